Context: an optimization exercise on an open-source flow, tuned for small area. The choices shown serve that exercise and are no tape-out recipe. At most, simulation tests tie the RTL to the original design; equivalence was not proved. Order is by start time. A run may have started before the one above it ended, and the first run may already hold edits. Not every run is shown, and edits may drop behaviour that the tests do not exercise. No functional check of the RTL was part of runs 19 and 20.

==> design/flow/design.v <==
`timescale 1ns / 1ps
module clockrecovery (input  clk,
		      input  reset,
		      input  tos_in,
		      output tos_ce,
		      output tos_data);
   parameter CLK_FREQUENCY = 100000000;
   parameter SAMPLE_RATE = 48000;
   parameter BIT_RATE = SAMPLE_RATE * 32 * 2 * 2;
   parameter CLOCKS_PER_PERIOD = CLK_FREQUENCY / BIT_RATE;
   parameter SAMPLE_AT = CLOCKS_PER_PERIOD / 2;
   reg [5:0] 	     ctr;
   wire 	     ctr_reset;
   always @(posedge clk)
     begin
	if (ctr_reset)
	  ctr <= 0;
	else begin
	   if (ctr == CLOCKS_PER_PERIOD - 1)
	     ctr <= 0;
	   else
	     ctr <= ctr + 1'b1;
	end
     end;
   reg [2:0] shift_reg;
   reg [1:0] clean_reg;
   always @(posedge clk or posedge reset)
     begin
	if (reset)
	  begin
	     shift_reg <= 3'b000;
	     clean_reg <= 2'b00;
	  end
	else
	  begin
	     shift_reg <= { tos_in, shift_reg[2:1] };
	     casez (shift_reg)
	       3'b010:  clean_reg <= 2'b00;
	       3'b101:  clean_reg <= 2'b11;
	       default: clean_reg <= shift_reg[1:0];
	     endcase  
	  end;  
     end;
   wire at_edge = (~clean_reg[0] & clean_reg[1]);
   assign ctr_reset = reset | at_edge;
   reg data;
   reg dce;
   always @(posedge clk or posedge reset)
     begin
	if (reset)
	  begin
	     data <= 1'b0;
	     dce <= 1'b0;
	  end
	else
	  begin
	     dce <= 1'b0;
	     if (ctr == SAMPLE_AT) begin
		data <= clean_reg[0];
		dce <= 1'b1;
	     end
	  end;  
     end;
   assign tos_ce = dce;
   assign tos_data = data;
endmodule
`timescale 1ns / 1ps
module capture(input 		 clock,
	       input 		 reset,
	       input 		 tos_in,
	       input [31:0] 	 frames,
	       input 		 start,
	       output reg [31:0] frames_remaining,
	       output 		 done,
	       output reg 	 sync,
	       input [2:0] 	 cs_word_sel,
	       output reg [31:0] cs_word,
	       output 		 cmd_clk,
	       output reg 	 cmd_en,
	       output reg [2:0]  cmd_instr,
	       output reg [5:0]  cmd_bl,
	       output reg [29:0] cmd_byte_addr,
	       input 		 cmd_empty,
	       input 		 cmd_full,
	       output 		 wr_clk,
	       output reg 	 wr_en,
	       output [3:0] 	 wr_mask,
	       output reg [31:0] wr_data,
	       input 		 wr_full,
	       input 		 wr_empty,
	       input [6:0] 	 wr_count,
	       input 		 wr_underrun,
	       input 		 wr_error,
	       output 		 rd_clk,
	       output 		 rd_en,
	       input [31:0] 	 rd_data,
	       input 		 rd_full,
	       input 		 rd_empty,
	       input [6:0] 	 rd_count,
	       input 		 rd_overflow,
	       input 		 rd_error,
	       output [15:0] 	 debug);
   assign cmd_clk = clock;
   assign wr_clk = clock;
   assign rd_clk = clock;
   assign wr_mask = 0;
   assign rd_en = 0;
   localparam MEM_WRITE    = 3'b000;
   localparam MEM_READ     = 3'b001;
   localparam MEM_WRITE_AP = 3'b010;
   localparam MEM_READ_AP  = 3'b011;
   localparam MEM_REFRESH  = 3'b100;
   reg [29:0] 	  address;
   assign done = frames_remaining == 0;
   wire       tos_ce;
   wire       tos_data;
   clockrecovery cdr(clock, reset, tos_in, tos_ce, tos_data);
   reg [7:0] 	syncword;
   wire 	tos_bsync;
   wire 	tos_msync;
   wire 	tos_wsync;
   always @(posedge clock or posedge reset) begin
      if (reset)
	syncword <= 0;
      else if (tos_ce)
	syncword <= { syncword[6:0], tos_data };
   end;
   assign tos_bsync = (syncword == 8'b11101000
		       || syncword == 8'b00010111);
   assign tos_msync = (syncword == 8'b11100010
		       || syncword == 8'b00011101);
   assign tos_wsync = (syncword == 8'b11100100
		       || syncword == 8'b00011011);
   reg [31:0] word;
   reg        word_complete;
   wire       tos_sync = tos_bsync || tos_msync || tos_wsync;
   reg 	      prev_bm;  
   reg 	      bm_bit;   
   reg [4:0]  bits;     
   reg        parity;   
   wire        decoded_bit = prev_bm ^ tos_data;
   wire        next_parity = parity ^ decoded_bit;
   wire [31:0] next_word = { next_parity, word[29:0], decoded_bit };
   localparam STATE_IDLE          = 3'b000;
   localparam STATE_BEGIN_CAPTURE = 3'b001;
   localparam STATE_WAIT_WORD     = 3'b010;
   localparam STATE_WRITE_WORD    = 3'b011;
   reg [2:0]  state;
   reg [2:0]  next_state;
   always @(posedge clock or posedge reset) begin
      if (reset)
	state <= STATE_IDLE;
      else
	state <= next_state;
   end
   always @(*) begin
      next_state = state;
      case (state)
	STATE_IDLE:
	  if (start)
	    next_state = STATE_BEGIN_CAPTURE;
	STATE_BEGIN_CAPTURE:
	  next_state = STATE_WAIT_WORD;
	STATE_WAIT_WORD:
	  if (frames_remaining == 0)
	    next_state = STATE_IDLE;
	  else if (word_complete)
	    next_state = STATE_WRITE_WORD;
	STATE_WRITE_WORD:
	  next_state = STATE_WAIT_WORD;
      endcase
   end
   integer n;
   always @(posedge clock or posedge reset) begin
      if (reset) begin
	 wr_en <= 1'b0;
	 cmd_en <= 1'b0;
	 frames_remaining <= 0;
      end else begin
	 wr_en <= 1'b0;
	 cmd_en <= 1'b0;
	 case (next_state)
	   STATE_IDLE:
	     ;
	   STATE_BEGIN_CAPTURE:
	     begin
		frames_remaining <= frames;
		address <= 0;
	     end
	   STATE_WAIT_WORD:
	     ;
	   STATE_WRITE_WORD:
	     begin
		for (n = 0; n < 32; n = n + 1) begin
		   wr_data[n] <= word[31 - n];
		end
		wr_en <= 1'b1;
		frames_remaining <= frames_remaining - 1;
		cmd_instr <= MEM_WRITE;
		cmd_byte_addr <= address;
		cmd_bl <= 0;
		cmd_en <= 1'b1;
		address <= address + 29'h4;
	     end
	 endcase  
      end  
   end  
   reg [191:0] channel_status;
   reg [191:0] next_channel_status;
   assign debug[0] = word_complete;
   assign debug[1] = word[1];
   assign debug[2] = tos_bsync;
   assign debug[5:3] = cs_word_sel;
   assign debug[15:6] = 0;
   always @(posedge clock) begin
      if (word_complete)
	 next_channel_status <= { next_channel_status[190:0], word[1] };
      if (tos_bsync)
	channel_status <= next_channel_status;
   end  
   always @(*) begin
      case (cs_word_sel)
	3'd0:
	  cs_word = channel_status[191:160];
	3'd1:
	  cs_word = channel_status[159:128];
	3'd2:
	  cs_word = channel_status[127:96];
	3'd3:
	  cs_word = channel_status[95:64];
	3'd4:
	  cs_word = channel_status[63:32];
	3'd5:
	  cs_word = channel_status[31:0];
	default:
	  cs_word = 0;
      endcase
   end
   always @(posedge clock or posedge reset) begin
      if (reset) begin
	 sync <= 1'b0;
	 word_complete <= 1'b0;
      end else begin
	 word_complete <= 1'b0;
	 if (tos_ce) begin
	    if (tos_sync) begin
	       bm_bit <= 1'b1;
	       if (tos_bsync)
		 word <= 4'b0000;
	       else if (tos_msync)
		 word <= 4'b0010;
	       else if (tos_wsync)
		 word <= 4'b0001;
	       bits <= 4;
	       parity <= 1'b0;
	       sync <= 1'b1;
	    end else if (sync) begin
	       bm_bit <= ~bm_bit;
	       if (bm_bit) begin
		  parity <= next_parity;
		  word <= next_word;
		  bits <= bits + 1'b1;
		  if (bits == 5'b11111) begin
		     word_complete <= 1'b1;
		     sync <= 1'b0;
		  end
	       end
	    end  
	    prev_bm <= tos_data;
	 end  
      end  
   end  
endmodule  
`timescale 1ns / 1ps
module command(input             clock,
	       input 		 reset,
	       output reg [31:0] capture_frames,
	       output reg 	 capture_start,
	       input [31:0] 	 capture_frames_remaining,
	       input 		 capture_done,
	       input 		 capture_sync,
	       output reg [2:0]  cs_word_sel,
	       input [31:0] 	 cs_word,
	       output reg [31:0] tx,
	       output reg 	 tx_en,
	       input 		 tx_ce,
	       input [31:0] 	 rx,
	       output reg 	 rx_en,
	       input 		 rx_ce,
               output 		 cmd_clk,
               output reg 	 cmd_en,
               output reg [2:0]  cmd_instr,
               output reg [5:0]  cmd_bl,
               output reg [29:0] cmd_byte_addr,
               input 		 cmd_empty,
               input 		 cmd_full,
               output 		 wr_clk,
               output reg 	 wr_en,
               output [3:0] 	 wr_mask,
               output reg [31:0] wr_data,
               input 		 wr_full,
               input 		 wr_empty,
               input [6:0] 	 wr_count,
               input 		 wr_underrun,
               input 		 wr_error,
               output 		 rd_clk,
               output reg 	 rd_en,
               input [31:0] 	 rd_data,
               input 		 rd_full,
               input 		 rd_empty,
               input [6:0] 	 rd_count,
               input 		 rd_overflow,
               input 		 rd_error);
   assign cmd_clk = clock;
   assign wr_clk = clock;
   assign rd_clk = clock;
   assign wr_mask = 0;
   localparam CMD_NOP      = 31'd0;
   localparam CMD_READ     = 31'd1;
   localparam CMD_WRITE    = 31'd2;
   localparam CMD_CAPTURE  = 31'd3;
   localparam CMD_STATUS   = 31'd4;
   localparam CMD_CHSTATUS = 31'd5;
   localparam STATE_IDLE             = 4'b0000;
   localparam STATE_CMD              = 4'b0001;
   localparam STATE_ARGS             = 4'b0010;
   localparam STATE_READ             = 4'b0011;
   localparam STATE_READ_BURST       = 4'b0100;
   localparam STATE_READ_BURST_WAIT  = 4'b0101;
   localparam STATE_WRITE            = 4'b0110;
   localparam STATE_WRITE_BURST      = 4'b0111;
   localparam STATE_CAPTURE          = 4'b1000;
   localparam STATE_STATUS           = 4'b1001;
   localparam STATE_STATUS_2         = 4'b1010;
   localparam STATE_STATUS_3         = 4'b1011;
   localparam STATE_CHSTATUS         = 4'b1100;
   localparam STATE_CHSTATUS_2       = 4'b1101;
   localparam STATE_CHSTATUS_3       = 4'b1110;
   localparam MEM_WRITE    = 3'b000;
   localparam MEM_READ     = 3'b001;
   localparam MEM_WRITE_AP = 3'b010;
   localparam MEM_READ_AP  = 3'b011;
   localparam MEM_REFRESH  = 3'b100;
   reg [31:0] command;
   reg [31:0] args[0:7];
   reg [2:0]  nargs;
   reg [2:0]  argndx;
   reg [3:0]  state;
   reg [3:0]  next_state;
   always @(posedge clock or posedge reset) begin
      if (reset)
	state <= STATE_IDLE;
      else
	state <= next_state;
   end
   always @(*) begin
      next_state = state;
      case (state)
	STATE_IDLE:
	  if (rx_ce)
	    next_state = STATE_CMD;
	STATE_CMD:
	  case (command)
	    CMD_NOP:
	      next_state = STATE_IDLE;
	    CMD_STATUS:
	      next_state = STATE_STATUS;
	    CMD_CHSTATUS:
	      next_state = STATE_CHSTATUS;
	    CMD_READ, CMD_WRITE, CMD_CAPTURE:
	      next_state = STATE_ARGS;
	    default:
	      next_state = STATE_IDLE;
	  endcase
	STATE_ARGS:
	  if (nargs == argndx) begin
	     case (command)
	       CMD_READ:
		 next_state = STATE_READ;
	       CMD_WRITE:
		 next_state = STATE_WRITE;
	       CMD_CAPTURE:
		 next_state = STATE_CAPTURE;
	     endcase  
	  end  
	STATE_READ:
	  next_state = STATE_READ_BURST;
	STATE_READ_BURST:
	  if (tx_en)
	    next_state = STATE_READ_BURST_WAIT;
	STATE_READ_BURST_WAIT:
	  if (burst_len == 0) begin
	     if (args[1] == 0)
	       next_state = STATE_IDLE;
	     else
	       next_state = STATE_READ;
	  end else begin
	     next_state = STATE_READ_BURST;
	  end
	STATE_WRITE:
	  next_state = STATE_WRITE_BURST;
	STATE_WRITE_BURST:
	  if (burst_len == 0) begin
	     if (args[1] == 0)
	       next_state = STATE_IDLE;
	     else
	       next_state = STATE_WRITE;
	  end
	STATE_STATUS:
	  if (tx_en)
	    next_state = STATE_STATUS_2;
	STATE_STATUS_2:
	  next_state = STATE_STATUS_3;
	STATE_STATUS_3:
	  if (tx_en)
	    next_state = STATE_IDLE;
	STATE_CHSTATUS:
	  next_state = STATE_CHSTATUS_2;
	STATE_CHSTATUS_2:
	  if (tx_en)
	    next_state = STATE_CHSTATUS_3;
	STATE_CHSTATUS_3:
	  if (cs_word_sel == 3'd6)
	    next_state = STATE_IDLE;
	  else
	    next_state = STATE_CHSTATUS_2;
	default:
	  next_state = STATE_IDLE;
      endcase  
   end
   wire [2:0] next_argndx = argndx + 1'b1;
   wire [5:0] to_do = args[1] > 32 ? 32 : args[1];
   reg [5:0]  burst_len;
   always @(posedge clock or posedge reset) begin
      if (reset) begin
	 capture_start <= 1'b0;
	 tx_en <= 1'b0;
	 rx_en <= 1'b0;
	 rd_en <= 1'b0;
	 wr_en <= 1'b0;
	 cmd_en <= 1'b0;
	 capture_start <= 1'b0;
	 cs_word_sel <= 3'd0;
      end else begin
	 tx_en <= 1'b0;
	 rx_en <= 1'b0;
	 rd_en <= 1'b0;
	 wr_en <= 1'b0;
	 cmd_en <= 1'b0;
	 capture_start <= 1'b0;
	 case (next_state)
	   STATE_IDLE:
	     rx_en <= 1'b1;
	   STATE_CMD:
	     begin
		command <= rx;
		argndx <= 0;
		case (rx)
		  CMD_NOP:
		    nargs <= 0;
		  CMD_READ:
		    begin
		       nargs <= 2;
		       rx_en <= 1'b1;
		    end
		  CMD_WRITE:
		    begin
		       nargs <= 2;
		       rx_en <= 1'b1;
		    end
		  CMD_CAPTURE:
		    begin
		       nargs <= 1;
		       rx_en <= 1'b1;
		    end
		  default:
		    nargs <= 0;
		endcase  
	     end  
	   STATE_ARGS:
	     begin
		if (!rx_ce)
		  rx_en <= 1'b1;
		else begin
		   args[argndx] <= rx;
		   argndx <= next_argndx;
		   rx_en <= next_argndx != nargs;
		end
	     end  
	   STATE_READ:
	     begin
		args[0] <= args[0] + { to_do, 2'b00 };
		args[1] <= args[1] - to_do;
		cmd_instr <= MEM_READ;
		cmd_byte_addr <= { args[0][29:2], 2'b00 };
		cmd_bl <= to_do - 1'b1;
		cmd_en <= 1'b1;
		burst_len <= to_do;
	     end
	   STATE_READ_BURST:
	     begin
		if (!rd_empty && tx_ce) begin
		   tx <= rd_data;
		   tx_en <= 1'b1;
		   rd_en <= 1'b1;
		   burst_len <= burst_len - 1'b1;
		end
	     end
	   STATE_READ_BURST_WAIT:
	     ;
	   STATE_WRITE:
	     begin
		args[0] <= args[0] + { to_do, 2'b00 };
		args[1] <= args[1] - to_do;
		cmd_instr <= MEM_WRITE;
		cmd_byte_addr <= { args[0][29:2], 2'b00 };
		cmd_bl <= to_do - 1'b1;
		burst_len <= to_do;
		rx_en <= !wr_full;
	     end
	   STATE_WRITE_BURST:
	     begin
		if (!wr_full && rx_ce) begin
		   wr_data <= rx;
		   wr_en <= 1'b1;
		   burst_len <= burst_len - 1'b1;
		   if (burst_len == 1)
		     cmd_en <= 1'b1;
		end
		rx_en <= !wr_full;
	     end  
	   STATE_CAPTURE:
	     begin
		if (capture_done) begin
		   capture_frames <= args[0];
		   capture_start <= 1'b1;
		end
	     end
	   STATE_STATUS:
	     begin
		if (tx_ce) begin
		   tx <= { 30'b0, capture_done, capture_sync };
		   tx_en <= 1'b1;
		end
	     end
	   STATE_STATUS_2:
	     ;
	   STATE_STATUS_3:
	     begin
		if (tx_ce) begin
		   tx <= capture_frames_remaining;
		   tx_en <= 1'b1;
		end
	     end
	   STATE_CHSTATUS:
	     cs_word_sel <= 0;
	   STATE_CHSTATUS_2:
	     begin
		if (tx_ce) begin
		   tx <= cs_word;
		   tx_en <= 1'b1;
		   cs_word_sel <= cs_word_sel + 1'b1;
		end
	     end
	   STATE_CHSTATUS_3:
	     ;
	 endcase  
      end
   end
endmodule  
`timescale 1ns / 1ps
module ftdififo(input             clock,
		input 		  reset,
		input [7:0] 	  usb_data_in,
		output [7:0] 	  usb_data_out,
		output 		  usb_data_oe,
		input 		  usb_rxf,
		input 		  usb_txe,
		output reg 	  usb_rd,
		output reg 	  usb_wr,
		output 		  usb_siwua,
		input [31:0] 	  tx,
		input 		  tx_en,
		output reg 	  tx_ce,
		output reg [31:0] rx,
		input 		  rx_en,
		output reg 	  rx_ce);
   assign usb_siwua = 0;
   reg [31:0] 		      tx_data;
   reg [1:0] 		      tx_bytes;
   reg [1:0] 		      rx_bytes;
   localparam STATE_IDLE    = 4'b0000;
   localparam STATE_READ    = 4'b0001;  
   localparam STATE_READ_1  = 4'b0010;  
   localparam STATE_READ_2  = 4'b0011;  
   localparam STATE_READ_3  = 4'b0100;  
   localparam STATE_READ_4  = 4'b0101;  
   localparam STATE_WRITE   = 4'b1000;  
   localparam STATE_WRITE_1 = 4'b1001;  
   localparam STATE_WRITE_2 = 4'b1010;  
   localparam STATE_WRITE_3 = 4'b1011;  
   reg [4:0] 		      state;
   reg [4:0] 		      next_state;
   reg [7:0] 		      usb_out;
   reg 			      usb_oe;
   assign usb_data_out = usb_out;
   assign usb_data_oe = usb_oe;
   reg [1:0] 		      txebuf;
   reg [1:0] 		      rxfbuf;
   always @(posedge clock or posedge reset) begin
      if (reset) begin
	 txebuf <= 2'b11;
	 rxfbuf <= 2'b11;
      end else begin
	 txebuf <= { txebuf[0] | usb_txe, usb_txe };
	 rxfbuf <= { rxfbuf[0] | usb_rxf, usb_rxf };
      end
   end
   wire txe = txebuf[1];
   wire rxf = rxfbuf[1];
   always @(posedge clock or posedge reset) begin
      if (reset)
	state <= STATE_IDLE;
      else
	state <= next_state;
   end
   always @(*) begin
      next_state = state;
      case (state)
	STATE_IDLE:
	  if (rx_en && !rxf)
	    next_state = STATE_READ;
	  else if (!tx_ce && !txe)
	    next_state = STATE_WRITE;
	STATE_READ:
	  next_state = STATE_READ_1;
	STATE_READ_1:
	  next_state = STATE_READ_2;
	STATE_READ_2:
	  next_state = STATE_READ_3;
	STATE_READ_3:
	  next_state = STATE_READ_4;
	STATE_READ_4:
	  next_state = STATE_IDLE;
	STATE_WRITE:
	  next_state = STATE_WRITE_1;
	STATE_WRITE_1:
	  next_state = STATE_WRITE_2;
	STATE_WRITE_2:
	  next_state = STATE_WRITE_3;
	STATE_WRITE_3:
	  next_state = STATE_IDLE;
      endcase  
   end
   always @(posedge clock or posedge reset) begin
      if (reset) begin
	 usb_oe <= 1'b0;
	 usb_rd <= 1'b1;
	 usb_wr <= 1'b1;
	 tx_ce <= 1'b1;
	 rx_ce <= 1'b0;
	 rx_bytes <= 2'b0;
	 tx_bytes <= 2'b0;
      end else begin
	 usb_oe <= 1'b0;
	 usb_rd <= 1'b1;
	 usb_wr <= 1'b1;
	 rx_ce <= 1'b0;
	 case (next_state)
	   STATE_IDLE:
	     if (tx_ce && tx_en) begin
		tx_data <= tx;
		tx_ce <= 1'b0;
	     end
	   STATE_READ:
	     usb_rd <= 1'b0;
	   STATE_READ_1:
	     usb_rd <= 1'b0;
	   STATE_READ_2:
	     begin
		usb_rd <= 1'b0;
		rx <= { rx[23:0], usb_data_in };
	     end
	   STATE_READ_3:
	     begin
		if (rx_bytes == 3)
		  rx_ce <= 1'b1;
		rx_bytes <= rx_bytes + 1'b1;
	     end
	   STATE_READ_4:
	     ;
	   STATE_WRITE:
	     begin
		usb_oe <= 1'b1;
		usb_out <= tx_data[31:24];
	     end
	   STATE_WRITE_1:
	     begin
		usb_oe <= 1'b1;
		usb_wr <= 1'b0;
		tx_data <= { tx_data[23:0], 8'b0 };
	     end
	   STATE_WRITE_2:
	     usb_wr <= 1'b0;
	   STATE_WRITE_3:
	     begin
		usb_wr <= 1'b0;
		if (tx_bytes == 3)
		  tx_ce <= 1'b1;
		tx_bytes <= tx_bytes + 1'b1;
	     end
	 endcase
      end
   end
endmodule  
`timescale 1ns / 1ps
module toslink_core(
    input 	  clock,
    input 	  reset,
    input 	  tos_in,
    input [7:0]   usb_data_in,
    output [7:0]  usb_data_out,
    output 	  usb_data_oe,
    input 	  usb_rxf,
    input 	  usb_txe,
    output 	  usb_rd,
    output 	  usb_wr,
    output 	  usb_siwua,
    output 	  port0_cmd_en,
    output [2:0]  port0_cmd_instr,
    output [5:0]  port0_cmd_bl,
    output [29:0] port0_cmd_byte_addr,
    output 	  port0_wr_en,
    output [31:0] port0_wr_data,
    input 	  port0_wr_full,
    output 	  port0_rd_en,
    input [31:0]  port0_rd_data,
    input 	  port0_rd_empty,
    output 	  port1_cmd_en,
    output [2:0]  port1_cmd_instr,
    output [5:0]  port1_cmd_bl,
    output [29:0] port1_cmd_byte_addr,
    output 	  port1_wr_en,
    output [31:0] port1_wr_data,
    output 	  done_led,
    output 	  sync_led,
    output [15:0] debug);
   wire [31:0] fifo_tx;
   wire        fifo_tx_en;
   wire        fifo_tx_ce;
   wire [31:0] fifo_rx;
   wire        fifo_rx_en;
   wire        fifo_rx_ce;
   wire [31:0] capture_frames;
   wire [31:0] capture_frames_remaining;
   wire        capture_start;
   wire        capture_done;
   wire        capture_sync;
   wire [2:0]  cs_word_sel;
   wire [31:0] cs_word;
   wire        port0_cmd_clk, port0_wr_clk, port0_rd_clk;
   wire [3:0]  port0_wr_mask;
   wire        port1_cmd_clk, port1_wr_clk, port1_rd_clk;
   wire [3:0]  port1_wr_mask;
   wire        port1_rd_en;
   assign done_led = capture_done;
   assign sync_led = capture_sync;
   command command(.clock(clock),
                   .reset(reset),
		   .capture_frames(capture_frames),
		   .capture_start(capture_start),
		   .capture_done(capture_done),
		   .capture_frames_remaining(capture_frames_remaining),
		   .capture_sync(capture_sync),
		   .cs_word_sel(cs_word_sel),
		   .cs_word(cs_word),
                   .rx(fifo_rx),
                   .rx_en(fifo_rx_en),
                   .rx_ce(fifo_rx_ce),
                   .tx(fifo_tx),
                   .tx_en(fifo_tx_en),
                   .tx_ce(fifo_tx_ce),
                   .cmd_clk(port0_cmd_clk),
                   .cmd_en(port0_cmd_en),
                   .cmd_instr(port0_cmd_instr),
                   .cmd_bl(port0_cmd_bl),
                   .cmd_byte_addr(port0_cmd_byte_addr),
                   .cmd_empty(1'b1),
                   .cmd_full(1'b0),
                   .wr_clk(port0_wr_clk),
                   .wr_en(port0_wr_en),
                   .wr_mask(port0_wr_mask),
                   .wr_data(port0_wr_data),
                   .wr_full(port0_wr_full),
                   .wr_empty(1'b1),
                   .wr_count(7'd0),
                   .wr_underrun(1'b0),
                   .wr_error(1'b0),
                   .rd_clk(port0_rd_clk),
                   .rd_en(port0_rd_en),
                   .rd_data(port0_rd_data),
                   .rd_full(1'b0),
                   .rd_empty(port0_rd_empty),
                   .rd_count(7'd0),
                   .rd_overflow(1'b0),
                   .rd_error(1'b0));
   ftdififo fifo(.clock(clock),
                 .reset(reset),
                 .usb_data_in(usb_data_in),
                 .usb_data_out(usb_data_out),
                 .usb_data_oe(usb_data_oe),
                 .usb_rxf(usb_rxf),
                 .usb_txe(usb_txe),
                 .usb_rd(usb_rd),
                 .usb_wr(usb_wr),
                 .usb_siwua(usb_siwua),
                 .tx(fifo_tx),
                 .tx_en(fifo_tx_en),
                 .tx_ce(fifo_tx_ce),
                 .rx(fifo_rx),
                 .rx_en(fifo_rx_en),
                 .rx_ce(fifo_rx_ce));
   capture capture(.clock(clock),
		   .reset(reset),
		   .tos_in(tos_in),
		   .frames(capture_frames),
		   .start(capture_start),
		   .frames_remaining(capture_frames_remaining),
		   .done(capture_done),
		   .sync(capture_sync),
		   .cs_word_sel(cs_word_sel),
		   .cs_word(cs_word),
                   .cmd_clk(port1_cmd_clk),
                   .cmd_en(port1_cmd_en),
                   .cmd_instr(port1_cmd_instr),
                   .cmd_bl(port1_cmd_bl),
                   .cmd_byte_addr(port1_cmd_byte_addr),
                   .cmd_empty(1'b1),
                   .cmd_full(1'b0),
                   .wr_clk(port1_wr_clk),
                   .wr_en(port1_wr_en),
                   .wr_mask(port1_wr_mask),
                   .wr_data(port1_wr_data),
                   .wr_full(1'b0),
                   .wr_empty(1'b1),
                   .wr_count(7'd0),
                   .wr_underrun(1'b0),
                   .wr_error(1'b0),
                   .rd_clk(port1_rd_clk),
                   .rd_en(port1_rd_en),
                   .rd_data(32'd0),
                   .rd_full(1'b0),
                   .rd_empty(1'b1),
                   .rd_count(7'd0),
                   .rd_overflow(1'b0),
                   .rd_error(1'b0),
		   .debug(debug));
endmodule
==> design/flow/run.sh <==
#!/bin/bash
# synth_recipe.tcl (not shown) runs the flow's synth.tcl, then flattens the netlist and writes it again
# the make line also repeats each setting of config.mk as NAME=value (left out here)
make -C /OpenROAD-flow-scripts/flow DESIGN_CONFIG=/design/flow/config.mk WORK_HOME=/design/flow/orfs CLKGATE_MAP_FILE= SYNTH_SCRIPT=/design/flow/synth_recipe.tcl finish
==> design/flow/config.mk <==
export PLATFORM = sky130hd
export DESIGN_NAME = toslink_core
export DESIGN_NICKNAME = toslink_core
export VERILOG_FILES = /design/flow/design.v
export SDC_FILE = /design/flow/constraint.sdc
export NUM_CORES = 4
export LEC_CHECK = 0
export CAP_MARGIN = 20
export CORE_MARGIN = 2
export CORE_UTILIZATION = 40
export SLEW_MARGIN = 20
==> design/flow/constraint.sdc <==
create_clock -name core_clock -period 10.0 [get_ports {clock}]
set_input_delay 2.0000 -clock core_clock [delete_from_list [all_inputs] [get_ports {clock}]]
set_output_delay 2.0000 -clock core_clock [all_outputs]
set_load 0.01 [all_outputs]
==> results.yml, run 1 <==
finish:
  syn_to_final_growth_pct: 18.3
  antennaDiodeCount: 0
  largest_registers: "capture.channel_status x192, capture.next_channel_status x192, command.args x64"
  stdcell_count: 3654
  drive_above_1_share: 0.140
  multi_input_area_sq_um: 7950
  area.sequential_sq_um: 26900
  n_fill_cell: 7514
  nets: 2488
  design_area_sq_um: 41900
cts:
  worstSkewPairLatency_ns: 0.66
  hold_buffers: 0
  ctsLongestPathBuffers: 3
  clkTransAtPathRegs_ns: 0.06
  clock-sinks: 912
  cts_tree: "done"
  post-cts-setup-buffer-count: 0
  cts_inserted_buffers: 94
  htree_levels: 3
  clock-root-buffer: "clkbuf_16"
  cts_resized: 0
synthesis:
  postSynthAreaPerCell_sq_um: 16.2
  synthArstFlopShare: 0.0921
  syn_inst: 2183
  synth_area_leader_cell: "edfxtp_1"
  seq_area_frac_synth: 0.759
  synth_seq_cells: 912
  synthTopCellsByCount: "edfxtp_1 (822), mux2_2 (129), nor2_1 (119), nand2_1 (114)"
  ys_warn_count: 5
  synth_area_leaders: "edfxtp_1 (70%), dfrtp_1 (5.4%), mux2_2 (4.1%), xor2_1 (1.3%), nor2_1 (1.3%)"
  yosysUniqueCellTypes: 80
  synth-edff-count: 822
  synth.top_cell.area_share: 0.696
  yosysMostFrequentCell: "edfxtp_1"
  syn_area_sq_um: 35400
  synth_flop_cell: "edfxtp_1"
sta:
  rsz0062_at_grt: "no"
  period_needed_ns: 5.47
  tns_ns: 0
  setup_viol: 0
  tightest_slew_ns: 1.15
  fmax_ghz: 0.183
  slew_violations: 0
  maxSlewHeadroom: 0.231
  period_share: 0.547
  worst_slack_ns: 4.53
  skew_ns: 0.0376
  hold_viol_final: 0
worst_setup_path:
  critPathMaxStageDelay_ns: 0.66
  crit_type: "reg2out"
  r2r_end: "command.args[0][24]$_DFFE_PP_"
  path_max_fanout: 10
  slowest_stage: "or4_1"
  path_cells: "or4_1 -> or2_2 -> or4_1 -> inv_1 -> clkdlybuf4s50_1"
  cp.arrival_ns: 3.47
  regToRegStartpoint: "command.args[1][8]$_DFFE_PP_"
  crit_path_end_kind: "output port"
  path_delay_family: "simple AND/OR/NAND/NOR gates"
  cp_data_required_time_ns: 8.00
  r2r_cells: 16
  crit_buf_inv: 2
  critPathMostFrequentCell: "or4_1"
  reg2reg_slack_ns: 4.74
  cp-start-kind: "register"
placed_design:
  hpwl_um: 51500
  portBuffers: 197
  place_congestion: 0.850
  placed_cell_area_sq_um: 38800
  place_ws_ns: 4.79
  dp.cells: 3480
routing:
  drt_iter0_markers: 2163
  drt-vias-per-instance: 5.37
  drc: 0
  vias: 19600
  postRouteAntennaNets: 0
  dr.pass1.iters: 7
  wl_um: 79100
  wl_per_cell_um: 21.7
floorplan:
  fp.dieW_um: 302
  rows: 109
  initial_core_util: 0.402
  io_pins: 224
  fp.coreArea_sq_um: 88100
  fp.dieH_um: 302
  fp.dieArea_sq_um: 91000
global_routing:
  gr-usage-met2: 0.255
  gr-usage-all-layers: 0.172
  grt_pass1_vias: 19300
  grt_util_met1: 0.255
  grt_use_met3: 0.0370
  grt_max_degree: 188
  grt_pass1_wl_um: 119000
  antenna_found_initial: 3
  grt.busiest_layer: "met1"
  overflow: 0
job:
  maxCapViolCount: 0
run_status:
  status: "timing/DRC/antenna clean"
worst_hold_path:
  hold_class: "reg2reg"
  hold_path_depth: 0
  worstHoldEndpoint: "capture.cdr.clean_reg[0]$_DFF_PP0_"
  hp-start: "capture.cdr.shift_reg[0]$_DFF_PP0_"
per-stage QoR:
stage / utilization / hold slack [ns]
2_1_floorplan: - / 0.357
3_3_place_gp: 0.440 / 0.363
3_5_place_dp: 0.440 / 0.373
4_1_cts: 0.475 / 0.388
5_1_grt: 0.476 / 0.404
6_report: 0.476 / 0.380
cell usage in the layout, fill, tap and decap left out, types with 10 or more instances in the layout:
cell	instances
a211oi_1	22
clkbuf_16	94
clkbuf_1	24
a21oi_1	49
dfrtp_1	75
clkdlybuf4s50_1	197
xor2_1	52
nand2_1	114
nand3_1	44
clkinv_2	17
nor4_1	31
a21o_1	10
inv_1	55
nand4_1	18
mux2_2	129
xnor2_1	50
bufinv_16	11
o22ai_1	11
edfxtp_1	822
or2_2	11
nor2b_1	15
buf_4	29
a222oi_1	28
nand2b_1	14
nor2_1	112
o21ai_0	37
clkinv_1	12
mux2i_1	17
and3_1	17
a221oi_1	17
and2_1	40
ha_1	26
a221o_1	33
nor3_1	48
a22o_1	10
or4_1	12
conb_1	27
or3_1	15
logic make-up after synthesis:
group / synth area share
DFF: 0.759
and+or+nand+nor: 0.0746
AOI/OAI and AO/OA: 0.0622
buffers and inverters: 0.0222
muxes: 0.0458
xor gates and xnor gates: 0.0252
adders and majority gates: 0.0104
other: 0.000212
metal layers:
layer	part of all wire	wire length, um
met2	0.44	35100
met1	0.45	35600
met5	0.00016	13
met3	0.081	6390
met4	0.026	2070
worst max path at each step:
stage	depth (start not counted)	start	slack [ns]	endpoint
3_3_place_gp	6	reset	4.80	command.args[0][11]$_DFFE_PP_
3_5_place_dp	16	command.args[1][16]$_DFFE_PP_	4.79	command.args[0][24]$_DFFE_PP_
2_1_floorplan	4	capture.word_complete$_DFF_PP0_	1.08	capture.cmd_byte_addr[10]$_DFFE_PP_
4_1_cts	5	capture.frames_remaining[22]$_DFFE_PP0N_	4.48	done_led
6_report	5	capture.frames_remaining[22]$_DFFE_PP0N_	4.53	done_led
5_1_grt	16	command.args[1][16]$_DFFE_PP_	4.19	command.args[0][24]$_DFFE_PP_
area by class of cell:
cell class	instances	area share
Sequential cell	912	0.642
Timing Repair Buffer	229	0.0540
Tap cell	1165	0.0348
Clock buffer	122	0.0596
Multi-Input combinational cell	1119	0.190
Inverter	57	0.00516
Clock inverter	50	0.0144
Power of run 1 is not shown: the default activity estimate is doubtful for this run.
==> run 2: changes to the inputs <==
==> design/flow/design.v (replaced) <==
`timescale 1ns / 1ps
module clockrecovery (input  clk,
		      input  reset,
		      input  tos_in,
		      output tos_ce,
		      output tos_data);
   reg [3:0] ctr;
   wire      ctr_reset;
   always @(posedge clk)
     if (ctr_reset)
       ctr <= 4'd0;
     else
       ctr <= ctr + 1'b1;
   reg [2:0] shift_reg;
   reg [1:0] clean_reg;
   always @(posedge clk or posedge reset)
     if (reset) begin
	shift_reg <= 3'b000;
	clean_reg <= 2'b00;
     end else begin
	shift_reg <= { tos_in, shift_reg[2:1] };
	clean_reg <= { (shift_reg[2] & shift_reg[1]) | (shift_reg[2] & shift_reg[0]) |
		       (shift_reg[1] & shift_reg[0]), shift_reg[0] };
     end
   wire at_edge = ~clean_reg[0] & clean_reg[1];
   assign ctr_reset = reset | at_edge;
   reg data;
   reg dce;
   always @(posedge clk or posedge reset)
     if (reset) begin
	data <= 1'b0;
	dce <= 1'b0;
     end else begin
	dce <= ctr == 4'd8;
	if (ctr == 4'd8)
	  data <= clean_reg[0];
     end
   assign tos_ce = dce;
   assign tos_data = data;
endmodule
`timescale 1ns / 1ps
module capture(input 		 clock,
	       input 		 reset,
	       input 		 tos_in,
	       input [31:0] 	 frames,
	       input 		 start,
	       output reg [31:0] frames_remaining,
	       output 		 done,
	       output reg 	 sync,
	       input [2:0] 	 cs_word_sel,
	       output [31:0] 	 cs_word,
	       output 		 cmd_en,
	       output [2:0] 	 cmd_instr,
	       output [5:0] 	 cmd_bl,
	       output [29:0] 	 cmd_byte_addr,
	       output 		 wr_en,
	       output [31:0] 	 wr_data,
	       output [15:0] 	 debug);
   assign done = frames_remaining == 0;
   wire       tos_ce;
   wire       tos_data;
   clockrecovery cdr(clock, reset, tos_in, tos_ce, tos_data);
   reg [7:0] 	syncword;
   always @(posedge clock or posedge reset) begin
      if (reset)
	syncword <= 0;
      else if (tos_ce)
	syncword <= { syncword[6:0], tos_data };
   end
   wire [7:0] sw = syncword[0] ? ~syncword : syncword;
   wire       sw_head = sw[7:4] == 4'b1110;
   wire       tos_bsync = sw_head && sw[3:1] == 3'b100;
   wire       tos_msync = sw_head && sw[3:1] == 3'b001;
   wire       tos_wsync = sw_head && sw[3:1] == 3'b010;
   wire       tos_sync = tos_bsync || tos_msync || tos_wsync;
   reg [31:0] word;
   reg        word_complete;
   reg 	      prev_bm;  
   reg 	      bm_bit;   
   reg [4:0]  bits;     
   wire        decoded_bit = prev_bm ^ tos_data;
   localparam STATE_IDLE          = 2'b00;
   localparam STATE_BEGIN_CAPTURE = 2'b01;
   localparam STATE_WAIT_WORD     = 2'b10;
   localparam STATE_WRITE_WORD    = 2'b11;
   reg [1:0]  state;
   reg [1:0]  next_state;
   always @(posedge clock or posedge reset) begin
      if (reset)
	state <= STATE_IDLE;
      else
	state <= next_state;
   end
   always @(*) begin
      next_state = state;
      case (state)
	STATE_IDLE:
	  if (start)
	    next_state = STATE_BEGIN_CAPTURE;
	STATE_BEGIN_CAPTURE:
	  next_state = STATE_WAIT_WORD;
	STATE_WAIT_WORD:
	  if (done)
	    next_state = STATE_IDLE;
	  else if (word_complete)
	    next_state = STATE_WRITE_WORD;
	STATE_WRITE_WORD:
	  next_state = STATE_WAIT_WORD;
      endcase
   end
   reg [29:2] address;
   always @(posedge clock or posedge reset) begin
      if (reset)
	frames_remaining <= 0;
      else if (next_state == STATE_BEGIN_CAPTURE)
	frames_remaining <= frames;
      else if (next_state == STATE_WRITE_WORD)
	frames_remaining <= frames_remaining - 1;
   end
   always @(posedge clock)
     if (next_state == STATE_BEGIN_CAPTURE)
       address <= 28'hfffffff;
     else if (next_state == STATE_WRITE_WORD)
       address <= address + 1'b1;
   genvar n;
   generate
      for (n = 0; n < 32; n = n + 1) begin : rev
	 assign wr_data[n] = word[31 - n];
      end
   endgenerate
   assign wr_en = state == STATE_WRITE_WORD;
   assign cmd_en = state == STATE_WRITE_WORD;
   assign cmd_instr = 3'b000;
   assign cmd_bl = 6'd0;
   assign cmd_byte_addr = { address, 2'b00 };
   reg [191:0] channel_status;
   reg [191:0] next_channel_status;
   assign debug[0] = word_complete;
   assign debug[1] = word[1];
   assign debug[2] = tos_bsync;
   assign debug[5:3] = cs_word_sel;
   assign debug[15:6] = 0;
   always @(posedge clock) begin
      if (word_complete)
	 next_channel_status <= { next_channel_status[190:0], word[1] };
      if (tos_bsync)
	channel_status <= next_channel_status;
   end
   wire [31:0] cs_lo = cs_word_sel[1] ?
	       (cs_word_sel[0] ? channel_status[95:64] : channel_status[127:96]) :
	       (cs_word_sel[0] ? channel_status[159:128] : channel_status[191:160]);
   wire [31:0] cs_hi = cs_word_sel[0] ? channel_status[31:0] : channel_status[63:32];
   assign cs_word = cs_word_sel[2] ? cs_hi : cs_lo;
   always @(posedge clock or posedge reset) begin
      if (reset) begin
	 sync <= 1'b0;
	 word_complete <= 1'b0;
      end else begin
	 word_complete <= 1'b0;
	 if (tos_ce) begin
	    if (tos_sync)
	      sync <= 1'b1;
	    else if (sync && bm_bit && bits == 5'b11111) begin
	       word_complete <= 1'b1;
	       sync <= 1'b0;
	    end
	 end
      end
   end
   always @(posedge clock) begin
      if (tos_ce) begin
	 if (tos_sync) begin
	    bm_bit <= 1'b1;
	    word[31] <= 1'b0;
	    word[2:0] <= { 1'b0, tos_msync, tos_wsync };
	    bits <= 5'd4;
	 end else if (sync) begin
	    bm_bit <= ~bm_bit;
	    if (bm_bit) begin
	       word <= { word[31] ^ decoded_bit, word[29:0], decoded_bit };
	       bits <= bits + 1'b1;
	    end
	 end
	 prev_bm <= tos_data;
      end
   end
endmodule  
`timescale 1ns / 1ps
module command(input             clock,
	       input 		 reset,
	       output [31:0] 	 capture_frames,
	       output reg 	 capture_start,
	       input [31:0] 	 capture_frames_remaining,
	       input 		 capture_done,
	       input 		 capture_sync,
	       output reg [2:0]  cs_word_sel,
	       input [31:0] 	 cs_word,
	       output reg [31:0] tx,
	       output reg 	 tx_en,
	       input 		 tx_ce,
	       input [31:0] 	 rx,
	       output reg 	 rx_en,
	       input 		 rx_ce,
               output 		 cmd_en,
               output [2:0] 	 cmd_instr,
               output [5:0] 	 cmd_bl,
               output [29:0] 	 cmd_byte_addr,
               output reg 	 wr_en,
               output [31:0] 	 wr_data,
               input 		 wr_full,
               output 		 rd_en,
               input [31:0] 	 rd_data,
               input 		 rd_empty);
   localparam STATE_IDLE             = 4'b0000;
   localparam STATE_CMD              = 4'b0001;
   localparam STATE_ARGS             = 4'b0010;
   localparam STATE_READ             = 4'b0011;
   localparam STATE_READ_BURST       = 4'b0100;
   localparam STATE_READ_BURST_WAIT  = 4'b0101;
   localparam STATE_WRITE            = 4'b0110;
   localparam STATE_WRITE_BURST      = 4'b0111;
   localparam STATE_CAPTURE          = 4'b1000;
   localparam STATE_STATUS           = 4'b1001;
   localparam STATE_STATUS_2         = 4'b1010;
   localparam STATE_STATUS_3         = 4'b1011;
   localparam STATE_CHSTATUS         = 4'b1100;
   localparam STATE_CHSTATUS_2       = 4'b1101;
   localparam STATE_CHSTATUS_3       = 4'b1110;
   wire       rx_small = rx[31:3] == 29'd0;
   wire       is_nop      = rx_small && rx[2:0] == 3'd0;
   wire       is_read     = rx_small && rx[2:0] == 3'd1;
   wire       is_write    = rx_small && rx[2:0] == 3'd2;
   wire       is_capture  = rx_small && rx[2:0] == 3'd3;
   wire       is_status   = rx_small && rx[2:0] == 3'd4;
   wire       is_chstatus = rx_small && rx[2:0] == 3'd5;
   reg [1:0]  kind;
   reg [1:0]  argndx;
   reg [31:0] args0;   
   reg [31:0] args1;   
   reg [3:0]  state;
   reg [3:0]  next_state;
   reg [5:0]  bl;
   reg [5:0]  cnt;
   wire       burst_done = cnt == bl;
   wire       args_done = argndx[1] | (argndx[0] & kind == 2'b11);
   always @(posedge clock or posedge reset) begin
      if (reset)
	state <= STATE_IDLE;
      else
	state <= next_state;
   end
   always @(*) begin
      next_state = state;
      case (state)
	STATE_IDLE:
	  if (rx_ce)
	    next_state = STATE_CMD;
	STATE_CMD:
	  if (is_status)
	    next_state = STATE_STATUS;
	  else if (is_chstatus)
	    next_state = STATE_CHSTATUS;
	  else if (is_read || is_write || is_capture)
	    next_state = STATE_ARGS;
	  else
	    next_state = STATE_IDLE;
	STATE_ARGS:
	  if (args_done) begin
	     case (kind)
	       2'b01:
		 next_state = STATE_READ;
	       2'b10:
		 next_state = STATE_WRITE;
	       default:
		 next_state = STATE_CAPTURE;
	     endcase
	  end
	STATE_READ:
	  next_state = STATE_READ_BURST;
	STATE_READ_BURST:
	  if (tx_en)
	    next_state = STATE_READ_BURST_WAIT;
	STATE_READ_BURST_WAIT:
	  if (burst_done) begin
	     if (args1 == 0)
	       next_state = STATE_IDLE;
	     else
	       next_state = STATE_READ;
	  end else begin
	     next_state = STATE_READ_BURST;
	  end
	STATE_WRITE:
	  next_state = STATE_WRITE_BURST;
	STATE_WRITE_BURST:
	  if (burst_done) begin
	     if (args1 == 0)
	       next_state = STATE_IDLE;
	     else
	       next_state = STATE_WRITE;
	  end
	STATE_STATUS:
	  if (tx_en)
	    next_state = STATE_STATUS_2;
	STATE_STATUS_2:
	  next_state = STATE_STATUS_3;
	STATE_STATUS_3:
	  if (tx_en)
	    next_state = STATE_IDLE;
	STATE_CHSTATUS:
	  next_state = STATE_CHSTATUS_2;
	STATE_CHSTATUS_2:
	  if (tx_en)
	    next_state = STATE_CHSTATUS_3;
	STATE_CHSTATUS_3:
	  if (cs_word_sel == 3'd6)
	    next_state = STATE_IDLE;
	  else
	    next_state = STATE_CHSTATUS_2;
	default:
	  next_state = STATE_IDLE;
      endcase  
   end
   wire       gt32 = (|args1[31:6]) | (args1[5] & (|args1[4:0]));
   wire [5:0] to_do = gt32 ? 6'd32 : args1[5:0];
   wire [31:0] args1_left = gt32 ? { args1[31:5] - 1'b1, args1[4:0] } : 32'd0;
   assign cmd_en = state == STATE_READ ||
		   (state == STATE_WRITE_BURST && burst_done && bl != 6'd63);
   assign cmd_instr = { 2'b00, state == STATE_READ };
   assign cmd_bl = bl;
   assign cmd_byte_addr = { args0[29:2], 2'b00 };
   assign rd_en = state == STATE_READ_BURST && tx_en;
   assign wr_data = rx;
   assign capture_frames = args0;
   wire       advance = state == STATE_READ ||
			(state == STATE_WRITE_BURST && burst_done);
   always @(posedge clock)
     if (advance)
       args0[29:7] <= args0[29:7] + 1'b1;
     else if (next_state == STATE_ARGS && rx_ce && !argndx[0])
       args0 <= rx;
   always @(posedge clock) begin
      case (next_state)
	STATE_CMD:
	  begin
	     kind <= { is_write | is_capture, is_read | is_capture };
	     argndx <= 2'd0;
	  end
	STATE_ARGS:
	  if (rx_ce) begin
	     if (argndx[0])
	       args1 <= rx;
	     argndx <= argndx + 1'b1;
	  end
	STATE_READ, STATE_WRITE:
	  begin
	     args1 <= args1_left;
	     bl <= to_do - 1'b1;
	     cnt <= 6'd63;
	  end
	STATE_READ_BURST:
	  if (!rd_empty && tx_ce) begin
	     tx <= rd_data;
	     cnt <= cnt + 1'b1;
	  end
	STATE_WRITE_BURST:
	  if (!wr_full && rx_ce)
	    cnt <= cnt + 1'b1;
	STATE_STATUS:
	  if (tx_ce)
	    tx <= { 30'b0, capture_done, capture_sync };
	STATE_STATUS_3:
	  if (tx_ce)
	    tx <= capture_frames_remaining;
	STATE_CHSTATUS_2:
	  if (tx_ce)
	    tx <= cs_word;
      endcase
   end
   always @(posedge clock or posedge reset) begin
      if (reset) begin
	 capture_start <= 1'b0;
	 tx_en <= 1'b0;
	 rx_en <= 1'b0;
	 wr_en <= 1'b0;
	 cs_word_sel <= 3'd0;
      end else begin
	 tx_en <= 1'b0;
	 rx_en <= 1'b0;
	 wr_en <= 1'b0;
	 capture_start <= 1'b0;
	 case (next_state)
	   STATE_IDLE:
	     rx_en <= 1'b1;
	   STATE_CMD:
	     rx_en <= is_read | is_write | is_capture;
	   STATE_ARGS:
	     rx_en <= !rx_ce || !(argndx[0] || kind == 2'b11);
	   STATE_READ_BURST:
	     tx_en <= !rd_empty && tx_ce;
	   STATE_WRITE:
	     rx_en <= !wr_full;
	   STATE_WRITE_BURST:
	     begin
		wr_en <= !wr_full && rx_ce;
		rx_en <= !wr_full;
	     end
	   STATE_CAPTURE:
	     capture_start <= capture_done;
	   STATE_STATUS, STATE_STATUS_3:
	     tx_en <= tx_ce;
	   STATE_CHSTATUS:
	     cs_word_sel <= 3'd0;
	   STATE_CHSTATUS_2:
	     if (tx_ce) begin
		tx_en <= 1'b1;
		cs_word_sel <= cs_word_sel + 1'b1;
	     end
	 endcase  
      end
   end
endmodule  
`timescale 1ns / 1ps
module ftdififo(input             clock,
		input 		  reset,
		input [7:0] 	  usb_data_in,
		output [7:0] 	  usb_data_out,
		output 		  usb_data_oe,
		input 		  usb_rxf,
		input 		  usb_txe,
		output 		  usb_rd,
		output 		  usb_wr,
		output 		  usb_siwua,
		input [31:0] 	  tx,
		input 		  tx_en,
		output reg 	  tx_ce,
		output reg [31:0] rx,
		input 		  rx_en,
		output 		  rx_ce);
   assign usb_siwua = 0;
   reg [1:0] 		      tx_bytes;
   reg [1:0] 		      rx_bytes;
   localparam STATE_IDLE    = 4'b0000;
   localparam STATE_READ    = 4'b0001;  
   localparam STATE_READ_1  = 4'b0010;  
   localparam STATE_READ_2  = 4'b0011;  
   localparam STATE_READ_3  = 4'b0100;  
   localparam STATE_READ_4  = 4'b0101;  
   localparam STATE_WRITE   = 4'b1000;  
   localparam STATE_WRITE_1 = 4'b1001;  
   localparam STATE_WRITE_2 = 4'b1010;  
   localparam STATE_WRITE_3 = 4'b1011;  
   reg [3:0] 		      state;
   reg [3:0] 		      next_state;
   reg [1:0] 		      txebuf;
   reg [1:0] 		      rxfbuf;
   always @(posedge clock or posedge reset) begin
      if (reset) begin
	 txebuf <= 2'b11;
	 rxfbuf <= 2'b11;
      end else begin
	 txebuf <= { txebuf[0] | usb_txe, usb_txe };
	 rxfbuf <= { rxfbuf[0] | usb_rxf, usb_rxf };
      end
   end
   wire txe = txebuf[1];
   wire rxf = rxfbuf[1];
   always @(posedge clock or posedge reset) begin
      if (reset)
	state <= STATE_IDLE;
      else
	state <= next_state;
   end
   always @(*) begin
      next_state = state;
      case (state)
	STATE_IDLE:
	  if (rx_en && !rxf)
	    next_state = STATE_READ;
	  else if (!tx_ce && !txe)
	    next_state = STATE_WRITE;
	STATE_READ:
	  next_state = STATE_READ_1;
	STATE_READ_1:
	  next_state = STATE_READ_2;
	STATE_READ_2:
	  next_state = STATE_READ_3;
	STATE_READ_3:
	  next_state = STATE_READ_4;
	STATE_READ_4:
	  next_state = STATE_IDLE;
	STATE_WRITE:
	  next_state = STATE_WRITE_1;
	STATE_WRITE_1:
	  next_state = STATE_WRITE_2;
	STATE_WRITE_2:
	  next_state = STATE_WRITE_3;
	STATE_WRITE_3:
	  next_state = STATE_IDLE;
      endcase  
   end
   assign usb_rd = !(state == STATE_READ || state == STATE_READ_1 ||
		     state == STATE_READ_2);
   assign usb_wr = !(state == STATE_WRITE_1 || state == STATE_WRITE_2 ||
		     state == STATE_WRITE_3);
   assign usb_data_oe = state == STATE_WRITE || state == STATE_WRITE_1;
   assign rx_ce = state == STATE_READ_3 && rx_bytes == 2'd0;
   assign usb_data_out = tx_bytes[1] ? (tx_bytes[0] ? tx[7:0] : tx[15:8])
                                     : (tx_bytes[0] ? tx[23:16] : tx[31:24]);
   always @(posedge clock)
     if (state == STATE_READ_1)
       rx <= { rx[23:0], usb_data_in };
   always @(posedge clock or posedge reset) begin
      if (reset) begin
	 tx_ce <= 1'b1;
	 rx_bytes <= 2'b0;
	 tx_bytes <= 2'b0;
      end else begin
	 if (next_state == STATE_IDLE && tx_ce && tx_en)
	   tx_ce <= 1'b0;
	 if (state == STATE_READ_2)
	   rx_bytes <= rx_bytes + 1'b1;
	 if (state == STATE_WRITE_2) begin
	    if (tx_bytes == 3)
	      tx_ce <= 1'b1;
	    tx_bytes <= tx_bytes + 1'b1;
	 end
      end
   end
endmodule  
`timescale 1ns / 1ps
module toslink_core(
    input 	  clock,
    input 	  reset,
    input 	  tos_in,
    input [7:0]   usb_data_in,
    output [7:0]  usb_data_out,
    output 	  usb_data_oe,
    input 	  usb_rxf,
    input 	  usb_txe,
    output 	  usb_rd,
    output 	  usb_wr,
    output 	  usb_siwua,
    output 	  port0_cmd_en,
    output [2:0]  port0_cmd_instr,
    output [5:0]  port0_cmd_bl,
    output [29:0] port0_cmd_byte_addr,
    output 	  port0_wr_en,
    output [31:0] port0_wr_data,
    input 	  port0_wr_full,
    output 	  port0_rd_en,
    input [31:0]  port0_rd_data,
    input 	  port0_rd_empty,
    output 	  port1_cmd_en,
    output [2:0]  port1_cmd_instr,
    output [5:0]  port1_cmd_bl,
    output [29:0] port1_cmd_byte_addr,
    output 	  port1_wr_en,
    output [31:0] port1_wr_data,
    output 	  done_led,
    output 	  sync_led,
    output [15:0] debug);
   wire [31:0] fifo_tx;
   wire        fifo_tx_en;
   wire        fifo_tx_ce;
   wire [31:0] fifo_rx;
   wire        fifo_rx_en;
   wire        fifo_rx_ce;
   wire [31:0] capture_frames;
   wire [31:0] capture_frames_remaining;
   wire        capture_start;
   wire        capture_done;
   wire        capture_sync;
   wire [2:0]  cs_word_sel;
   wire [31:0] cs_word;
   assign done_led = capture_done;
   assign sync_led = capture_sync;
   command command(.clock(clock),
                   .reset(reset),
		   .capture_frames(capture_frames),
		   .capture_start(capture_start),
		   .capture_done(capture_done),
		   .capture_frames_remaining(capture_frames_remaining),
		   .capture_sync(capture_sync),
		   .cs_word_sel(cs_word_sel),
		   .cs_word(cs_word),
                   .rx(fifo_rx),
                   .rx_en(fifo_rx_en),
                   .rx_ce(fifo_rx_ce),
                   .tx(fifo_tx),
                   .tx_en(fifo_tx_en),
                   .tx_ce(fifo_tx_ce),
                   .cmd_en(port0_cmd_en),
                   .cmd_instr(port0_cmd_instr),
                   .cmd_bl(port0_cmd_bl),
                   .cmd_byte_addr(port0_cmd_byte_addr),
                   .wr_en(port0_wr_en),
                   .wr_data(port0_wr_data),
                   .wr_full(port0_wr_full),
                   .rd_en(port0_rd_en),
                   .rd_data(port0_rd_data),
                   .rd_empty(port0_rd_empty));
   ftdififo fifo(.clock(clock),
                 .reset(reset),
                 .usb_data_in(usb_data_in),
                 .usb_data_out(usb_data_out),
                 .usb_data_oe(usb_data_oe),
                 .usb_rxf(usb_rxf),
                 .usb_txe(usb_txe),
                 .usb_rd(usb_rd),
                 .usb_wr(usb_wr),
                 .usb_siwua(usb_siwua),
                 .tx(fifo_tx),
                 .tx_en(fifo_tx_en),
                 .tx_ce(fifo_tx_ce),
                 .rx(fifo_rx),
                 .rx_en(fifo_rx_en),
                 .rx_ce(fifo_rx_ce));
   capture capture(.clock(clock),
		   .reset(reset),
		   .tos_in(tos_in),
		   .frames(capture_frames),
		   .start(capture_start),
		   .frames_remaining(capture_frames_remaining),
		   .done(capture_done),
		   .sync(capture_sync),
		   .cs_word_sel(cs_word_sel),
		   .cs_word(cs_word),
                   .cmd_en(port1_cmd_en),
                   .cmd_instr(port1_cmd_instr),
                   .cmd_bl(port1_cmd_bl),
                   .cmd_byte_addr(port1_cmd_byte_addr),
                   .wr_en(port1_wr_en),
                   .wr_data(port1_wr_data),
		   .debug(debug));
endmodule
==> run 2 against run 1 <==
Against the previous run:
- maximum frequency decreased by 2.5%
- critical endpoint unchanged
- die area decreased by 22%
- clock-buffer cell count decreased by 37
- synthesized area decreased by 22%
- worst hold slack got worse by 0.0022 ns
- largest cell class unchanged
- sequential share of layout area decreased by 4.3 points
- highest routed layer is now met4
- critical path depth unchanged
- first-iteration DRC count decreased by 32%
- clock skew increased by 0.0046 ns
- global-route usage increased by 0.53 points
- via count decreased by 19%
- sequential cell count decreased by 238
==> results.yml, run 2 <==
run_status:
  status: "timing/DRC/antenna clean"
sta:
  hold_viol_final: 0
  slew_violations: 0
  period_needed_ns: 5.61
  rsz0062_at_grt: "no"
  period_share: 0.561
  tightest_slew_ns: 1.10
  maxSlewHeadroom: 0.266
  skew_ns: 0.0422
  tns_ns: 0
  setup_viol: 0
  fmax_ghz: 0.178
floorplan:
  fp.dieH_um: 266
  fp.dieArea_sq_um: 70800
  initial_core_util: 0.402
  fp.dieW_um: 266
  io_pins: 224
  fp.coreArea_sq_um: 68300
  rows: 96
synthesis:
  postSynthAreaPerCell_sq_um: 14.8
  yosysUniqueCellTypes: 87
  synth_xor_area_frac: 0.0309
  yosysMostFrequentCell: "edfxtp_1"
  synth_seq_cells: 674
  ys_warn_count: 4
  synth_area_leaders: "edfxtp_1 (62%), dfrtp_1 (6.4%), mux4_2 (3.3%), dfxtp_1 (2.3%), nand2_1 (2.3%)"
  seq_area_frac_synth: 0.712
  syn_inst: 1852
  synth_compound_area_frac: 0.0696
  synthArstFlopShare: 0.111
  synthAdderAreaFrac: 0.00856
  syn_area_sq_um: 27500
  synth_mux_area_frac: 0.0523
  synth-edff-count: 567
  synth_top_family_by_area: "simple AND/OR/NAND/NOR gates"
  synth.top_cell.area_share: 0.620
  synthSimpleGateAreaFrac: 0.0913
  synth_area_leader_cell: "edfxtp_1"
  synthTopCellsByCount: "edfxtp_1 (567), nand2_1 (169), o21ai_0 (100), nor2_1 (90), dfrtp_1 (70)"
  synth_flop_cell: "edfxtp_1"
finish:
  layout_common_cells: "edfxtp_1 (567), clkdlybuf4s50_1 (197), nand2_1 (169), o21ai_0 (98), nor2_1 (89)"
  largest_registers: "capture.channel_status x192, capture.next_channel_status x192"
  nets: 2098
  syn_to_final_growth_pct: 18.7
  drive_above_1_share: 0.115
  final_common_cell: "edfxtp_1"
cts:
  cts_inserted_buffers: 71
  htree_levels: 3
  ctsLongestPathBuffers: 3
  cts_tree: "done"
  clkTransAtPathRegs_ns: 0.06
  clock-root-buffer: "clkbuf_16"
  post-cts-setup-buffer-count: 0
  clock-sinks: 674
  worstSkewPairLatency_ns: 0.64
  cts_resized: 0
  hold_buffers: 0
worst_hold_path:
  hold_class: "reg2reg"
global_routing:
  grt_pass1_wl_um: 96400
  grt_max_degree: 95
  gr-usage-all-layers: 0.178
  overflow: 0
  antenna_found_initial: 2
  grt_pass1_vias: 15700
worst_setup_path:
  critPathMostFrequentCell: "or4_4"
  slowest_stage: "clkdlybuf4s50_1"
  path_delay_family: "simple AND/OR/NAND/NOR gates"
  crit_type: "reg2out"
  path_max_fanout: 6
  crit_buf_inv: 1
  crit_path_end_kind: "output port"
  critPathMaxStageDelay_ns: 0.69
  cp.arrival_ns: 3.61
  cp_data_required_time_ns: 8.00
  path_cells: "or4_4 -> or4_4 -> or3b_4 -> nor3_2 -> clkdlybuf4s50_1"
  cp-start-kind: "register"
placed_design:
  hpwl_um: 42900
  portBuffers: 197
  place_congestion: 0.875
routing:
  vias: 15800
  dr.pass1.iters: 5
  drc: 0
  drt_iter0_markers: 1477
  drt-vias-per-instance: 5.33
  wl_per_cell_um: 21.2
  postRouteAntennaNets: 0
  wl_um: 63000
job:
  maxCapViolCount: 0
[run 2: cell types whose count changed after synthesis, moves of 28 or more]
| cell | change |
|---|---|
| a221o_1 | -30 |
| a222oi_1 | -28 |
| buf_4 | +31 |
| edfxtp_1 | -255 |
| mux2_2 | -116 |
| mux4_2 | +40 |
| nand2_1 | +55 |
| nor2_1 | -29 |
| o211ai_1 | +29 |
| o21ai_0 | +63 |
[run 2: layer usage]
layer  wire length (um)  part of all wire  track usage
met2              30800              0.49        0.293
met4               1330             0.021       0.0524
met5                  0                 0            0
met1              27700              0.44        0.244
met3               3150             0.050       0.0287
[run 2: area by class of cell]
type                            count  area, sq um
Antenna cell                        3         7.51
Clock buffer                       85         1870
Clock inverter                     41          637
Fill cell                        5791        35700
Inverter                           40          156
Multi-Input combinational cell   1022         7100
Sequential cell                   674        19600
Tap cell                          882         1100
Timing Repair Buffer              224         2180
[run 2: cell families after synthesis]
| logic type | count (synthesis) |
|---|---|
| buffers and inverters | 181 |
| DFF | 674 |
| and+or+nand+nor | 498 |
| muxes | 92 |
| adders and majority gates | 19 |
| other | 1 |
| xor gates and xnor gates | 96 |
| AOI/OAI and AO/OA | 291 |
[run 2: metrics by stage]
stage / setup slack [ns] / util / hold WS, ns / cell area [sq um] / std cells
after floorplan: 0.983 / - / 0.356 / 27600 / 1877
after global placement: 5.06 / 0.440 / 0.360 / 30100 / 2842
after detailed placement: 5.03 / 0.440 / 0.371 / 30100 / 2842
after CTS: 4.35 / 0.477 / 0.385 / 32600 / 2968
after global routing: 4.28 / 0.477 / 0.393 / 32600 / 2968
final: 4.39 / 0.477 / 0.378 / 32600 / 2971
[run 2: worst paths after layout]
check / start / to / slack, ns / depth (start not counted)
worst min register to register: capture.cdr.shift_reg[0]$_DFF_PP0_ / capture.cdr.clean_reg[0]$_DFF_PP0_ / 0.38 / 0
max in group asynchronous: reset / capture.word_complete$_DFF_PP0_ / 7.18 / 3
worst max-delay path: capture.frames_remaining[19]$_DFFE_PP0P_ / done_led / 4.39 / 5
min in group asynchronous: reset / capture.sync$_DFFE_PP0P_ / 1.68 / 2
worst min-delay path: capture.cdr.shift_reg[0]$_DFF_PP0_ / capture.cdr.clean_reg[0]$_DFF_PP0_ / 0.38 / 0
worst max register to register: fifo.rx[15]$_DFFE_PP_ / command.args1[4]$_DFFE_PP_ / 5.37 / 9
[run 2: worst reg2reg max path: cells and delay by family (launching register included)]
family                 cells  cell delay, ns
XOR/XNOR                   1            0.88
AO/OA/AOI/OAI              1            0.28
flip-flops                 1            0.48
AND/OR/NAND/NOR            6            2.50
buffers and inverters      1            0.20
Power of run 2 is not shown: the default activity estimate is doubtful for this run.
==> run 3: changes to the inputs <==
--- a/design/flow/config.mk
+++ b/design/flow/config.mk
@@ -8,4 +8,6 @@
 export CAP_MARGIN = 20
 export CORE_MARGIN = 2
 export CORE_UTILIZATION = 40
+export CTS_BUF_LIST = sky130_fd_sc_hd__clkbuf_8 sky130_fd_sc_hd__clkbuf_16
+export CTS_CLUSTER_SIZE = 16
 export SLEW_MARGIN = 20
==> run 3 against run 2 <==
Against the previous run:
- still clean
- final area about the same
- cell count about the same
- synthesized area unchanged
- utilization about the same
- sequential cell count unchanged
- register-to-register slack better by 0.02 ns
- synthesized cell count unchanged
- maximum frequency about the same
- largest cell class unchanged
==> results.yml, run 3 <==
worst_setup_path:
  path_cells: "or4_4 -> or4_4 -> or3b_4 -> nor3_2 -> clkdlybuf4s50_1"
  r2r_end: "command.args1[4]$_DFFE_PP_"
  cp_data_required_time_ns: 8.00
  r2r_cells: 9
  path_delay_family: "simple AND/OR/NAND/NOR gates"
  cp-start-kind: "register"
  crit_type: "reg2out"
  critPathMostFrequentCell: "or4_4"
  crit_buf_inv: 1
  cp.arrival_ns: 3.60
  reg2reg_slack_ns: 5.39
  path_max_fanout: 6
  critPathMaxStageDelay_ns: 0.69
  regToRegStartpoint: "fifo.rx[15]$_DFFE_PP_"
  slowest_stage: "clkdlybuf4s50_1"
  crit_path_end_kind: "output port"
synthesis:
  synth.top_cell.area_share: 0.620
  synth_flop_cell: "edfxtp_1"
  yosysMostFrequentCell: "edfxtp_1"
  synth-edff-count: 567
  synth_area_leader_cell: "edfxtp_1"
  seq_area_frac_synth: 0.712
  synth_seq_cells: 674
  synthTopCellsByCount: "edfxtp_1 (567), nand2_1 (169), o21ai_0 (100), nor2_1 (90), dfrtp_1 (70)"
  postSynthAreaPerCell_sq_um: 14.8
  yosysUniqueCellTypes: 87
  ys_warn_count: 4
  syn_inst: 1852
  synth_area_leaders: "edfxtp_1 (62%), dfrtp_1 (6.4%), mux4_2 (3.3%), dfxtp_1 (2.3%), nand2_1 (2.3%)"
  synthArstFlopShare: 0.111
  syn_area_sq_um: 27500
sta:
  worst_slack_ns: 4.40
  skew_ns: 0.0427
  tightest_slew_ns: 1.08
  rsz0062_at_grt: "no"
  maxSlewHeadroom: 0.275
  tns_ns: 0
  period_needed_ns: 5.60
  setup_viol: 0
  fmax_ghz: 0.178
  slew_violations: 0
  period_share: 0.560
  hold_viol_final: 0
finish:
  layout_common_cells: "edfxtp_1 (567), clkdlybuf4s50_1 (197), nand2_1 (169), o21ai_0 (98), nor2_1 (89)"
  nets: 2098
  area.sequential_sq_um: 19600
  stdcell_count: 2970
  n_fill_cell: 5792
  drive_above_1_share: 0.115
  final_common_cell: "edfxtp_1"
  syn_to_final_growth_pct: 18.7
  multi_input_area_sq_um: 7100
  largest_registers: "capture.channel_status x192, capture.next_channel_status x192"
worst_hold_path:
  hold_class: "reg2reg"
  hp-start: "capture.cdr.shift_reg[1]$_DFF_PP0_"
  hold_path_depth: 0
  worstHoldEndpoint: "capture.cdr.shift_reg[0]$_DFF_PP0_"
placed_design:
  place_ws_ns: 5.03
  dp.cells: 2842
  portBuffers: 197
  place_congestion: 0.875
  hpwl_um: 42900
global_routing:
  gr-usage-all-layers: 0.178
  antenna_found_initial: 2
  grt_max_degree: 95
  grt_pass1_wl_um: 96400
  grt_pass1_vias: 15700
  overflow: 0
cts:
  clock-sinks: 674
  cts_resized: 0
  cts_inserted_buffers: 71
  post-cts-setup-buffer-count: 0
  ctsLongestPathBuffers: 3
  worstSkewPairLatency_ns: 0.64
  htree_levels: 3
  clkTransAtPathRegs_ns: 0.06
  clock-root-buffer: "clkbuf_16"
  cts_tree: "done"
  hold_buffers: 0
routing:
  topRoutingLayerUsed: "met4"
  wl_per_cell_um: 21.2
  wl_um: 63100
  wl_met3_um: 3250
  dr.pass1.iters: 5
  drt_iter0_markers: 1654
  drt-vias-per-instance: 5.35
  postRouteAntennaNets: 0
  drc: 0
  route.met2.wl_um: 30800
  vias: 15900
  met1Wirelength_um: 27700
floorplan:
  rows: 96
  fp.dieH_um: 266
  fp.dieArea_sq_um: 70800
  initial_core_util: 0.402
  fp.dieW_um: 266
  io_pins: 224
  fp.coreArea_sq_um: 68300
job:
  maxCapViolCount: 0
run_status:
  status: "timing/DRC/antenna clean"
## run 3: layout make-up
cell class,instances,share of cell area
Sequential cell,674,0.600
Antenna cell,2,0.000153
Timing Repair Buffer,224,0.0668
Tap cell,882,0.0338
Clock buffer,75,0.0562
Inverter,40,0.00480
Multi-Input combinational cell,1022,0.218
Clock inverter,51,0.0207
## run 3: routing by layer
metal  vias up  track usage
li1       7286            -
met1      8031        0.244
met2       468        0.293
met3        95       0.0287
met4         0       0.0524
met5         -            0
## run 3: how the worst max path moves through the flow
stage | startpoint | to | slack (ns) | depth (start not counted)
after floorplan | capture.syncword[3]$_DFFE_PP0P_ | debug[2] | 0.98 | 4
after global placement | capture.frames_remaining[19]$_DFFE_PP0P_ | done_led | 5.06 | 5
after detailed placement | capture.frames_remaining[19]$_DFFE_PP0P_ | done_led | 5.03 | 5
after CTS | capture.frames_remaining[19]$_DFFE_PP0P_ | done_led | 4.35 | 5
after global routing | capture.frames_remaining[19]$_DFFE_PP0P_ | done_led | 4.28 | 5
final | capture.frames_remaining[19]$_DFFE_PP0P_ | done_led | 4.40 | 5
## run 3: kinds of logic (layout without fill, tap and decap cells)
family / Yosys count / after routing / share of synthesized area
buffers and inverters: 181 / 390 / 0.0357
adder cells (fa/ha/maj): 19 / 19 / 0.00856
AND/OR/NAND/NOR: 498 / 498 / 0.0913
AO/OA/AOI/OAI: 291 / 291 / 0.0696
other: 1 / 28 / 0.000136
XOR/XNOR: 96 / 96 / 0.0309
flip-flops: 674 / 674 / 0.712
multiplexers: 92 / 92 / 0.0523
## run 3: metrics by stage
step | area [sq um] | utilization | hold WS [ns]
floorplan | 27600 | - | 0.356
global placement | 30100 | 0.440 | 0.360
detailed placement | 30100 | 0.440 | 0.371
CTS | 32600 | 0.477 | 0.385
global route | 32600 | 0.477 | 0.393
finish | 32600 | 0.477 | 0.380
Power of run 3 is not shown: the default activity estimate is doubtful for this run.
==> run 4: changes to the inputs <==
==> design/flow/flow/run.sh (new file) <==
#!/bin/bash
# The standard layout, with buf_1 port buffers and a clock tree without
# dummy loads.  Each tool's output goes to the ORFS logs; make's to standard.log.
set -e
cat >> config.mk <<'EOC'
export BUFFER_PORTS_ARGS = -buffer_cell sky130_fd_sc_hd__buf_1
export CTS_ARGS = -sink_clustering_enable -repair_clock_nets -dont_use_dummy_load -buf_list sky130_fd_sc_hd__clkbuf_8 -sink_clustering_size 20
EOC
bash standard.sh > standard.log 2>&1
==> design/flow/standard.sh (new file) <==
#!/bin/bash
# synth_recipe.tcl (not shown) runs the flow's synth.tcl, then flattens the netlist and writes it again
# the make line also repeats each setting of config.mk as NAME=value (left out here)
make -C /OpenROAD-flow-scripts/flow DESIGN_CONFIG=/design/flow/config.mk WORK_HOME=/design/flow/orfs CLKGATE_MAP_FILE= SYNTH_SCRIPT=/design/flow/synth_recipe.tcl "${@:-finish}"
--- a/design/flow/config.mk
+++ b/design/flow/config.mk
@@ -8,6 +8,6 @@
 export CAP_MARGIN = 20
 export CORE_MARGIN = 2
 export CORE_UTILIZATION = 40
-export CTS_BUF_LIST = sky130_fd_sc_hd__clkbuf_8 sky130_fd_sc_hd__clkbuf_16
-export CTS_CLUSTER_SIZE = 16
 export SLEW_MARGIN = 20
+export BUFFER_PORTS_ARGS = -buffer_cell sky130_fd_sc_hd__buf_1
+export CTS_ARGS = -sink_clustering_enable -repair_clock_nets -dont_use_dummy_load -buf_list sky130_fd_sc_hd__clkbuf_8 -sink_clustering_size 20
removed: design/flow/run.sh
==> run 4 against run 3 <==
Against the previous run:
- still clean on timing, DRC and antenna
- cell count decreased by 0.84%
- sequential share of layout area increased by 4.6 points
- synthesized cell count unchanged
- register-to-register slack got worse by 0.16 ns
- sequential cell count unchanged
- non-clock buffer count decreased by 4
- critical path type unchanged
- critical endpoint unchanged
- largest cell class unchanged
==> results.yml, run 4 <==
placed_design:
  placed_cell_area_sq_um: 28900
  hpwl_um: 43900
  portBuffers: 197
  place_congestion: 0.886
worst_setup_path:
  crit_type: "reg2out"
  crit_start: "capture.frames_remaining[19]$_DFFE_PP0P_"
  path_max_fanout: 6
  crit_end: "done_led"
  cp_data_required_time_ns: 8.00
  reg2reg_slack_ns: 5.23
  regToRegStartpoint: "command.bl[5]$_DFFE_PN_"
  r2r_cells: 9
  crit_path_end_kind: "output port"
  cp-start-kind: "register"
  cp.arrival_ns: 3.34
  r2r_end: "command.args1[0]$_DFFE_PP_"
synthesis:
  synthArstFlopShare: 0.111
  yosysMostFrequentCell: "edfxtp_1"
  synth_seq_cells: 674
  ys_warn_count: 4
  synthSimpleGateAreaFrac: 0.0913
  synth_top_family_by_area: "simple AND/OR/NAND/NOR gates"
  synth_compound_area_frac: 0.0696
  synthAdderAreaFrac: 0.00856
  synth_mux_area_frac: 0.0523
  postSynthAreaPerCell_sq_um: 14.8
  synth-edff-count: 567
  syn_inst: 1852
  seq_area_frac_synth: 0.712
  synth_area_leaders: "edfxtp_1 (62%), dfrtp_1 (6.4%), mux4_2 (3.3%), dfxtp_1 (2.3%), nand2_1 (2.3%)"
  synth.top_cell.area_share: 0.620
  syn_area_sq_um: 27500
  synthTopCellsByCount: "edfxtp_1 (567), nand2_1 (169), o21ai_0 (100), nor2_1 (90), dfrtp_1 (70)"
  synth_area_leader_cell: "edfxtp_1"
  synth_xor_area_frac: 0.0309
  yosysUniqueCellTypes: 87
  synth_flop_cell: "edfxtp_1"
sta:
  fmax_ghz: 0.187
  hold_viol_final: 0
  period_needed_ns: 5.34
  tns_ns: 0
  slew_violations: 0
  setup_viol: 0
  skew_ns: 0.0835
  maxSlewHeadroom: 0.305
  rsz0062_at_grt: "no"
  tightest_slew_ns: 1.04
  period_share: 0.534
cts:
  clock-sinks: 674
  clkTransAtPathRegs_ns: 0.06
  htree_levels: 3
  ctsLongestPathBuffers: 3
  worstSkewPairLatency_ns: 0.71
  cts_tree: "done"
  hold_buffers: 0
  cts_resized: 0
  clock-root-buffer: "clkbuf_8"
  cts_inserted_buffers: 105
  post-cts-setup-buffer-count: 0
finish:
  layout_common_cells: "edfxtp_1 (567), buf_1 (197), nand2_1 (169), clkbuf_8 (105), o21ai_0 (98)"
  drive_above_1_share: 0.113
  syn_to_final_growth_pct: 10.3
  area.sequential_sq_um: 19600
  n_fill_cell: 6047
  design_area_sq_um: 30300
  multi_input_area_sq_um: 7110
  nets: 2128
  final_common_cell: "edfxtp_1"
  largest_registers: "capture.channel_status x192, capture.next_channel_status x192"
floorplan:
  fp.dieW_um: 266
  fp.dieArea_sq_um: 70800
  initial_core_util: 0.402
  io_pins: 224
  rows: 96
  fp.coreArea_sq_um: 68300
  fp.dieH_um: 266
global_routing:
  grt_pass1_vias: 15700
  gr-usage-all-layers: 0.179
  overflow: 0
  antenna_found_initial: 4
  grt_pass1_wl_um: 96400
  grt_max_degree: 152
routing:
  drc: 0
  drt-vias-per-instance: 5.39
  vias: 15900
  drt_iter0_markers: 1559
  dr.pass1.iters: 5
  wl_um: 63700
  wl_per_cell_um: 21.6
  postRouteAntennaNets: 0
job:
  maxCapViolCount: 0
worst_hold_path:
  hold_class: "reg2reg"
run_status:
  status: "timing/DRC/antenna clean"
-- run 4: cell counts after synthesis --
No cell type changed its count.
-- run 4: layout make-up --
| type | count | share of cell area |
|---|---|---|
| sequential | 674 | 0.645 |
| multi-input combinational | 1022 | 0.235 |
| clock buffer | 105 | 0.0477 |
| tap | 882 | 0.0364 |
| timing repair buffer | 220 | 0.0306 |
| inverter | 40 | 0.00516 |
| antenna | 2 | 0.000165 |
-- run 4: worst min path at each step --
stage,startpoint,to,slack [ns],cells past startpoint
after global routing,capture.cdr.shift_reg[1]$_DFF_PP0_,capture.cdr.shift_reg[0]$_DFF_PP0_,0.38,0
after detailed placement,capture.cdr.shift_reg[1]$_DFF_PP0_,capture.cdr.shift_reg[0]$_DFF_PP0_,0.37,0
after CTS,capture.cdr.shift_reg[0]$_DFF_PP0_,capture.cdr.clean_reg[0]$_DFF_PP0_,0.38,0
after global placement,capture.cdr.shift_reg[1]$_DFF_PP0_,capture.cdr.shift_reg[0]$_DFF_PP0_,0.36,0
final,capture.cdr.shift_reg[0]$_DFF_PP0_,capture.cdr.clean_reg[0]$_DFF_PP0_,0.37,0
after floorplan,capture.cdr.shift_reg[2]$_DFF_PP0_,capture.cdr.shift_reg[1]$_DFF_PP0_,0.36,0
-- run 4: kinds of logic (layout without fill, tap and decap cells) --
| logic type | Yosys count | count (layout) |
|---|---|---|
| buf+inv | 181 | 365 |
| mux | 92 | 92 |
| simple gates | 498 | 498 |
| xor+xnor | 96 | 96 |
| other cells | 1 | 28 |
| compound gates | 291 | 291 |
| fa+ha+maj | 19 | 19 |
| flops | 674 | 674 |
-- run 4: layer usage --
metal	routed length, um	part of all wire	up-vias	track usage
met5	23	0.00036	-	0
met1	27000	0.42	8024	0.237
met4	1420	0.022	4	0.0585
met2	31500	0.49	492	0.296
met3	3670	0.058	98	0.0355
li1	-	-	7270	-
-- run 4: metrics by stage --
step                      setup WS (ns)  cells   util  hold WS [ns]
after global routing               4.55   2943  0.443         0.384
after floorplan                   0.983   1877      -         0.356
final                              4.66   2945  0.443         0.374
after global placement             5.39   2838  0.422         0.362
after detailed placement           5.27   2838  0.422         0.368
after CTS                          4.59   2943  0.443         0.378
-- run 4: worst max-delay path, stage by stage (launching register included) --
cell	delay, ns
dfrtp_1	0.44
or4_4	0.58
or4_4	0.43
or3b_4	0.44
nor3_2	0.45
buf_1	0.29
Power of run 4 is not shown: the default activity estimate is doubtful for this run.
==> run 5: changes to the inputs <==
==> design/flow/flow/run.sh (replaced) <==
#!/bin/bash
# The standard layout, with buf_1 port buffers and a clock tree without
# dummy loads.  Each tool's output goes to the ORFS logs; make's to standard.log.
set -e
cat >> config.mk <<'EOC'
export BUFFER_PORTS_ARGS = -buffer_cell sky130_fd_sc_hd__buf_1
export CTS_ARGS = -sink_clustering_enable -repair_clock_nets -dont_use_dummy_load -buf_list sky130_fd_sc_hd__clkbuf_4 -sink_clustering_size 12
EOC
bash standard.sh > standard.log 2>&1
--- a/design/flow/config.mk
+++ b/design/flow/config.mk
@@ -10,4 +10,4 @@
 export CORE_UTILIZATION = 40
 export SLEW_MARGIN = 20
 export BUFFER_PORTS_ARGS = -buffer_cell sky130_fd_sc_hd__buf_1
-export CTS_ARGS = -sink_clustering_enable -repair_clock_nets -dont_use_dummy_load -buf_list sky130_fd_sc_hd__clkbuf_8 -sink_clustering_size 20
+export CTS_ARGS = -sink_clustering_enable -repair_clock_nets -dont_use_dummy_load -buf_list sky130_fd_sc_hd__clkbuf_4 -sink_clustering_size 12
==> run 5 against run 4 <==
Against the previous run:
- synthesized cell count is the same
- register-to-register slack barely moved
- utilization is 0.25 points lower
- via count grew 2.7%
- first-iteration DRC count fell by 13%
- clock-buffer cell count increased by 65
- routed wire length increased by 0.82%
- critical path depth is the same
- synthesized area stayed put
- critical path type unchanged
==> results.yml, run 5 <==
synthesis:
  syn_area_sq_um: 27500
  ys_warn_count: 4
  yosysMostFrequentCell: "edfxtp_1"
  syn_inst: 1852
  yosysUniqueCellTypes: 87
  synth_seq_cells: 674
  synthArstFlopShare: 0.111
  seq_area_frac_synth: 0.712
  synth_area_leader_cell: "edfxtp_1"
  synth-edff-count: 567
  synth.top_cell.area_share: 0.620
  synth_flop_cell: "edfxtp_1"
  postSynthAreaPerCell_sq_um: 14.8
  synthTopCellsByCount: "edfxtp_1 (567), nand2_1 (169), o21ai_0 (100), nor2_1 (90), dfrtp_1 (70)"
  synth_area_leaders: "edfxtp_1 (62%), dfrtp_1 (6.4%), mux4_2 (3.3%), dfxtp_1 (2.3%), nand2_1 (2.3%)"
routing:
  vias: 16300
  drt_iter0_markers: 1361
  wl_per_cell_um: 21.3
  dr.pass1.iters: 5
  drt-vias-per-instance: 5.42
  wl_um: 64200
  drc: 0
  postRouteAntennaNets: 0
worst_setup_path:
  crit_type: "reg2out"
  reg2reg_slack_ns: 5.23
  r2r_end: "command.args1[0]$_DFFE_PP_"
  crit_path_end_kind: "output port"
  crit_start: "capture.frames_remaining[19]$_DFFE_PP0P_"
  path_max_fanout: 6
  r2r_cells: 9
  regToRegStartpoint: "fifo.rx[13]$_DFFE_PP_"
  cp_data_required_time_ns: 8.00
  cp-start-kind: "register"
  cp.arrival_ns: 3.60
  crit_end: "done_led"
floorplan:
  fp.dieW_um: 266
  fp.dieH_um: 266
  fp.coreArea_sq_um: 68300
  initial_core_util: 0.402
  rows: 96
  fp.dieArea_sq_um: 70800
  io_pins: 224
global_routing:
  overflow: 0
  grt_pass1_vias: 16200
  antenna_found_initial: 5
  grt_max_degree: 152
  gr-usage-all-layers: 0.181
  grt_pass1_wl_um: 97200
placed_design:
  place_ws_ns: 5.27
  place_congestion: 0.886
  portBuffers: 197
  hpwl_um: 43900
  placed_cell_area_sq_um: 28900
sta:
  worst_slack_ns: 4.40
  period_share: 0.560
  slew_violations: 0
  fmax_ghz: 0.178
  tightest_slew_ns: 1.02
  skew_ns: 0.102
  maxSlewHeadroom: 0.316
  setup_viol: 0
  period_needed_ns: 5.60
  hold_viol_final: 0
  tns_ns: 0
  rsz0062_at_grt: "no"
finish:
  drive_above_1_share: 0.140
  design_area_sq_um: 30100
  syn_to_final_growth_pct: 9.70
  layout_common_cells: "edfxtp_1 (567), buf_1 (197), clkbuf_4 (170), nand2_1 (169), o21ai_0 (98)"
  nets: 2193
  largest_registers: "capture.channel_status x192, capture.next_channel_status x192"
  final_common_cell: "edfxtp_1"
cts:
  post-cts-setup-buffer-count: 0
  htree_levels: 4
  ctsLongestPathBuffers: 3
  clkTransAtPathRegs_ns: 0.05
  cts_tree: "done"
  clock-root-buffer: "clkbuf_4"
  cts_inserted_buffers: 170
  clock-sinks: 674
  worstSkewPairLatency_ns: 0.98
  cts_resized: 0
  hold_buffers: 0
worst_hold_path:
  hold_class: "reg2reg"
  hp-start: "capture.cdr.shift_reg[1]$_DFF_PP0_"
run_status:
  status: "timing/DRC/antenna clean"
job:
  maxCapViolCount: 0
==> run 5: changes by cell type in the layout (fill, tap and decap cells not counted), sizes merged <==
| cell | previous run | this run |
|---|---|---|
| clkbuf | 105 | 170 |
==> run 5: through the flow <==
step / instances / util / hold slack, ns
finish: 3010 / 0.441 / 0.376
global route: 3009 / 0.441 / 0.386
CTS: 3008 / 0.441 / 0.380
detailed placement: 2838 / 0.422 / 0.368
global placement: 2838 / 0.422 / 0.362
floorplan: 1877 / - / 0.356
==> run 5: kinds of logic after synthesis <==
family,synth area share
other,0.000136
adder cells (fa/ha/maj),0.00856
AO/OA/AOI/OAI,0.0696
AND/OR/NAND/NOR,0.0913
XOR/XNOR,0.0309
flip-flops,0.712
multiplexers,0.0523
buffers and inverters,0.0357
==> run 5: area by class of cell <==
class | instances | area, sq um
clock buffers | 170 | 1280
flip-flops and latches | 674 | 19600
fillers | 6105 | 38200
diodes | 2 | 5.00
multi-input cells | 1022 | 7110
inverters | 40 | 156
well taps | 882 | 1100
repair buffers | 220 | 928
==> run 5: worst min path at each step <==
stage                                               endpoint  depth (start not counted)
after global routing      capture.cdr.shift_reg[0]$_DFF_PP0_                          0
after global placement    capture.cdr.shift_reg[0]$_DFF_PP0_                          0
final                     capture.cdr.shift_reg[0]$_DFF_PP0_                          0
after CTS                 capture.cdr.shift_reg[0]$_DFF_PP0_                          0
after detailed placement  capture.cdr.shift_reg[0]$_DFF_PP0_                          0
after floorplan           capture.cdr.shift_reg[1]$_DFF_PP0_                          0
==> run 5: metal layers <==
| layer | wire [um] | up-vias | GRT usage |
|---|---|---|---|
| met5 | 37 | - | 0 |
| met4 | 1620 | 6 | 0.0670 |
| met3 | 3780 | 117 | 0.0506 |
| met2 | 31700 | 531 | 0.294 |
| met1 | 27100 | 8200 | 0.233 |
| li1 | - | 7469 | - |
==> run 5: critical path, cell delays in order (launching register included) <==
cell     delay [ns]
dfrtp_1        0.44
or4_4          0.58
or4_4          0.43
or3b_4         0.44
nor3_2         0.47
buf_1          0.29
Power of run 5 is not shown: the default activity estimate is doubtful for this run.
==> run 6: changes to the inputs <==
--- a/design/flow/design.v
+++ b/design/flow/design.v
@@ -75,7 +75,7 @@
    wire       tos_sync = tos_bsync || tos_msync || tos_wsync;
    reg [31:0] word;
    reg        word_complete;
-   reg 	      prev_bm;  
+   wire       prev_bm = syncword[0];
    reg 	      bm_bit;   
    reg [4:0]  bits;     
    wire        decoded_bit = prev_bm ^ tos_data;
@@ -181,7 +181,6 @@
 	       bits <= bits + 1'b1;
 	    end
 	 end
-	 prev_bm <= tos_data;
       end
    end
 endmodule  
==> design/flow/flow/run.sh (replaced) <==
#!/bin/bash
# The standard layout, with buf_1 port buffers and a clock tree without
# dummy loads.  Each tool's output goes to the ORFS logs; make's to standard.log.
set -e
cat >> config.mk <<'EOC'
export BUFFER_PORTS_ARGS = -buffer_cell sky130_fd_sc_hd__buf_1
export CTS_ARGS = -sink_clustering_enable -repair_clock_nets -dont_use_dummy_load -buf_list sky130_fd_sc_hd__clkbuf_4 -sink_clustering_size 10 -sink_clustering_max_diameter 40
EOC
bash standard.sh > standard.log 2>&1
--- a/design/flow/config.mk
+++ b/design/flow/config.mk
@@ -10,4 +10,4 @@
 export CORE_UTILIZATION = 40
 export SLEW_MARGIN = 20
 export BUFFER_PORTS_ARGS = -buffer_cell sky130_fd_sc_hd__buf_1
-export CTS_ARGS = -sink_clustering_enable -repair_clock_nets -dont_use_dummy_load -buf_list sky130_fd_sc_hd__clkbuf_4 -sink_clustering_size 12
+export CTS_ARGS = -sink_clustering_enable -repair_clock_nets -dont_use_dummy_load -buf_list sky130_fd_sc_hd__clkbuf_4 -sink_clustering_size 10 -sink_clustering_max_diameter 40
==> run 6 against run 5 <==
Against the previous run:
- sequential cell count shrank 1
- utilization decreased by 0.57 points
- routed wire length grew 0.33%
- setup slack improved by 0.28 ns
- register-to-register slack better by 0.09 ns
- still clean on timing, DRC and antenna
- worst hold slack worse by 0.0073 ns
- die area about the same
- via count decreased by 0.94%
- global-route usage is 0.12 points lower
- maximum frequency rose by 5.2%
- first-iteration DRC count up 33%
- critical path type unchanged
- sequential share of layout area is 0.75 points higher
==> results.yml, run 6 <==
synthesis:
  seq_area_frac_synth: 0.711
  syn_inst: 1842
  postSynthAreaPerCell_sq_um: 14.9
  synth_flop_cell: "edfxtp_1"
  yosysUniqueCellTypes: 81
  synthArstFlopShare: 0.111
  synthSimpleGateAreaFrac: 0.0888
  synth-edff-count: 566
  synthAdderAreaFrac: 0.00856
  synth_area_leader_cell: "edfxtp_1"
  yosysMostFrequentCell: "edfxtp_1"
  synth_mux_area_frac: 0.0620
  synth.top_cell.area_share: 0.619
  synthTopCellsByCount: "edfxtp_1 (566), nor2_1 (163), nand2_1 (96), a21oi_1 (70), dfrtp_1 (70)"
  syn_area_sq_um: 27500
  synth_seq_cells: 673
  synth_area_leaders: "edfxtp_1 (62%), dfrtp_1 (6.4%), mux4_2 (3.3%), dfxtp_1 (2.3%), nor2_1 (2.2%)"
  synth_xor_area_frac: 0.0287
  synth_compound_area_frac: 0.0678
  synth_top_family_by_area: "simple AND/OR/NAND/NOR gates"
  ys_warn_count: 4
global_routing:
  gr-usage-all-layers: 0.180
  grt_pass1_wl_um: 96500
  grt_pass1_vias: 15800
  antenna_found_initial: 5
  grt_max_degree: 82
  overflow: 0
routing:
  wl_met3_um: 4890
  drc: 0
  dr.pass1.iters: 5
  route.met2.wl_um: 29300
  postRouteAntennaNets: 0
  wl_per_cell_um: 21.9
  drt_iter0_markers: 1816
  topRoutingLayerUsed: "met5"
  met1Wirelength_um: 28200
  vias: 16200
  drt-vias-per-instance: 5.49
  wl_um: 64400
run_status:
  status: "timing/DRC/antenna clean"
finish:
  layout_common_cells: "edfxtp_1 (566), buf_1 (197), nor2_1 (161), clkbuf_4 (104), nand2_1 (96)"
  largest_registers: "capture.channel_status x192, capture.next_channel_status x192"
  syn_to_final_growth_pct: 8.31
  nets: 2129
  drive_above_1_share: 0.124
  final_common_cell: "edfxtp_1"
cts:
  post-cts-setup-buffer-count: 0
  htree_levels: 3
  cts_resized: 0
  ctsLongestPathBuffers: 3
  worstSkewPairLatency_ns: 0.91
  clock-root-buffer: "clkbuf_4"
  clkTransAtPathRegs_ns: 0.09
  cts_tree: "done"
  cts_inserted_buffers: 104
  hold_buffers: 0
  clock-sinks: 673
floorplan:
  initial_core_util: 0.402
  rows: 96
  io_pins: 224
  fp.dieH_um: 266
  fp.dieW_um: 266
  fp.dieArea_sq_um: 70800
  fp.coreArea_sq_um: 68300
sta:
  setup_viol: 0
  hold_viol_final: 0
  maxSlewHeadroom: 0.271
  fmax_ghz: 0.188
  period_share: 0.533
  tightest_slew_ns: 1.09
  slew_violations: 0
  skew_ns: 0.163
  period_needed_ns: 5.33
  rsz0062_at_grt: "no"
  tns_ns: 0
worst_hold_path:
  hp-start: "capture.next_channel_status[63]$_DFFE_PP_"
  hold_class: "reg2reg"
worst_setup_path:
  regToRegStartpoint: "command.args1[8]$_DFFE_PP_"
  cp.arrival_ns: 3.33
  crit_start: "command.bl[0]$_DFFE_PN_"
  cp-start-kind: "register"
  path_max_fanout: 38
  crit_path_end_kind: "output port"
  cp_data_required_time_ns: 8.00
  crit_type: "reg2out"
placed_design:
  place_congestion: 0.866
  portBuffers: 197
  hpwl_um: 44000
job:
  maxCapViolCount: 0
==> run 6: final timing paths <==
kind | to | slack [ns] | depth (start not counted)
worst max-delay path | port0_cmd_en | 4.67 | 8
worst min-delay path | capture.channel_status[63]$_DFFE_PP_ | 0.37 | 0
worst max register to register | command.args0[14]$_DFFE_PP_ | 5.32 | 8
worst min register to register | capture.channel_status[63]$_DFFE_PP_ | 0.37 | 0
max in group asynchronous | command.cs_word_sel[0]$_DFFE_PP0P_ | 7.70 | 3
min in group asynchronous | capture.syncword[0]$_DFFE_PP0P_ | 0.99 | 2
==> run 6: kinds of logic (layout without fill, tap and decap cells) <==
family | after synthesis | count (layout)
compound gates | 275 | 275
xor+xnor | 90 | 90
fa+ha+maj | 19 | 19
buf+inv | 179 | 374
other cells | 1 | 28
flops | 673 | 673
simple gates | 493 | 493
mux | 112 | 112
==> run 6: through the flow <==
step,worst slack (ns),cells,area [sq um],utilization,hold WS (ns)
4_1_cts,4.51,2943,29700,0.435,0.357
2_1_floorplan,1.01,1867,27600,-,0.356
6_report,4.67,2946,29700,0.435,0.368
3_5_place_dp,5.22,2839,28900,0.423,0.373
5_1_grt,4.39,2945,29700,0.435,0.384
3_3_place_gp,5.29,2838,28900,0.423,0.368
==> run 6: routing by layer <==
layer	up-vias	track usage
met4	2	0.0720
li1	7340	-
met3	126	0.0357
met1	8067	0.255
met2	634	0.274
met5	-	0
==> run 6: area by class of cell <==
class	instances	area, sq um
diodes	2	5.00
clock buffers	104	781
fillers	6152	38600
inverters	46	174
multi-input cells	1015	7200
flip-flops and latches	673	19500
well taps	882	1100
repair buffers	224	953
==> run 6: worst max-delay path, cell delays in order (launching register included) <==
cell and delay, ns:
edfxtp_1 0.44, xor2_1 0.18, nor4_1 0.47, and2_1 0.27, a21o_1 0.15, buf_4 0.35
inv_1 0.30, nor2_1 0.17, buf_1 0.17
Power of run 6 is not shown: the default activity estimate is doubtful for this run.
==> run 7: changes to the inputs <==
==> design/flow/flow/run.sh (replaced) <==
#!/bin/bash
# The standard layout, with buf_1 port buffers and a clock tree without
# dummy loads.  Each tool's output goes to the ORFS logs; make's to standard.log.
set -e
cat >> config.mk <<'EOC'
export BUFFER_PORTS_ARGS = -buffer_cell sky130_fd_sc_hd__buf_1
export CTS_ARGS = -sink_clustering_enable -repair_clock_nets -dont_use_dummy_load -buf_list sky130_fd_sc_hd__clkbuf_8 -sink_clustering_size 20 -sink_clustering_max_diameter 50
EOC
bash standard.sh > standard.log 2>&1
--- a/design/flow/config.mk
+++ b/design/flow/config.mk
@@ -10,4 +10,4 @@
 export CORE_UTILIZATION = 40
 export SLEW_MARGIN = 20
 export BUFFER_PORTS_ARGS = -buffer_cell sky130_fd_sc_hd__buf_1
-export CTS_ARGS = -sink_clustering_enable -repair_clock_nets -dont_use_dummy_load -buf_list sky130_fd_sc_hd__clkbuf_4 -sink_clustering_size 10 -sink_clustering_max_diameter 40
+export CTS_ARGS = -sink_clustering_enable -repair_clock_nets -dont_use_dummy_load -buf_list sky130_fd_sc_hd__clkbuf_8 -sink_clustering_size 20 -sink_clustering_max_diameter 50
==> run 7 against run 6 <==
Against the previous run:
- utilization up 0.36 points
- non-clock buffer count unchanged
- first-iteration DRC count fell by 10%
- clock skew is 0.073 ns lower
- worst hold slack better by 0.019 ns
- register-to-register slack better by 0.07 ns
- synthesized area is the same
- global-route usage is 0.12 points lower
- final area grew 0.83%
- routed wire length down 0.54%
- sequential share of layout area fell by 0.54 points
- maximum frequency is 3.2% higher
==> results.yml, run 7 <==
synthesis:
  synth_area_leaders: "edfxtp_1 (62%), dfrtp_1 (6.4%), mux4_2 (3.3%), dfxtp_1 (2.3%), nor2_1 (2.2%)"
  syn_area_sq_um: 27500
  synth_flop_cell: "edfxtp_1"
  synth_seq_cells: 673
  synthTopCellsByCount: "edfxtp_1 (566), nor2_1 (163), nand2_1 (96), a21oi_1 (70), dfrtp_1 (70)"
  yosysMostFrequentCell: "edfxtp_1"
  syn_inst: 1842
  seq_area_frac_synth: 0.711
  ys_warn_count: 4
  synth-edff-count: 566
  postSynthAreaPerCell_sq_um: 14.9
  synthArstFlopShare: 0.111
  synth_area_leader_cell: "edfxtp_1"
  yosysUniqueCellTypes: 81
  synth.top_cell.area_share: 0.619
finish:
  layout_common_cells: "edfxtp_1 (566), buf_1 (197), nor2_1 (161), nand2_1 (96), clkbuf_8 (75)"
  drive_above_1_share: 0.112
  syn_to_final_growth_pct: 9.21
  antennaDiodeCount: 0
  stdcell_count: 2915
  largest_registers: "capture.channel_status x192, capture.next_channel_status x192"
  nets: 2100
  final_common_cell: "edfxtp_1"
global_routing:
  antenna_found_initial: 2
  grt_util_met1: 0.258
  grt_use_met3: 0.0294
  grt_pass1_vias: 15500
  grt_max_degree: 82
  grt.busiest_layer: "met2"
  gr-usage-met2: 0.282
  grt_pass1_wl_um: 96000
  overflow: 0
  gr-usage-all-layers: 0.179
cts:
  clock-sinks: 673
  cts_inserted_buffers: 75
  clock-root-buffer: "clkbuf_8"
  cts_resized: 0
  cts_tree: "done"
  worstSkewPairLatency_ns: 0.71
  ctsLongestPathBuffers: 3
  htree_levels: 3
  hold_buffers: 0
  post-cts-setup-buffer-count: 0
  clkTransAtPathRegs_ns: 0.08
sta:
  maxSlewHeadroom: 0.285
  whs_ns: 0.388
  fmax_ghz: 0.194
  setup_viol: 0
  hold_viol_final: 0
  skew_ns: 0.0902
  period_share: 0.516
  period_needed_ns: 5.16
  slew_violations: 0
  tns_ns: 0
  tightest_slew_ns: 1.06
  rsz0062_at_grt: "no"
placed_design:
  portBuffers: 197
  place_congestion: 0.866
  hpwl_um: 44000
  dp.cells: 2839
worst_setup_path:
  slowest_stage: "nor4_1"
  r2r_cells: 8
  crit_path_end_kind: "output port"
  path_cells: "xor2_1 -> nor4_1 -> and2_1 -> a21o_1 -> buf_4 -> inv_1 -> nor2_1 -> buf_1"
  crit_type: "reg2out"
  cp.arrival_ns: 3.16
  reg2reg_slack_ns: 5.39
  path_max_fanout: 38
  regToRegStartpoint: "command.args1[8]$_DFFE_PP_"
  cp_data_required_time_ns: 8.00
  critPathMaxStageDelay_ns: 0.47
  path_delay_family: "simple AND/OR/NAND/NOR gates"
  crit_buf_inv: 3
  cp-start-kind: "register"
  r2r_end: "command.args0[10]$_DFFE_PP_"
floorplan:
  rows: 96
  fp.coreArea_sq_um: 68300
  fp.dieH_um: 266
  fp.dieArea_sq_um: 70800
  initial_core_util: 0.402
  fp.dieW_um: 266
  io_pins: 224
routing:
  drc: 0
  wl_per_cell_um: 22.0
  wl_um: 64100
  dr.pass1.iters: 5
  vias: 16000
  postRouteAntennaNets: 0
  drt-vias-per-instance: 5.48
  drt_iter0_markers: 1630
worst_hold_path:
  hold_path_depth: 0
  hold_class: "reg2reg"
  worstHoldEndpoint: "capture.cdr.shift_reg[0]$_DFF_PP0_"
  hp-start: "capture.cdr.shift_reg[1]$_DFF_PP0_"
job:
  maxCapViolCount: 0
run_status:
  status: "timing/DRC/antenna clean"
run 7: cell count changes in the layout (fill, tap and decap cells not counted), sizes merged:
cell    before  now
clkbuf     104   75
diode        2    0
run 7: layout make-up:
class                   count  area [sq um]
fillers                  6080         38400
flip-flops and latches    673         19500
multi-input cells        1015          7200
well taps                 882          1100
clock buffers              75          1030
repair buffers            224           953
inverters                  46           174
run 7: logic make-up after synthesis:
| logic type | count (synthesis) | synth area share |
|---|---|---|
| other | 1 | 0.000137 |
| AOI/OAI and AO/OA | 275 | 0.0678 |
| adders and majority gates | 19 | 0.00856 |
| buffers and inverters | 179 | 0.0333 |
| xor gates and xnor gates | 90 | 0.0287 |
| and+or+nand+nor | 493 | 0.0888 |
| muxes | 112 | 0.0620 |
| DFF | 673 | 0.711 |
run 7: worst max-delay path by stage:
stage / from / endpoint / slack [ns] / cells past startpoint
2_1_floorplan: capture.syncword[3]$_DFFE_PP0P_ / debug[2] / 1.01 / 4
3_3_place_gp: command.args1[8]$_DFFE_PP_ / command.args0[10]$_DFFE_PP_ / 5.29 / 7
3_5_place_dp: command.args1[8]$_DFFE_PP_ / command.args0[14]$_DFFE_PP_ / 5.22 / 7
4_1_cts: command.cnt[0]$_SDFFCE_PN1P_ / port0_cmd_en / 4.72 / 8
5_1_grt: command.cnt[0]$_SDFFCE_PN1P_ / port0_cmd_en / 4.58 / 8
6_report: command.cnt[0]$_SDFFCE_PN1P_ / port0_cmd_en / 4.84 / 8
run 7: metal layers:
| metal | vias up | share of wire |
|---|---|---|
| li1 | 7245 | - |
| met1 | 8071 | 0.45 |
| met2 | 565 | 0.47 |
| met3 | 86 | 0.066 |
| met4 | 0 | 0.018 |
| met5 | - | 0 |
run 7: per-stage QoR:
step	util	area [sq um]	setup slack (ns)
finish	0.439	30000	4.84
global placement	0.423	28900	5.29
CTS	0.439	30000	4.72
floorplan	-	27600	1.01
global route	0.439	30000	4.58
detailed placement	0.423	28900	5.22
Power of run 7 is not shown: the default activity estimate is doubtful for this run.
==> run 8: changes to the inputs <==
--- a/design/flow/config.mk
+++ b/design/flow/config.mk
@@ -7,7 +7,7 @@
 export LEC_CHECK = 0
 export CAP_MARGIN = 20
 export CORE_MARGIN = 2
-export CORE_UTILIZATION = 40
+export CORE_UTILIZATION = 65
 export SLEW_MARGIN = 20
 export BUFFER_PORTS_ARGS = -buffer_cell sky130_fd_sc_hd__buf_1
 export CTS_ARGS = -sink_clustering_enable -repair_clock_nets -dont_use_dummy_load -buf_list sky130_fd_sc_hd__clkbuf_8 -sink_clustering_size 20 -sink_clustering_max_diameter 50
==> run 8 against run 7 <==
Against the previous run:
- still clean
- clock-buffer cell count down 24
- sequential share of layout area grew 1.7 points
- critical path depth unchanged
- setup slack got worse by 0.032 ns
- die area down 38%
- cell count shrank 13%
- via count fell by 2.0%
- global-route usage grew 8.7 points
- synthesized area unchanged
- maximum frequency down 0.61%
- first-iteration DRC count rose by 0.55%
- clock skew fell by 0.021 ns
- highest routed layer unchanged
==> results.yml, run 8 <==
worst_setup_path:
  r2r_cells: 7
  cp.arrival_ns: 3.19
  crit_start: "command.bl[0]$_DFFE_PN_"
  cp-start-kind: "register"
  critPathMaxStageDelay_ns: 0.47
  crit_path_end_kind: "output port"
  regToRegStartpoint: "command.args1[8]$_DFFE_PP_"
  crit_type: "reg2out"
  cp_data_required_time_ns: 8.00
  path_cells: "xor2_1 -> nor4_1 -> and2_1 -> a21o_1 -> buf_4 -> inv_1 -> nor2_1 -> buf_1"
  slowest_stage: "nor4_1"
  path_max_fanout: 38
synthesis:
  synth-edff-count: 566
  seq_area_frac_synth: 0.711
  synth_flop_cell: "edfxtp_1"
  synth_area_leader_cell: "edfxtp_1"
  synth_seq_cells: 673
  synth.top_cell.area_share: 0.619
  ys_warn_count: 4
  syn_area_sq_um: 27500
  yosysUniqueCellTypes: 81
  synthTopCellsByCount: "edfxtp_1 (566), nor2_1 (163), nand2_1 (96), a21oi_1 (70), dfrtp_1 (70)"
  synthArstFlopShare: 0.111
  postSynthAreaPerCell_sq_um: 14.9
  synth_area_leaders: "edfxtp_1 (62%), dfrtp_1 (6.4%), mux4_2 (3.3%), dfxtp_1 (2.3%), nor2_1 (2.2%)"
  yosysMostFrequentCell: "edfxtp_1"
  syn_inst: 1842
cts:
  cts_inserted_buffers: 51
  post-cts-setup-buffer-count: 0
  clock-sinks: 673
  clkTransAtPathRegs_ns: 0.10
  worstSkewPairLatency_ns: 0.66
  cts_tree: "done"
  htree_levels: 2
  clock-root-buffer: "clkbuf_8"
  ctsLongestPathBuffers: 3
  cts_resized: 0
  hold_buffers: 0
floorplan:
  fp.dieArea_sq_um: 43900
  fp.dieW_um: 210
  io_pins: 224
  fp.coreArea_sq_um: 41900
  rows: 75
  fp.dieH_um: 210
  initial_core_util: 0.656
global_routing:
  grt_max_degree: 166
  overflow: 0
  grt_pass1_vias: 15000
  antenna_found_initial: 2
  grt_pass1_wl_um: 88200
  gr-usage-all-layers: 0.266
finish:
  design_area_sq_um: 29200
  final_common_cell: "edfxtp_1"
  drive_above_1_share: 0.0993
  layout_common_cells: "edfxtp_1 (566), buf_1 (197), nor2_1 (161), nand2_1 (96)"
  largest_registers: "capture.channel_status x192, capture.next_channel_status x192"
  nets: 2071
  n_fill_cell: 2832
  stdcell_count: 2546
  syn_to_final_growth_pct: 6.37
routing:
  drt_iter0_markers: 1639
  wl_um: 58100
  drt-vias-per-instance: 6.15
  wl_per_cell_um: 22.8
  vias: 15700
  drc: 0
  postRouteAntennaNets: 0
  dr.pass1.iters: 5
sta:
  setup_viol: 0
  maxSlewHeadroom: 0.302
  skew_ns: 0.0695
  period_share: 0.519
  tightest_slew_ns: 1.04
  hold_viol_final: 0
  period_needed_ns: 5.19
  slew_violations: 0
  whs_ns: 0.388
  fmax_ghz: 0.193
  tns_ns: 0
  rsz0062_at_grt: "no"
placed_design:
  place_congestion: 0.873
  placed_cell_area_sq_um: 28500
  portBuffers: 197
  hpwl_um: 39600
  dp.cells: 2491
worst_hold_path:
  hp-start: "capture.cdr.shift_reg[2]$_DFF_PP0_"
  hold_path_depth: 0
  hold_class: "reg2reg"
run_status:
  status: "timing/DRC/antenna clean"
job:
  maxCapViolCount: 0
run 8: cell counts after synthesis:
Identical to the previous run, type by type.
run 8: cell families after synthesis:
group / count (synthesis) / synth area share
and+or+nand+nor: 493 / 0.0888
AOI/OAI and AO/OA: 275 / 0.0678
muxes: 112 / 0.0620
xor gates and xnor gates: 90 / 0.0287
other: 1 / 0.000137
DFF: 673 / 0.711
buffers and inverters: 179 / 0.0333
adders and majority gates: 19 / 0.00856
run 8: worst max-delay path, delay by kind of cell, from the launching register on:
family / cells / cell delay, ns
simple gates: 3 / 0.95
buf+inv: 3 / 0.81
flops: 1 / 0.45
xor+xnor: 1 / 0.19
compound gates: 1 / 0.15
run 8: per-layer routing:
layer	part of all wire	track usage	routed length, um	up-vias
met5	0	0	0	-
met3	0.061	0.0325	3540	96
met2	0.48	0.431	28100	520
met1	0.42	0.384	24600	7850
li1	-	-	-	7184
met4	0.030	0.0876	1750	0
run 8: path summary, 6_finish.rpt:
path	end	slack, ns
hold / removal	capture.cdr.shift_reg[1]$_DFF_PP0_	0.39
min in group asynchronous	capture.cdr.data$_DFFE_PP0P_	1.21
max in group asynchronous	command.cs_word_sel[0]$_DFFE_PP0P_	7.51
hold reg to reg	capture.cdr.shift_reg[1]$_DFF_PP0_	0.39
setup reg to reg	command.args1[1]$_DFFE_PP_	5.57
setup / recovery	port0_cmd_en	4.81
run 8: metrics by stage:
| stage | util | worst slack (ns) |
|---|---|---|
| after detailed placement | 0.681 | 5.27 |
| after global routing | 0.698 | 4.57 |
| final | 0.698 | 4.81 |
| after CTS | 0.697 | 4.77 |
| after global placement | 0.681 | 5.36 |
| after floorplan | - | 1.01 |
run 8: layout make-up:
cell class / instances / area, sq um / area share
Inverter: 46 / 174 / 0.00595
Tap cell: 539 / 674 / 0.0231
Clock buffer: 51 / 702 / 0.0240
Multi-Input combinational cell: 1015 / 7200 / 0.246
Sequential cell: 673 / 19500 / 0.668
Timing Repair Buffer: 219 / 933 / 0.0319
Antenna cell: 3 / 7.51 / 0.000257
Power of run 8 is not shown: the default activity estimate is doubtful for this run.
==> run 9: changes to the inputs <==
--- a/design/flow/design.v
+++ b/design/flow/design.v
@@ -27,14 +27,13 @@
    reg data;
    reg dce;
    always @(posedge clk or posedge reset)
-     if (reset) begin
-	data <= 1'b0;
-	dce <= 1'b0;
-     end else begin
-	dce <= ctr == 4'd8;
-	if (ctr == 4'd8)
-	  data <= clean_reg[0];
-     end
+     if (reset)
+       dce <= 1'b0;
+     else
+       dce <= ctr == 4'd8;
+   always @(posedge clk)
+     if (ctr == 4'd8)
+       data <= clean_reg[0];
    assign tos_ce = dce;
    assign tos_data = data;
 endmodule
==> design/flow/flow/run.sh (replaced) <==
#!/bin/bash
# The standard layout, with buf_1 port buffers and a clock tree without
# dummy loads.  Each tool's output goes to the ORFS logs; make's to standard.log.
set -e
cat >> config.mk <<'EOC'
export BUFFER_PORTS_ARGS = -buffer_cell sky130_fd_sc_hd__buf_1
export CTS_ARGS = -sink_clustering_enable -repair_clock_nets -dont_use_dummy_load -buf_list sky130_fd_sc_hd__clkbuf_4 -sink_clustering_size 10 -sink_clustering_max_diameter 40
EOC
bash standard.sh > standard.log 2>&1
--- a/design/flow/config.mk
+++ b/design/flow/config.mk
@@ -10,4 +10,4 @@
 export CORE_UTILIZATION = 65
 export SLEW_MARGIN = 20
 export BUFFER_PORTS_ARGS = -buffer_cell sky130_fd_sc_hd__buf_1
-export CTS_ARGS = -sink_clustering_enable -repair_clock_nets -dont_use_dummy_load -buf_list sky130_fd_sc_hd__clkbuf_8 -sink_clustering_size 20 -sink_clustering_max_diameter 50
+export CTS_ARGS = -sink_clustering_enable -repair_clock_nets -dont_use_dummy_load -buf_list sky130_fd_sc_hd__clkbuf_4 -sink_clustering_size 10 -sink_clustering_max_diameter 40
==> run 9 against run 8 <==
Against the previous run:
- global-route usage down 0.39 points
- via count down 0.61%
- synthesized area fell by 1.1%
==> results.yml, run 9 <==
global_routing:
  grt_pass1_wl_um: 86500
  gr-usage-all-layers: 0.262
  overflow: 0
  grt_pass1_vias: 15000
  grt_max_degree: 162
  antenna_found_initial: 2
synthesis:
  synth.top_cell.area_share: 0.627
  seq_area_frac_synth: 0.719
  synth_area_leaders: "edfxtp_1 (63%), dfrtp_1 (6.4%), mux4_2 (3.3%), dfxtp_1 (2.4%), o21ai_0 (2.0%)"
  synthArstFlopShare: 0.110
  yosysMostFrequentCell: "edfxtp_1"
  postSynthAreaPerCell_sq_um: 15.0
  syn_area_sq_um: 27200
  yosysUniqueCellTypes: 77
  ys_warn_count: 4
  synth_seq_cells: 673
  synth-edff-count: 567
  synth_flop_cell: "edfxtp_1"
  synth_area_leader_cell: "edfxtp_1"
  syn_inst: 1805
  synthTopCellsByCount: "edfxtp_1 (567), nor2_1 (123), nand2_1 (117), o21ai_0 (106), dfrtp_1 (69)"
sta:
  period_share: 0.531
  hold_viol_final: 0
  period_needed_ns: 5.31
  maxSlewHeadroom: 0.229
  tns_ns: 0
  rsz0062_at_grt: "no"
  skew_ns: 0.114
  slew_violations: 0
  fmax_ghz: 0.188
  tightest_slew_ns: 1.15
  whs_ns: 0.379
  setup_viol: 0
floorplan:
  fp.dieW_um: 208
  io_pins: 224
  initial_core_util: 0.662
  fp.dieH_um: 208
  fp.coreArea_sq_um: 41000
  rows: 74
  fp.dieArea_sq_um: 43400
routing:
  postRouteAntennaNets: 0
  vias: 15600
  wl_um: 56300
  wl_per_cell_um: 22.2
  dr.pass1.iters: 7
  drc: 0
  drt_iter0_markers: 1525
  drt-vias-per-instance: 6.15
finish:
  layout_common_cells: "edfxtp_1 (567), buf_1 (197), nor2_1 (122), nand2_1 (117), o21ai_0 (106)"
  n_fill_cell: 2831
  largest_registers: "capture.channel_status x192, capture.next_channel_status x192"
  final_common_cell: "edfxtp_1"
  nets: 2063
  drive_above_1_share: 0.0977
  syn_to_final_growth_pct: 6.17
  design_area_sq_um: 28800
placed_design:
  portBuffers: 197
  hpwl_um: 38100
  place_congestion: 0.862
  placed_cell_area_sq_um: 28200
cts:
  worstSkewPairLatency_ns: 0.87
  cts_resized: 0
  clkTransAtPathRegs_ns: 0.10
  hold_buffers: 0
  cts_tree: "done"
  cts_inserted_buffers: 85
  clock-root-buffer: "clkbuf_4"
  post-cts-setup-buffer-count: 0
  htree_levels: 3
  ctsLongestPathBuffers: 3
  clock-sinks: 673
worst_setup_path:
  r2r_end: "command.tx[27]$_DFFE_PP_"
  regToRegStartpoint: "command.args1[8]$_DFFE_PP_"
  slowest_stage: "nor4_1"
  path_max_fanout: 7
  cp-start-kind: "register"
  crit_buf_inv: 1
  cp_data_required_time_ns: 8.00
  crit_type: "reg2out"
  r2r_cells: 10
  cp.arrival_ns: 3.31
  path_cells: "nor4_1 -> nand4_1 -> nor3_1 -> buf_1"
  critPathMaxStageDelay_ns: 0.87
  reg2reg_slack_ns: 5.17
  path_delay_family: "simple AND/OR/NAND/NOR gates"
  crit_path_end_kind: "output port"
worst_hold_path:
  hold_class: "reg2reg"
  hold_path_depth: 0
  worstHoldEndpoint: "capture.cdr.shift_reg[0]$_DFF_PP0_"
  hp-start: "capture.cdr.shift_reg[1]$_DFF_PP0_"
job:
  maxCapViolCount: 0
run_status:
  status: "timing/DRC/antenna clean"
==> run 9: cell count changes after synthesis, sizes merged, moves of 9 or more <==
cell   change
and3      +16
nand2     +21
o21ai     +39
o41ai     +25
xor2      +10
mux2      -23
a21oi     -19
nor3       -9
inv       -12
nor2      -39
==> run 9: per-stage QoR <==
stage	setup WS (ns)	std cells	utilization
after floorplan	0.978	1830	-
after global placement	5.31	2443	0.687
after detailed placement	5.19	2443	0.687
after CTS	4.72	2528	0.702
after global routing	4.37	2531	0.703
final	4.69	2531	0.703
==> run 9: worst max-delay path by stage <==
| stage | startpoint | end | depth (start not counted) | slack, ns |
|---|---|---|---|---|
| final | capture.frames_remaining[2]$_DFFE_PP0P_ | done_led | 4 | 4.69 |
| after global routing | capture.frames_remaining[2]$_DFFE_PP0P_ | done_led | 4 | 4.37 |
| after CTS | capture.frames_remaining[2]$_DFFE_PP0P_ | done_led | 4 | 4.72 |
| after detailed placement | command.cs_word_sel[1]$_DFFE_PP0P_ | command.args0[29]$_DFFE_PP_ | 10 | 5.19 |
| after global placement | command.cs_word_sel[1]$_DFFE_PP0P_ | command.args0[27]$_DFFE_PP_ | 10 | 5.31 |
| after floorplan | capture.syncword[0]$_DFFE_PP0P_ | debug[2] | 4 | 0.98 |
==> run 9: kinds of logic (layout without fill, tap and decap cells) <==
group,Yosys count,after routing,synth area share
flip-flops,673,673,0.719
XOR/XNOR,96,96,0.0312
buffers and inverters,171,337,0.0320
adder cells (fa/ha/maj),19,19,0.00866
other,1,29,0.000138
AND/OR/NAND/NOR,457,457,0.0835
AO/OA/AOI/OAI,301,301,0.0745
multiplexers,87,87,0.0510
==> run 9: routing by layer <==
layer / vias up / part of all wire / global-route usage / wire length [um]
met4: 0 / 0.024 / 0.0727 / 1330
li1: 7174 / - / - / -
met2: 542 / 0.48 / 0.422 / 27100
met3: 98 / 0.065 / 0.0474 / 3660
met1: 7741 / 0.43 / 0.374 / 24200
met5: - / 0 / 0 / 0
==> run 9: final cells by class <==
cell class / instances / area, sq um / area share
Sequential cell: 673 / 19500 / 0.677
Multi-Input combinational cell: 986 / 6950 / 0.241
Timing Repair Buffer: 218 / 910 / 0.0315
Tap cell: 532 / 666 / 0.0231
Clock buffer: 85 / 638 / 0.0221
Inverter: 34 / 129 / 0.00447
Antenna cell: 3 / 7.51 / 0.000260
Power of run 9 is not shown: the default activity estimate is doubtful for this run.
==> run 10: changes to the inputs <==
==> design/flow/flow/run.sh (replaced) <==
#!/bin/bash
# The standard layout, with three changes:
#  - ABC maps the combinational logic for area (amap) instead of speed; the
#    rest of the synthesis is synth_recipe.tcl's (same flip-flops and names);
#  - buf_1 port buffers;
#  - a clock tree of clkbuf_4 without dummy loads.
# make's output goes to standard.log; each tool's to the ORFS logs.
set -e
here=$PWD
cat > my_synth.tcl <<EOS
proc abc {args} {
  set i [lsearch \$args -script]
  set args [lreplace \$args \$i [expr {\$i+1}] -script $here/flow/abc_area.script]
  yosys abc {*}\$args
}
EOS
cat synth_recipe.tcl >> my_synth.tcl
cat >> config.mk <<'EOC'
export BUFFER_PORTS_ARGS = -buffer_cell sky130_fd_sc_hd__buf_1
export CTS_ARGS = -sink_clustering_enable -repair_clock_nets -dont_use_dummy_load -buf_list sky130_fd_sc_hd__clkbuf_4 -sink_clustering_size 10 -sink_clustering_max_diameter 40
EOC
bash standard.sh SYNTH_SCRIPT=$here/my_synth.tcl finish > standard.log 2>&1
==> design/flow/flow/abc_area.script (new file) <==
strash
dch
amap
topo
==> run 10 against run 9 <==
Against the previous run:
- still clean
- synthesized area down 2.1%
- first-iteration DRC count rose by 16%
- sequential cell count unchanged
- utilization hardly changed
- critical path depth grew 6
- synthesized cell count up 6.3%
==> results.yml, run 10 <==
cts:
  clock-sinks: 673
  cts_tree: "done"
  cts_inserted_buffers: 86
  post-cts-setup-buffer-count: 0
  clkTransAtPathRegs_ns: 0.09
  cts_resized: 0
  clock-root-buffer: "clkbuf_4"
  worstSkewPairLatency_ns: 0.83
  hold_buffers: 0
  ctsLongestPathBuffers: 3
  htree_levels: 3
floorplan:
  fp.dieArea_sq_um: 42600
  fp.coreArea_sq_um: 40600
  fp.dieH_um: 206
  io_pins: 224
  initial_core_util: 0.654
  fp.dieW_um: 206
  rows: 74
sta:
  fmax_ghz: 0.138
  hold_viol_final: 0
  setup_viol: 0
  tightest_slew_ns: 1.12
  slew_violations: 0
  period_share: 0.722
  tns_ns: 0
  maxSlewHeadroom: 0.253
  rsz0062_at_grt: "no"
  skew_ns: 0.0778
  period_needed_ns: 7.22
  worst_slack_ns: 2.78
finish:
  layout_common_cells: "edfxtp_1 (567), clkinv_1 (215), buf_1 (197), nor2_1 (142), nand2_1 (113)"
  design_area_sq_um: 28600
  nets: 2260
  drive_above_1_share: 0.0597
  largest_registers: "capture.channel_status x192, capture.next_channel_status x192"
  syn_to_final_growth_pct: 7.41
  final_common_cell: "edfxtp_1"
worst_setup_path:
  crit_path_end_kind: "output port"
  cp_data_required_time_ns: 8.00
  reg2reg_slack_ns: 3.41
  path_depth: 10
  path_max_fanout: 26
  path_cells: "clkinv_1 -> nor2_1 -> a211oi_1 -> o2111ai_1 -> a2111oi_0 -> clkinv_1 -> o22ai_2 -> clkinv_1 -> nor2_1 -> buf_1"
  slowest_stage: "clkinv_1"
  path_delay_family: "compound AO/OA/AOI/OAI gates"
  cp-start-kind: "register"
  critPathMostFrequentCell: "clkinv_1"
  crit_type: "reg2out"
  r2r_cells: 19
  crit_buf_inv: 4
  cp.arrival_ns: 5.22
  critPathMaxStageDelay_ns: 0.99
routing:
  postRouteAntennaNets: 0
  drt_iter0_markers: 1769
  dr.pass1.iters: 7
  wl_um: 60300
  drc: 0
  vias: 17100
  wl_per_cell_um: 22.1
  drt-vias-per-instance: 6.27
synthesis:
  synthArstFlopShare: 0.110
  synth_area_leader_cell: "edfxtp_1"
  synth_flop_cell: "edfxtp_1"
  syn_area_sq_um: 26600
  seq_area_frac_synth: 0.734
  synth-edff-count: 567
  syn_inst: 1919
  synthTopCellsByCount: "edfxtp_1 (567), clkinv_1 (218), nor2_1 (145), nand2_1 (114), o22ai_1 (102)"
  synth.top_cell.area_share: 0.640
  postSynthAreaPerCell_sq_um: 13.9
  synth_seq_cells: 673
  yosysUniqueCellTypes: 50
  yosysMostFrequentCell: "edfxtp_1"
  synth_area_leaders: "edfxtp_1 (64%), dfrtp_1 (6.5%), clkinv_1 (3.1%), o221ai_1 (2.7%), dfxtp_1 (2.4%)"
  ys_warn_count: 4
global_routing:
  antenna_found_initial: 2
  grt_max_degree: 80
  grt_pass1_wl_um: 91300
  grt_pass1_vias: 16100
  gr-usage-all-layers: 0.286
  overflow: 0
job:
  maxCapViolCount: 0
placed_design:
  portBuffers: 197
  hpwl_um: 41400
  place_congestion: 0.926
  placed_cell_area_sq_um: 27900
  place_ws_ns: 3.44
run_status:
  status: "timing/DRC/antenna clean"
worst_hold_path:
  hold_class: "reg2reg"
  hold_path_depth: 0
[run 10: cell count changes in the layout (fill, tap and decap cells not counted), moves of 41 or more]
cell,before,now
clkinv_1,0,215
o21ai_0,106,65
o221ai_1,1,83
o22ai_1,3,100
xnor2_1,50,0
xor2_1,45,0
[run 10: worst paths after layout]
kind / from / to
worst max-delay path: command.cnt[3]$_SDFFCE_PN1P_ / port0_cmd_en
min in group asynchronous: reset / capture.sync$_DFFE_PP0P_
worst min register to register: capture.cdr.shift_reg[1]$_DFF_PP0_ / capture.cdr.shift_reg[0]$_DFF_PP0_
worst max register to register: command.args1[7]$_DFFE_PP_ / command.tx[13]$_DFFE_PP_
worst min-delay path: capture.cdr.shift_reg[1]$_DFF_PP0_ / capture.cdr.shift_reg[0]$_DFF_PP0_
max in group asynchronous: reset / command.cs_word_sel[0]$_DFFE_PP0P_
[run 10: layout make-up]
class	instances	area, sq um
Fill cell	2844	12100
Tap cell	532	666
Multi-Input combinational cell	994	5970
Sequential cell	673	19500
Clock buffer	86	646
Timing Repair Buffer	222	927
Antenna cell	3	7.51
Inverter	218	820
[run 10: through the flow]
| stage | hold slack, ns | instances | util |
|---|---|---|---|
| 2_1_floorplan | 0.354 | 1944 | - |
| 3_3_place_gp | 0.361 | 2638 | 0.687 |
| 3_5_place_dp | 0.370 | 2639 | 0.687 |
| 4_1_cts | 0.391 | 2725 | 0.703 |
| 5_1_grt | 0.402 | 2728 | 0.703 |
| 6_report | 0.388 | 2728 | 0.703 |
[run 10: worst register-to-register path, stage by stage (launching register included)]
cell       delay (ns)
edfxtp_1         0.41
nor3_1           0.27
clkinv_1         0.13
nor3_1           0.26
clkinv_1         0.13
nor2_1           0.15
clkinv_1         0.10
nor2_1           0.14
clkinv_1         0.15
or3_1            0.40
nor4_1           0.64
o31ai_1          0.18
a2111oi_0        0.72
clkinv_1         0.31
nand2_1          0.22
nor2_2           0.06
buf_4            0.24
nor3_1           0.51
clkinv_1         0.88
o221ai_1         0.46
[run 10: logic make-up after synthesis]
kind of cell / share of synthesized area
other: 0.000141
and+or+nand+nor: 0.0778
adders and majority gates: 0.00847
buffers and inverters: 0.0473
DFF: 0.734
AOI/OAI and AO/OA: 0.132
[run 10: routing by layer]
layer  share of wire  wire length (um)  global-route usage
met5               0                 0                   0
met4           0.038              2300               0.118
met3           0.082              4950              0.0533
met2            0.46             27900               0.439
met1            0.42             25100               0.409
Power of run 10 is not shown: the default activity estimate is doubtful for this run.
==> run 11: changes to the inputs <==
--- a/design/flow/flow/run.sh
+++ b/design/flow/flow/run.sh
@@ -1,6 +1,6 @@
 #!/bin/bash
 # The standard layout, with three changes:
-#  - ABC maps the combinational logic for area (amap) instead of speed; the
+#  - ABC maps the combinational logic for area (dc2, dch, amap) instead of speed; the
 #    rest of the synthesis is synth_recipe.tcl's (same flip-flops and names);
 #  - buf_1 port buffers;
 #  - a clock tree of clkbuf_4 without dummy loads.
==> design/flow/flow/abc_area.script (replaced) <==
strash
ifraig
dc2
dch -f
amap
topo
==> run 11 against run 10 <==
Against the previous run:
- setup slack gained 0.68 ns
- sequential share of layout area barely moved
- first-iteration DRC count shrank 12%
- die area fell by 0.22%
- clock-buffer cell count up 4
- worst hold slack got worse by 0.0046 ns
- routed wire length rose by 1.1%
- maximum frequency up 10%
==> results.yml, run 11 <==
worst_setup_path:
  crit_path_end_kind: "register"
  cp_data_required_time_ns: 10.57
  crit_type: "reg2reg"
  path_max_fanout: 23
  cp-start-kind: "register"
  cp.arrival_ns: 7.12
cts:
  ctsLongestPathBuffers: 3
  cts_tree: "done"
  clock-sinks: 673
  cts_inserted_buffers: 90
  hold_buffers: 0
  htree_levels: 3
  clock-root-buffer: "clkbuf_4"
  clkTransAtPathRegs_ns: 0.10
  worstSkewPairLatency_ns: 0.85
  post-cts-setup-buffer-count: 0
  cts_resized: 0
sta:
  period_needed_ns: 6.55
  slew_violations: 0
  setup_viol: 0
  skew_ns: 0.0970
  tns_ns: 0
  maxSlewHeadroom: 0.249
  period_share: 0.655
  tightest_slew_ns: 1.12
  fmax_ghz: 0.153
  rsz0062_at_grt: "no"
  hold_viol_final: 0
global_routing:
  grt_max_degree: 78
  gr-usage-all-layers: 0.289
  overflow: 0
  antenna_found_initial: 2
  grt_pass1_wl_um: 91700
  grt_pass1_vias: 16200
synthesis:
  synth-edff-count: 567
  synthTopCellsByCount: "edfxtp_1 (567), nor2_1 (201), clkinv_1 (165), nand2_1 (154), o21ai_0 (125)"
  syn_inst: 1938
  synth_area_leaders: "edfxtp_1 (64%), dfrtp_1 (6.5%), nor2_1 (2.8%), dfxtp_1 (2.4%), o21ai_0 (2.4%)"
  yosysMostFrequentCell: "edfxtp_1"
  seq_area_frac_synth: 0.736
  synth_area_leader_cell: "edfxtp_1"
  synthArstFlopShare: 0.110
  synth.top_cell.area_share: 0.642
  synth_flop_cell: "edfxtp_1"
  postSynthAreaPerCell_sq_um: 13.7
  synth_seq_cells: 673
  syn_area_sq_um: 26500
  ys_warn_count: 4
  yosysUniqueCellTypes: 52
job:
  maxCapViolCount: 0
finish:
  n_fill_cell: 2829
  syn_to_final_growth_pct: 7.75
  drive_above_1_share: 0.0630
  largest_registers: "capture.channel_status x192, capture.next_channel_status x192"
  final_common_cell: "edfxtp_1"
  nets: 2288
  layout_common_cells: "edfxtp_1 (567), nor2_1 (200), buf_1 (197), clkinv_1 (163), nand2_1 (154)"
routing:
  postRouteAntennaNets: 0
  drc: 0
  vias: 17200
  drt_iter0_markers: 1555
  wl_per_cell_um: 22.1
  wl_um: 61000
  drt-vias-per-instance: 6.22
  dr.pass1.iters: 5
floorplan:
  fp.dieH_um: 206
  fp.dieArea_sq_um: 42500
  rows: 74
  fp.dieW_um: 206
  io_pins: 224
  initial_core_util: 0.654
  fp.coreArea_sq_um: 40600
placed_design:
  hpwl_um: 41300
  place_congestion: 0.894
  portBuffers: 197
worst_hold_path:
  hold_class: "reg2reg"
run_status:
  status: "timing/DRC/antenna clean"
-- run 11: cell count changes after synthesis, sizes merged, moves of 21 or more --
cell / before / now
o21ai: 66 / 125
nor2: 145 / 201
o221ai: 83 / 29
clkinv: 218 / 165
nand2: 114 / 154
o221a: 0 / 30
o22ai: 102 / 75
a221oi: 38 / 13
o22a: 37 / 13
o311a: 0 / 22
a21oi: 88 / 67
-- run 11: cells by family after synthesis --
kind of cell             Yosys count  synth area share
AO/OA/AOI/OAI                    474             0.123
XOR/XNOR                           3          0.000990
adder cells (fa/ha/maj)           18           0.00849
buffers and inverters            224            0.0399
flip-flops                       673             0.736
other                              1          0.000141
AND/OR/NAND/NOR                  545            0.0914
-- run 11: worst paths after layout --
path                                                     from                            endpoint  slack (ns)  cells after the start
setup reg to reg                  command.args1[20]$_DFFE_PP_         command.args1[31]$_DFFE_PP_        3.45                     18
max in group asynchronous                               reset  command.cs_word_sel[0]$_DFFE_PP0P_        7.79                      3
setup / recovery                  command.args1[20]$_DFFE_PP_         command.args1[31]$_DFFE_PP_        3.45                     18
hold / removal             capture.cdr.shift_reg[2]$_DFF_PP0_  capture.cdr.shift_reg[1]$_DFF_PP0_        0.38                      0
min in group asynchronous                               reset            capture.sync$_DFFE_PP0P_        0.96                      2
hold reg to reg            capture.cdr.shift_reg[2]$_DFF_PP0_  capture.cdr.shift_reg[1]$_DFF_PP0_        0.38                      0
-- run 11: layout make-up --
cell class | count | area, sq um | share of cell area
Tap cell | 532 | 666 | 0.0233
Sequential cell | 673 | 19500 | 0.683
Antenna cell | 5 | 12.5 | 0.000438
Multi-Input combinational cell | 1066 | 6120 | 0.214
Inverter | 165 | 621 | 0.0217
Timing Repair Buffer | 227 | 965 | 0.0337
Clock buffer | 90 | 676 | 0.0236
-- run 11: through the flow --
stage	util	hold WS (ns)	cell area [sq um]	setup WS (ns)	instances
final	0.705	0.384	28600	3.45	2758
after global routing	0.705	0.403	28600	2.94	2758
after CTS	0.705	0.404	28600	3.53	2753
after detailed placement	0.688	0.374	27900	3.64	2663
after global placement	0.688	0.376	27900	3.81	2663
after floorplan	-	0.348	26600	0.388	1963
-- run 11: per-layer routing --
layer  wire length [um]  GRT usage
met5                  0          0
met1              25100      0.406
met4               2040      0.115
met3               4510     0.0527
met2              29300      0.454
-- run 11: critical path, stage by stage (launching register included) --
cell and delay (ns):
edfxtp_1 0.43, or2_0 0.29, or3_1 0.40, or4_1 0.43
nor4_1 0.50, and3_1 0.30, nor3_1 0.06, nor2_1 0.10
o21ai_0 0.12, or4_1 0.42, a2111oi_1 0.31, buf_4 0.23
nand2_1 0.10, o32ai_2 0.15, buf_4 0.34, clkinv_1 0.59
nor2_1 0.51, clkinv_1 0.60, o21ai_0 0.38
Power of run 11 is not shown: the default activity estimate is doubtful for this run.
==> run 12: changes to the inputs <==
--- a/design/flow/flow/run.sh
+++ b/design/flow/flow/run.sh
@@ -1,6 +1,6 @@
 #!/bin/bash
 # The standard layout, with three changes:
-#  - ABC maps the combinational logic for area (dc2, dch, amap) instead of speed; the
+#  - ABC maps the combinational logic for area (dc2, then dch and amap five times) instead of speed; the
 #    rest of the synthesis is synth_recipe.tcl's (same flip-flops and names);
 #  - buf_1 port buffers;
 #  - a clock tree of clkbuf_4 without dummy loads.
==> design/flow/flow/abc_area.script (replaced) <==
strash
ifraig
dc2
dch -f
amap
strash
dch -f
amap
strash
dch -f
amap
strash
dch -f
amap
strash
dch -f
amap
topo
==> run 12 against run 11 <==
Against the previous run:
- clock skew decreased by 0.025 ns
- first-iteration DRC count increased by 12%
- sequential share of layout area increased by 0.91 points
- register-to-register slack improved by 0.66 ns
- synthesized cell count decreased by 3.3%
- maximum frequency decreased by 12%
- critical endpoint is now port0_cmd_en
==> results.yml, run 12 <==
worst_setup_path:
  regToRegStartpoint: "command.bl[1]$_DFFE_PN_"
  cp.arrival_ns: 5.40
  path_delay_family: "compound AO/OA/AOI/OAI gates"
  path_max_fanout: 25
  crit_buf_inv: 3
  cp_data_required_time_ns: 8.00
  reg2reg_slack_ns: 4.11
  crit_start: "command.bl[1]$_DFFE_PN_"
  slowest_stage: "clkinv_1"
  path_cells: "nor2_1 -> a21oi_1 -> a221oi_1 -> nand2_1 -> a2111oi_0 -> clkinv_1 -> o22ai_2 -> clkinv_1 -> a31oi_1 -> buf_1"
  path_depth: 10
  crit_type: "reg2out"
  r2r_end: "command.args1[6]$_DFFE_PP_"
  cp-start-kind: "register"
  critPathMostFrequentCell: "clkinv_1"
  crit_path_end_kind: "output port"
  r2r_cells: 20
  critPathMaxStageDelay_ns: 1.03
synthesis:
  synth_area_leaders: "edfxtp_1 (65%), dfrtp_1 (6.6%), o22ai_1 (4.1%), clkinv_1 (2.6%), dfxtp_1 (2.4%)"
  syn_inst: 1874
  synth_compound_area_frac: 0.126
  synth-edff-count: 567
  synth_seq_cells: 673
  ys_warn_count: 4
  synth_area_leader_cell: "edfxtp_1"
  yosysUniqueCellTypes: 45
  yosysMostFrequentCell: "edfxtp_1"
  postSynthAreaPerCell_sq_um: 14.0
  synth_top_family_by_area: "compound AO/OA/AOI/OAI gates"
  seq_area_frac_synth: 0.745
  synthTopCellsByCount: "edfxtp_1 (567), clkinv_1 (180), o22ai_1 (170), nor2_1 (137), nand2_1 (126)"
  synthSimpleGateAreaFrac: 0.0779
  synth_mux_area_frac: 0
  synth_xor_area_frac: 0
  synth.top_cell.area_share: 0.649
  syn_area_sq_um: 26200
  synthArstFlopShare: 0.110
  synthAdderAreaFrac: 0.00859
  synth_flop_cell: "edfxtp_1"
global_routing:
  grt_pass1_wl_um: 90300
  gr-usage-all-layers: 0.289
  grt_pass1_vias: 16000
  overflow: 0
  grt_max_degree: 83
  antenna_found_initial: 2
sta:
  setup_viol: 0
  maxSlewHeadroom: 0.277
  tightest_slew_ns: 1.08
  hold_viol_final: 0
  rsz0062_at_grt: "no"
  tns_ns: 0
  whs_ns: 0.307
  worst_slack_ns: 2.60
  slew_violations: 0
  skew_ns: 0.0724
  period_share: 0.740
  fmax_ghz: 0.135
  period_needed_ns: 7.40
floorplan:
  rows: 73
  io_pins: 224
  fp.dieH_um: 205
  initial_core_util: 0.659
  fp.dieW_um: 205
  fp.coreArea_sq_um: 39800
  fp.dieArea_sq_um: 42000
placed_design:
  place_ws_ns: 3.55
  place_congestion: 0.954
  portBuffers: 197
  hpwl_um: 40600
cts:
  cts_inserted_buffers: 89
  hold_buffers: 0
  htree_levels: 3
  clock-root-buffer: "clkbuf_4"
  worstSkewPairLatency_ns: 0.83
  clock-sinks: 673
  clkTransAtPathRegs_ns: 0.09
  ctsLongestPathBuffers: 3
  cts_tree: "done"
  post-cts-setup-buffer-count: 0
  cts_resized: 0
routing:
  wl_um: 59700
  vias: 16900
  postRouteAntennaNets: 0
  drt-vias-per-instance: 6.31
  dr.pass1.iters: 5
  drt_iter0_markers: 1739
  wl_per_cell_um: 22.3
  drc: 0
finish:
  layout_common_cells: "edfxtp_1 (567), buf_1 (197), clkinv_1 (178), o22ai_1 (169), nor2_1 (134)"
  nets: 2218
  fin_util: 0.708
  syn_to_final_growth_pct: 7.59
  drive_above_1_share: 0.0618
  largest_registers: "capture.channel_status x192, capture.next_channel_status x192"
  final_common_cell: "edfxtp_1"
worst_hold_path:
  worstHoldEndpoint: "capture.cdr.shift_reg[1]$_DFF_PP0_"
  hp-start: "capture.cdr.shift_reg[2]$_DFF_PP0_"
  hold_path_depth: 0
  hold_class: "reg2reg"
job:
  maxCapViolCount: 0
run_status:
  status: "timing/DRC/antenna clean"
## run 12: changes by cell type after synthesis, sizes merged, moves of 12 or more
cell	change
o21ai	-45
a22o	+27
o221ai	+15
clkinv	+15
nor2	-64
nand2	-28
nor3	-13
a22oi	+15
a31oi	-12
o221a	-30
o311a	-22
o22ai	+95
## run 12: cells by family after synthesis
| logic type | after synthesis |
|---|---|
| and+or+nand+nor | 446 |
| AOI/OAI and AO/OA | 497 |
| buffers and inverters | 239 |
| DFF | 673 |
| adders and majority gates | 18 |
| other | 1 |
## run 12: worst reg2reg max path, stage by stage, from the launching register on
cell and delay, ns:
edfxtp_1 0.45, nor2_1 0.13, a21oi_1 0.05, a221oi_1 0.23
nand2_1 0.09, a2111oi_0 0.76, clkinv_1 0.29, nor3_1 0.25
nor3_1 0.10, o21ai_0 0.08, nor4_1 0.07, o221ai_1 0.16
clkinv_1 0.32, nor2_1 0.23, clkinv_1 0.15, o32ai_2 0.23
buf_4 0.34, clkinv_1 0.52, nor2_1 0.35, clkinv_1 0.56
o21ai_0 0.37
## run 12: how the worst max path moves through the flow
stage	to
finish	port0_cmd_en
global route	port0_cmd_en
CTS	port0_cmd_en
detailed placement	port0_cmd_en
global placement	port0_cmd_en
floorplan	debug[2]
## run 12: metrics by stage
stage          cell area (sq um)  instances
5_1_grt                    28200       2677
2_1_floorplan              26300       1899
6_report                   28200       2677
3_3_place_gp               27500       2587
3_5_place_dp               27500       2587
4_1_cts                    28200       2676
## run 12: layout make-up
type                            instances  area [sq um]
Antenna cell                            1          2.50
Clock buffer                           89           668
Fill cell                            2836         11600
Inverter                              180           677
Multi-Input combinational cell        987          5750
Sequential cell                       673         19500
Tap cell                              525           657
Timing Repair Buffer                  222           927
## run 12: routing by layer
metal  global-route usage  wire length (um)  vias to the layer above
li1                     -                 -                     7735
met2                0.461             28800                      802
met1                0.399             23800                     8220
met5                    0                 0                        -
met3               0.0555              5090                      138
met4                0.113              2000                        0
Power of run 12 is not shown: the default activity estimate is doubtful for this run.
==> run 13: changes to the inputs <==
--- a/design/flow/design.v
+++ b/design/flow/design.v
@@ -145,11 +145,15 @@
       if (tos_bsync)
 	channel_status <= next_channel_status;
    end
-   wire [31:0] cs_lo = cs_word_sel[1] ?
-	       (cs_word_sel[0] ? channel_status[95:64] : channel_status[127:96]) :
-	       (cs_word_sel[0] ? channel_status[159:128] : channel_status[191:160]);
-   wire [31:0] cs_hi = cs_word_sel[0] ? channel_status[31:0] : channel_status[63:32];
-   assign cs_word = cs_word_sel[2] ? cs_hi : cs_lo;
+   genvar k;
+   generate
+      for (k = 0; k < 6; k = k + 1) begin : cs_sel
+	 wire [31:0] w = channel_status[191 - 32 * k -: 32] &
+			 {32{cs_word_sel == k}};
+      end
+   endgenerate
+   assign cs_word = cs_sel[0].w | cs_sel[1].w | cs_sel[2].w |
+		    cs_sel[3].w | cs_sel[4].w | cs_sel[5].w;
    always @(posedge clock or posedge reset) begin
       if (reset) begin
 	 sync <= 1'b0;
@@ -336,6 +340,15 @@
        args0[29:7] <= args0[29:7] + 1'b1;
      else if (next_state == STATE_ARGS && rx_ce && !argndx[0])
        args0 <= rx;
+   wire        ld_read = next_state == STATE_READ_BURST && !rd_empty;
+   wire        ld_status = next_state == STATE_STATUS;
+   wire        ld_frames = next_state == STATE_STATUS_3;
+   wire        ld_cs = next_state == STATE_CHSTATUS_2;
+   wire        tx_load = tx_ce && (ld_read || ld_status || ld_frames || ld_cs);
+   wire [31:0] tx_next = (rd_data & {32{ld_read}}) |
+			 (capture_frames_remaining & {32{ld_frames}}) |
+			 ({ 30'b0, capture_done, capture_sync } & {32{ld_status}}) |
+			 (cs_word & {32{ld_cs}});
    always @(posedge clock) begin
       case (next_state)
 	STATE_CMD:
@@ -356,23 +369,14 @@
 	     cnt <= 6'd63;
 	  end
 	STATE_READ_BURST:
-	  if (!rd_empty && tx_ce) begin
-	     tx <= rd_data;
-	     cnt <= cnt + 1'b1;
-	  end
+	  if (!rd_empty && tx_ce)
+	    cnt <= cnt + 1'b1;
 	STATE_WRITE_BURST:
 	  if (!wr_full && rx_ce)
 	    cnt <= cnt + 1'b1;
-	STATE_STATUS:
-	  if (tx_ce)
-	    tx <= { 30'b0, capture_done, capture_sync };
-	STATE_STATUS_3:
-	  if (tx_ce)
-	    tx <= capture_frames_remaining;
-	STATE_CHSTATUS_2:
-	  if (tx_ce)
-	    tx <= cs_word;
       endcase
+      if (tx_load)
+	tx <= tx_next;
    end
    always @(posedge clock or posedge reset) begin
       if (reset) begin
==> run 13 against run 12 <==
Against the previous run:
- critical path depth grew 8
- final area shrank 0.82%
- routed wire length shrank 1.4%
- die area shrank 0.86%
- cell count shrank 1.2%
- utilization shrank 0.26 points
- clock skew grew 0.034 ns
- synthesized cell count shrank 1.6%
- non-clock buffer count shrank 2
- sequential cell count is the same
- global-route usage shrank 0.30 points
- via count shrank 2.5%
==> results.yml, run 13 <==
run_status:
  status: "timing/DRC/antenna clean"
floorplan:
  rows: 73
  fp.dieH_um: 204
  initial_core_util: 0.656
  io_pins: 224
  fp.coreArea_sq_um: 39600
  fp.dieW_um: 204
  fp.dieArea_sq_um: 41600
routing:
  wl_um: 58900
  vias: 16500
  postRouteAntennaNets: 0
  wl_per_cell_um: 22.3
  drt-vias-per-instance: 6.23
  dr.pass1.iters: 7
  drc: 0
  drt_iter0_markers: 1967
cts:
  cts_resized: 0
  clkTransAtPathRegs_ns: 0.10
  cts_tree: "done"
  cts_inserted_buffers: 87
  worstSkewPairLatency_ns: 0.81
  post-cts-setup-buffer-count: 0
  hold_buffers: 0
  clock-root-buffer: "clkbuf_4"
  htree_levels: 3
  clock-sinks: 673
  ctsLongestPathBuffers: 3
finish:
  syn_to_final_growth_pct: 7.64
  layout_common_cells: "edfxtp_1 (567), buf_1 (197), clkinv_1 (185), nor2_1 (135), o21ai_0 (111)"
  largest_registers: "capture.channel_status x192, capture.next_channel_status x192"
  final_common_cell: "edfxtp_1"
  nets: 2187
  drive_above_1_share: 0.0624
synthesis:
  syn_inst: 1844
  synth_seq_cells: 673
  synth-edff-count: 567
  synth.top_cell.area_share: 0.655
  synth_flop_cell: "edfxtp_1"
  syn_area_sq_um: 26000
  synth_area_leaders: "edfxtp_1 (65%), dfrtp_1 (6.6%), clkinv_1 (2.7%), dfxtp_1 (2.5%), o21ai_0 (2.2%)"
  synthTopCellsByCount: "edfxtp_1 (567), clkinv_1 (186), nor2_1 (139), o21ai_0 (113), a21oi_1 (109)"
  yosysUniqueCellTypes: 46
  yosysMostFrequentCell: "edfxtp_1"
  synthArstFlopShare: 0.110
  synth_area_leader_cell: "edfxtp_1"
  ys_warn_count: 4
  postSynthAreaPerCell_sq_um: 14.1
  seq_area_frac_synth: 0.751
worst_setup_path:
  path_delay_family: "compound AO/OA/AOI/OAI gates"
  crit_type: "reg2reg"
  path_max_fanout: 29
  crit_path_end_kind: "register"
  path_depth: 18
  crit_buf_inv: 5
  slowest_stage: "a2111oi_0"
  cp.arrival_ns: 6.41
  critPathMaxStageDelay_ns: 0.67
  path_cells: "clkinv_1 -> o22ai_1 -> a221o_1 -> or4_1 -> a2111oi_0 -> clkinv_1 -> nor2_1 -> nor2_1 -> a211o_1 -> nor2_1 -> nand3_1 -> o21a_1 -> nor2_2 -> buf_4 -> clkinv_1 -> nor2_1 -> clkinv_1 -> o21ai_0"
  cp-start-kind: "register"
  r2r_cells: 18
  cp_data_required_time_ns: 10.60
placed_design:
  hpwl_um: 39300
  place_congestion: 0.903
  portBuffers: 197
global_routing:
  overflow: 0
  grt_max_degree: 165
  gr-usage-all-layers: 0.286
  grt_pass1_wl_um: 89700
  grt_pass1_vias: 15700
  antenna_found_initial: 4
sta:
  tns_ns: 0
  fmax_ghz: 0.172
  rsz0062_at_grt: "no"
  hold_viol_final: 0
  maxSlewHeadroom: 0.296
  skew_ns: 0.106
  period_share: 0.582
  slew_violations: 0
  tightest_slew_ns: 1.06
  setup_viol: 0
  period_needed_ns: 5.82
worst_hold_path:
  hold_class: "reg2reg"
  hold_path_depth: 0
job:
  maxCapViolCount: 0
## run 13: path summary, 6_finish.rpt
| check | start | to | slack, ns |
|---|---|---|---|
| min in group asynchronous | reset | capture.frames_remaining[14]$_DFFE_PP0P_ | 1.48 |
| setup reg to reg | command.cnt[5]$_SDFFCE_PN1P_ | command.args1[10]$_DFFE_PP_ | 4.18 |
| max in group asynchronous | reset | capture.word_complete$_DFF_PP0_ | 7.78 |
| setup / recovery | command.cnt[5]$_SDFFCE_PN1P_ | command.args1[10]$_DFFE_PP_ | 4.18 |
| hold reg to reg | capture.cdr.shift_reg[2]$_DFF_PP0_ | capture.cdr.shift_reg[1]$_DFF_PP0_ | 0.39 |
| hold / removal | capture.cdr.shift_reg[2]$_DFF_PP0_ | capture.cdr.shift_reg[1]$_DFF_PP0_ | 0.39 |
## run 13: logic make-up (layout without fill, tap and decap cells)
family          after synthesis  after routing  synth area share
simple gates                430            430            0.0767
flops                       673            673             0.751
compound gates              474            474             0.118
fa+ha+maj                    21             21            0.0101
buf+inv                     245            493            0.0438
other cells                   1             29          0.000144
## run 13: layout make-up
class | instances | area, sq um
timing repair buffer | 220 | 937
clock buffer | 87 | 653
tap | 525 | 657
antenna | 3 | 7.51
multi-input combinational | 951 | 5500
inverter | 186 | 699
sequential | 673 | 19500
fill | 2778 | 11700
## run 13: stage by stage
stage / hold slack [ns] / setup slack (ns) / utilization / std cells / instance area [sq um]
2_1_floorplan: 0.348 / 0.398 / - / 1869 / 26100
3_3_place_gp: 0.367 / 4.32 / 0.689 / 2555 / 27300
3_5_place_dp: 0.368 / 4.24 / 0.689 / 2555 / 27300
4_1_cts: 0.394 / 4.13 / 0.706 / 2642 / 28000
5_1_grt: 0.405 / 3.60 / 0.706 / 2645 / 28000
6_report: 0.389 / 4.18 / 0.706 / 2645 / 28000
## run 13: routing by layer
metal | vias to the layer above | track usage | wire length (um)
met1 | 8080 | 0.418 | 24400
met5 | - | 0 | 0
met2 | 760 | 0.446 | 28100
li1 | 7519 | - | -
met3 | 122 | 0.0525 | 4870
met4 | 0 | 0.0870 | 1540
## run 13: worst reg2reg max path, stage by stage (launching register included)
cell       delay, ns
edfxtp_1        0.41
clkinv_1        0.08
o22ai_1         0.08
a221o_1         0.26
or4_1           0.40
a2111oi_0       0.67
clkinv_1        0.20
nor2_1          0.23
nor2_1          0.06
a211o_1         0.29
nor2_1          0.34
nand3_1         0.21
o21a_1          0.20
nor2_2          0.07
buf_4           0.33
clkinv_1        0.48
nor2_1          0.30
clkinv_1        0.63
o21ai_0         0.41
Power of run 13 is not shown: the default activity estimate is doubtful for this run.
==> run 14: changes to the inputs <==
--- a/design/flow/config.mk
+++ b/design/flow/config.mk
@@ -5,9 +5,9 @@
 export SDC_FILE = /design/flow/constraint.sdc
 export NUM_CORES = 4
 export LEC_CHECK = 0
-export CAP_MARGIN = 20
+export CAP_MARGIN = 5
 export CORE_MARGIN = 2
 export CORE_UTILIZATION = 65
-export SLEW_MARGIN = 20
+export SLEW_MARGIN = 5
 export BUFFER_PORTS_ARGS = -buffer_cell sky130_fd_sc_hd__buf_1
 export CTS_ARGS = -sink_clustering_enable -repair_clock_nets -dont_use_dummy_load -buf_list sky130_fd_sc_hd__clkbuf_4 -sink_clustering_size 10 -sink_clustering_max_diameter 40
==> run 14 against run 13 <==
Against the previous run:
- still clean on timing, DRC and antenna
- via count decreased by 0.12%
- non-clock buffer count unchanged
- clock skew increased by 0.0035 ns
- synthesized cell count did not move
- register-to-register slack got worse by 0.18 ns
==> results.yml, run 14 <==
routing:
  vias: 16500
  dr.pass1.iters: 7
  drt_iter0_markers: 1963
  drt-vias-per-instance: 6.22
  drc: 0
  postRouteAntennaNets: 0
  wl_per_cell_um: 22.3
  wl_um: 58900
synthesis:
  synth_flop_cell: "edfxtp_1"
  synth.top_cell.area_share: 0.655
  synth_area_leader_cell: "edfxtp_1"
  syn_area_sq_um: 26000
  syn_inst: 1844
  synth_seq_cells: 673
  synth_area_leaders: "edfxtp_1 (65%), dfrtp_1 (6.6%), clkinv_1 (2.7%), dfxtp_1 (2.5%), o21ai_0 (2.2%)"
  yosysUniqueCellTypes: 46
  ys_warn_count: 4
  postSynthAreaPerCell_sq_um: 14.1
  seq_area_frac_synth: 0.751
  synthArstFlopShare: 0.110
  yosysMostFrequentCell: "edfxtp_1"
  synth-edff-count: 567
  synthTopCellsByCount: "edfxtp_1 (567), clkinv_1 (186), nor2_1 (139), o21ai_0 (113), a21oi_1 (109)"
sta:
  setup_viol: 0
  skew_ns: 0.109
  fmax_ghz: 0.167
  tns_ns: 0
  slew_violations: 0
  period_needed_ns: 5.99
  period_share: 0.599
  maxSlewHeadroom: 0.212
  rsz0062_at_grt: "no"
  tightest_slew_ns: 1.18
  hold_viol_final: 0
finish:
  layout_common_cells: "edfxtp_1 (567), buf_1 (197), clkinv_1 (185), nor2_1 (136), o21ai_0 (111)"
  drive_above_1_share: 0.0619
  area.sequential_sq_um: 19500
  nets: 2187
  final_common_cell: "edfxtp_1"
  largest_registers: "capture.channel_status x192, capture.next_channel_status x192"
  n_fill_cell: 2777
  multi_input_area_sq_um: 5500
  syn_to_final_growth_pct: 7.63
worst_setup_path:
  critPathMaxStageDelay_ns: 1.10
  cp_data_required_time_ns: 10.71
  path_delay_family: "simple AND/OR/NAND/NOR gates"
  regToRegStartpoint: "capture.frames_remaining[21]$_DFFE_PP0P_"
  cp.arrival_ns: 6.70
  reg2reg_slack_ns: 4.01
  critPathMostFrequentCell: "clkinv_1"
  path_depth: 13
  path_cells: "clkinv_1 -> nand3_1 -> or3_1 -> or3_1 -> nor4_1 -> clkinv_1 -> nand4_1 -> buf_4 -> clkinv_1 -> nor2_1 -> clkinv_1 -> a31oi_1 -> o32a_1"
  r2r_end: "capture.frames_remaining[29]$_DFFE_PP0P_"
  r2r_cells: 13
  crit_path_end_kind: "register"
  crit_type: "reg2reg"
  path_max_fanout: 25
  crit_buf_inv: 5
  cp-start-kind: "register"
  slowest_stage: "nor2_1"
cts:
  hold_buffers: 0
  clock-sinks: 673
  post-cts-setup-buffer-count: 0
  cts_inserted_buffers: 87
  cts_tree: "done"
  ctsLongestPathBuffers: 3
  worstSkewPairLatency_ns: 0.82
  clkTransAtPathRegs_ns: 0.09
  htree_levels: 3
  clock-root-buffer: "clkbuf_4"
  cts_resized: 0
global_routing:
  antenna_found_initial: 4
  gr-usage-all-layers: 0.286
  grt_max_degree: 165
  overflow: 0
  grt_pass1_wl_um: 89700
  grt_pass1_vias: 15700
worst_hold_path:
  hp-start: "capture.cdr.shift_reg[2]$_DFF_PP0_"
  hold_class: "reg2reg"
  worstHoldEndpoint: "capture.cdr.shift_reg[1]$_DFF_PP0_"
  hold_path_depth: 0
placed_design:
  portBuffers: 197
  hpwl_um: 39300
  place_congestion: 0.903
floorplan:
  rows: 73
  initial_core_util: 0.656
  io_pins: 224
  fp.coreArea_sq_um: 39600
  fp.dieW_um: 204
  fp.dieH_um: 204
  fp.dieArea_sq_um: 41600
run_status:
  status: "timing/DRC/antenna clean"
job:
  maxCapViolCount: 0
==> run 14: cell counts after synthesis <==
Identical to the previous run, type by type.
==> run 14: per-stage QoR <==
stage               instances  cell area (sq um)  hold slack [ns]  setup WS [ns]   util
global placement         2555              27300            0.367           4.32  0.689
CTS                      2642              28000            0.394           4.13  0.706
global route             2645              28000            0.405           3.60  0.706
floorplan                1869              26100            0.348          0.398      -
detailed placement       2555              27300            0.368           4.24  0.689
finish                   2645              28000            0.388           4.01  0.706
==> run 14: cell type report <==
| cell class | count | share of cell area |
|---|---|---|
| tap | 525 | 0.0235 |
| clock buffer | 87 | 0.0233 |
| sequential | 673 | 0.698 |
| inverter | 186 | 0.0250 |
| multi-input combinational | 951 | 0.196 |
| timing repair buffer | 220 | 0.0335 |
| antenna | 3 | 0.000268 |
==> run 14: how the worst max path moves through the flow <==
stage	from	to	slack, ns
floorplan	capture.syncword[0]$_DFFE_PP0P_	debug[2]	0.40
global placement	capture.frames_remaining[21]$_DFFE_PP0P_	capture.frames_remaining[29]$_DFFE_PP0P_	4.32
detailed placement	command.cnt[3]$_SDFFCE_PN1P_	command.args1[26]$_DFFE_PP_	4.24
CTS	command.cnt[5]$_SDFFCE_PN1P_	port0_cmd_en	4.13
global route	command.cnt[5]$_SDFFCE_PN1P_	command.args1[10]$_DFFE_PP_	3.60
finish	capture.frames_remaining[21]$_DFFE_PP0P_	capture.frames_remaining[29]$_DFFE_PP0P_	4.01
==> run 14: per-layer routing <==
metal	vias up	GRT usage	routed length (um)
li1	7523	-	-
met1	8051	0.418	24200
met2	766	0.446	28000
met3	122	0.0525	5100
met4	0	0.0870	1560
met5	-	0	0
==> run 14: cells by family (layout without fill, tap and decap cells) <==
logic type,count (synthesis),count (layout),share of synthesized area
AOI/OAI and AO/OA,474,474,0.118
other,1,29,0.000144
buffers and inverters,245,493,0.0438
adders and majority gates,21,21,0.0101
DFF,673,673,0.751
and+or+nand+nor,430,430,0.0767
==> run 14: worst reg2reg max path, cell delays in order, from the launching register on <==
cell      delay, ns
dfrtp_1        0.41
clkinv_1       0.11
nand3_1        0.10
or3_1          0.35
or3_1          0.32
nor4_1         0.73
clkinv_1       0.41
nand4_1        0.19
buf_4          0.30
clkinv_1       0.57
nor2_1         1.10
clkinv_1       0.78
a31oi_1        0.39
o32a_1         0.16
Power of run 14 is not shown: the default activity estimate is doubtful for this run.
==> run 15: changes to the inputs <==
==> design/flow/flow/run.sh (replaced) <==
#!/bin/bash
# The standard layout, with three changes:
#  - ABC maps the combinational logic for area (dc2, then dch and amap -m twelve times) instead of speed; the
#    rest of the synthesis is synth_recipe.tcl's (same flip-flops and names);
#  - buf_1 port buffers;
#  - a clock tree of clkbuf_4 without dummy loads.
# make's output goes to standard.log; each tool's to the ORFS logs.
set -e
here=$PWD
cat > my_synth.tcl <<EOS
proc abc {args} {
  set i [lsearch \$args -script]
  set args [lreplace \$args \$i [expr {\$i+1}] -script $here/flow/abc_area.script]
  yosys abc {*}\$args
}
EOS
cat synth_recipe.tcl >> my_synth.tcl
cat >> config.mk <<'EOC'
export BUFFER_PORTS_ARGS = -buffer_cell sky130_fd_sc_hd__buf_1
export CTS_ARGS = -sink_clustering_enable -repair_clock_nets -dont_use_dummy_load -buf_list {sky130_fd_sc_hd__clkbuf_2 sky130_fd_sc_hd__clkbuf_4} -sink_clustering_size 8 -sink_clustering_max_diameter 35
EOC
bash standard.sh SYNTH_SCRIPT=$here/my_synth.tcl finish > standard.log 2>&1
==> design/flow/flow/abc_area.script (replaced) <==
strash
ifraig
dc2
dch -f
amap -m
strash
dch -f
amap -m
strash
dch -f
amap -m
strash
dch -f
amap -m
strash
dch -f
amap -m
strash
dch -f
amap -m
strash
dch -f
amap -m
strash
dch -f
amap -m
strash
dch -f
amap -m
strash
dch -f
amap -m
strash
dch -f
amap -m
strash
dch -f
amap -m
topo
==> design/flow/config.mk (replaced) <==
export PLATFORM = sky130hd
export DESIGN_NAME = toslink_core
export DESIGN_NICKNAME = toslink_core
export VERILOG_FILES = /design/flow/design.v
export SDC_FILE = /design/flow/constraint.sdc
export NUM_CORES = 4
export LEC_CHECK = 0
export CAP_MARGIN = 20
export CORE_MARGIN = 2
export CORE_UTILIZATION = 65
export SLEW_MARGIN = 20
export BUFFER_PORTS_ARGS = -buffer_cell sky130_fd_sc_hd__buf_1
export CTS_ARGS = -sink_clustering_enable -repair_clock_nets -dont_use_dummy_load -buf_list {sky130_fd_sc_hd__clkbuf_2 sky130_fd_sc_hd__clkbuf_4} -sink_clustering_size 8 -sink_clustering_max_diameter 35
==> run 15 against run 14 <==
Against the previous run:
- still clean
- cell count down 0.53%
- maximum frequency down 8.7%
- synthesized cell count down 1.7%
- routed wire length down 0.25%
- clock skew down 0.015 ns
- non-clock buffer count up 2
- sequential cell count unchanged
- synthesized area down 0.44%
- setup slack worse by 0.57 ns
- via count down 1.1%
- final area about the same
- register-to-register slack worse by 0.57 ns
- largest cell class unchanged
==> results.yml, run 15 <==
finish:
  drive_above_1_share: 0.0722
  syn_to_final_growth_pct: 8.20
  final_common_cell: "edfxtp_1"
  nets: 2175
  n_fill_cell: 2772
  layout_common_cells: "edfxtp_1 (567), buf_1 (197), clkinv_1 (158), nor2_1 (133), nand2_1 (126)"
  area.sequential_sq_um: 19500
  fin_util: 0.708
  multi_input_area_sq_um: 5490
  largest_registers: "capture.channel_status x192, capture.next_channel_status x192"
routing:
  wl_um: 58700
  drt-vias-per-instance: 6.19
  postRouteAntennaNets: 0
  drt_iter0_markers: 1612
  wl_per_cell_um: 22.3
  drc: 0
  dr.pass1.iters: 7
  vias: 16300
synthesis:
  synthAdderAreaFrac: 0.0102
  seq_area_frac_synth: 0.754
  syn_area_sq_um: 25900
  synth_area_leaders: "edfxtp_1 (66%), dfrtp_1 (6.7%), dfxtp_1 (2.5%), clkinv_1 (2.3%), o21ai_0 (2.1%)"
  synth-edff-count: 567
  synth_xor_area_frac: 0
  yosysUniqueCellTypes: 50
  postSynthAreaPerCell_sq_um: 14.3
  synth_compound_area_frac: 0.119
  synth_mux_area_frac: 0
  synthSimpleGateAreaFrac: 0.0758
  synth_flop_cell: "edfxtp_1"
  synth_top_family_by_area: "compound AO/OA/AOI/OAI gates"
  synth.top_cell.area_share: 0.658
  synthTopCellsByCount: "edfxtp_1 (567), clkinv_1 (160), nor2_1 (136), nand2_1 (126), o21ai_0 (108)"
  yosysMostFrequentCell: "edfxtp_1"
  synth_seq_cells: 673
  syn_inst: 1813
  synth_area_leader_cell: "edfxtp_1"
  ys_warn_count: 4
  synthArstFlopShare: 0.110
cts:
  clkTransAtPathRegs_ns: 0.08
  clock-root-buffer: "clkbuf_4"
  hold_buffers: 0
  clock-sinks: 673
  post-cts-setup-buffer-count: 0
  cts_tree: "done"
  htree_levels: 3
  ctsLongestPathBuffers: 3
  worstSkewPairLatency_ns: 0.83
  cts_resized: 0
  cts_inserted_buffers: 104
floorplan:
  fp.dieH_um: 204
  fp.dieW_um: 204
  fp.dieArea_sq_um: 41400
  fp.coreArea_sq_um: 39500
  initial_core_util: 0.654
  io_pins: 224
  rows: 73
worst_setup_path:
  r2r_cells: 19
  r2r_end: "command.args1[6]$_DFFE_PP_"
  cp-start-kind: "register"
  path_max_fanout: 32
  regToRegStartpoint: "command.args1[20]$_DFFE_PP_"
  crit_path_end_kind: "register"
  cp.arrival_ns: 7.14
  reg2reg_slack_ns: 3.44
  crit_type: "reg2reg"
  cp_data_required_time_ns: 10.58
run_status:
  status: "timing/DRC/antenna clean"
sta:
  period_needed_ns: 6.56
  tightest_slew_ns: 1.10
  rsz0062_at_grt: "no"
  slew_violations: 0
  period_share: 0.656
  tns_ns: 0
  maxSlewHeadroom: 0.264
  setup_viol: 0
  fmax_ghz: 0.152
  skew_ns: 0.0948
  hold_viol_final: 0
placed_design:
  portBuffers: 197
  hpwl_um: 38800
  place_congestion: 0.886
worst_hold_path:
  worstHoldEndpoint: "capture.next_channel_status[169]$_DFFE_PP_"
  hp-start: "capture.next_channel_status[168]$_DFFE_PP_"
  hold_path_depth: 0
  hold_class: "reg2reg"
global_routing:
  grt_pass1_wl_um: 88600
  grt_max_degree: 80
  gr-usage-all-layers: 0.287
  grt_pass1_vias: 15600
  overflow: 0
  antenna_found_initial: 1
job:
  maxCapViolCount: 0
run 15: cell type report:
| cell class | instances | area share |
|---|---|---|
| antenna | 1 | 0.0000894 |
| clock buffer | 104 | 0.0279 |
| inverter | 160 | 0.0215 |
| multi-input combinational | 946 | 0.196 |
| sequential | 673 | 0.697 |
| tap | 525 | 0.0235 |
| timing repair buffer | 222 | 0.0338 |
run 15: cell families (layout without fill, tap and decap cells):
group / Yosys count / in the layout
adders and majority gates: 21 / 21
buffers and inverters: 219 / 486
AOI/OAI and AO/OA: 467 / 467
DFF: 673 / 673
other: 1 / 27
and+or+nand+nor: 432 / 432
run 15: worst max path at each step:
| stage | slack [ns] | to | from | cells after the start |
|---|---|---|---|---|
| after floorplan | 0.43 | debug[2] | capture.syncword[0]$_DFFE_PP0P_ | 5 |
| after global placement | 3.37 | command.args1[6]$_DFFE_PP_ | command.args1[20]$_DFFE_PP_ | 17 |
| after detailed placement | 3.60 | command.args1[6]$_DFFE_PP_ | command.args1[20]$_DFFE_PP_ | 17 |
| after CTS | 3.54 | command.args1[6]$_DFFE_PP_ | command.args1[20]$_DFFE_PP_ | 17 |
| after global routing | 2.98 | command.args1[6]$_DFFE_PP_ | command.args1[20]$_DFFE_PP_ | 19 |
| final | 3.44 | command.args1[6]$_DFFE_PP_ | command.args1[20]$_DFFE_PP_ | 19 |
run 15: per-layer routing:
layer	routed length, um	vias to the layer above	part of all wire	GRT usage
li1	-	7477	-	-
met5	0	-	0	0
met2	27800	716	0.47	0.441
met1	24600	7990	0.42	0.412
met3	5030	93	0.086	0.0658
met4	1330	0	0.023	0.0938
run 15: critical path, stage by stage, from the launching register on:
cell,delay (ns)
edfxtp_1,0.47
or4_1,0.57
or2_0,0.25
or3_1,0.37
or2_0,0.25
or3_1,0.41
nor3_1,0.48
and3_1,0.28
nor3_1,0.09
a21oi_1,0.12
o2111ai_1,0.31
clkinv_1,0.23
nand3_1,0.17
o21a_1,0.20
nor2_2,0.07
buf_4,0.34
clkinv_1,0.45
nor2_1,0.27
clkinv_1,0.61
o21ai_0,0.41
run 15: metrics by stage:
stage / area (sq um) / std cells / hold WS [ns] / setup WS [ns]
global route: 28000 / 2631 / 0.404 / 2.98
detailed placement: 27200 / 2525 / 0.377 / 3.60
CTS: 28000 / 2629 / 0.374 / 3.54
floorplan: 26000 / 1838 / 0.348 / 0.426
finish: 28000 / 2631 / 0.395 / 3.44
global placement: 27200 / 2525 / 0.359 / 3.37
Power of run 15 is not shown: the default activity estimate is doubtful for this run.
==> run 16: changes to the inputs <==
--- a/design/flow/flow/run.sh
+++ b/design/flow/flow/run.sh
@@ -17,6 +17,6 @@
 cat synth_recipe.tcl >> my_synth.tcl
 cat >> config.mk <<'EOC'
 export BUFFER_PORTS_ARGS = -buffer_cell sky130_fd_sc_hd__buf_1
-export CTS_ARGS = -sink_clustering_enable -repair_clock_nets -dont_use_dummy_load -buf_list {sky130_fd_sc_hd__clkbuf_2 sky130_fd_sc_hd__clkbuf_4} -sink_clustering_size 8 -sink_clustering_max_diameter 35
+export CTS_ARGS = -sink_clustering_enable -repair_clock_nets -dont_use_dummy_load -buf_list sky130_fd_sc_hd__clkbuf_4 -sink_clustering_size 10 -sink_clustering_max_diameter 40
 EOC
 bash standard.sh SYNTH_SCRIPT=$here/my_synth.tcl finish > standard.log 2>&1
==> design/flow/config.mk (replaced) <==
export PLATFORM = sky130hd
export DESIGN_NAME = toslink_core
export DESIGN_NICKNAME = toslink_core
export VERILOG_FILES = /design/flow/design.v
export SDC_FILE = /design/flow/constraint.sdc
export NUM_CORES = 4
export LEC_CHECK = 0
export CAP_MARGIN = 20
export CORE_MARGIN = 2
export CORE_UTILIZATION = 70
export SLEW_MARGIN = 20
export BUFFER_PORTS_ARGS = -buffer_cell sky130_fd_sc_hd__buf_1
export CTS_ARGS = -sink_clustering_enable -repair_clock_nets -dont_use_dummy_load -buf_list sky130_fd_sc_hd__clkbuf_4 -sink_clustering_size 10 -sink_clustering_max_diameter 40
==> run 16 against run 15 <==
Against the previous run:
- maximum frequency is 0.38% higher
- die area decreased by 7.0%
- worst hold slack got worse by 0.0059 ns
- global-route usage rose by 1.4 points
- final area shrank 0.82%
- synthesized area stayed put
- sequential cell count stayed put
- cell count is 3.0% lower
- critical path depth unchanged
- sequential share of layout area up 0.58 points
- non-clock buffer count fell by 1
- utilization is 5.2 points higher
- highest routed layer unchanged
==> results.yml, run 16 <==
run_status:
  status: "timing/DRC/antenna clean"
worst_hold_path:
  hold_path_depth: 0
  hold_class: "reg2reg"
worst_setup_path:
  critPathMaxStageDelay_ns: 0.65
  critPathMostFrequentCell: "clkinv_1"
  slowest_stage: "clkinv_1"
  cp_data_required_time_ns: 10.56
  crit_path_end_kind: "register"
  cp.arrival_ns: 7.09
  path_max_fanout: 32
  crit_type: "reg2reg"
  crit_buf_inv: 4
  r2r_cells: 19
  path_delay_family: "simple AND/OR/NAND/NOR gates"
  path_cells: "or4_1 -> or2_0 -> or3_1 -> or2_0 -> or3_1 -> nor3_1 -> and3_1 -> nor3_1 -> a21oi_1 -> o2111ai_1 -> clkinv_1 -> nand3_1 -> o21a_1 -> nor2_2 -> buf_4 -> clkinv_1 -> nor2_1 -> clkinv_1 -> o21ai_0"
  cp-start-kind: "register"
  path_depth: 19
cts:
  hold_buffers: 0
  clock-sinks: 673
  htree_levels: 3
  clkTransAtPathRegs_ns: 0.09
  worstSkewPairLatency_ns: 0.80
  cts_inserted_buffers: 83
  cts_resized: 0
  ctsLongestPathBuffers: 3
  post-cts-setup-buffer-count: 0
  cts_tree: "done"
  clock-root-buffer: "clkbuf_4"
floorplan:
  fp.dieW_um: 196
  fp.dieArea_sq_um: 38500
  fp.coreArea_sq_um: 36500
  io_pins: 224
  initial_core_util: 0.709
  rows: 70
  fp.dieH_um: 196
sta:
  fmax_ghz: 0.153
  maxSlewHeadroom: 0.321
  setup_viol: 0
  rsz0062_at_grt: "no"
  tightest_slew_ns: 1.01
  period_share: 0.653
  slew_violations: 0
  tns_ns: 0
  hold_viol_final: 0
  skew_ns: 0.0821
  period_needed_ns: 6.53
finish:
  nets: 2153
  area.sequential_sq_um: 19500
  final_common_cell: "edfxtp_1"
  stdcell_count: 2552
  multi_input_area_sq_um: 5490
  syn_to_final_growth_pct: 7.31
  n_fill_cell: 2255
  layout_common_cells: "edfxtp_1 (567), buf_1 (197), clkinv_1 (159), nor2_1 (133), nand2_1 (126)"
  drive_above_1_share: 0.0614
  largest_registers: "capture.channel_status x192, capture.next_channel_status x192"
synthesis:
  syn_area_sq_um: 25900
  postSynthAreaPerCell_sq_um: 14.3
  synth_area_leaders: "edfxtp_1 (66%), dfrtp_1 (6.7%), dfxtp_1 (2.5%), clkinv_1 (2.3%), o21ai_0 (2.1%)"
  synthTopCellsByCount: "edfxtp_1 (567), clkinv_1 (160), nor2_1 (136), nand2_1 (126), o21ai_0 (108)"
  yosysMostFrequentCell: "edfxtp_1"
  synth.top_cell.area_share: 0.658
  synth_flop_cell: "edfxtp_1"
  synth-edff-count: 567
  synthArstFlopShare: 0.110
  ys_warn_count: 4
  yosysUniqueCellTypes: 50
  synth_area_leader_cell: "edfxtp_1"
  synth_seq_cells: 673
  seq_area_frac_synth: 0.754
  syn_inst: 1813
global_routing:
  grt_max_degree: 88
  grt_pass1_vias: 15500
  antenna_found_initial: 1
  overflow: 0
  grt_pass1_wl_um: 87100
  gr-usage-all-layers: 0.301
job:
  maxCapViolCount: 0
placed_design:
  dp.cells: 2467
  portBuffers: 197
  hpwl_um: 38500
  place_congestion: 0.867
routing:
  wl_um: 57400
  drt-vias-per-instance: 6.38
  drc: 0
  postRouteAntennaNets: 0
  wl_per_cell_um: 22.5
  drt_iter0_markers: 1683
  vias: 16300
  dr.pass1.iters: 7
-- run 16: per-stage QoR --
| stage | worst slack (ns) | instance area (sq um) | utilization | hold WS [ns] |
|---|---|---|---|---|
| 6_report | 3.47 | 27800 | 0.760 | 0.390 |
| 5_1_grt | 3.03 | 27800 | 0.760 | 0.398 |
| 4_1_cts | 3.26 | 27700 | 0.759 | 0.392 |
| 3_5_place_dp | 3.29 | 27100 | 0.742 | 0.370 |
| 3_3_place_gp | 3.50 | 27100 | 0.742 | 0.360 |
| 2_1_floorplan | 0.426 | 26000 | - | 0.348 |
-- run 16: cells by family after synthesis --
logic type / share of synthesized area
flops: 0.754
simple gates: 0.0758
other cells: 0.000145
compound gates: 0.119
fa+ha+maj: 0.0102
buf+inv: 0.0402
-- run 16: cell type report --
| cell class | count | share of cell area |
|---|---|---|
| multi-input combinational | 946 | 0.198 |
| clock buffer | 83 | 0.0224 |
| timing repair buffer | 221 | 0.0340 |
| sequential | 673 | 0.703 |
| tap | 468 | 0.0211 |
| inverter | 160 | 0.0216 |
| antenna | 1 | 0.0000901 |
-- run 16: worst paths after layout --
| path | startpoint | to | slack (ns) |
|---|---|---|---|
| max | command.args1[20]$_DFFE_PP_ | command.args1[20]$_DFFE_PP_ | 3.47 |
| min | capture.cdr.shift_reg[2]$_DFF_PP0_ | capture.cdr.shift_reg[1]$_DFF_PP0_ | 0.39 |
| max reg2reg | command.args1[20]$_DFFE_PP_ | command.args1[20]$_DFFE_PP_ | 3.47 |
| min reg2reg | capture.cdr.shift_reg[2]$_DFF_PP0_ | capture.cdr.shift_reg[1]$_DFF_PP0_ | 0.39 |
| max in group asynchronous | reset | command.rx_en$_DFF_PP0_ | 7.81 |
| min in group asynchronous | reset | capture.cdr.shift_reg[2]$_DFF_PP0_ | 1.03 |
-- run 16: worst register-to-register path, delay by kind of cell (launching register included) --
kind,cells,cell delay (ns)
buffers and inverters,4,1.65
AOI/OAI and AO/OA,4,1.04
DFF,1,0.46
and+or+nand+nor,11,3.20
-- run 16: layer usage --
metal	track usage	part of all wire	wire length, um
met5	0	0	0
met4	0.0878	0.021	1220
met3	0.0636	0.094	5410
met2	0.471	0.47	27100
met1	0.438	0.41	23700
Power of run 16 is not shown: the default activity estimate is doubtful for this run.
==> run 17: changes to the inputs <==
--- a/design/flow/config.mk
+++ b/design/flow/config.mk
@@ -7,7 +7,7 @@
 export LEC_CHECK = 0
 export CAP_MARGIN = 20
 export CORE_MARGIN = 2
-export CORE_UTILIZATION = 70
+export CORE_UTILIZATION = 65
 export SLEW_MARGIN = 20
 export BUFFER_PORTS_ARGS = -buffer_cell sky130_fd_sc_hd__buf_1
 export CTS_ARGS = -sink_clustering_enable -repair_clock_nets -dont_use_dummy_load -buf_list sky130_fd_sc_hd__clkbuf_4 -sink_clustering_size 10 -sink_clustering_max_diameter 40
==> run 17 against run 16 <==
Against the previous run:
- still clean on timing, DRC and antenna
- clock-buffer cell count grew 3
- die area grew 7.5%
- synthesized cell count did not move
- cell count increased by 2.4%
- routed wire length is 2.1% higher
- non-clock buffer count increased by 1
- setup slack improved by 0.0019 ns
- utilization shrank 5.6 points
- critical endpoint unchanged
- highest routed layer unchanged
==> results.yml, run 17 <==
synthesis:
  seq_area_frac_synth: 0.754
  synthTopCellsByCount: "edfxtp_1 (567), clkinv_1 (160), nor2_1 (136), nand2_1 (126), o21ai_0 (108)"
  synth.top_cell.area_share: 0.658
  synth-edff-count: 567
  synth_area_leader_cell: "edfxtp_1"
  synthArstFlopShare: 0.110
  synth_flop_cell: "edfxtp_1"
  yosysUniqueCellTypes: 50
  yosysMostFrequentCell: "edfxtp_1"
  syn_inst: 1813
  postSynthAreaPerCell_sq_um: 14.3
  synth_area_leaders: "edfxtp_1 (66%), dfrtp_1 (6.7%), dfxtp_1 (2.5%), clkinv_1 (2.3%), o21ai_0 (2.1%)"
  synth_seq_cells: 673
  ys_warn_count: 4
  syn_area_sq_um: 25900
global_routing:
  gr-usage-all-layers: 0.285
  grt_max_degree: 80
  grt_use_met3: 0.0607
  grt_pass1_wl_um: 88100
  gr-usage-met2: 0.437
  antenna_found_initial: 1
  overflow: 0
  grt_pass1_vias: 15300
  grt.busiest_layer: "met2"
  grt_util_met1: 0.416
placed_design:
  portBuffers: 197
  placed_cell_area_sq_um: 27200
  hpwl_um: 38800
  place_congestion: 0.886
worst_setup_path:
  cp.arrival_ns: 7.12
  crit_type: "reg2reg"
  critPathMaxStageDelay_ns: 0.62
  path_delay_family: "simple AND/OR/NAND/NOR gates"
  cp_data_required_time_ns: 10.59
  path_max_fanout: 32
  path_cells: "or4_1 -> or2_0 -> or3_1 -> or2_0 -> or3_1 -> nor3_1 -> and3_1 -> nor3_1 -> a21oi_1 -> o2111ai_1 -> clkinv_1 -> nand3_1 -> o21a_1 -> nor2_2 -> buf_4 -> clkinv_1 -> nor2_1 -> clkinv_1 -> o21ai_0"
  slowest_stage: "clkinv_1"
  critPathMostFrequentCell: "clkinv_1"
  cp-start-kind: "register"
  crit_buf_inv: 4
  crit_path_end_kind: "register"
sta:
  maxSlewHeadroom: 0.268
  skew_ns: 0.0894
  tightest_slew_ns: 1.10
  period_needed_ns: 6.53
  slew_violations: 0
  period_share: 0.653
  hold_viol_final: 0
  rsz0062_at_grt: "no"
  fmax_ghz: 0.153
  tns_ns: 0
  setup_viol: 0
routing:
  drt-vias-per-instance: 6.18
  dr.pass1.iters: 6
  wl_um: 58600
  postRouteAntennaNets: 0
  drc: 0
  drt_iter0_markers: 1824
  wl_per_cell_um: 22.4
  vias: 16200
floorplan:
  io_pins: 224
  fp.dieH_um: 204
  fp.coreArea_sq_um: 39500
  fp.dieArea_sq_um: 41400
  fp.dieW_um: 204
  initial_core_util: 0.654
  rows: 73
worst_hold_path:
  hold_class: "reg2reg"
cts:
  ctsLongestPathBuffers: 3
  cts_resized: 0
  htree_levels: 3
  clock-sinks: 673
  cts_inserted_buffers: 86
  clock-root-buffer: "clkbuf_4"
  post-cts-setup-buffer-count: 0
  worstSkewPairLatency_ns: 0.82
  hold_buffers: 0
  clkTransAtPathRegs_ns: 0.10
  cts_tree: "done"
finish:
  n_fill_cell: 2780
  nets: 2157
  area.sequential_sq_um: 19500
  layout_common_cells: "edfxtp_1 (567), buf_1 (197), clkinv_1 (158), nor2_1 (133), nand2_1 (126)"
  multi_input_area_sq_um: 5490
  design_area_sq_um: 27900
  syn_to_final_growth_pct: 7.63
  drive_above_1_share: 0.0642
  final_common_cell: "edfxtp_1"
  largest_registers: "capture.channel_status x192, capture.next_channel_status x192"
run_status:
  status: "timing/DRC/antenna clean"
job:
  maxCapViolCount: 0
## run 17: cell families after synthesis
logic type	after synthesis	share of synthesized area
buffers and inverters	219	0.0402
adder cells (fa/ha/maj)	21	0.0102
flip-flops	673	0.754
AO/OA/AOI/OAI	467	0.119
AND/OR/NAND/NOR	432	0.0758
other	1	0.000145
## run 17: worst register-to-register path, stage by stage (launching register included)
cell and delay, ns:
edfxtp_1 0.47, or4_1 0.56, or2_0 0.25, or3_1 0.37, or2_0 0.24, or3_1 0.41
nor3_1 0.48, and3_1 0.28, nor3_1 0.09, a21oi_1 0.12, o2111ai_1 0.31, clkinv_1 0.23
nand3_1 0.17, o21a_1 0.20, nor2_2 0.07, buf_4 0.35, clkinv_1 0.47, nor2_1 0.28
clkinv_1 0.62, o21ai_0 0.40
## run 17: worst paths after layout
| path | from | to | slack, ns | depth (start not counted) |
|---|---|---|---|---|
| setup / recovery | command.args1[20]$_DFFE_PP_ | command.args1[20]$_DFFE_PP_ | 3.47 | 19 |
| hold / removal | capture.cdr.shift_reg[0]$_DFF_PP0_ | capture.cdr.clean_reg[0]$_DFF_PP0_ | 0.39 | 0 |
| setup reg to reg | command.args1[20]$_DFFE_PP_ | command.args1[20]$_DFFE_PP_ | 3.47 | 19 |
| hold reg to reg | capture.cdr.shift_reg[0]$_DFF_PP0_ | capture.cdr.clean_reg[0]$_DFF_PP0_ | 0.39 | 0 |
| max in group asynchronous | reset | command.wr_en$_DFF_PP0_ | 7.79 | 3 |
| min in group asynchronous | reset | capture.word_complete$_DFF_PP0_ | 1.02 | 2 |
## run 17: final cells by class
type / instances / area share
diodes: 1 / 0.0000898
clock buffers: 86 / 0.0232
inverters: 160 / 0.0216
multi-input cells: 946 / 0.197
flip-flops and latches: 673 / 0.701
well taps: 525 / 0.0236
repair buffers: 222 / 0.0336
## run 17: layer usage
metal	routed length, um	part of all wire
met5	0	0
met4	1580	0.027
met3	5320	0.091
met2	27300	0.47
met1	24400	0.42
## run 17: stage by stage
step,hold slack [ns],setup slack (ns),cells,utilization
after global routing,0.407,2.99,2613,0.704
after CTS,0.392,3.58,2611,0.704
after detailed placement,0.377,3.60,2525,0.688
after global placement,0.359,3.37,2525,0.687
after floorplan,0.348,0.426,1838,-
final,0.392,3.47,2613,0.704
Power of run 17 is not shown: the default activity estimate is doubtful for this run.
==> run 18: changes to the inputs <==
--- a/design/flow/design.v
+++ b/design/flow/design.v
@@ -237,7 +237,7 @@
    wire       is_chstatus = rx_small && rx[2:0] == 3'd5;
    reg [1:0]  kind;
    reg [1:0]  argndx;
-   reg [31:0] args0;   
+   reg [29:2] args0;   
    reg [31:0] args1;   
    reg [3:0]  state;
    reg [3:0]  next_state;
@@ -332,14 +332,14 @@
    assign cmd_byte_addr = { args0[29:2], 2'b00 };
    assign rd_en = state == STATE_READ_BURST && tx_en;
    assign wr_data = rx;
-   assign capture_frames = args0;
+   assign capture_frames = rx;
    wire       advance = state == STATE_READ ||
 			(state == STATE_WRITE_BURST && burst_done);
    always @(posedge clock)
      if (advance)
        args0[29:7] <= args0[29:7] + 1'b1;
      else if (next_state == STATE_ARGS && rx_ce && !argndx[0])
-       args0 <= rx;
+       args0 <= rx[29:2];
    wire        ld_read = next_state == STATE_READ_BURST && !rd_empty;
    wire        ld_status = next_state == STATE_STATUS;
    wire        ld_frames = next_state == STATE_STATUS_3;
==> run 18 against run 17 <==
Against the previous run:
- utilization grew 1.2 points
- synthesized area down 0.88%
- final area decreased by 0.16%
- highest routed layer is now met5
- routed wire length shrank 1.5%
- clock-buffer cell count stayed put
==> results.yml, run 18 <==
floorplan:
  fp.dieW_um: 203
  fp.coreArea_sq_um: 38800
  fp.dieArea_sq_um: 41100
  rows: 72
  io_pins: 224
  fp.dieH_um: 203
  initial_core_util: 0.661
global_routing:
  grt_max_degree: 186
  overflow: 0
  antenna_found_initial: 2
  grt_pass1_vias: 15400
  grt_pass1_wl_um: 87400
  gr-usage-all-layers: 0.284
synthesis:
  yosysMostFrequentCell: "edfxtp_1"
  synth_seq_cells: 669
  synthTopCellsByCount: "edfxtp_1 (563), clkinv_1 (169), nor2_1 (165), a21oi_1 (112), o21ai_0 (110)"
  synthSimpleGateAreaFrac: 0.0795
  synth_area_leader_cell: "edfxtp_1"
  synth_mux_area_frac: 0
  postSynthAreaPerCell_sq_um: 14.2
  seq_area_frac_synth: 0.756
  yosysUniqueCellTypes: 49
  synth_xor_area_frac: 0.000683
  synth-edff-count: 563
  synth.top_cell.area_share: 0.659
  synthArstFlopShare: 0.111
  synth_compound_area_frac: 0.119
  synth_flop_cell: "edfxtp_1"
  syn_inst: 1807
  synth_area_leaders: "edfxtp_1 (66%), dfrtp_1 (6.7%), dfxtp_1 (2.5%), clkinv_1 (2.5%), nor2_1 (2.4%)"
  syn_area_sq_um: 25700
  synthAdderAreaFrac: 0.0102
  synth_top_family_by_area: "compound AO/OA/AOI/OAI gates"
  ys_warn_count: 4
worst_setup_path:
  cp.arrival_ns: 7.79
  critPathMaxStageDelay_ns: 1.06
  slowest_stage: "clkinv_1"
  path_max_fanout: 33
  path_cells: "clkinv_1 -> nand2_1 -> or4_1 -> or3_1 -> or3_1 -> nand3b_1 -> nor4_1 -> and3_1 -> o21ai_0 -> a211oi_1 -> clkinv_1 -> nand2_1 -> nor2_1 -> a32oi_1 -> clkinv_1 -> o21ai_0 -> clkinv_1"
  critPathMostFrequentCell: "clkinv_1"
  crit_path_end_kind: "register"
  cp_data_required_time_ns: 10.21
  path_delay_family: "simple AND/OR/NAND/NOR gates"
  crit_buf_inv: 4
  reg2reg_slack_ns: 2.42
  crit_type: "reg2reg"
  cp-start-kind: "register"
sta:
  hold_viol_final: 0
  slew_violations: 0
  period_share: 0.758
  skew_ns: 0.0815
  period_needed_ns: 7.58
  setup_viol: 0
  tightest_slew_ns: 1.09
  maxSlewHeadroom: 0.273
  tns_ns: 0
  rsz0062_at_grt: "no"
  fmax_ghz: 0.132
  whs_ns: 0.378
finish:
  final_common_cell: "edfxtp_1"
  syn_to_final_growth_pct: 8.41
  drive_above_1_share: 0.0608
  nets: 2175
  largest_registers: "capture.channel_status x192, capture.next_channel_status x192"
  layout_common_cells: "edfxtp_1 (563), buf_1 (197), clkinv_1 (168), nor2_1 (163), a21oi_1 (112)"
placed_design:
  place_congestion: 0.918
  hpwl_um: 38600
  portBuffers: 197
routing:
  drc: 0
  vias: 16200
  drt_iter0_markers: 1510
  drt-vias-per-instance: 6.16
  wl_per_cell_um: 22.0
  dr.pass1.iters: 6
  postRouteAntennaNets: 0
  wl_um: 57700
cts:
  worstSkewPairLatency_ns: 0.81
  clock-root-buffer: "clkbuf_4"
  cts_resized: 0
  clkTransAtPathRegs_ns: 0.11
  cts_tree: "done"
  ctsLongestPathBuffers: 3
  cts_inserted_buffers: 86
  htree_levels: 3
  hold_buffers: 0
  clock-sinks: 669
  post-cts-setup-buffer-count: 0
job:
  maxCapViolCount: 0
worst_hold_path:
  hold_class: "reg2reg"
run_status:
  status: "timing/DRC/antenna clean"
==> run 18: cell count changes after synthesis, moves of 8 or more <==
cell / delta
a221oi_1: +9
o32ai_1: +9
nor2_1: +29
o221ai_1: -8
nand2_1: -26
a21oi_1: +11
clkinv_1: +9
buf_4: -28
a22o_1: +9
a222oi_1: -9
==> run 18: cell type report <==
class | instances | area (sq um)
antenna | 1 | 2.50
inverter | 169 | 636
sequential | 669 | 19400
tap | 518 | 648
clock buffer | 86 | 646
timing repair buffer | 218 | 910
fill | 2643 | 11000
multi-input combinational | 963 | 5560
==> run 18: cell families after synthesis <==
logic type	after synthesis
AND/OR/NAND/NOR	446
XOR/XNOR	2
buffers and inverters	200
other	1
AO/OA/AOI/OAI	468
flip-flops	669
adder cells (fa/ha/maj)	21
==> run 18: path summary, 6_finish.rpt <==
kind / startpoint / depth (start not counted) / endpoint
max in group asynchronous: reset / 3 / fifo.state[2]$_DFF_PP0_
max reg2reg: command.args1[11]$_DFFE_PP_ / 17 / command.args1[21]$_DFFE_PP_
min: capture.cdr.shift_reg[2]$_DFF_PP0_ / 0 / capture.cdr.shift_reg[1]$_DFF_PP0_
min reg2reg: capture.cdr.shift_reg[2]$_DFF_PP0_ / 0 / capture.cdr.shift_reg[1]$_DFF_PP0_
min in group asynchronous: reset / 3 / capture.word_complete$_DFF_PP0_
max: command.args1[11]$_DFFE_PP_ / 17 / command.args1[21]$_DFFE_PP_
==> run 18: through the flow <==
| step | worst slack (ns) | cells | util | instance area [sq um] |
|---|---|---|---|---|
| after global routing | 1.67 | 2624 | 0.716 | 27800 |
| after detailed placement | 2.61 | 2537 | 0.699 | 27200 |
| after CTS | 2.53 | 2623 | 0.716 | 27800 |
| after floorplan | 0.420 | 1832 | - | 25800 |
| after global placement | 2.93 | 2537 | 0.699 | 27200 |
| final | 2.42 | 2624 | 0.716 | 27800 |
==> run 18: per-layer routing <==
layer	track usage	vias to the layer above	share of wire	wire length, um
met3	0.0562	114	0.085	4910
met1	0.411	7861	0.42	24500
li1	-	7453	-	-
met4	0.111	2	0.031	1790
met2	0.433	744	0.46	26500
met5	0	-	0.00023	13
Power of run 18 is not shown: the default activity estimate is doubtful for this run.
==> run 19: changes to the inputs <==
--- a/design/flow/design.v
+++ b/design/flow/design.v
@@ -72,7 +72,9 @@
    wire       tos_msync = sw_head && sw[3:1] == 3'b001;
    wire       tos_wsync = sw_head && sw[3:1] == 3'b010;
    wire       tos_sync = tos_bsync || tos_msync || tos_wsync;
-   reg [31:0] word;
+   reg [29:0] word_lo;
+   reg 	      parity;
+   wire [31:0] word = { parity, 1'b0, word_lo };
    reg        word_complete;
    wire       prev_bm = syncword[0];
    reg 	      bm_bit;   
@@ -174,13 +176,14 @@
       if (tos_ce) begin
 	 if (tos_sync) begin
 	    bm_bit <= 1'b1;
-	    word[31] <= 1'b0;
-	    word[2:0] <= { 1'b0, tos_msync, tos_wsync };
+	    parity <= 1'b0;
+	    word_lo[1:0] <= { tos_msync, tos_wsync };
 	    bits <= 5'd4;
 	 end else if (sync) begin
 	    bm_bit <= ~bm_bit;
 	    if (bm_bit) begin
-	       word <= { word[31] ^ decoded_bit, word[29:0], decoded_bit };
+	       parity <= parity ^ decoded_bit;
+	       word_lo <= { word_lo[28:0], decoded_bit };
 	       bits <= bits + 1'b1;
 	    end
 	 end
==> run 19 against run 18 <==
Against the previous run:
- cell count grew 0.65%
- worst hold slack gained 0.010 ns
- setup slack gained 0.71 ns
- first-iteration DRC count shrank 3.2%
- non-clock buffer count grew 5
- synthesized area is essentially flat
- critical path type unchanged
- highest routed layer is now met4
- final area grew 0.16%
- sequential cell count shrank 1
- utilization grew 0.11 points
- clock skew grew 0.037 ns
- still clean
- critical path depth grew 3
==> results.yml, run 19 <==
global_routing:
  overflow: 0
  gr-usage-all-layers: 0.277
  grt_pass1_vias: 15600
  grt_max_degree: 80
  grt_pass1_wl_um: 86200
  antenna_found_initial: 2
cts:
  worstSkewPairLatency_ns: 0.84
  clkTransAtPathRegs_ns: 0.10
  clock-root-buffer: "clkbuf_4"
  clock-sinks: 668
  ctsLongestPathBuffers: 3
  post-cts-setup-buffer-count: 0
  hold_buffers: 0
  cts_inserted_buffers: 86
  cts_tree: "done"
  htree_levels: 3
  cts_resized: 0
finish:
  final_common_cell: "edfxtp_1"
  layout_common_cells: "edfxtp_1 (562), buf_1 (196), clkinv_1 (190), nor2_1 (153), nand2_1 (113)"
  largest_registers: "capture.channel_status x192, capture.next_channel_status x192"
  syn_to_final_growth_pct: 8.53
  nets: 2191
  drive_above_1_share: 0.0622
floorplan:
  fp.dieArea_sq_um: 41100
  initial_core_util: 0.661
  fp.dieW_um: 203
  io_pins: 224
  fp.coreArea_sq_um: 38800
  rows: 72
  fp.dieH_um: 203
worst_setup_path:
  slowest_stage: "clkinv_1"
  path_max_fanout: 27
  cp-start-kind: "register"
  cp.arrival_ns: 7.08
  cp_data_required_time_ns: 10.20
  critPathMaxStageDelay_ns: 0.81
  path_cells: "clkinv_1 -> nand3_1 -> or3_1 -> or2_0 -> nor2_1 -> clkinv_1 -> nor2_1 -> clkinv_1 -> nor2_1 -> nand2_1 -> nor2_1 -> a21oi_1 -> nor4_1 -> clkinv_1 -> nand2_1 -> nor2_1 -> o22ai_1 -> clkinv_1 -> o21ai_0 -> clkinv_1"
  critPathMostFrequentCell: "clkinv_1"
  crit_type: "reg2reg"
  crit_path_end_kind: "register"
sta:
  rsz0062_at_grt: "no"
  period_needed_ns: 6.88
  slew_violations: 0
  tightest_slew_ns: 1.15
  tns_ns: 0
  period_share: 0.688
  hold_viol_final: 0
  maxSlewHeadroom: 0.231
  fmax_ghz: 0.145
  setup_viol: 0
  skew_ns: 0.118
routing:
  drt_iter0_markers: 1461
  wl_per_cell_um: 21.5
  drc: 0
  dr.pass1.iters: 5
  wl_um: 56700
  drt-vias-per-instance: 6.14
  vias: 16200
  postRouteAntennaNets: 0
synthesis:
  syn_inst: 1819
  synth_area_leaders: "edfxtp_1 (66%), dfrtp_1 (6.7%), clkinv_1 (2.8%), dfxtp_1 (2.5%), nor2_1 (2.3%)"
  yosysMostFrequentCell: "edfxtp_1"
  synth-edff-count: 562
  syn_area_sq_um: 25700
  ys_warn_count: 4
  synth.top_cell.area_share: 0.658
  synthTopCellsByCount: "edfxtp_1 (562), clkinv_1 (191), nor2_1 (154), nand2_1 (113), o21ai_0 (107)"
  synthArstFlopShare: 0.111
  postSynthAreaPerCell_sq_um: 14.1
  synth_seq_cells: 668
  yosysUniqueCellTypes: 47
  synth_flop_cell: "edfxtp_1"
  seq_area_frac_synth: 0.755
  synth_area_leader_cell: "edfxtp_1"
run_status:
  status: "timing/DRC/antenna clean"
placed_design:
  place_congestion: 0.864
  hpwl_um: 38400
  portBuffers: 196
job:
  maxCapViolCount: 0
worst_hold_path:
  hold_class: "reg2reg"
## run 19: cell type report
| cell class | instances | area [sq um] |
|---|---|---|
| sequential | 668 | 19400 |
| tap | 518 | 648 |
| inverter | 191 | 718 |
| clock buffer | 86 | 646 |
| fill | 2675 | 11000 |
| antenna | 2 | 5.00 |
| timing repair buffer | 223 | 958 |
| multi-input combinational | 953 | 5500 |
## run 19: worst max-delay path, delay by kind of cell, from the launching register on
| kind | cells | cell delay (ns) |
|---|---|---|
| AOI/OAI and AO/OA | 3 | 1.24 |
| buffers and inverters | 6 | 2.12 |
| DFF | 1 | 0.44 |
| and+or+nand+nor | 11 | 2.45 |
## run 19: worst paths after layout
path | to | start | slack [ns] | depth (start not counted)
max in group asynchronous | capture.frames_remaining[3]$_DFFE_PP0P_ | reset | 7.72 | 3
worst max register to register | command.args1[21]$_DFFE_PP_ | command.args1[8]$_DFFE_PP_ | 3.12 | 20
worst min register to register | capture.cdr.shift_reg[1]$_DFF_PP0_ | capture.cdr.shift_reg[2]$_DFF_PP0_ | 0.39 | 0
min in group asynchronous | capture.syncword[2]$_DFFE_PP0P_ | reset | 1.14 | 2
worst max-delay path | command.args1[21]$_DFFE_PP_ | command.args1[8]$_DFFE_PP_ | 3.12 | 20
worst min-delay path | capture.cdr.shift_reg[1]$_DFF_PP0_ | capture.cdr.shift_reg[2]$_DFF_PP0_ | 0.39 | 0
## run 19: cells by family (layout without fill, tap and decap cells)
family	Yosys count	count (layout)	synth area share
DFF	668	668	0.755
adders and majority gates	21	21	0.0102
and+or+nand+nor	447	447	0.0792
buffers and inverters	224	500	0.0374
other	1	29	0.000146
AOI/OAI and AO/OA	458	458	0.118
## run 19: stage by stage
| stage | hold WS [ns] | area, sq um | util | worst slack, ns | instances |
|---|---|---|---|---|---|
| 3_5_place_dp | 0.369 | 27200 | 0.700 | 2.64 | 2552 |
| 2_1_floorplan | 0.348 | 25800 | - | 0.422 | 1845 |
| 6_report | 0.388 | 27900 | 0.717 | 3.12 | 2641 |
| 4_1_cts | 0.394 | 27800 | 0.717 | 2.57 | 2638 |
| 3_3_place_gp | 0.358 | 27200 | 0.700 | 2.93 | 2552 |
| 5_1_grt | 0.411 | 27900 | 0.717 | 2.45 | 2640 |
## run 19: metal layers
metal | up-vias | share of wire | GRT usage
li1 | 7520 | - | -
met1 | 7938 | 0.41 | 0.386
met2 | 655 | 0.49 | 0.452
met3 | 90 | 0.073 | 0.0409
met4 | 0 | 0.029 | 0.105
met5 | - | 0 | 0
Power of run 19 is not shown: the default activity estimate is doubtful for this run.
==> run 20: changes to the inputs <==
--- a/design/flow/flow/run.sh
+++ b/design/flow/flow/run.sh
@@ -1,6 +1,6 @@
 #!/bin/bash
 # The standard layout, with three changes:
-#  - ABC maps the combinational logic for area (dc2, then dch and amap -m twelve times) instead of speed; the
+#  - ABC maps the combinational logic for area (dc2, then six rounds of dch and &nf with delay relaxed) instead of speed; the
 #    rest of the synthesis is synth_recipe.tcl's (same flip-flops and names);
 #  - buf_1 port buffers;
 #  - a clock tree of clkbuf_4 without dummy loads.
==> design/flow/flow/abc_area.script (replaced) <==
strash
ifraig
dc2
strash
&get -n
&st
&dch -f
&nf -R 1000 -p -C 32
&put
strash
&get -n
&st
&dch -f
&nf -R 1000 -p -C 32
&put
strash
&get -n
&st
&dch -f
&nf -R 1000 -p -C 32
&put
strash
&get -n
&st
&dch -f
&nf -R 1000 -p -C 32
&put
strash
&get -n
&st
&dch -f
&nf -R 1000 -p -C 32
&put
strash
&get -n
&st
&dch -f
&nf -R 1000 -p -C 32
&put
topo
==> run 20 against run 19 <==
Against the previous run:
- sequential share of layout area rose by 0.61 points
- worst hold slack got worse by 0.017 ns
- global-route usage rose by 0.49 points
- critical path depth fell by 3
- non-clock buffer count fell by 1
- largest cell class unchanged
- highest routed layer unchanged
==> results.yml, run 20 <==
global_routing:
  gr-usage-all-layers: 0.282
  antenna_found_initial: 1
  grt_pass1_vias: 14800
  gr-usage-met2: 0.441
  grt_use_met3: 0.0572
  grt_util_met1: 0.402
  grt_pass1_wl_um: 87000
  grt.busiest_layer: "met2"
  grt_max_degree: 80
  overflow: 0
placed_design:
  portBuffers: 196
  hpwl_um: 37800
  place_congestion: 0.876
  placed_cell_area_sq_um: 27000
worst_setup_path:
  cp_data_required_time_ns: 10.42
  crit_path_end_kind: "register"
  crit_type: "reg2reg"
  cp.arrival_ns: 6.30
  cp-start-kind: "register"
  path_max_fanout: 36
finish:
  fin_util: 0.715
  nets: 2004
  drive_above_1_share: 0.0724
  syn_to_final_growth_pct: 8.46
  largest_registers: "capture.channel_status x192, capture.next_channel_status x192"
  layout_common_cells: "edfxtp_1 (562), buf_1 (196), nand2_1 (173), o21ai_0 (97), clkbuf_4 (86)"
  final_common_cell: "edfxtp_1"
  design_area_sq_um: 27600
synthesis:
  synthArstFlopShare: 0.111
  synth_area_leaders: "edfxtp_1 (66%), dfrtp_1 (6.8%), nand2_1 (2.6%), dfxtp_1 (2.5%), o21ai_0 (1.9%)"
  syn_inst: 1632
  synthTopCellsByCount: "edfxtp_1 (562), nand2_1 (173), o21ai_0 (98), nor2_1 (72), dfrtp_1 (69)"
  syn_area_sq_um: 25500
  yosysMostFrequentCell: "edfxtp_1"
  seq_area_frac_synth: 0.761
  postSynthAreaPerCell_sq_um: 15.6
  synth_seq_cells: 668
  ys_warn_count: 4
  synth_area_leader_cell: "edfxtp_1"
  synth.top_cell.area_share: 0.663
  yosysUniqueCellTypes: 57
  synth_flop_cell: "edfxtp_1"
  synth-edff-count: 562
cts:
  hold_buffers: 0
  clock-root-buffer: "clkbuf_4"
  worstSkewPairLatency_ns: 0.78
  clock-sinks: 668
  cts_resized: 0
  post-cts-setup-buffer-count: 0
  cts_inserted_buffers: 86
  htree_levels: 3
  ctsLongestPathBuffers: 3
  cts_tree: "done"
  clkTransAtPathRegs_ns: 0.10
floorplan:
  fp.dieH_um: 202
  io_pins: 224
  rows: 72
  initial_core_util: 0.659
  fp.dieArea_sq_um: 40800
  fp.coreArea_sq_um: 38600
  fp.dieW_um: 202
sta:
  period_needed_ns: 5.88
  tns_ns: 0
  period_share: 0.588
  fmax_ghz: 0.170
  slew_violations: 0
  setup_viol: 0
  skew_ns: 0.0896
  tightest_slew_ns: 1.07
  whs_ns: 0.371
  rsz0062_at_grt: "no"
  hold_viol_final: 0
  maxSlewHeadroom: 0.282
routing:
  postRouteAntennaNets: 0
  drt_iter0_markers: 1425
  wl_per_cell_um: 23.3
  drc: 0
  vias: 15400
  drt-vias-per-instance: 6.28
  wl_um: 57100
  dr.pass1.iters: 7
worst_hold_path:
  hold_class: "reg2reg"
job:
  maxCapViolCount: 0
run_status:
  status: "timing/DRC/antenna clean"
-- run 20: cell types whose count changed after synthesis, moves of 13 or more --
cell	change
nand2b_1	+14
a21oi_1	-57
nor3_1	-19
o221ai_1	-22
a31oi_1	+16
o32ai_1	-13
xor2_1	+31
a221o_1	+27
o22ai_1	-46
clkinv_1	-164
xnor2_1	+45
nor2_1	-82
nand2_1	+60
-- run 20: layout make-up --
cell class | instances | area [sq um]
Sequential cell | 668 | 19400
Fill cell | 2556 | 11000
Multi-Input combinational cell | 931 | 5910
Timing Repair Buffer | 222 | 931
Tap cell | 518 | 648
Clock buffer | 86 | 646
Inverter | 27 | 103
Antenna cell | 1 | 2.50
-- run 20: metrics by stage --
stage                     cells  setup WS [ns]
after floorplan            1658           1.58
after global placement     2366           4.06
after detailed placement   2366           3.89
after CTS                  2452           3.84
after global routing       2453           3.66
final                      2453           4.12
-- run 20: worst max-delay path, stage by stage (launching register included) --
cell and delay, ns:
edfxtp_1 0.46, or4_1 0.57, or2_0 0.26, nor2_1 0.15
nand3_1 0.15, nor2_1 0.13, nand2_1 0.09, nor3_1 0.44
nor4b_1 0.58, o221ai_1 0.23, nor4_1 0.39, nand2_1 0.26
nand3_1 0.18, nor2_1 0.07, a31oi_2 0.14, buf_4 0.37
or2_1 0.64, and2_0 0.37
-- run 20: cells by family after synthesis --
family	synth area share
flops	0.761
simple gates	0.0845
compound gates	0.0926
xor+xnor	0.0261
buf+inv	0.0134
fa+ha+maj	0.0107
mux	0.0115
other cells	0.000147
-- run 20: path summary, 6_finish.rpt --
check | from | endpoint | slack [ns] | depth (start not counted)
worst max-delay path | command.args1[10]$_DFFE_PP_ | command.args1[3]$_DFFE_PP_ | 4.12 | 17
worst min-delay path | capture.cdr.shift_reg[2]$_DFF_PP0_ | capture.cdr.shift_reg[1]$_DFF_PP0_ | 0.37 | 0
worst max register to register | command.args1[10]$_DFFE_PP_ | command.args1[3]$_DFFE_PP_ | 4.12 | 17
worst min register to register | capture.cdr.shift_reg[2]$_DFF_PP0_ | capture.cdr.shift_reg[1]$_DFF_PP0_ | 0.37 | 0
max in group asynchronous | reset | command.state[1]$_DFF_PP0_ | 7.78 | 3
min in group asynchronous | reset | capture.syncword[5]$_DFFE_PP0P_ | 1.47 | 3
-- run 20: per-layer routing --
| metal | up-vias | wire (um) |
|---|---|---|
| li1 | 6983 | - |
| met4 | 0 | 1420 |
| met5 | - | 0 |
| met1 | 7686 | 23700 |
| met3 | 88 | 4460 |
| met2 | 657 | 27500 |
Power of run 20 is not shown: the default activity estimate is doubtful for this run.
==> run 21: changes to the inputs <==
--- a/design/flow/design.v
+++ b/design/flow/design.v
@@ -72,9 +72,7 @@
    wire       tos_msync = sw_head && sw[3:1] == 3'b001;
    wire       tos_wsync = sw_head && sw[3:1] == 3'b010;
    wire       tos_sync = tos_bsync || tos_msync || tos_wsync;
-   reg [29:0] word_lo;
-   reg 	      parity;
-   wire [31:0] word = { parity, 1'b0, word_lo };
+   reg [31:0] word;
    reg        word_complete;
    wire       prev_bm = syncword[0];
    reg 	      bm_bit;   
@@ -176,14 +174,13 @@
       if (tos_ce) begin
 	 if (tos_sync) begin
 	    bm_bit <= 1'b1;
-	    parity <= 1'b0;
-	    word_lo[1:0] <= { tos_msync, tos_wsync };
+	    word[31] <= 1'b0;
+	    word[2:0] <= { 1'b0, tos_msync, tos_wsync };
 	    bits <= 5'd4;
 	 end else if (sync) begin
 	    bm_bit <= ~bm_bit;
 	    if (bm_bit) begin
-	       parity <= parity ^ decoded_bit;
-	       word_lo <= { word_lo[28:0], decoded_bit };
+	       word <= { word[31] ^ decoded_bit, word[29:0], decoded_bit };
 	       bits <= bits + 1'b1;
 	    end
 	 end
==> run 21 against run 20 <==
Against the previous run:
- clock skew grew 0.023 ns
- cell count shrank 0.77%
- via count shrank 0.51%
- synthesized area shrank 0.25%
- worst hold slack gained 0.018 ns
- critical path depth shrank 2
- routed wire length shrank 2.5%
- die area shrank 0.25%
- maximum frequency shrank 1.3%
- synthesized cell count shrank 1.0%
- global-route usage shrank 0.70 points
==> results.yml, run 21 <==
synthesis:
  synth_seq_cells: 669
  synth_xor_area_frac: 0.0252
  synthAdderAreaFrac: 0.0107
  seq_area_frac_synth: 0.764
  synth_top_family_by_area: "compound AO/OA/AOI/OAI gates"
  synth-edff-count: 563
  synthTopCellsByCount: "edfxtp_1 (563), nand2_1 (174), o21ai_0 (85), dfrtp_1 (69), nor2_1 (65)"
  yosysUniqueCellTypes: 58
  syn_inst: 1615
  syn_area_sq_um: 25400
  synthArstFlopShare: 0.111
  postSynthAreaPerCell_sq_um: 15.7
  yosysMostFrequentCell: "edfxtp_1"
  ys_warn_count: 4
  synth_area_leaders: "edfxtp_1 (67%), dfrtp_1 (6.8%), nand2_1 (2.6%), dfxtp_1 (2.5%), o21ai_0 (1.7%)"
  synth_flop_cell: "edfxtp_1"
  synth_mux_area_frac: 0.0115
  synth.top_cell.area_share: 0.666
  synth_area_leader_cell: "edfxtp_1"
  synth_compound_area_frac: 0.0915
  synthSimpleGateAreaFrac: 0.0834
cts:
  post-cts-setup-buffer-count: 0
  htree_levels: 3
  clkTransAtPathRegs_ns: 0.11
  clock-sinks: 669
  worstSkewPairLatency_ns: 0.85
  cts_inserted_buffers: 84
  cts_resized: 0
  ctsLongestPathBuffers: 3
  cts_tree: "done"
  hold_buffers: 0
  clock-root-buffer: "clkbuf_4"
finish:
  syn_to_final_growth_pct: 8.44
  largest_registers: "capture.channel_status x192, capture.next_channel_status x192"
  layout_common_cells: "edfxtp_1 (563), buf_1 (197), nand2_1 (173), o21ai_0 (84), clkbuf_4 (84)"
  final_common_cell: "edfxtp_1"
  design_area_sq_um: 27500
  nets: 1985
  drive_above_1_share: 0.0710
  fin_util: 0.713
sta:
  skew_ns: 0.112
  period_needed_ns: 5.96
  maxSlewHeadroom: 0.332
  period_share: 0.596
  tns_ns: 0
  tightest_slew_ns: 0.998
  hold_viol_final: 0
  rsz0062_at_grt: "no"
  setup_viol: 0
  slew_violations: 0
  fmax_ghz: 0.168
routing:
  dr.pass1.iters: 8
  drt-vias-per-instance: 6.30
  drt_iter0_markers: 1702
  vias: 15300
  wl_per_cell_um: 22.9
  drc: 0
  postRouteAntennaNets: 0
  wl_um: 55600
job:
  maxCapViolCount: 0
global_routing:
  overflow: 0
  grt_pass1_vias: 14700
  antenna_found_initial: 1
  grt_pass1_wl_um: 84800
  grt_max_degree: 120
  gr-usage-all-layers: 0.275
worst_setup_path:
  path_max_fanout: 35
  crit_type: "reg2reg"
  cp_data_required_time_ns: 10.45
  cp.arrival_ns: 6.40
  regToRegStartpoint: "command.args1[10]$_DFFE_PP_"
  cp-start-kind: "register"
  crit_start: "command.args1[10]$_DFFE_PP_"
  crit_path_end_kind: "register"
placed_design:
  place_congestion: 0.879
  hpwl_um: 36300
  placed_cell_area_sq_um: 26900
  portBuffers: 197
floorplan:
  fp.dieW_um: 202
  io_pins: 224
  fp.dieH_um: 202
  rows: 72
  fp.coreArea_sq_um: 38600
  fp.dieArea_sq_um: 40700
  initial_core_util: 0.657
worst_hold_path:
  hp-start: "capture.next_channel_status[68]$_DFFE_PP_"
  hold_class: "reg2reg"
run_status:
  status: "timing/DRC/antenna clean"
==> run 21: layout make-up <==
type / count / area, sq um
multi-input combinational: 910 / 5800
tap: 518 / 648
inverter: 31 / 118
antenna: 1 / 2.50
clock buffer: 84 / 631
fill: 2603 / 11100
sequential: 669 / 19400
timing repair buffer: 221 / 932
==> run 21: worst max-delay path, stage by stage (launching register included) <==
cell and delay, ns:
edfxtp_1 0.45, or3_1 0.45, or4_1 0.45, or3_1 0.36
or3_1 0.36, or2_0 0.28, nor3_1 0.48, a311oi_1 0.23
a2111o_1 0.33, or2_0 0.37, nand2_1 0.15, nor2_1 0.06
a31oi_2 0.14, buf_4 0.37, or2_1 0.70, and2_0 0.39
==> run 21: kinds of logic after synthesis <==
kind of cell / after synthesis
other: 1
adders and majority gates: 22
DFF: 669
AOI/OAI and AO/OA: 329
and+or+nand+nor: 442
muxes: 18
buffers and inverters: 61
xor gates and xnor gates: 73
==> run 21: final timing paths <==
path	end	slack, ns	depth (start not counted)
max in group asynchronous	capture.frames_remaining[2]$_DFFE_PP0P_	7.74	3
min in group asynchronous	capture.syncword[6]$_DFFE_PP0P_	1.19	2
worst max-delay path	command.args1[4]$_DFFE_PP_	4.04	15
worst min register to register	capture.channel_status[68]$_DFFE_PP_	0.39	0
worst max register to register	command.args1[4]$_DFFE_PP_	4.04	15
worst min-delay path	capture.channel_status[68]$_DFFE_PP_	0.39	0
==> run 21: per-stage QoR <==
step / std cells / setup WS [ns] / hold slack (ns)
after global placement: 2349 / 3.98 / 0.363
final: 2434 / 4.04 / 0.389
after floorplan: 1640 / 1.92 / 0.356
after CTS: 2433 / 4.11 / 0.374
after detailed placement: 2349 / 4.17 / 0.369
after global routing: 2434 / 3.63 / 0.415
==> run 21: layer usage <==
metal	up-vias	global-route usage	routed length, um	part of all wire
met2	711	0.427	26200	0.47
met5	-	0	0	0
met1	7607	0.399	23500	0.42
met3	104	0.0476	4280	0.077
met4	0	0.106	1680	0.030
li1	6914	-	-	-
Power of run 21 is not shown: the default activity estimate is doubtful for this run.
==> run 22: changes to the inputs <==
--- a/design/flow/flow/run.sh
+++ b/design/flow/flow/run.sh
@@ -17,6 +17,6 @@
 cat synth_recipe.tcl >> my_synth.tcl
 cat >> config.mk <<'EOC'
 export BUFFER_PORTS_ARGS = -buffer_cell sky130_fd_sc_hd__buf_1
-export CTS_ARGS = -sink_clustering_enable -repair_clock_nets -dont_use_dummy_load -buf_list sky130_fd_sc_hd__clkbuf_4 -sink_clustering_size 10 -sink_clustering_max_diameter 40
+export CTS_ARGS = -sink_clustering_enable -repair_clock_nets -dont_use_dummy_load -buf_list sky130_fd_sc_hd__clkbuf_4 -sink_clustering_size 11 -sink_clustering_max_diameter 40
 EOC
 bash standard.sh SYNTH_SCRIPT=$here/my_synth.tcl finish > standard.log 2>&1
--- a/design/flow/config.mk
+++ b/design/flow/config.mk
@@ -10,4 +10,4 @@
 export CORE_UTILIZATION = 65
 export SLEW_MARGIN = 20
 export BUFFER_PORTS_ARGS = -buffer_cell sky130_fd_sc_hd__buf_1
-export CTS_ARGS = -sink_clustering_enable -repair_clock_nets -dont_use_dummy_load -buf_list sky130_fd_sc_hd__clkbuf_4 -sink_clustering_size 10 -sink_clustering_max_diameter 40
+export CTS_ARGS = -sink_clustering_enable -repair_clock_nets -dont_use_dummy_load -buf_list sky130_fd_sc_hd__clkbuf_4 -sink_clustering_size 11 -sink_clustering_max_diameter 40
==> run 22 against run 21 <==
Against the previous run:
- sequential share of layout area rose by 0.077 points
- die area did not move
- critical path depth did not move
- non-clock buffer count did not move
- global-route usage fell by 0.085 points
- cell count fell by 0.16%
- maximum frequency rose by 0.34%
==> results.yml, run 22 <==
sta:
  maxSlewHeadroom: 0.329
  fmax_ghz: 0.168
  hold_viol_final: 0
  tns_ns: 0
  skew_ns: 0.0980
  period_share: 0.594
  setup_viol: 0
  tightest_slew_ns: 1.00
  period_needed_ns: 5.94
  slew_violations: 0
  rsz0062_at_grt: "no"
routing:
  drc: 0
  dr.pass1.iters: 7
  postRouteAntennaNets: 0
  drt_iter0_markers: 1652
  wl_um: 55300
  wl_per_cell_um: 22.8
  drt-vias-per-instance: 6.27
  vias: 15200
worst_setup_path:
  crit_buf_inv: 1
  crit_path_end_kind: "register"
  r2r_end: "command.args1[0]$_DFFE_PP_"
  reg2reg_slack_ns: 4.06
  path_delay_family: "simple AND/OR/NAND/NOR gates"
  cp-start-kind: "register"
  critPathMaxStageDelay_ns: 0.69
  critPathMostFrequentCell: "or3_1"
  cp_data_required_time_ns: 10.45
  r2r_cells: 15
  regToRegStartpoint: "command.args1[10]$_DFFE_PP_"
  crit_type: "reg2reg"
  path_max_fanout: 35
  path_cells: "or3_1 -> or4_1 -> or3_1 -> or3_1 -> or2_0 -> nor3_1 -> a311oi_1 -> a2111o_1 -> or2_0 -> nand2_1 -> nor2_1 -> a31oi_2 -> buf_4 -> or2_1 -> and2_0"
  cp.arrival_ns: 6.38
  slowest_stage: "or2_1"
global_routing:
  grt_pass1_wl_um: 84500
  gr-usage-all-layers: 0.274
  antenna_found_initial: 1
  grt_max_degree: 120
  overflow: 0
  grt_pass1_vias: 14600
job:
  maxCapViolCount: 0
cts:
  hold_buffers: 0
  cts_resized: 0
  worstSkewPairLatency_ns: 0.83
  ctsLongestPathBuffers: 3
  clkTransAtPathRegs_ns: 0.11
  cts_tree: "done"
  post-cts-setup-buffer-count: 0
  clock-sinks: 669
  clock-root-buffer: "clkbuf_4"
  htree_levels: 3
  cts_inserted_buffers: 80
worst_hold_path:
  hold_class: "reg2reg"
  worstHoldEndpoint: "capture.cdr.shift_reg[0]$_DFF_PP0_"
  hp-start: "capture.cdr.shift_reg[1]$_DFF_PP0_"
  hold_path_depth: 0
placed_design:
  place_congestion: 0.879
  hpwl_um: 36300
  portBuffers: 197
floorplan:
  io_pins: 224
  fp.dieH_um: 202
  fp.dieArea_sq_um: 40700
  rows: 72
  fp.dieW_um: 202
  fp.coreArea_sq_um: 38600
  initial_core_util: 0.657
synthesis:
  seq_area_frac_synth: 0.764
  synth.top_cell.area_share: 0.666
  postSynthAreaPerCell_sq_um: 15.7
  syn_area_sq_um: 25400
  synth-edff-count: 563
  synth_flop_cell: "edfxtp_1"
  ys_warn_count: 4
  synth_seq_cells: 669
  synthArstFlopShare: 0.111
  yosysMostFrequentCell: "edfxtp_1"
  yosysUniqueCellTypes: 58
  synth_area_leaders: "edfxtp_1 (67%), dfrtp_1 (6.8%), nand2_1 (2.6%), dfxtp_1 (2.5%), o21ai_0 (1.7%)"
  synth_area_leader_cell: "edfxtp_1"
  syn_inst: 1615
  synthTopCellsByCount: "edfxtp_1 (563), nand2_1 (174), o21ai_0 (85), dfrtp_1 (69), nor2_1 (65)"
finish:
  largest_registers: "capture.channel_status x192, capture.next_channel_status x192"
  drive_above_1_share: 0.0691
  syn_to_final_growth_pct: 8.33
  nets: 1981
  layout_common_cells: "edfxtp_1 (563), buf_1 (197), nand2_1 (173), o21ai_0 (84), clkbuf_4 (80)"
  final_common_cell: "edfxtp_1"
  fin_util: 0.712
run_status:
  status: "timing/DRC/antenna clean"
-- run 22: cell counts after synthesis --
No cell type changed its count.
-- run 22: cells by family after synthesis --
logic type,count (synthesis),share of synthesized area
xor gates and xnor gates,73,0.0252
buffers and inverters,61,0.0134
adders and majority gates,22,0.0107
AOI/OAI and AO/OA,329,0.0915
muxes,18,0.0115
and+or+nand+nor,442,0.0834
other,1,0.000148
DFF,669,0.764
-- run 22: area by class of cell --
| class | instances | area, sq um |
|---|---|---|
| antenna | 1 | 2.50 |
| clock buffer | 80 | 601 |
| fill | 2611 | 11100 |
| inverter | 31 | 118 |
| multi-input combinational | 910 | 5800 |
| sequential | 669 | 19400 |
| tap | 518 | 648 |
| timing repair buffer | 221 | 932 |
-- run 22: metrics by stage --
step	hold WS, ns	instance area, sq um	std cells	setup WS [ns]
after floorplan	0.356	25500	1640	1.92
after global placement	0.363	26900	2349	3.98
after detailed placement	0.369	26900	2349	4.17
after CTS	0.392	27500	2429	4.07
after global routing	0.416	27500	2430	3.59
final	0.389	27500	2430	4.06
-- run 22: per-layer routing --
metal	up-vias	part of all wire	GRT usage	routed length [um]
met2	715	0.47	0.423	25800
met4	0	0.034	0.111	1870
met3	123	0.082	0.0436	4570
met1	7502	0.42	0.400	23100
li1	6905	-	-	-
met5	-	0	0	0
-- run 22: worst max path at each step --
stage                                    startpoint                    endpoint  slack [ns]  cells past startpoint
CTS                     command.args1[10]$_DFFE_PP_  command.args1[0]$_DFFE_PP_        4.07                     15
detailed placement      command.args1[10]$_DFFE_PP_  command.args1[2]$_DFFE_PP_        4.17                     15
finish                  command.args1[10]$_DFFE_PP_  command.args1[0]$_DFFE_PP_        4.06                     15
global route            command.args1[10]$_DFFE_PP_  command.args1[0]$_DFFE_PP_        3.59                     15
floorplan           capture.syncword[0]$_DFFE_PP0P_                    debug[2]        1.92                      5
global placement        command.args1[10]$_DFFE_PP_  command.args1[0]$_DFFE_PP_        3.98                     15
-- run 22: worst reg2reg max path: stages (launching register included) --
cell and delay, ns:
edfxtp_1 0.45, or3_1 0.45, or4_1 0.45, or3_1 0.36, or3_1 0.36, or2_0 0.28
nor3_1 0.49, a311oi_1 0.22, a2111o_1 0.33, or2_0 0.36, nand2_1 0.14, nor2_1 0.06
a31oi_2 0.14, buf_4 0.37, or2_1 0.70, and2_0 0.39
Power of run 22 is not shown: the default activity estimate is doubtful for this run.
==> run 23: changes to the inputs <==
--- a/design/flow/flow/run.sh
+++ b/design/flow/flow/run.sh
@@ -17,6 +17,6 @@
 cat synth_recipe.tcl >> my_synth.tcl
 cat >> config.mk <<'EOC'
 export BUFFER_PORTS_ARGS = -buffer_cell sky130_fd_sc_hd__buf_1
-export CTS_ARGS = -sink_clustering_enable -repair_clock_nets -dont_use_dummy_load -buf_list sky130_fd_sc_hd__clkbuf_4 -sink_clustering_size 11 -sink_clustering_max_diameter 40
+export CTS_ARGS = -sink_clustering_enable -repair_clock_nets -dont_use_dummy_load -buf_list sky130_fd_sc_hd__clkbuf_4 -sink_clustering_size 10 -sink_clustering_max_diameter 40
 EOC
 bash standard.sh SYNTH_SCRIPT=$here/my_synth.tcl finish > standard.log 2>&1
==> design/flow/config.mk (replaced) <==
export PLATFORM = sky130hd
export DESIGN_NAME = toslink_core
export DESIGN_NICKNAME = toslink_core
export VERILOG_FILES = /design/flow/design.v
export SDC_FILE = /design/flow/constraint.sdc
export NUM_CORES = 4
export LEC_CHECK = 0
export CAP_MARGIN = 20
export CORE_MARGIN = 2
export CORE_UTILIZATION = 70
export SLEW_MARGIN = 20
export BUFFER_PORTS_ARGS = -buffer_cell sky130_fd_sc_hd__buf_1
export CTS_ARGS = -sink_clustering_enable -repair_clock_nets -dont_use_dummy_load -buf_list sky130_fd_sc_hd__clkbuf_4 -sink_clustering_size 10 -sink_clustering_max_diameter 40
==> run 23 against run 22 <==
Against the previous run:
- still clean on timing, DRC and antenna
- non-clock buffer count decreased by 1
- cell count decreased by 2.3%
- synthesized area unchanged
- sequential cell count unchanged
- critical path type unchanged
- highest routed layer unchanged
==> results.yml, run 23 <==
run_status:
  status: "timing/DRC/antenna clean"
sta:
  hold_viol_final: 0
  period_needed_ns: 5.89
  skew_ns: 0.0763
  tns_ns: 0
  worst_slack_ns: 4.11
  slew_violations: 0
  tightest_slew_ns: 1.06
  rsz0062_at_grt: "no"
  period_share: 0.589
  setup_viol: 0
  maxSlewHeadroom: 0.294
  fmax_ghz: 0.170
  whs_ns: 0.395
global_routing:
  grt_util_met1: 0.422
  antenna_found_initial: 3
  gr-usage-all-layers: 0.301
  grt_pass1_vias: 15000
  gr-usage-met2: 0.471
  grt_max_degree: 83
  grt_pass1_wl_um: 85600
  grt_use_met3: 0.0567
  grt.busiest_layer: "met2"
  overflow: 0
finish:
  drive_above_1_share: 0.0701
  largest_registers: "capture.channel_status x192, capture.next_channel_status x192"
  layout_common_cells: "edfxtp_1 (563), buf_1 (197), nand2_1 (173), o21ai_0 (84), clkbuf_4 (81)"
  syn_to_final_growth_pct: 8.05
  nets: 1981
  design_area_sq_um: 27400
  final_common_cell: "edfxtp_1"
floorplan:
  fp.dieArea_sq_um: 37800
  initial_core_util: 0.712
  rows: 69
  fp.dieH_um: 194
  io_pins: 224
  fp.coreArea_sq_um: 35700
  fp.dieW_um: 194
synthesis:
  synth_xor_area_frac: 0.0252
  synth_seq_cells: 669
  synth_area_leaders: "edfxtp_1 (67%), dfrtp_1 (6.8%), nand2_1 (2.6%), dfxtp_1 (2.5%), o21ai_0 (1.7%)"
  synth.top_cell.area_share: 0.666
  synthTopCellsByCount: "edfxtp_1 (563), nand2_1 (174), o21ai_0 (85), dfrtp_1 (69), nor2_1 (65)"
  yosysUniqueCellTypes: 58
  yosysMostFrequentCell: "edfxtp_1"
  synth_mux_area_frac: 0.0115
  synth_top_family_by_area: "compound AO/OA/AOI/OAI gates"
  synthSimpleGateAreaFrac: 0.0834
  syn_area_sq_um: 25400
  syn_inst: 1615
  postSynthAreaPerCell_sq_um: 15.7
  seq_area_frac_synth: 0.764
  synthAdderAreaFrac: 0.0107
  synth_flop_cell: "edfxtp_1"
  synth-edff-count: 563
  synth_compound_area_frac: 0.0915
  ys_warn_count: 4
  synthArstFlopShare: 0.111
  synth_area_leader_cell: "edfxtp_1"
worst_setup_path:
  cp-start-kind: "register"
  slowest_stage: "or2_0"
  cp.arrival_ns: 6.34
  cp_data_required_time_ns: 10.45
  crit_path_end_kind: "register"
  regToRegStartpoint: "command.args1[10]$_DFFE_PP_"
  crit_type: "reg2reg"
  critPathMaxStageDelay_ns: 0.61
  path_max_fanout: 35
  crit_start: "command.args1[10]$_DFFE_PP_"
  path_cells: "or3_1 -> or4_1 -> or3_1 -> or3_1 -> or2_0 -> nor3_1 -> a311oi_1 -> a2111o_1 -> or2_0 -> nand2_1 -> nor2_1 -> a31oi_2 -> buf_4 -> or2_0 -> buf_6 -> and2_0"
cts:
  cts_tree: "done"
  cts_inserted_buffers: 81
  clock-root-buffer: "clkbuf_4"
  clkTransAtPathRegs_ns: 0.11
  post-cts-setup-buffer-count: 0
  worstSkewPairLatency_ns: 0.80
  hold_buffers: 0
  cts_resized: 0
  ctsLongestPathBuffers: 3
  htree_levels: 3
  clock-sinks: 669
placed_design:
  place_ws_ns: 4.14
  hpwl_um: 37200
  place_congestion: 0.923
  placed_cell_area_sq_um: 26800
  portBuffers: 197
routing:
  dr.pass1.iters: 7
  wl_um: 56100
  wl_per_cell_um: 23.6
  drt_iter0_markers: 1495
  postRouteAntennaNets: 0
  drt-vias-per-instance: 6.49
  drc: 0
  vias: 15400
job:
  maxCapViolCount: 0
worst_hold_path:
  hp-start: "capture.cdr.shift_reg[1]$_DFF_PP0_"
  hold_class: "reg2reg"
[run 23: cell types whose count changed in the layout (fill, tap and decap cells not counted), sizes merged]
cell,before,now
buf,221,220
clkbuf,80,81
diode,1,2
[run 23: area by class of cell]
class | instances | area [sq um]
multi-input combinational | 910 | 5810
antenna | 2 | 5.00
timing repair buffer | 220 | 916
clock buffer | 81 | 608
inverter | 31 | 118
tap | 461 | 577
sequential | 669 | 19400
fill | 2183 | 8210
[run 23: stage by stage]
stage	util	std cells
after CTS	0.769	2372
after floorplan	-	1640
after detailed placement	0.752	2291
final	0.770	2374
after global placement	0.752	2290
after global routing	0.770	2374
[run 23: worst max-delay path: cells and delay by family, from the launching register on]
kind	cells	cell delay (ns)
compound gates	3	0.68
buf+inv	2	0.60
simple gates	11	3.84
flops	1	0.45
[run 23: cells by family (layout without fill, tap and decap cells)]
| logic type | after synthesis | count (layout) |
|---|---|---|
| simple gates | 442 | 442 |
| mux | 18 | 18 |
| compound gates | 329 | 329 |
| xor+xnor | 73 | 73 |
| buf+inv | 61 | 332 |
| fa+ha+maj | 22 | 22 |
| other cells | 1 | 28 |
| flops | 669 | 669 |
[run 23: final timing paths]
check / endpoint / slack [ns] / cells past startpoint
setup / recovery: command.args1[0]$_DFFE_PP_ / 4.11 / 16
hold / removal: capture.cdr.shift_reg[0]$_DFF_PP0_ / 0.39 / 0
setup reg to reg: command.args1[0]$_DFFE_PP_ / 4.11 / 16
hold reg to reg: capture.cdr.shift_reg[0]$_DFF_PP0_ / 0.39 / 0
max in group asynchronous: capture.word_complete$_DFF_PP0_ / 7.73 / 3
min in group asynchronous: fifo.state[3]$_DFF_PP0_ / 1.12 / 2
[run 23: metal layers]
layer  up-vias  wire length [um]  share of wire
met5         -                 0              0
met4         0              2100          0.037
met3       137              5170          0.092
met2       802             26800           0.48
met1      7552             22000           0.39
li1       6906                 -              -
Power of run 23 is not shown: the default activity estimate is doubtful for this run.

==> afterwards: timing with drivers on the ports <==
Ports are ideal in the flow. The routed layouts listed here were re-timed in OpenROAD.
Step 1, drivers: a clkbuf_16 drives clock and a buf_2 each remaining input, both assumed.
Step 2 adds t to the input delays and takes it off the output delays; t is the mean of the earliest and latest rising clock arrival at the registers after step 1. Input paths then give back, and output paths get back, about the clock's delay inside the block.
Slacks: ideal ports / drivers / drivers and shift; pairs: ideal ports / drivers.
run	t (ns)	slack for setup (ns)	worst register clock-pin slew, ns	worst data-port slew with drivers (ns)
run 1	0.708	4.532 / 4.467 / 4.744	0.07 / 0.07	0.04
run 2	0.680	4.393 / 4.331 / 5.012	0.06 / 0.06	0.10
run 3	0.680	4.397 / 4.335 / 5.016	0.06 / 0.06	0.09
run 4	0.725	4.661 / 4.603 / 5.234	0.07 / 0.07	0.11
run 5	0.989	4.397 / 4.336 / 5.230	0.07 / 0.07	0.11
run 6	0.885	4.674 / 4.618 / 5.317	0.11 / 0.11	0.11
run 7	0.709	4.840 / 4.786 / 5.388	0.11 / 0.11	0.11
run 8	0.686	4.808 / 4.755 / 5.442	0.12 / 0.12	0.10
run 9	0.870	4.694 / 4.641 / 5.171	0.11 / 0.11	0.05
run 10	0.852	2.775 / 2.719 / 3.408	0.11 / 0.11	0.10
run 11	0.855	3.452 / 3.452 / 3.452	0.12 / 0.12	0.05
run 12	0.848	2.596 / 2.541 / 3.389	0.11 / 0.11	0.07
run 13	0.818	4.184 / 4.184 / 4.184	0.12 / 0.12	0.10
run 14	0.817	4.009 / 4.009 / 4.009	0.12 / 0.12	0.10
run 15	0.841	3.440 / 3.440 / 3.440	0.10 / 0.10	0.05
run 16	0.814	3.465 / 3.465 / 3.465	0.11 / 0.11	0.04
run 17	0.838	3.467 / 3.467 / 3.467	0.12 / 0.12	0.05
run 18	0.824	2.418 / 2.418 / 2.418	0.11 / 0.11	0.05
run 19	0.831	3.124 / 3.124 / 3.124	0.11 / 0.11	0.07
run 20	0.795	4.119 / 4.119 / 4.119	0.11 / 0.11	0.06
run 21	0.840	4.044 / 4.044 / 4.044	0.12 / 0.12	0.05
run 22	0.830	4.065 / 4.065 / 4.065	0.12 / 0.12	0.05
run 23	0.822	4.109 / 4.109 / 4.109	0.12 / 0.12	0.09
After both steps setup and hold are still met in every run listed.
